This design comes from an exercise in tuning for small area on the open sky130 flow, not from production work.
Function was checked by simulation only, so behaviour that the tests miss may differ from the original.
Order is by start time. A run may have started before the one above it ended, and the first run may already hold edits.
Not every run is shown, and edits may drop behaviour that the tests do not exercise.
The clock cells of runs 11 to 15 come from the design's own scripts or RTL, not from TritonCTS.
The flow treats the clock pin as an ideal source. Dropping or thinning the clock tree relies on that and would not hold on a real chip.
Power and IR drop assume default switching activity.

==> flow/run.sh <==
#!/bin/bash
# synth_recipe.tcl (not shown) runs the flow's synth.tcl, then flattens the netlist and writes it again
# the make line also repeats each setting of config.mk as NAME=value (left out here)
make -C /OpenROAD-flow-scripts/flow DESIGN_CONFIG=/design/flow/config.mk WORK_HOME=/design/flow/orfs CLKGATE_MAP_FILE= SYNTH_SCRIPT=/design/flow/synth_recipe.tcl finish
==> flow/config.mk <==
export PLATFORM = sky130hd
export DESIGN_NAME = top_level
export DESIGN_NICKNAME = top_level
export VERILOG_FILES = /design/flow/design.v
export SDC_FILE = /design/flow/constraint.sdc
export NUM_CORES = 4
export LEC_CHECK = 0
export CAP_MARGIN = 20
export CORE_MARGIN = 2
export CORE_UTILIZATION = 40
export SLEW_MARGIN = 20
==> flow/constraint.sdc <==
create_clock -name core_clock -period 10.0 [get_ports {clk}]
set_input_delay 2.0000 -clock core_clock [delete_from_list [all_inputs] [get_ports {clk}]]
set_output_delay 2.0000 -clock core_clock [all_outputs]
set_load 0.01 [all_outputs]
==> flow/design.v <==
module top_level(input wire clk, input wire rst, input wire[7:0] data, input wire[3:0] address, input wire wr, output wire[3:0] ch0_audio, ch1_audio, ch2_audio);
reg[9:0] active_sample0;
reg[9:0] active_sample1;
reg[9:0] active_sample2;
wire[9:0] triangle_sample;
wire[9:0] sawtooth_sample;
wire[9:0] noise_sample;
wire[9:0] ch0_pulse_sample;
wire[9:0] ch1_pulse_sample;
wire[9:0] sine_sample;
wire channel0_clk;
wire channel1_clk;
wire channel2_clk;
reg[7:0] ch0_freq;
reg[7:0] ch0_p_vol;
reg[7:0] ch0_duty;
reg[5:0] ch0_ctrl;
reg[7:0] ch1_freq;
reg[7:0] ch1_p_vol;
reg[7:0] ch1_duty;
reg[4:0] ch1_ctrl;
reg[7:0] ch2_freq;
reg[7:0] ch2_sample;
reg[4:0] ch2_ctrl;
always @(posedge clk)
begin
	if(rst)
	begin
		ch0_freq <= 8'h00;
		ch0_p_vol <= 8'h00;
		ch0_duty <= 8'h00;
		ch0_ctrl <= 6'h00;
		ch1_freq <= 8'h00;
		ch1_p_vol <= 8'h00;
		ch1_duty <= 8'h00;
		ch1_ctrl <= 5'h00;
		ch2_freq <= 8'h00;
		ch2_sample <= 8'h00;
		ch2_ctrl <= 5'h00;
	end
	else if(wr)
	begin
		if(~address[3])
			case(address[2:0])
			3'b000: ch0_freq <= data;
			3'b001: ch0_p_vol <= data;
			3'b010: ch0_duty <= data;
			3'b011: ch0_ctrl <= data[5:0];
			3'b100: ch1_freq <= data;
			3'b101: ch1_p_vol <= data;
			3'b110: ch1_duty <= data;
			3'b111: ch1_ctrl <= data[4:0];
			endcase
		else
			case(address[1:0])
			2'b00: ch2_freq <= data;
			2'b01: ch2_sample <= data;
			2'b10: ch2_ctrl <= data[4:0];
			2'b11: ch2_ctrl <= data[4:0];
			endcase
	end
end
always @(*)
begin
	case(ch0_ctrl[5:4])
	2'b00: active_sample0 = noise_sample;
	2'b01: active_sample0 = triangle_sample;
	2'b10: active_sample0 = noise_sample;
	2'b11: active_sample0 = ch0_pulse_sample;
	endcase
	if(ch1_ctrl[4])
		active_sample1 = sawtooth_sample;
	else
		active_sample1 = ch1_pulse_sample;
	if(ch2_ctrl[4])
		active_sample2 = sine_sample;
	else
		active_sample2 = {ch2_sample, 2'b00};
end
clock_synth csynth0(.rst(rst), .clk(clk), .freq(ch0_freq), .channel_clk(channel0_clk));
DAC DAC0_inst(.sample(active_sample0), .rst(rst), .clk(clk), .vol(ch0_ctrl[3:0]), .audio(ch0_audio));
triangle_synth tsynth0(.rst(rst), .clk(clk), .t_clk(channel0_clk), .triangle(triangle_sample));
pulse_synth psynth0(.duty(ch0_duty), .triangle(triangle_sample[9:2]), .p_vol(ch0_p_vol), .pulse(ch0_pulse_sample));
noise_synth nsynth0(.rst(rst), .clk(clk), .noise_clk(channel0_clk), .noise_sample(noise_sample));
clock_synth csynth1(.rst(rst), .clk(clk), .freq(ch1_freq), .channel_clk(channel1_clk));
DAC DAC1_inst(.sample(active_sample1), .rst(rst), .clk(clk), .vol(ch1_ctrl[3:0]), .audio(ch1_audio));
sawtooth_synth ssynth1(.rst(rst), .clk(clk), .s_clk(channel1_clk), .sawtooth(sawtooth_sample));
pulse_synth psynth1(.duty(ch1_duty), .triangle(sawtooth_sample[9:2]), .p_vol(ch1_p_vol), .pulse(ch1_pulse_sample));
clock_synth_low csynth2(.rst(rst), .clk(clk), .freq(ch2_freq), .channel_clk(channel2_clk));
DAC DAC2_inst(.sample(active_sample2), .rst(rst), .clk(clk), .vol(ch2_ctrl[3:0]), .audio(ch2_audio));
sine_synth isynth2(.rst(rst), .clk(clk), .channel_clk(channel2_clk), .sine_sample(sine_sample));
endmodule
module DAC(input wire[9:0]sample, input wire rst, input wire clk, input wire[3:0] vol, output wire[3:0] audio);
reg[9:0] DAC_counter;
reg comp_out;
assign audio = vol & {4{comp_out}};
always @(posedge clk)
begin
	if(rst)
		DAC_counter <= 10'd0;
	else
		DAC_counter <= DAC_counter + 10'd1;
end
always @(*)
begin
	comp_out = 1'b0;
	if(sample > DAC_counter)
		comp_out = 1'b1;
end
endmodule
module clock_synth(input wire rst, input wire clk, input wire[7:0] freq, output reg channel_clk);
reg[7:0] clk_count;
always @(posedge clk)
begin
	if(rst)
	begin
		channel_clk <= 1'b0;
		clk_count <= 8'h0;
	end
	else if(clk_count == freq)
	begin
		channel_clk <= 1'b1;
		clk_count <= 8'h0;
	end
	else
	begin
	channel_clk <= 1'b0;
	clk_count <= clk_count + 8'h1;
	end
end
endmodule
module clock_synth_low(input wire rst, input wire clk, input wire[7:0] freq, output reg channel_clk);
reg[9:0] clk_count;
always @(posedge clk)
begin
	if(rst)
	begin
		channel_clk <= 1'b0;
		clk_count <= 10'h0;
	end
	else if(clk_count[9:2] == freq)
	begin
		channel_clk <= 1'b1;
		clk_count <= 8'h0;
	end
	else
	begin
	channel_clk <= 1'b0;
	clk_count <= clk_count + 8'h1;
	end
end
endmodule
module triangle_synth(input wire rst, input wire clk, input wire t_clk, output reg[9:0] triangle);
reg counter_dir;
always @(posedge clk)
begin
	if(rst)
	begin
		triangle <= 10'd0;
		counter_dir <= 1'b0;
	end
	else
	begin
		if(t_clk)
			triangle <= triangle + {{9{counter_dir}}, 1'b1};
		if(triangle == 10'd1023)
			counter_dir <= 1'b1;
		if(triangle == 10'd1)
			counter_dir <= 1'b0;
	end
end
endmodule
module sawtooth_synth(input wire rst, input wire clk, input wire s_clk, output wire[9:0] sawtooth);
reg[10:0] sawtooth_counter;
always @(posedge clk)
begin
	if(rst)
		sawtooth_counter <= 11'd0;
	else if(s_clk)
		sawtooth_counter <= sawtooth_counter + 11'd1;
end
assign sawtooth = sawtooth_counter[10:1];
endmodule
module pulse_synth(input wire[7:0] duty, input wire[7:0] triangle, input wire[7:0] p_vol, output wire[9:0] pulse);
assign pulse = (duty > triangle) ? {p_vol, 2'b00} : 10'd0;
endmodule
module noise_synth(input wire rst, input wire clk, input wire noise_clk, output reg[9:0] noise_sample);
wire next_bit;
reg[9:0] s_reg;
reg[3:0] cycle_count;
assign next_bit = s_reg[3] ^ s_reg[0];
always @(posedge clk)
begin
	if(rst)
	begin
		s_reg <= 10'h001;
		cycle_count <= 4'h0;
		noise_sample <= 10'h000;
	end
	else if(noise_clk)
	begin
		s_reg <= {next_bit, s_reg[9:1]};
		if(cycle_count == 4'd9)
		begin
			cycle_count <= 4'h0;
			noise_sample <= s_reg;
		end
		else
			cycle_count <= cycle_count + 4'h1;
	end
end
endmodule
module sine_synth(input wire rst, input wire clk, input wire channel_clk, output wire[9:0] sine_sample);
reg[7:0] triangle;
reg direction;
reg[13:0] integral;
always @(posedge clk)
begin
	if(rst)
	begin
		triangle <= 8'd0;
		direction <= 1'b0;
		integral <= 14'd0;
	end
	else if(channel_clk)
	begin
		triangle <= triangle + {{7{direction}}, 1'b1};
		if(triangle == 8'd126)
			direction <= 1'b1;
		if(triangle == 8'h82)
			direction <= 1'b0;
		integral <= integral + {{6{triangle[7]}}, triangle};
	end
end
assign sine_sample = integral[13:4];
endmodule
==> impl_metrics.xml, run 1 <==
<?xml version="1.0" encoding="UTF-8"?>
<metrics>
  <group name="min_path">
    <metric name="hp-start" unit="">ch2_sample[7]</metric>
    <metric name="worst_hold_path.num_cells" unit="">2</metric>
    <metric name="worstHoldPathType" unit="">flip-flop to flip-flop</metric>
    <metric name="endpoint_of_the_worst_hold_path" unit="">ch2_sample[7]</metric>
  </group>
  <group name="sta">
    <metric name="max_freq" unit="GHz">0.155</metric>
    <metric name="clock-skew-final" unit="ps">41.7</metric>
    <metric name="hold_viol_final" unit="">0</metric>
    <metric name="setup-tns-final" unit="ps">0</metric>
    <metric name="worst_setup_slack_after_layout" unit="ps">3550</metric>
    <metric name="finalCriticalPeriod" unit="ps">6450</metric>
    <metric name="grt_setup_unrepaired" unit="">false</metric>
    <metric name="worst-slew-pin-transition" unit="ps">1050</metric>
    <metric name="setup_viol" unit="">0</metric>
    <metric name="timing.max_slew.rel_slack" unit="">0.298</metric>
    <metric name="final.period_utilization" unit="">0.645</metric>
    <metric name="final-max-slew-violation-count" unit="">0</metric>
  </group>
  <group name="route">
    <metric name="detail_route.wirelength" unit="mm">23.5</metric>
    <metric name="drc" unit="">0</metric>
    <metric name="drt-wirelength-per-cell" unit="um">14.8</metric>
    <metric name="drt-initial-drc-count" unit="">350</metric>
    <metric name="dr.pass1.iters" unit="">4</metric>
    <metric name="total_via_count_in_the_routed_design" unit="">8141</metric>
    <metric name="average_via_count_per_standard_cell" unit="">5.12</metric>
    <metric name="antenna_violating_nets_post_route" unit="">0</metric>
  </group>
  <group name="grt">
    <metric name="groute.layer.met1.usage" unit="">0.225</metric>
    <metric name="grtUsageMet3" unit="">0.0242</metric>
    <metric name="grt_start_max_net_pins" unit="">101</metric>
    <metric name="via_count_of_the_first_global_routing_pass" unit="">8037</metric>
    <metric name="globalRoute.totalOverflow" unit="">0</metric>
    <metric name="wire_length_of_the_first_global_routing_pass" unit="mm">39.8</metric>
    <metric name="grt_most_used_layer" unit="">met2</metric>
    <metric name="antenna_found_initial" unit="">0</metric>
    <metric name="groute.usage.overall" unit="">0.168</metric>
    <metric name="met2_usage" unit="">0.287</metric>
  </group>
  <group name="logic_synthesis">
    <metric name="asyncSetResetFlopFracSynth" unit="">0</metric>
    <metric name="post_synth_net_total" unit="">1328</metric>
    <metric name="synth_unique_cells" unit="">57</metric>
    <metric name="number_of_enable_flip_flop_cells_after_synthesis" unit="">0</metric>
    <metric name="ys.flop_type" unit="">dfxtp_1</metric>
    <metric name="synth_register_bits" unit="">208</metric>
    <metric name="number_of_instances_in_the_synthesized_netlist" unit="">1230</metric>
    <metric name="synth-seq-area-share" unit="">0.385</metric>
    <metric name="syn-cell-area" unit="mm2">0.0108</metric>
    <metric name="postSynthAreaPerCell" unit="um2">8.79</metric>
    <metric name="ys_warn_count" unit="">8</metric>
  </group>
  <group name="placement">
    <metric name="detailed_place_hpwl" unit="mm">15.9</metric>
    <metric name="detailedPlace.worstSlack" unit="ps">4120</metric>
    <metric name="portBuffers" unit="">26</metric>
    <metric name="gp_routability_congestion" unit="">0.803</metric>
  </group>
  <group name="cts">
    <metric name="cts_resized" unit="">0</metric>
    <metric name="cts_inserted_buffers" unit="">24</metric>
    <metric name="clock_sinks" unit="">208</metric>
    <metric name="cts.path.max_buffers" unit="">3</metric>
    <metric name="clock_slew_at_the_register_clock_pins_of_the_worst_setup_and_hold_paths" unit="ps">60</metric>
    <metric name="postCtsSetupBuffers" unit="">0</metric>
    <metric name="cts_max_level" unit="">1</metric>
    <metric name="cts_hold_repair.buffers" unit="">0</metric>
    <metric name="clock_tree.root_cell" unit="">clkbuf_16</metric>
    <metric name="clock_tree_from_tritoncts" unit="">built</metric>
    <metric name="clock_insertion_delay_worst_skew" unit="ps">540</metric>
  </group>
  <group name="critical_path">
    <metric name="worstRegToRegCells" unit="">6</metric>
    <metric name="critical_path_end_type" unit="">output port</metric>
    <metric name="crit_path_frequent_cell" unit="">o21a_1</metric>
    <metric name="worst-setup-path-type" unit="">flip-flop to output port</metric>
    <metric name="cp.required" unit="ps">8000</metric>
    <metric name="slowest_stage_cell_crit_path" unit="">a221oi_1</metric>
    <metric name="crit_path_max_fanout" unit="">8</metric>
    <metric name="worst-endpoint-arrival" unit="ps">4450</metric>
    <metric name="reg2reg_from" unit="">isynth2.triangle[7]</metric>
    <metric name="crit_path_cell_chain" unit="">inv_1 &gt; ha_1 &gt; nor2b_1 &gt; o21a_1 &gt; o21a_1 &gt; o21ai_0 &gt; a221oi_1 &gt; a22o_1 &gt; ha_1 &gt; a21o_1 &gt; a21o_1 &gt; a21oi_1 &gt; nor2_1 &gt; o21a_1 &gt; and2_1 &gt; clkdlybuf4s50_1</metric>
    <metric name="regToRegEndpoint" unit="">isynth2.integral[13]</metric>
    <metric name="startpoint_type" unit="">flip-flop</metric>
    <metric name="critical_path_s_largest_stage_delay" unit="ps">850</metric>
    <metric name="reg2reg_setup_slack" unit="ps">7560</metric>
    <metric name="critical_path_buf_inv_count" unit="">2</metric>
    <metric name="critPathTopFamily" unit="">compound AO/OA/AOI/OAI gates</metric>
  </group>
  <group name="status">
    <metric name="run_status" unit="">no timing/DRC/antenna violations</metric>
  </group>
  <group name="cells_and_area">
    <metric name="largest_registers" unit="">isynth2.integral x14, ssynth1.sawtooth_counter x11</metric>
    <metric name="multi_input_area" unit="mm2">0.00623</metric>
    <metric name="post-route-util" unit="">0.459</metric>
    <metric name="antennaDiodeCount" unit="">0</metric>
    <metric name="top_register" unit="">isynth2.integral</metric>
    <metric name="post_route_cells_drive_above_1_share" unit="">0.0520</metric>
    <metric name="finalNetCount" unit="">1332</metric>
    <metric name="area.growth.synth_to_final" unit="%">13.3</metric>
    <metric name="number_of_flip_flops_in_the_largest_register" unit="">14</metric>
    <metric name="register_area" unit="mm2">0.00416</metric>
    <metric name="fillers" unit="">2597</metric>
  </group>
  <group name="floorplan">
    <metric name="core" unit="mm2">0.0267</metric>
    <metric name="die-area" unit="mm2">0.0284</metric>
    <metric name="num_io_pins" unit="">27</metric>
    <metric name="start_util" unit="">0.405</metric>
    <metric name="die-height" unit="um">168</metric>
    <metric name="placementRows" unit="">60</metric>
    <metric name="die-width" unit="um">168</metric>
  </group>
  <group name="power_and_ir_drop">
    <metric name="worst_ir_drop_vdd" unit="V">0.000121</metric>
    <metric name="power.density" unit="mW/mm2">164</metric>
    <metric name="leakage" unit="nW">5.15</metric>
  </group>
  <group name="job">
    <metric name="maxCapViolations" unit="">0</metric>
  </group>
</metrics>
[final cells by class]
type / instances / share of cell area
Clock buffer: 28 / 0.0535
Timing Repair Buffer: 30 / 0.0238
Tap cell: 341 / 0.0348
Multi-Input combinational cell: 910 / 0.509
Sequential cell: 208 / 0.340
Clock inverter: 14 / 0.0211
Inverter: 60 / 0.0184
[placed cells by master (no fill, tap or decap), types with 41 or more instances in the layout]
cell type,instances
dfxtp_1,208
ha_1,80
inv_1,59
mux2i_1,104
nand2_1,59
nand3_1,65
nor2_1,200
o21ai_0,41
xnor2_1,48
xor2_1,44
[power breakdown]
group	switching, W	internal, W	total (W)	leakage (nW)
sequential	0.0000217	0.000849	0.000871	1.68
clock	0.000358	0.000648	0.00101	0.450
combinational	0.0000838	0.0000546	0.000138	3.02
total	0.000464	0.00155	0.00202	5.15
[worst register-to-register path, cell delays in order (launching register included)]
cell and delay (ps):
dfxtp_1 650, ha_1 410, a21o_1 240, a2111o_1 360
and3_1 200, o211ai_2 140, mux2_1 330
[cells in the mapped netlist, types with 9 or more instances]
cell / instances / area share
xnor2_1: 48 / 0.039
clkbuf_1: 39 / 0.014
nand2_1: 59 / 0.020
nor2b_1: 20 / 0.012
nand3b_1: 10 / 0.0069
and2_1: 14 / 0.0081
a21o_1: 20 / 0.014
buf_1: 9 / 0.0031
nand3_1: 65 / 0.030
nor3_1: 17 / 0.0079
a21oi_1: 40 / 0.019
o21ai_0: 41 / 0.019
ha_1: 80 / 0.093
dfxtp_1: 208 / 0.38
a211oi_1: 10 / 0.0069
xor2_1: 44 / 0.036
inv_1: 59 / 0.020
and3_1: 20 / 0.012
nand4_1: 15 / 0.0087
nor4_1: 10 / 0.0058
a22o_1: 9 / 0.0073
mux2i_1: 104 / 0.096
nor2_1: 200 / 0.069
[worst max path at each step]
stage	cells past startpoint	to	from	slack (ps)
global placement	16	ch1_audio[3]	ssynth1.sawtooth_counter[4]	4190
floorplan	15	ch1_audio[0]	ssynth1.sawtooth_counter[4]	5060
detailed placement	16	ch1_audio[2]	ssynth1.sawtooth_counter[4]	4120
global route	16	ch1_audio[2]	ssynth1.sawtooth_counter[4]	3260
finish	16	ch1_audio[2]	ssynth1.sawtooth_counter[4]	3550
CTS	16	ch1_audio[2]	ssynth1.sawtooth_counter[4]	3540
[metal layers]
layer | wire [um] | vias up
li1 | - | 4253
met2 | 10900 | 81
met3 | 762 | 28
met4 | 313 | 0
met5 | 0 | -
met1 | 11600 | 3779
[kinds of logic (layout without fill, tap and decap cells)]
group           Yosys count  count (layout)  share of synthesized area
fa+ha+maj                83              83                     0.0981
buf+inv                 112             132                     0.0393
xor+xnor                 92              92                     0.0745
compound gates          167             167                      0.100
mux                     113             113                      0.106
simple gates            455             455                      0.197
flops                   208             208                      0.385
[stage by stage]
stage / instance area [um2] / total power (W) / std cells / hold slack (ps)
finish: 12300 / 0.00202 / 1591 / 451
global placement: 11300 / 0.00102 / 1549 / 441
floorplan: 10800 / 0.000987 / 1230 / 426
global route: 12300 / 0.00209 / 1591 / 482
CTS: 12300 / 0.00204 / 1591 / 453
detailed placement: 11300 / 0.00103 / 1549 / 445
==> inputs of run 2 (changes only) <==
==> flow/design.v (replaced) <==
module top_level(input wire clk, input wire rst, input wire[7:0] data, input wire[3:0] address, input wire wr, output wire[3:0] ch0_audio, ch1_audio, ch2_audio);
reg[7:0] ch0_freq;
reg[7:0] ch0_p_vol;
reg[7:0] ch0_duty;
reg[5:0] ch0_ctrl;
reg[7:0] ch1_freq;
reg[7:0] ch1_p_vol;
reg[7:0] ch1_duty;
reg[4:0] ch1_ctrl;
reg[7:0] ch2_freq;
reg[7:0] ch2_sample;
reg[4:0] ch2_ctrl;
wire[7:0] wdata = rst ? 8'h00 : data;
wire wsel = wr | rst;
wire lo = ~address[3] | rst;
wire hi = address[3] | rst;
always @(posedge clk)
begin
	if(wsel & lo & ((address[2:0] == 3'd0) | rst)) ch0_freq <= wdata;
	if(wsel & lo & ((address[2:0] == 3'd1) | rst)) ch0_p_vol <= wdata;
	if(wsel & lo & ((address[2:0] == 3'd2) | rst)) ch0_duty <= wdata;
	if(wsel & lo & ((address[2:0] == 3'd3) | rst)) ch0_ctrl <= wdata[5:0];
	if(wsel & lo & ((address[2:0] == 3'd4) | rst)) ch1_freq <= wdata;
	if(wsel & lo & ((address[2:0] == 3'd5) | rst)) ch1_p_vol <= wdata;
	if(wsel & lo & ((address[2:0] == 3'd6) | rst)) ch1_duty <= wdata;
	if(wsel & lo & ((address[2:0] == 3'd7) | rst)) ch1_ctrl <= wdata[4:0];
	if(wsel & hi & ((address[1:0] == 2'd0) | rst)) ch2_freq <= wdata;
	if(wsel & hi & ((address[1:0] == 2'd1) | rst)) ch2_sample <= wdata;
	if(wsel & hi & (address[1] | rst)) ch2_ctrl <= wdata[4:0];
end
reg[9:0] dac_count;
always @(posedge clk)
	if(rst) dac_count <= 10'd0;
	else dac_count <= dac_count + 10'd1;
reg[7:0] div0;
reg tick0;
always @(posedge clk)
	if(rst) begin div0 <= 8'd0; tick0 <= 1'b0; end
	else if(div0 == ch0_freq) begin div0 <= 8'd0; tick0 <= 1'b1; end
	else begin div0 <= div0 + 8'd1; tick0 <= 1'b0; end
reg[7:0] div1;
reg tick1;
always @(posedge clk)
	if(rst) begin div1 <= 8'd0; tick1 <= 1'b0; end
	else if(div1 == ch1_freq) begin div1 <= 8'd0; tick1 <= 1'b1; end
	else begin div1 <= div1 + 8'd1; tick1 <= 1'b0; end
reg[9:0] div2;
reg tick2;
always @(posedge clk)
	if(rst) begin div2 <= 10'd0; tick2 <= 1'b0; end
	else if(div2[9:2] == ch2_freq) begin div2 <= 10'd0; tick2 <= 1'b1; end
	else begin div2 <= div2 + 10'd1; tick2 <= 1'b0; end
reg[9:0] ch0_tri;
reg ch0_dir;
always @(posedge clk)
	if(rst) begin ch0_tri <= 10'd0; ch0_dir <= 1'b0; end
	else begin
		if(tick0) ch0_tri <= ch0_tri + {{9{ch0_dir}}, 1'b1};
		if(ch0_tri == 10'd1023) ch0_dir <= 1'b1;
		if(ch0_tri == 10'd1) ch0_dir <= 1'b0;
	end
reg[9:0] noise;
reg[3:0] noise_cnt;
wire noise_zero = (noise == 10'd0);
wire[9:0] noise_next = {noise[9] ^ noise[2] ^ noise[5],
                        noise[8] ^ noise[1] ^ noise[4],
                        noise[7] ^ noise[0] ^ noise[3],
                        noise[6:0] ^ noise[9:3]} | {1'b0, noise_zero, 6'd0, noise_zero, 1'b0};
always @(posedge clk)
	if(rst) begin noise <= 10'd0; noise_cnt <= 4'd0; end
	else if(tick0) begin
		if(noise_cnt == 4'd9) begin noise_cnt <= 4'd0; noise <= noise_next; end
		else noise_cnt <= noise_cnt + 4'd1;
	end
reg[10:0] saw1;
always @(posedge clk)
	if(rst) saw1 <= 11'd0;
	else if(tick1) saw1 <= saw1 + 11'd1;
reg[7:0] sin_tri;
reg sin_dir;
reg[13:0] sin_acc;
always @(posedge clk)
	if(rst) begin sin_tri <= 8'd0; sin_dir <= 1'b0; sin_acc <= 14'd0; end
	else if(tick2) begin
		sin_tri <= sin_tri + {{7{sin_dir}}, 1'b1};
		if(sin_tri == 8'd126) sin_dir <= 1'b1;
		if(sin_tri == 8'h82) sin_dir <= 1'b0;
		sin_acc <= sin_acc + {{6{sin_tri[7]}}, sin_tri};
	end
reg[9:0] s0;
always @(*)
	case(ch0_ctrl[5:4])
	2'b01: s0 = ch0_tri;
	2'b11: s0 = (ch0_duty > ch0_tri[9:2]) ? {ch0_p_vol, 2'b00} : 10'd0;
	default: s0 = noise;
	endcase
wire[9:0] s1 = ch1_ctrl[4] ? saw1[10:1] : ((ch1_duty > saw1[10:3]) ? {ch1_p_vol, 2'b00} : 10'd0);
wire[9:0] s2 = ch2_ctrl[4] ? sin_acc[13:4] : {ch2_sample, 2'b00};
assign ch0_audio = ch0_ctrl[3:0] & {4{s0 > dac_count}};
assign ch1_audio = ch1_ctrl[3:0] & {4{s1 > dac_count}};
assign ch2_audio = ch2_ctrl[3:0] & {4{s2 > dac_count}};
endmodule
==> run 2 against run 1 <==
  * Wire length down 16%
  * Clock skew down 33 ps
  * Synthesized area down 12%
  * Synthesized cell count down 22%
  * Register-to-register slack improved by 40 ps
  * Global-route usage fell by 0.18 points
  * Critical path depth unchanged
  * Maximum frequency increased by 4.2%
  * Critical endpoint is now ch1_audio[0]
  * Largest power group is now sequential cells
==> impl_metrics.xml, run 2 <==
<?xml version="1.0" encoding="UTF-8"?>
<metrics>
  <group name="status">
    <metric name="run_status" unit="">no timing/DRC/antenna violations</metric>
  </group>
  <group name="logic_synthesis">
    <metric name="number_of_instances_in_the_synthesized_netlist" unit="">956</metric>
    <metric name="postSynthAreaPerCell" unit="um2">9.94</metric>
    <metric name="synth_register_bits" unit="">178</metric>
    <metric name="synth-xor-area-share" unit="">0.0839</metric>
    <metric name="synth.top_cells.by_area" unit="">edfxtp_1 25%, dfxtp_1 21%, ha_1 10%</metric>
    <metric name="synth_unique_cells" unit="">61</metric>
    <metric name="synth-seq-area-share" unit="">0.459</metric>
    <metric name="asyncSetResetFlopFracSynth" unit="">0</metric>
    <metric name="largest_family_of_logic_cells_by_synthesized_area" unit="">simple AND/OR/NAND/NOR gates</metric>
    <metric name="synth_top_cell_area_share" unit="">0.253</metric>
    <metric name="synth-compound-area-share" unit="">0.110</metric>
    <metric name="ys.flop_type" unit="">dfxtp_1</metric>
    <metric name="synth_top_area_cell" unit="">edfxtp_1</metric>
    <metric name="number_of_enable_flip_flop_cells_after_synthesis" unit="">80</metric>
    <metric name="ys_warn_count" unit="">1</metric>
    <metric name="post_synth_most_frequent_cells" unit="">115 x nor2_1, 98 x dfxtp_1, 80 x edfxtp_1, 78 x ha_1, 57 x nand2_1</metric>
    <metric name="syn-cell-area" unit="mm2">0.00950</metric>
    <metric name="post-synth-top-count-cell" unit="">nor2_1</metric>
    <metric name="muxShareOfSynthArea" unit="">0.0232</metric>
    <metric name="post_synth_net_total" unit="">1052</metric>
    <metric name="post_synth_fa_ha_maj_area_fraction" unit="">0.109</metric>
    <metric name="synth-simple-area-share" unit="">0.185</metric>
  </group>
  <group name="cts">
    <metric name="clock_slew_at_the_register_clock_pins_of_the_worst_setup_and_hold_paths" unit="ps">70</metric>
    <metric name="clock_insertion_delay_worst_skew" unit="ps">430</metric>
    <metric name="clock_tree.root_cell" unit="">clkbuf_16</metric>
    <metric name="clock_tree_from_tritoncts" unit="">built</metric>
    <metric name="cts_max_level" unit="">4</metric>
    <metric name="clock_sinks" unit="">178</metric>
    <metric name="cts_resized" unit="">0</metric>
    <metric name="cts.path.max_buffers" unit="">2</metric>
    <metric name="cts_hold_repair.buffers" unit="">0</metric>
    <metric name="cts_inserted_buffers" unit="">17</metric>
    <metric name="postCtsSetupBuffers" unit="">0</metric>
  </group>
  <group name="critical_path">
    <metric name="critical_path_end_type" unit="">output port</metric>
    <metric name="worst-setup-path-type" unit="">flip-flop to output port</metric>
    <metric name="crit_path_max_fanout" unit="">8</metric>
    <metric name="startpoint_type" unit="">flip-flop</metric>
    <metric name="cp.required" unit="ps">8000</metric>
    <metric name="worst-endpoint-arrival" unit="ps">4190</metric>
  </group>
  <group name="route">
    <metric name="dr.pass1.iters" unit="">5</metric>
    <metric name="average_via_count_per_standard_cell" unit="">5.13</metric>
    <metric name="drt-initial-drc-count" unit="">268</metric>
    <metric name="detail_route.wirelength" unit="mm">19.8</metric>
    <metric name="drt-wirelength-per-cell" unit="um">15.1</metric>
    <metric name="total_via_count_in_the_routed_design" unit="">6707</metric>
    <metric name="antenna_violating_nets_post_route" unit="">0</metric>
    <metric name="drc" unit="">0</metric>
  </group>
  <group name="placement">
    <metric name="gp_routability_congestion" unit="">0.854</metric>
    <metric name="detailed_place_hpwl" unit="mm">13.7</metric>
    <metric name="place.detailed.instances" unit="">1276</metric>
    <metric name="portBuffers" unit="">26</metric>
    <metric name="placement.cell_area" unit="mm2">0.0101</metric>
  </group>
  <group name="sta">
    <metric name="max_freq" unit="GHz">0.162</metric>
    <metric name="hold_worst_slack" unit="ps">467</metric>
    <metric name="final.period_utilization" unit="">0.619</metric>
    <metric name="timing.max_slew.rel_slack" unit="">0.268</metric>
    <metric name="hold_viol_final" unit="">0</metric>
    <metric name="setup_viol" unit="">0</metric>
    <metric name="setup-tns-final" unit="ps">0</metric>
    <metric name="clock-skew-final" unit="ps">8.79</metric>
    <metric name="worst-slew-pin-transition" unit="ps">1100</metric>
    <metric name="final-max-slew-violation-count" unit="">0</metric>
    <metric name="grt_setup_unrepaired" unit="">false</metric>
    <metric name="finalCriticalPeriod" unit="ps">6190</metric>
  </group>
  <group name="cells_and_area">
    <metric name="area.growth.synth_to_final" unit="%">12.3</metric>
    <metric name="layout_commonest_cell" unit="">nor2_1</metric>
    <metric name="top_register" unit="">sin_acc</metric>
    <metric name="final_cell_count_no_fill" unit="">1308</metric>
    <metric name="number_of_flip_flops_in_the_largest_register" unit="">14</metric>
    <metric name="largest_registers" unit="">sin_acc x14, saw1 x11</metric>
    <metric name="post_route_cells_drive_above_1_share" unit="">0.0546</metric>
    <metric name="antennaDiodeCount" unit="">0</metric>
    <metric name="mostFrequentLayoutCells" unit="">115 x nor2_1, 98 x dfxtp_1, 80 x edfxtp_1, 78 x ha_1, 57 x nand2_1</metric>
    <metric name="fillers" unit="">2251</metric>
    <metric name="finalNetCount" unit="">1072</metric>
    <metric name="finalInstanceArea" unit="mm2">0.0107</metric>
  </group>
  <group name="power_and_ir_drop">
    <metric name="leakage" unit="nW">4.01</metric>
    <metric name="worst_ir_drop_vdd" unit="V">0.000132</metric>
    <metric name="power" unit="W">0.00165</metric>
    <metric name="power.density" unit="mW/mm2">154</metric>
  </group>
  <group name="floorplan">
    <metric name="start_util" unit="">0.406</metric>
    <metric name="placementRows" unit="">56</metric>
    <metric name="num_io_pins" unit="">27</metric>
    <metric name="die-area" unit="mm2">0.0250</metric>
    <metric name="core" unit="mm2">0.0234</metric>
    <metric name="die-width" unit="um">158</metric>
    <metric name="die-height" unit="um">158</metric>
  </group>
  <group name="job">
    <metric name="maxCapViolations" unit="">0</metric>
  </group>
  <group name="grt">
    <metric name="globalRoute.totalOverflow" unit="">0</metric>
    <metric name="groute.usage.overall" unit="">0.166</metric>
    <metric name="wire_length_of_the_first_global_routing_pass" unit="mm">32.1</metric>
    <metric name="via_count_of_the_first_global_routing_pass" unit="">6478</metric>
    <metric name="grt_start_max_net_pins" unit="">69</metric>
    <metric name="antenna_found_initial" unit="">0</metric>
  </group>
  <group name="min_path">
    <metric name="worstHoldPathType" unit="">flip-flop to flip-flop</metric>
  </group>
</metrics>
[run 2: changes by cell type in the layout (fill, tap and decap cells not counted), sizes merged, moves of 7 or more]
cell	delta
edfxtp	+80
nand3	-33
xnor2	-13
clkbuf	-11
bufinv	-7
nand3b	-8
inv	-8
xor2	+12
mux2i	-91
nand2b	+15
nor2	-86
and3	-16
a22oi	-8
dfxtp	-110
[run 2: layer usage]
| metal | share of wire | GRT usage |
|---|---|---|
| met3 | 0.029 | 0.0287 |
| met4 | 0.011 | 0.0506 |
| met1 | 0.50 | 0.228 |
| met2 | 0.46 | 0.267 |
| met5 | 0 | 0 |
[run 2: cell type report]
| class | instances | area (um2) | area share |
|---|---|---|---|
| multi-input cells | 705 | 4870 | 0.456 |
| flip-flops and latches | 178 | 4360 | 0.409 |
| clock buffers | 17 | 425 | 0.0399 |
| well taps | 319 | 399 | 0.0374 |
| repair buffers | 31 | 295 | 0.0277 |
| inverters | 43 | 161 | 0.0151 |
| clock inverters | 15 | 159 | 0.0149 |
[run 2: cell families (layout without fill, tap and decap cells)]
family / after synthesis / count (layout)
DFF: 178 / 178
xor gates and xnor gates: 91 / 91
adders and majority gates: 81 / 81
muxes: 21 / 21
buffers and inverters: 73 / 106
and+or+nand+nor: 350 / 350
AOI/OAI and AO/OA: 162 / 162
[run 2: stage by stage]
step	utilization	setup slack, ps
after floorplan	-	5230
after global placement	0.431	4420
after detailed placement	0.431	4340
after CTS	0.456	3840
after global routing	0.456	3600
final	0.456	3810
[run 2: final timing paths]
path	slack, ps	from	cells past startpoint	to
worst max-delay path	3810	saw1[4]	16	ch1_audio[0]
worst max register to register	7600	ch0_dir	7	ch0_tri[8]
worst min-delay path	470	div2[0]	1	div2[0]
worst min register to register	470	div2[0]	1	div2[0]
[run 2: power by group]
group / internal [W] / switching (W)
logic: 0.0000793 / 0.0000918
clock network: 0.000336 / 0.000322
registers: 0.000798 / 0.0000212
[run 2: critical path: stages, from the launching register on]
cell and delay, ps:
dfxtp_1 370, inv_1 80, ha_1 280, nor2b_1 130, o21a_1 120, o21a_1 100
o21ai_0 90, a221oi_2 600, a22o_1 260, ha_1 250, a21o_1 160, a21o_1 170
a21oi_1 140, nor2_1 60, o21a_1 240, and2_1 210, clkdlybuf4s50_1 480
==> inputs of run 3 (changes only) <==
--- a/flow/config.mk
+++ b/flow/config.mk
@@ -8,4 +8,5 @@
 export CAP_MARGIN = 20
 export CORE_MARGIN = 2
 export CORE_UTILIZATION = 40
+export CTS_BUF_LIST = sky130_fd_sc_hd__clkbuf_8
 export SLEW_MARGIN = 20
==> run 3 against run 2 <==
  * Still clean on timing, DRC and antenna
  * First-iteration DRC count up 23%
  * Non-clock buffer count unchanged
  * Highest routed layer unchanged
  * Combinational power about the same
  * Synthesized cell count unchanged
  * Register-to-register slack worse by 30 ps
==> impl_metrics.xml, run 3 <==
<?xml version="1.0" encoding="UTF-8"?>
<metrics>
  <group name="route">
    <metric name="dr.pass1.iters" unit="">7</metric>
    <metric name="drt-initial-drc-count" unit="">330</metric>
    <metric name="drt-wirelength-per-cell" unit="um">15.0</metric>
    <metric name="antenna_violating_nets_post_route" unit="">0</metric>
    <metric name="average_via_count_per_standard_cell" unit="">5.11</metric>
    <metric name="detail_route.wirelength" unit="mm">19.7</metric>
    <metric name="total_via_count_in_the_routed_design" unit="">6681</metric>
    <metric name="drc" unit="">0</metric>
  </group>
  <group name="placement">
    <metric name="detailed_place_hpwl" unit="mm">13.7</metric>
    <metric name="gp_routability_congestion" unit="">0.854</metric>
    <metric name="portBuffers" unit="">26</metric>
  </group>
  <group name="sta">
    <metric name="final.period_utilization" unit="">0.622</metric>
    <metric name="timing.max_slew.rel_slack" unit="">0.272</metric>
    <metric name="finalCriticalPeriod" unit="ps">6220</metric>
    <metric name="hold_viol_final" unit="">0</metric>
    <metric name="max_freq" unit="GHz">0.161</metric>
    <metric name="worst-slew-pin-transition" unit="ps">1090</metric>
    <metric name="setup-tns-final" unit="ps">0</metric>
    <metric name="clock-skew-final" unit="ps">15.1</metric>
    <metric name="final-max-slew-violation-count" unit="">0</metric>
    <metric name="setup_viol" unit="">0</metric>
    <metric name="grt_setup_unrepaired" unit="">false</metric>
  </group>
  <group name="critical_path">
    <metric name="worst-setup-path-type" unit="">flip-flop to output port</metric>
    <metric name="cp.required" unit="ps">8000</metric>
    <metric name="startpoint_type" unit="">flip-flop</metric>
    <metric name="crit_path_max_fanout" unit="">8</metric>
    <metric name="critical_path_end_type" unit="">output port</metric>
    <metric name="worst-endpoint-arrival" unit="ps">4220</metric>
    <metric name="worstRegToRegCells" unit="">7</metric>
  </group>
  <group name="logic_synthesis">
    <metric name="muxShareOfSynthArea" unit="">0.0232</metric>
    <metric name="post_synth_most_frequent_cells" unit="">115 x nor2_1, 98 x dfxtp_1, 80 x edfxtp_1, 78 x ha_1, 57 x nand2_1</metric>
    <metric name="largest_family_of_logic_cells_by_synthesized_area" unit="">simple AND/OR/NAND/NOR gates</metric>
    <metric name="post_synth_fa_ha_maj_area_fraction" unit="">0.109</metric>
    <metric name="synth-compound-area-share" unit="">0.110</metric>
    <metric name="asyncSetResetFlopFracSynth" unit="">0</metric>
    <metric name="post-synth-top-count-cell" unit="">nor2_1</metric>
    <metric name="ys.flop_type" unit="">dfxtp_1</metric>
    <metric name="number_of_enable_flip_flop_cells_after_synthesis" unit="">80</metric>
    <metric name="synth.top_cells.by_area" unit="">edfxtp_1 25%, dfxtp_1 21%, ha_1 10%</metric>
    <metric name="synth_unique_cells" unit="">61</metric>
    <metric name="post_synth_net_total" unit="">1052</metric>
    <metric name="postSynthAreaPerCell" unit="um2">9.94</metric>
    <metric name="syn-cell-area" unit="mm2">0.00950</metric>
    <metric name="synth-simple-area-share" unit="">0.185</metric>
    <metric name="synth-xor-area-share" unit="">0.0839</metric>
    <metric name="synth-seq-area-share" unit="">0.459</metric>
    <metric name="ys_warn_count" unit="">1</metric>
    <metric name="synth_top_area_cell" unit="">edfxtp_1</metric>
    <metric name="synth_top_cell_area_share" unit="">0.253</metric>
    <metric name="synth_register_bits" unit="">178</metric>
    <metric name="number_of_instances_in_the_synthesized_netlist" unit="">956</metric>
  </group>
  <group name="cells_and_area">
    <metric name="largest_registers" unit="">sin_acc x14, saw1 x11</metric>
    <metric name="number_of_flip_flops_in_the_largest_register" unit="">14</metric>
    <metric name="antennaDiodeCount" unit="">0</metric>
    <metric name="mostFrequentLayoutCells" unit="">115 x nor2_1, 98 x dfxtp_1, 80 x edfxtp_1, 78 x ha_1, 57 x nand2_1</metric>
    <metric name="post_route_cells_drive_above_1_share" unit="">0.0546</metric>
    <metric name="layout_commonest_cell" unit="">nor2_1</metric>
    <metric name="finalNetCount" unit="">1072</metric>
    <metric name="top_register" unit="">sin_acc</metric>
    <metric name="area.growth.synth_to_final" unit="%">10.3</metric>
  </group>
  <group name="cts">
    <metric name="clock_slew_at_the_register_clock_pins_of_the_worst_setup_and_hold_paths" unit="ps">110</metric>
    <metric name="cts_hold_repair.buffers" unit="">0</metric>
    <metric name="cts_resized" unit="">0</metric>
    <metric name="clock_sinks" unit="">178</metric>
    <metric name="cts.path.max_buffers" unit="">2</metric>
    <metric name="cts_inserted_buffers" unit="">17</metric>
    <metric name="clock_tree.root_cell" unit="">clkbuf_8</metric>
    <metric name="clock_insertion_delay_worst_skew" unit="ps">470</metric>
    <metric name="clock_tree_from_tritoncts" unit="">built</metric>
    <metric name="postCtsSetupBuffers" unit="">0</metric>
    <metric name="cts_max_level" unit="">4</metric>
  </group>
  <group name="floorplan">
    <metric name="placementRows" unit="">56</metric>
    <metric name="die-height" unit="um">158</metric>
    <metric name="num_io_pins" unit="">27</metric>
    <metric name="core" unit="mm2">0.0234</metric>
    <metric name="die-area" unit="mm2">0.0250</metric>
    <metric name="die-width" unit="um">158</metric>
    <metric name="start_util" unit="">0.406</metric>
  </group>
  <group name="status">
    <metric name="run_status" unit="">no timing/DRC/antenna violations</metric>
  </group>
  <group name="grt">
    <metric name="antenna_found_initial" unit="">0</metric>
    <metric name="globalRoute.totalOverflow" unit="">0</metric>
    <metric name="grt_start_max_net_pins" unit="">69</metric>
    <metric name="wire_length_of_the_first_global_routing_pass" unit="mm">32.0</metric>
    <metric name="via_count_of_the_first_global_routing_pass" unit="">6457</metric>
    <metric name="groute.usage.overall" unit="">0.164</metric>
  </group>
  <group name="power_and_ir_drop">
    <metric name="leakage" unit="nW">3.92</metric>
    <metric name="power" unit="W">0.00148</metric>
    <metric name="power.density" unit="mW/mm2">141</metric>
    <metric name="worst_ir_drop_vdd" unit="V">0.0000876</metric>
  </group>
  <group name="job">
    <metric name="maxCapViolations" unit="">0</metric>
  </group>
  <group name="min_path">
    <metric name="worst_hold_path.num_cells" unit="">1</metric>
    <metric name="worstHoldPathType" unit="">flip-flop to flip-flop</metric>
  </group>
</metrics>
[run 3: cell count changes in the layout (fill, tap and decap cells not counted)]
cell / before / now
clkbuf_8: 0 / 17
clkbuf_16: 17 / 0
[run 3: path summary, 6_finish.rpt]
path	from	endpoint	slack [ps]
setup / recovery	saw1[4]	ch1_audio[0]	3780
hold / removal	div2[0]	div2[0]	470
hold reg to reg	div2[0]	div2[0]	470
setup reg to reg	ch0_dir	ch0_tri[8]	7570
[run 3: cell type report]
class | instances | area [um2]
fill | 2277 | 12900
multi-input combinational | 705 | 4870
sequential | 178 | 4360
tap | 319 | 399
timing repair buffer | 31 | 295
clock buffer | 17 | 234
inverter | 43 | 161
clock inverter | 15 | 159
[run 3: cell families (layout without fill, tap and decap cells)]
group                    after synthesis  count (layout)
XOR/XNOR                              91              91
AO/OA/AOI/OAI                        162             162
adder cells (fa/ha/maj)               81              81
AND/OR/NAND/NOR                      350             350
multiplexers                          21              21
flip-flops                           178             178
buffers and inverters                 73             106
[run 3: metrics by stage]
step                      std cells  area (um2)  hold slack [ps]   util  setup slack [ps]
after detailed placement       1276       10100              452  0.431              4340
after global routing           1308       10500              504  0.448              3550
after CTS                      1308       10500              479  0.448              3790
final                          1308       10500              474  0.448              3780
after floorplan                 956        9500              426      -              5230
after global placement         1276       10100              444  0.431              4420
[run 3: where the power goes]
part           switching [W]  internal [W]
Combinational      0.0000915     0.0000793
Clock               0.000301      0.000189
Sequential         0.0000211      0.000798
[run 3: critical path, cell delays in order (launching register included)]
cell and delay, ps:
dfxtp_1 390, inv_1 90, ha_1 290, nor2b_1 130, o21a_1 120, o21a_1 110, o21ai_0 90, a221oi_2 590
a22o_1 260, ha_1 250, a21o_1 160, a21o_1 170, a21oi_1 140, nor2_1 60, o21a_1 240, and2_1 210
clkdlybuf4s50_1 480
[run 3: routing by layer]
metal / up-vias / routed length [um] / GRT usage
li1: 3446 / - / -
met1: 3137 / 9880 / 0.228
met2: 86 / 9020 / 0.265
met3: 12 / 558 / 0.0287
met4: 0 / 217 / 0.0455
met5: - / 0 / 0
==> inputs of run 4 (changes only) <==
==> flow/design.v (replaced) <==
module top_level(input wire clk, input wire rst, input wire[7:0] data, input wire[3:0] address, input wire wr, output wire[3:0] ch0_audio, ch1_audio, ch2_audio);
genvar i;
reg[7:0] ch0_freq;
reg[7:0] ch0_p_vol;
reg[7:0] ch0_nduty;
reg[5:0] ch0_ctrl;
reg[7:0] ch1_freq;
reg[7:0] ch1_p_vol;
reg[7:0] ch1_nduty;
reg[4:0] ch1_ctrl;
reg[7:0] ch2_freq;
reg[7:0] ch2_sample;
reg[4:0] ch2_ctrl;
wire[7:0] wdata = {8{~rst}} & data;
wire lo = wr & ~address[3];
wire hi = wr & address[3];
always @(posedge clk)
begin
	if(rst | (lo & (address[2:0] == 3'd0))) ch0_freq <= wdata;
	if(rst | (lo & (address[2:0] == 3'd1))) ch0_p_vol <= wdata;
	if(rst | (lo & (address[2:0] == 3'd2))) ch0_nduty <= ~wdata;
	if(rst | (lo & (address[2:0] == 3'd3))) ch0_ctrl <= wdata[5:0];
	if(rst | (lo & (address[2:0] == 3'd4))) ch1_freq <= wdata;
	if(rst | (lo & (address[2:0] == 3'd5))) ch1_p_vol <= wdata;
	if(rst | (lo & (address[2:0] == 3'd6))) ch1_nduty <= ~wdata;
	if(rst | (lo & (address[2:0] == 3'd7))) ch1_ctrl <= wdata[4:0];
	if(rst | (hi & (address[1:0] == 2'd0))) ch2_freq <= wdata;
	if(rst | (hi & (address[1:0] == 2'd1))) ch2_sample <= wdata;
	if(rst | (hi & address[1])) ch2_ctrl <= wdata[4:0];
end
reg[9:0] dac_n;
wire[10:0] dac_b;
assign dac_b[0] = 1'b1;
generate for(i=0;i<10;i=i+1) begin: dac_borrow
	assign dac_b[i+1] = dac_b[i] & ~dac_n[i];
end endgenerate
always @(posedge clk)
	dac_n <= {10{rst}} | (dac_n ^ dac_b[9:0]);
reg[7:0] div0;
reg tick0;
wire div0_match = ~|(div0 ^ ch0_freq);
wire[8:0] div0_c;
assign div0_c[0] = 1'b1;
generate for(i=0;i<8;i=i+1) begin: div0_carry
	assign div0_c[i+1] = div0_c[i] & div0[i];
end endgenerate
always @(posedge clk) begin
	div0 <= {8{~(rst | div0_match)}} & (div0 ^ div0_c[7:0]);
	tick0 <= ~rst & div0_match;
end
reg[7:0] div1;
reg tick1;
wire div1_match = ~|(div1 ^ ch1_freq);
wire[8:0] div1_c;
assign div1_c[0] = 1'b1;
generate for(i=0;i<8;i=i+1) begin: div1_carry
	assign div1_c[i+1] = div1_c[i] & div1[i];
end endgenerate
always @(posedge clk) begin
	div1 <= {8{~(rst | div1_match)}} & (div1 ^ div1_c[7:0]);
	tick1 <= ~rst & div1_match;
end
reg[9:0] div2;
reg tick2;
wire div2_match = ~|(div2[9:2] ^ ch2_freq);
wire[10:0] div2_c;
assign div2_c[0] = 1'b1;
generate for(i=0;i<10;i=i+1) begin: div2_carry
	assign div2_c[i+1] = div2_c[i] & div2[i];
end endgenerate
always @(posedge clk) begin
	div2 <= {10{~(rst | div2_match)}} & (div2 ^ div2_c[9:0]);
	tick2 <= ~rst & div2_match;
end
reg[9:0] ch0_tri;
reg ch0_dir;
wire[10:0] ch0_tc;
assign ch0_tc[0] = tick0;
generate for(i=0;i<10;i=i+1) begin: ch0_toggle
	assign ch0_tc[i+1] = ch0_tc[i] & (ch0_tri[i] ^ ch0_dir);
end endgenerate
always @(posedge clk) begin
	ch0_tri <= {10{~rst}} & (ch0_tri ^ ch0_tc[9:0]);
	if(rst) ch0_dir <= 1'b0;
	else if(&ch0_tri) ch0_dir <= 1'b1;
	else if(ch0_tri == 10'd1) ch0_dir <= 1'b0;
end
reg[9:0] noise;
reg[3:0] noise_cnt;
wire noise_zero = ~|noise;
wire noise_load = tick0 & (noise_cnt == 4'd9);
wire[9:0] noise_d = {noise[2] ^ noise[5], noise[1] ^ noise[4], noise[0] ^ noise[3], noise[9:3]}
                    | {1'b0, noise_zero, 6'd0, noise_zero, 1'b0};
always @(posedge clk) begin
	noise <= {10{~rst}} & (noise ^ ({10{noise_load}} & noise_d));
	if(rst | noise_load) noise_cnt <= 4'd0;
	else if(tick0) noise_cnt <= noise_cnt + 4'd1;
end
reg[10:0] saw1;
wire[11:0] saw1_c;
assign saw1_c[0] = tick1;
generate for(i=0;i<11;i=i+1) begin: saw1_carry
	assign saw1_c[i+1] = saw1_c[i] & saw1[i];
end endgenerate
always @(posedge clk)
	saw1 <= {11{~rst}} & (saw1 ^ saw1_c[10:0]);
reg[7:0] sin_tri;
reg sin_dir;
reg[9:0] sin_acc;
wire[63:0] sin_carry_table = 64'hdfccc300fcf33020;
wire sin_carry = sin_carry_table[{sin_tri[4:0], sin_dir}];
wire[8:0] sin_tc;
assign sin_tc[0] = tick2;
generate for(i=0;i<8;i=i+1) begin: sin_toggle
	assign sin_tc[i+1] = sin_tc[i] & (sin_tri[i] ^ sin_dir);
end endgenerate
wire sin_flip = tick2 & (sin_dir ? (sin_tri[7:2] == 6'b100000 && !sin_tri[0]) : (sin_tri[7:1] == 7'b0111111));
wire[9:0] sin_add = {10{tick2}} & {{6{sin_tri[7]}}, sin_tri[7:4]};
wire[10:0] sin_cy;
assign sin_cy[0] = tick2 & sin_carry;
wire[9:0] sin_sum;
generate for(i=0;i<10;i=i+1) begin: sin_adder
	assign sin_sum[i] = sin_acc[i] ^ sin_add[i] ^ sin_cy[i];
	assign sin_cy[i+1] = (sin_acc[i] & sin_add[i]) | (sin_acc[i] & sin_cy[i]) | (sin_add[i] & sin_cy[i]);
end endgenerate
always @(posedge clk) begin
	sin_tri <= {8{~rst}} & (sin_tri ^ sin_tc[7:0]);
	sin_dir <= ~rst & (sin_dir ^ sin_flip);
	sin_acc <= {10{~rst}} & sin_sum;
end
function gt_count(input [9:0] a, input [9:0] n);
	integer k; reg g;
	begin
		g = 1'b0;
		for(k=0;k<10;k=k+1) g = (a[k] & n[k]) | (a[k] & g) | (n[k] & g);
		gt_count = g;
	end
endfunction
function gt_duty(input [7:0] t, input [7:0] nd);
	integer k; reg g;
	begin
		g = 1'b1;
		for(k=0;k<8;k=k+1) g = (t[k] & nd[k]) | (t[k] & g) | (nd[k] & g);
		gt_duty = ~g;
	end
endfunction
reg[9:0] s0;
always @(*)
	case(ch0_ctrl[5:4])
	2'b01: s0 = ch0_tri;
	2'b11: s0 = gt_duty(ch0_tri[9:2], ch0_nduty) ? {ch0_p_vol, 2'b00} : 10'd0;
	default: s0 = noise;
	endcase
wire[9:0] s1 = ch1_ctrl[4] ? saw1[10:1] : (gt_duty(saw1[10:3], ch1_nduty) ? {ch1_p_vol, 2'b00} : 10'd0);
wire[9:0] s2 = ch2_ctrl[4] ? sin_acc : {ch2_sample, 2'b00};
assign ch0_audio = ch0_ctrl[3:0] & {4{gt_count(s0, dac_n)}};
assign ch1_audio = ch1_ctrl[3:0] & {4{gt_count(s1, dac_n)}};
assign ch2_audio = ch2_ctrl[3:0] & {4{gt_count(s2, dac_n)}};
endmodule
==> run 4 against run 3 <==
  * Critical path type is now flip-flop to flip-flop
  * Die area fell by 13%
  * Combinational power fell by 36%
  * Critical path depth did not move
  * Synthesized area fell by 13%
  * Sequential cell count fell by 4
==> impl_metrics.xml, run 4 <==
<?xml version="1.0" encoding="UTF-8"?>
<metrics>
  <group name="grt">
    <metric name="wire_length_of_the_first_global_routing_pass" unit="mm">27.5</metric>
    <metric name="antenna_found_initial" unit="">0</metric>
    <metric name="groute.usage.overall" unit="">0.160</metric>
    <metric name="grt_start_max_net_pins" unit="">88</metric>
    <metric name="via_count_of_the_first_global_routing_pass" unit="">5268</metric>
    <metric name="globalRoute.totalOverflow" unit="">0</metric>
  </group>
  <group name="critical_path">
    <metric name="worst-setup-path-type" unit="">flip-flop to flip-flop</metric>
    <metric name="critical_path_end_type" unit="">flip-flop</metric>
    <metric name="worst-endpoint-arrival" unit="ps">6030</metric>
    <metric name="crit_start" unit="">sin_tri[1]</metric>
    <metric name="startpoint_type" unit="">flip-flop</metric>
    <metric name="reg2reg_from" unit="">sin_tri[1]</metric>
    <metric name="crit_path_max_fanout" unit="">8</metric>
    <metric name="cp.required" unit="ps">10320</metric>
  </group>
  <group name="logic_synthesis">
    <metric name="number_of_enable_flip_flop_cells_after_synthesis" unit="">80</metric>
    <metric name="ys.flop_type" unit="">dfxtp_1</metric>
    <metric name="post_synth_most_frequent_cells" unit="">94 x dfxtp_1, 80 x edfxtp_1, 75 x nor2_1, 49 x inv_1, 48 x nand2_1</metric>
    <metric name="ys_warn_count" unit="">1</metric>
    <metric name="number_of_instances_in_the_synthesized_netlist" unit="">781</metric>
    <metric name="post_synth_net_total" unit="">849</metric>
    <metric name="synth_unique_cells" unit="">66</metric>
    <metric name="synth.top_cells.by_area" unit="">edfxtp_1 29%, dfxtp_1 23%, ha_1 6.7%</metric>
    <metric name="synth_register_bits" unit="">174</metric>
    <metric name="post-synth-top-count-cell" unit="">dfxtp_1</metric>
    <metric name="asyncSetResetFlopFracSynth" unit="">0</metric>
    <metric name="syn-cell-area" unit="mm2">0.00828</metric>
    <metric name="synth-seq-area-share" unit="">0.518</metric>
    <metric name="postSynthAreaPerCell" unit="um2">10.6</metric>
    <metric name="synth_top_cell_area_share" unit="">0.290</metric>
    <metric name="synth_top_area_cell" unit="">edfxtp_1</metric>
  </group>
  <group name="placement">
    <metric name="detailedPlace.worstSlack" unit="ps">4260</metric>
    <metric name="portBuffers" unit="">26</metric>
    <metric name="gp_routability_congestion" unit="">0.856</metric>
    <metric name="detailed_place_hpwl" unit="mm">11.6</metric>
  </group>
  <group name="sta">
    <metric name="hold_viol_final" unit="">0</metric>
    <metric name="setup_viol" unit="">0</metric>
    <metric name="worst_setup_slack_after_layout" unit="ps">4290</metric>
    <metric name="final.period_utilization" unit="">0.571</metric>
    <metric name="worst-slew-pin-transition" unit="ps">895</metric>
    <metric name="setup-tns-final" unit="ps">0</metric>
    <metric name="clock-skew-final" unit="ps">17.2</metric>
    <metric name="timing.max_slew.rel_slack" unit="">0.403</metric>
    <metric name="final-max-slew-violation-count" unit="">0</metric>
    <metric name="finalCriticalPeriod" unit="ps">5710</metric>
    <metric name="grt_setup_unrepaired" unit="">false</metric>
    <metric name="max_freq" unit="GHz">0.175</metric>
  </group>
  <group name="cts">
    <metric name="clock_slew_at_the_register_clock_pins_of_the_worst_setup_and_hold_paths" unit="ps">100</metric>
    <metric name="clock_tree_from_tritoncts" unit="">built</metric>
    <metric name="clock_sinks" unit="">174</metric>
    <metric name="cts_resized" unit="">0</metric>
    <metric name="clock_insertion_delay_worst_skew" unit="ps">460</metric>
    <metric name="cts_inserted_buffers" unit="">17</metric>
    <metric name="cts_hold_repair.buffers" unit="">0</metric>
    <metric name="cts_max_level" unit="">4</metric>
    <metric name="clock_tree.root_cell" unit="">clkbuf_8</metric>
    <metric name="postCtsSetupBuffers" unit="">0</metric>
    <metric name="cts.path.max_buffers" unit="">2</metric>
  </group>
  <group name="power_and_ir_drop">
    <metric name="worst_ir_drop_vdd" unit="V">0.0000971</metric>
    <metric name="power.net_switching" unit="W">0.000375</metric>
    <metric name="seq_power_share" unit="">0.566</metric>
    <metric name="p_int" unit="W">0.00104</metric>
    <metric name="power.density" unit="mW/mm2">155</metric>
    <metric name="pwr-share-clk" unit="">0.356</metric>
    <metric name="switching_share" unit="">0.264</metric>
    <metric name="leakage" unit="nW">3.66</metric>
    <metric name="power" unit="W">0.00142</metric>
    <metric name="pwr-share-comb" unit="">0.077</metric>
  </group>
  <group name="cells_and_area">
    <metric name="layout_commonest_cell" unit="">dfxtp_1</metric>
    <metric name="finalNetCount" unit="">863</metric>
    <metric name="post-route-util" unit="">0.452</metric>
    <metric name="post_route_cells_drive_above_1_share" unit="">0.0594</metric>
    <metric name="number_of_flip_flops_in_the_largest_register" unit="">11</metric>
    <metric name="fillers" unit="">1935</metric>
    <metric name="top_register" unit="">saw1</metric>
    <metric name="antennaDiodeCount" unit="">0</metric>
    <metric name="area.growth.synth_to_final" unit="%">10.9</metric>
    <metric name="mostFrequentLayoutCells" unit="">94 x dfxtp_1, 80 x edfxtp_1, 75 x nor2_1, 49 x inv_1, 48 x nand2_1</metric>
  </group>
  <group name="route">
    <metric name="drt-wirelength-per-cell" unit="um">15.5</metric>
    <metric name="average_via_count_per_standard_cell" unit="">5.07</metric>
    <metric name="antenna_violating_nets_post_route" unit="">0</metric>
    <metric name="drt-initial-drc-count" unit="">397</metric>
    <metric name="detail_route.wirelength" unit="mm">16.7</metric>
    <metric name="total_via_count_in_the_routed_design" unit="">5470</metric>
    <metric name="dr.pass1.iters" unit="">5</metric>
    <metric name="drc" unit="">0</metric>
  </group>
  <group name="floorplan">
    <metric name="die-height" unit="um">148</metric>
    <metric name="num_io_pins" unit="">27</metric>
    <metric name="start_util" unit="">0.408</metric>
    <metric name="die-area" unit="mm2">0.0219</metric>
    <metric name="die-width" unit="um">148</metric>
    <metric name="placementRows" unit="">52</metric>
    <metric name="core" unit="mm2">0.0203</metric>
  </group>
  <group name="min_path">
    <metric name="hp-start" unit="">div2[0]</metric>
    <metric name="worstHoldPathType" unit="">flip-flop to flip-flop</metric>
  </group>
  <group name="job">
    <metric name="maxCapViolations" unit="">0</metric>
  </group>
  <group name="status">
    <metric name="run_status" unit="">no timing/DRC/antenna violations</metric>
  </group>
</metrics>
==> run 4: cell types whose count changed in the layout (fill, tap and decap cells not counted), moves of 10 or more <==
cell     previous run  this run
xnor2_1            35        18
and2_1             15        28
nand3_1            32        10
nor3_1             21         7
nor2_1            115        75
xor2_1             56        46
ha_1               78        44
==> run 4: kinds of logic (layout without fill, tap and decap cells) <==
logic type	count (synthesis)	after routing	synth area share
flops	174	174	0.518
mux	10	10	0.0128
compound gates	152	152	0.122
xor+xnor	64	64	0.0677
simple gates	240	240	0.147
buf+inv	82	109	0.0373
fa+ha+maj	59	59	0.0957
==> run 4: worst paths after layout <==
| kind | end | slack (ps) | cells after the start |
|---|---|---|---|
| worst max-delay path | sin_acc[9] | 4290 | 16 |
| worst min register to register | div2[0] | 430 | 1 |
| worst max register to register | sin_acc[9] | 4290 | 16 |
| worst min-delay path | div2[0] | 430 | 1 |
==> run 4: per-layer routing <==
layer,up-vias,part of all wire,GRT usage
met2,82,0.47,0.259
met3,13,0.028,0.0272
met4,0,0.013,0.0533
li1,2774,-,-
met5,-,0,0
met1,2601,0.49,0.219
==> run 4: final cells by class <==
type	count	area (um2)	share of cell area
sequential	174	4280	0.467
timing repair buffer	27	263	0.0286
multi-input combinational	525	3680	0.401
inverter	50	188	0.0204
clock inverter	15	189	0.0206
tap	270	338	0.0368
clock buffer	17	234	0.0255
==> run 4: stage by stage <==
stage | cells | hold WS [ps] | cell area, um2
final | 1078 | 426 | 9180
after global routing | 1078 | 458 | 9180
after floorplan | 781 | 398 | 8280
after detailed placement | 1046 | 417 | 8760
after CTS | 1078 | 434 | 9180
after global placement | 1046 | 416 | 8760
==> run 4: power groups by stage <==
stage,sequential (W),clock [W],combinational [W]
after floorplan,0.000809,0,0.0000766
after global placement,0.000820,0,0.000110
after detailed placement,0.000821,0,0.000110
after CTS,0.000804,0.000523,0.000111
after global routing,0.000809,0.000546,0.000123
final,0.000804,0.000506,0.000110
==> run 4: worst max-delay path, stage by stage (launching register included) <==
cell and delay [ps]:
dfxtp_1 500, inv_1 130, ha_1 280, o311ai_0 300, o211ai_1 180, fa_1 440, fa_1 420, fa_1 420
fa_1 420, fa_1 420, fa_1 430, fa_1 430, fa_1 430, fa_1 410, xor2_1 170, xnor2_1 140
nor2_1 50
==> inputs of run 5 (changes only) <==
==> flow/flow/run.sh (new file) <==
#!/bin/bash
# Layout flow: the standard ORFS flow (standard.sh) with these changes:
#  - synthesis maps logic with an area-oriented ABC script (flow/abc_area.script)
#    in place of ORFS's delay-oriented one; everything else in synthesis is
#    the standard flow's own script, so the registers are the standard synthesis's;
#  - port buffers are sky130_fd_sc_hd__buf_1;
#  - CTS builds the tree from clkbuf_8 without dummy loads.
# Each tool's full output goes to the ORFS logs under orfs/logs; make's own
# output goes to flow.log here.
set -euo pipefail
here=$(pwd)
mkdir -p "$here/myflow"
# The standard flow's synthesis script, with synth.tcl patched to use our ABC script
sed "s#source \$::env(SCRIPTS_DIR)/synth.tcl#source $here/myflow/synth.tcl#" synth_recipe.tcl > "$here/myflow/synth_recipe.tcl"
sed 's#^source \$::env(SCRIPTS_DIR)/synth_preamble.tcl#&\nset abc_args [lreplace $abc_args 1 1 $::env(AREA_ABC_SCRIPT)]#' \
  "$FLOW_HOME/scripts/synth.tcl" > "$here/myflow/synth.tcl"
grep -q AREA_ABC_SCRIPT "$here/myflow/synth.tcl"
export AREA_ABC_SCRIPT="$here/flow/abc_area.script"
bash standard.sh \
  SYNTH_SCRIPT="$here/myflow/synth_recipe.tcl" \
  AREA_ABC_SCRIPT="$AREA_ABC_SCRIPT" \
  BUFFER_PORTS_ARGS="-buffer_cell sky130_fd_sc_hd__buf_1" \
  CTS_ARGS="-sink_clustering_enable -repair_clock_nets -dont_use_dummy_load -buf_list sky130_fd_sc_hd__clkbuf_8" \
  finish > "$here/flow.log" 2>&1
==> flow/flow/abc_area.script (new file) <==
strash
dch -f
amap
strash
dch -f
amap
==> flow/standard.sh (new file) <==
#!/bin/bash
# synth_recipe.tcl (not shown) runs the flow's synth.tcl, then flattens the netlist and writes it again
# the make line also repeats each setting of config.mk as NAME=value (left out here)
make -C /OpenROAD-flow-scripts/flow DESIGN_CONFIG=/design/flow/config.mk WORK_HOME=/design/flow/orfs CLKGATE_MAP_FILE= SYNTH_SCRIPT=/design/flow/synth_recipe.tcl "${@:-finish}"
--- a/flow/config.mk
+++ b/flow/config.mk
@@ -8,5 +8,4 @@
 export CAP_MARGIN = 20
 export CORE_MARGIN = 2
 export CORE_UTILIZATION = 40
-export CTS_BUF_LIST = sky130_fd_sc_hd__clkbuf_8
 export SLEW_MARGIN = 20
removed: flow/run.sh
==> run 5 against run 4 <==
  * Still clean on timing, DRC and antenna
  * Sequential cell count unchanged
  * Final area decreased by 9.6%
  * Via count decreased by 1.7%
  * Wire length decreased by 2.7%
  * Clock skew increased by 8.2 ps
  * Worst hold slack improved by 2.6 ps
  * Core utilization decreased by 0.88 points
  * Combinational power decreased by 15%
  * Clock power decreased by 28%
  * Synthesized area decreased by 7.9%
  * Critical path type is now flip-flop to output port
  * Critical endpoint is now ch1_audio[1]
==> impl_metrics.xml, run 5 <==
<?xml version="1.0" encoding="UTF-8"?>
<metrics>
  <group name="status">
    <metric name="run_status" unit="">no timing/DRC/antenna violations</metric>
  </group>
  <group name="logic_synthesis">
    <metric name="synth_unique_cells" unit="">41</metric>
    <metric name="post-synth-top-count-cell" unit="">dfxtp_1</metric>
    <metric name="ys_warn_count" unit="">1</metric>
    <metric name="number_of_enable_flip_flop_cells_after_synthesis" unit="">80</metric>
    <metric name="postSynthAreaPerCell" unit="um2">10.7</metric>
    <metric name="synth-seq-area-share" unit="">0.562</metric>
    <metric name="synth_register_bits" unit="">174</metric>
    <metric name="post_synth_most_frequent_cells" unit="">94 x dfxtp_1, 80 x edfxtp_1, 79 x clkinv_1, 78 x nor2_1, 70 x nand2_1</metric>
    <metric name="synth_top_cell_area_share" unit="">0.315</metric>
    <metric name="post_synth_net_total" unit="">782</metric>
    <metric name="ys.flop_type" unit="">dfxtp_1</metric>
    <metric name="syn-cell-area" unit="mm2">0.00762</metric>
    <metric name="synth_top_area_cell" unit="">edfxtp_1</metric>
    <metric name="asyncSetResetFlopFracSynth" unit="">0</metric>
    <metric name="number_of_instances_in_the_synthesized_netlist" unit="">714</metric>
    <metric name="synth.top_cells.by_area" unit="">edfxtp_1 32%, dfxtp_1 25%, ha_1 7.2%</metric>
  </group>
  <group name="sta">
    <metric name="final.period_utilization" unit="">0.627</metric>
    <metric name="clock-skew-final" unit="ps">25.4</metric>
    <metric name="grt_setup_unrepaired" unit="">false</metric>
    <metric name="timing.max_slew.rel_slack" unit="">0.401</metric>
    <metric name="max_freq" unit="GHz">0.159</metric>
    <metric name="worst-slew-pin-transition" unit="ps">898</metric>
    <metric name="finalCriticalPeriod" unit="ps">6270</metric>
    <metric name="setup-tns-final" unit="ps">0</metric>
    <metric name="setup_viol" unit="">0</metric>
    <metric name="final-max-slew-violation-count" unit="">0</metric>
    <metric name="hold_viol_final" unit="">0</metric>
  </group>
  <group name="grt">
    <metric name="grt_start_max_net_pins" unit="">55</metric>
    <metric name="groute.usage.overall" unit="">0.170</metric>
    <metric name="via_count_of_the_first_global_routing_pass" unit="">5327</metric>
    <metric name="antenna_found_initial" unit="">0</metric>
    <metric name="globalRoute.totalOverflow" unit="">0</metric>
    <metric name="wire_length_of_the_first_global_routing_pass" unit="mm">26.8</metric>
  </group>
  <group name="cts">
    <metric name="cts_max_level" unit="">4</metric>
    <metric name="clock_slew_at_the_register_clock_pins_of_the_worst_setup_and_hold_paths" unit="ps">80</metric>
    <metric name="postCtsSetupBuffers" unit="">0</metric>
    <metric name="clock_sinks" unit="">174</metric>
    <metric name="cts_inserted_buffers" unit="">17</metric>
    <metric name="cts.path.max_buffers" unit="">2</metric>
    <metric name="clock_tree_from_tritoncts" unit="">built</metric>
    <metric name="clock_insertion_delay_worst_skew" unit="ps">450</metric>
    <metric name="cts_resized" unit="">0</metric>
    <metric name="cts_hold_repair.buffers" unit="">0</metric>
    <metric name="clock_tree.root_cell" unit="">clkbuf_8</metric>
  </group>
  <group name="cells_and_area">
    <metric name="final_cell_count_no_fill" unit="">997</metric>
    <metric name="antennaDiodeCount" unit="">0</metric>
    <metric name="fillers" unit="">1750</metric>
    <metric name="top_register" unit="">saw1</metric>
    <metric name="finalNetCount" unit="">833</metric>
    <metric name="mostFrequentLayoutCells" unit="">94 x dfxtp_1, 80 x edfxtp_1, 79 x clkinv_1, 78 x nor2_1, 70 x nand2_1</metric>
    <metric name="layout_commonest_cell" unit="">dfxtp_1</metric>
    <metric name="post_route_cells_drive_above_1_share" unit="">0.0315</metric>
    <metric name="area.growth.synth_to_final" unit="%">8.80</metric>
    <metric name="number_of_flip_flops_in_the_largest_register" unit="">11</metric>
  </group>
  <group name="floorplan">
    <metric name="die-width" unit="um">142</metric>
    <metric name="num_io_pins" unit="">27</metric>
    <metric name="die-area" unit="mm2">0.0202</metric>
    <metric name="placementRows" unit="">50</metric>
    <metric name="die-height" unit="um">142</metric>
    <metric name="start_util" unit="">0.408</metric>
    <metric name="core" unit="mm2">0.0187</metric>
  </group>
  <group name="critical_path">
    <metric name="startpoint_type" unit="">flip-flop</metric>
    <metric name="cp.required" unit="ps">8000</metric>
    <metric name="crit_path_max_fanout" unit="">8</metric>
    <metric name="worst-setup-path-type" unit="">flip-flop to output port</metric>
    <metric name="worstRegToRegCells" unit="">17</metric>
    <metric name="critical_path_end_type" unit="">output port</metric>
    <metric name="reg2reg_setup_slack" unit="ps">4190</metric>
    <metric name="worst-endpoint-arrival" unit="ps">4270</metric>
  </group>
  <group name="placement">
    <metric name="portBuffers" unit="">26</metric>
    <metric name="place.detailed.instances" unit="">980</metric>
    <metric name="detailed_place_hpwl" unit="mm">11.4</metric>
    <metric name="gp_routability_congestion" unit="">0.829</metric>
  </group>
  <group name="job">
    <metric name="maxCapViolations" unit="">0</metric>
  </group>
  <group name="power_and_ir_drop">
    <metric name="worst_ir_drop_vdd" unit="V">0.0000882</metric>
    <metric name="power.density" unit="mW/mm2">151</metric>
    <metric name="leakage" unit="nW">3.11</metric>
  </group>
  <group name="route">
    <metric name="detail_route.wirelength" unit="mm">16.2</metric>
    <metric name="dr.pass1.iters" unit="">5</metric>
    <metric name="drc" unit="">0</metric>
    <metric name="average_via_count_per_standard_cell" unit="">5.39</metric>
    <metric name="total_via_count_in_the_routed_design" unit="">5375</metric>
    <metric name="drt-wirelength-per-cell" unit="um">16.3</metric>
    <metric name="antenna_violating_nets_post_route" unit="">0</metric>
    <metric name="drt-initial-drc-count" unit="">305</metric>
  </group>
  <group name="min_path">
    <metric name="worst_hold_path.num_cells" unit="">1</metric>
    <metric name="worstHoldPathType" unit="">flip-flop to flip-flop</metric>
  </group>
</metrics>
run 5: cell types whose count changed after synthesis, moves of 17 or more:
cell and change:
a221oi_1 +20, xnor2_1 -18, clkbuf_1 -29, nand2b_1 -20
o221ai_1 +20, nand2_1 +22, clkinv_1 +79, and3_1 +17
and2_1 -28, inv_1 -49, xor2_1 -40
run 5: kinds of logic (layout without fill, tap and decap cells):
group | count (synthesis) | in the layout | share of synthesized area
buf+inv | 79 | 128 | 0.0389
simple gates | 222 | 222 | 0.132
fa+ha+maj | 53 | 53 | 0.0958
flops | 174 | 174 | 0.562
compound gates | 180 | 180 | 0.164
xor+xnor | 6 | 6 | 0.00689
run 5: layout make-up:
cell class	count	area, um2	share of cell area
clock buffers	17	234	0.0282
inverters	79	297	0.0358
multi-input cells	461	3040	0.367
flip-flops and latches	174	4280	0.517
well taps	234	293	0.0353
repair buffers	32	144	0.0173
run 5: power breakdown:
group	switching (W)	internal [W]
combinational	0.0000611	0.0000327
clock	0.000212	0.000150
sequential	0.0000175	0.000781
total	0.000291	0.000964
run 5: final timing paths:
| check | startpoint | end |
|---|---|---|
| max | ch1_nduty[2] | ch1_audio[1] |
| min | dac_n[0] | dac_n[0] |
| max reg2reg | sin_tri[0] | sin_acc[9] |
| min reg2reg | dac_n[0] | dac_n[0] |
run 5: per-stage QoR:
step                total power [W]   util  hold WS [ps]  worst slack, ps  area [um2]
finish                      0.00125  0.443           429             3730        8290
global route                0.00131  0.443           441             3110        8290
CTS                         0.00127  0.443           424             3700        8290
detailed placement         0.000909  0.431           411             4170        8060
global placement           0.000906  0.431           410             4280        8060
floorplan                  0.000871      -           384             4490        7620
run 5: per-layer routing:
layer,part of all wire,track usage
met1,0.45,0.208
met2,0.50,0.306
met4,0.011,0.0432
met3,0.034,0.0357
met5,0,0
run 5: critical path, cell delays in order, from the launching register on:
cell	delay (ps)
edfxtp_1	390
a22oi_1	180
nand2_1	80
o221ai_1	70
nand2_1	70
o221ai_1	70
nand2_1	80
a221oi_1	780
nand2_1	120
a31oi_1	190
o21ai_0	130
o22ai_1	160
nor2_1	70
o221ai_1	210
nand2_1	70
and2_0	170
a21oi_1	130
o21bai_1	130
nor2_1	70
o22ai_1	110
nor2b_1	70
nor2_1	90
nor2b_1	100
nor2b_1	140
buf_1	170
==> inputs of run 6 (changes only) <==
--- a/flow/config.mk
+++ b/flow/config.mk
@@ -5,7 +5,8 @@
 export SDC_FILE = /design/flow/constraint.sdc
 export NUM_CORES = 4
 export LEC_CHECK = 0
-export CAP_MARGIN = 20
+export CAP_MARGIN = 0
 export CORE_MARGIN = 2
 export CORE_UTILIZATION = 40
-export SLEW_MARGIN = 20
+export GPL_TIMING_DRIVEN = 0
+export SLEW_MARGIN = 0
==> run 6 against run 5 <==
  * Clock skew shrank 4.4 ps
  * First-iteration DRC count grew 15%
  * Synthesized area is the same
  * Clock-buffer cell count is the same
  * Sequential cell count is the same
  * Core utilization shrank 0.13 points
  * Clock power is essentially flat
  * Global-route usage grew 0.074 points
  * Total power shrank 0.34%
  * Final area shrank 0.30%
  * Synthesized cell count is the same
  * Via count grew 0.89%
  * Largest power group unchanged
==> impl_metrics.xml, run 6 <==
<?xml version="1.0" encoding="UTF-8"?>
<metrics>
  <group name="min_path">
    <metric name="hp-start" unit="">dac_n[0]</metric>
    <metric name="worst_hold_path.num_cells" unit="">1</metric>
    <metric name="endpoint_of_the_worst_hold_path" unit="">dac_n[0]</metric>
    <metric name="worstHoldPathType" unit="">flip-flop to flip-flop</metric>
  </group>
  <group name="cells_and_area">
    <metric name="number_of_flip_flops_in_the_largest_register" unit="">11</metric>
    <metric name="mostFrequentLayoutCells" unit="">94 x dfxtp_1, 80 x edfxtp_1, 78 x nor2_1, 78 x clkinv_1, 70 x nand2_1</metric>
    <metric name="post_route_cells_drive_above_1_share" unit="">0.0264</metric>
    <metric name="finalInstanceArea" unit="mm2">0.00827</metric>
    <metric name="antennaDiodeCount" unit="">0</metric>
    <metric name="area.growth.synth_to_final" unit="%">8.47</metric>
    <metric name="finalNetCount" unit="">828</metric>
    <metric name="layout_commonest_cell" unit="">dfxtp_1</metric>
    <metric name="top_register" unit="">saw1</metric>
  </group>
  <group name="status">
    <metric name="run_status" unit="">no timing/DRC/antenna violations</metric>
  </group>
  <group name="logic_synthesis">
    <metric name="ys.flop_type" unit="">dfxtp_1</metric>
    <metric name="synth_top_cell_area_share" unit="">0.315</metric>
    <metric name="synth-seq-area-share" unit="">0.562</metric>
    <metric name="post_synth_most_frequent_cells" unit="">94 x dfxtp_1, 80 x edfxtp_1, 79 x clkinv_1, 78 x nor2_1, 70 x nand2_1</metric>
    <metric name="synth_unique_cells" unit="">41</metric>
    <metric name="number_of_enable_flip_flop_cells_after_synthesis" unit="">80</metric>
    <metric name="number_of_instances_in_the_synthesized_netlist" unit="">714</metric>
    <metric name="synth.top_cells.by_area" unit="">edfxtp_1 32%, dfxtp_1 25%, ha_1 7.2%</metric>
    <metric name="ys_warn_count" unit="">1</metric>
    <metric name="synth_register_bits" unit="">174</metric>
    <metric name="asyncSetResetFlopFracSynth" unit="">0</metric>
    <metric name="post-synth-top-count-cell" unit="">dfxtp_1</metric>
    <metric name="syn-cell-area" unit="mm2">0.00762</metric>
    <metric name="postSynthAreaPerCell" unit="um2">10.7</metric>
    <metric name="synth_top_area_cell" unit="">edfxtp_1</metric>
    <metric name="post_synth_net_total" unit="">782</metric>
  </group>
  <group name="cts">
    <metric name="clock_slew_at_the_register_clock_pins_of_the_worst_setup_and_hold_paths" unit="ps">70</metric>
    <metric name="clock_tree.root_cell" unit="">clkbuf_8</metric>
    <metric name="cts.path.max_buffers" unit="">2</metric>
    <metric name="cts_max_level" unit="">4</metric>
    <metric name="cts_resized" unit="">0</metric>
    <metric name="clock_sinks" unit="">174</metric>
    <metric name="clock_insertion_delay_worst_skew" unit="ps">450</metric>
    <metric name="cts_hold_repair.buffers" unit="">0</metric>
    <metric name="cts_inserted_buffers" unit="">17</metric>
    <metric name="postCtsSetupBuffers" unit="">0</metric>
    <metric name="clock_tree_from_tritoncts" unit="">built</metric>
  </group>
  <group name="critical_path">
    <metric name="reg2reg_from" unit="">sin_tri[1]</metric>
    <metric name="regToRegEndpoint" unit="">sin_acc[9]</metric>
    <metric name="startpoint_type" unit="">flip-flop</metric>
    <metric name="critical_path_end_type" unit="">output port</metric>
    <metric name="crit_path_max_fanout" unit="">8</metric>
    <metric name="reg2reg_setup_slack" unit="ps">4190</metric>
    <metric name="worst-setup-path-type" unit="">flip-flop to output port</metric>
    <metric name="cp.required" unit="ps">8000</metric>
    <metric name="worst-endpoint-arrival" unit="ps">4480</metric>
    <metric name="worstRegToRegCells" unit="">17</metric>
  </group>
  <group name="route">
    <metric name="dr.pass1.iters" unit="">5</metric>
    <metric name="total_via_count_in_the_routed_design" unit="">5423</metric>
    <metric name="drt-initial-drc-count" unit="">352</metric>
    <metric name="drt-wirelength-per-cell" unit="um">15.9</metric>
    <metric name="detail_route.wirelength" unit="mm">15.8</metric>
    <metric name="average_via_count_per_standard_cell" unit="">5.47</metric>
    <metric name="drc" unit="">0</metric>
    <metric name="antenna_violating_nets_post_route" unit="">0</metric>
  </group>
  <group name="sta">
    <metric name="grt_setup_unrepaired" unit="">false</metric>
    <metric name="finalCriticalPeriod" unit="ps">6480</metric>
    <metric name="setup_viol" unit="">0</metric>
    <metric name="clock-skew-final" unit="ps">21.0</metric>
    <metric name="hold_viol_final" unit="">0</metric>
    <metric name="timing.max_slew.rel_slack" unit="">0.107</metric>
    <metric name="setup-tns-final" unit="ps">0</metric>
    <metric name="max_freq" unit="GHz">0.154</metric>
    <metric name="hold_worst_slack" unit="ps">430</metric>
    <metric name="final-max-slew-violation-count" unit="">0</metric>
    <metric name="final.period_utilization" unit="">0.648</metric>
    <metric name="worst-slew-pin-transition" unit="ps">1330</metric>
  </group>
  <group name="floorplan">
    <metric name="placementRows" unit="">50</metric>
    <metric name="die-height" unit="um">142</metric>
    <metric name="die-area" unit="mm2">0.0202</metric>
    <metric name="core" unit="mm2">0.0187</metric>
    <metric name="start_util" unit="">0.408</metric>
    <metric name="die-width" unit="um">142</metric>
    <metric name="num_io_pins" unit="">27</metric>
  </group>
  <group name="grt">
    <metric name="via_count_of_the_first_global_routing_pass" unit="">5441</metric>
    <metric name="groute.usage.overall" unit="">0.171</metric>
    <metric name="grt_start_max_net_pins" unit="">55</metric>
    <metric name="wire_length_of_the_first_global_routing_pass" unit="mm">27.1</metric>
    <metric name="globalRoute.totalOverflow" unit="">0</metric>
    <metric name="antenna_found_initial" unit="">0</metric>
  </group>
  <group name="power_and_ir_drop">
    <metric name="leakage" unit="nW">3.10</metric>
    <metric name="power.density" unit="mW/mm2">151</metric>
    <metric name="worst_ir_drop_vdd" unit="V">0.0000788</metric>
    <metric name="power" unit="W">0.00125</metric>
  </group>
  <group name="placement">
    <metric name="placement.cell_area" unit="mm2">0.00804</metric>
    <metric name="detailed_place_hpwl" unit="mm">11.3</metric>
    <metric name="gp_routability_congestion" unit="">0.815</metric>
    <metric name="portBuffers" unit="">26</metric>
  </group>
  <group name="job">
    <metric name="maxCapViolations" unit="">0</metric>
  </group>
</metrics>
==> run 6: cell counts after synthesis <==
No cell type changed its count.
==> run 6: kinds of logic after synthesis <==
group / share of synthesized area
adder cells (fa/ha/maj): 0.0958
flip-flops: 0.562
AND/OR/NAND/NOR: 0.132
XOR/XNOR: 0.00689
AO/OA/AOI/OAI: 0.164
buffers and inverters: 0.0389
==> run 6: final cells by class <==
type | instances | area, um2
fillers | 1690 | 10400
inverters | 79 | 297
multi-input cells | 461 | 3040
repair buffers | 27 | 119
clock buffers | 17 | 234
flip-flops and latches | 174 | 4280
well taps | 234 | 293
==> run 6: worst max-delay path by stage <==
stage               depth (start not counted)      endpoint          from  slack (ps)
floorplan                                  17    sin_acc[9]    sin_tri[0]        4490
global placement                            3  ch0_p_vol[1]           rst        2610
detailed placement                         23  ch1_audio[2]  ch1_nduty[2]        4010
CTS                                        23  ch1_audio[2]  ch1_nduty[2]        3510
global route                               23  ch1_audio[1]  ch1_nduty[2]        2810
finish                                     23  ch1_audio[2]  ch1_nduty[2]        3520
==> run 6: layer usage <==
layer,vias to the layer above,track usage,share of wire
li1,2717,-,-
met1,2590,0.218,0.46
met2,84,0.288,0.49
met3,32,0.0353,0.028
met4,0,0.0637,0.023
met5,-,0,0
==> run 6: metrics by stage <==
step	utilization	setup WS, ps	std cells
final	0.442	3520	992
after global placement	0.428	2610	974
after floorplan	-	4490	714
after detailed placement	0.430	4010	975
after CTS	0.442	3510	992
after global routing	0.442	2810	992
==> run 6: worst max-delay path: stages, from the launching register on <==
cell,delay (ps)
edfxtp_1,410
a22oi_1,180
nand2_1,80
o221ai_1,60
nand2_1,80
o221ai_1,80
nand2_1,70
a221oi_1,840
a22oi_1,220
nor2_1,150
o21ai_0,120
o22ai_1,170
nor2_1,80
o221ai_1,220
nand2_1,90
and2_0,180
a21oi_1,130
o21bai_1,130
o21ai_0,120
nor2b_1,140
nor2_1,100
nor2b_1,110
nor2b_1,120
buf_1,160
==> run 6: where the power goes <==
part / switching, W / internal (W) / leakage (nW)
clock: 0.000209 / 0.000150 / 0.122
sequential: 0.0000178 / 0.000781 / 1.54
combinational: 0.0000601 / 0.0000318 / 1.43
==> inputs of run 7 (changes only) <==
--- a/flow/flow/run.sh
+++ b/flow/flow/run.sh
@@ -20,5 +20,5 @@
   SYNTH_SCRIPT="$here/myflow/synth_recipe.tcl" \
   AREA_ABC_SCRIPT="$AREA_ABC_SCRIPT" \
   BUFFER_PORTS_ARGS="-buffer_cell sky130_fd_sc_hd__buf_1" \
-  CTS_ARGS="-sink_clustering_enable -repair_clock_nets -dont_use_dummy_load -buf_list sky130_fd_sc_hd__clkbuf_8" \
+  CTS_ARGS="-sink_clustering_enable -repair_clock_nets -dont_use_dummy_load -buf_list sky130_fd_sc_hd__clkbuf_8 -sink_clustering_size 30 -sink_clustering_max_diameter 120" \
   finish > "$here/flow.log" 2>&1
==> flow/config.mk (replaced) <==
export PLATFORM = sky130hd
export DESIGN_NAME = top_level
export DESIGN_NICKNAME = top_level
export VERILOG_FILES = /design/flow/design.v
export SDC_FILE = /design/flow/constraint.sdc
export NUM_CORES = 4
export LEC_CHECK = 0
export CAP_MARGIN = 20
export CORE_MARGIN = 2
export CORE_UTILIZATION = 40
export SLEW_MARGIN = 20
==> run 7 against run 6 <==
  * Still clean
  * Clock skew increased by 4.4 ps
  * Setup slack improved by 210 ps
  * Register-to-register slack about the same
  * Clock power about the same
  * Worst hold slack got worse by 1.2 ps
  * Die area unchanged
  * Synthesized cell count unchanged
  * Core utilization increased by 0.13 points
  * Via count decreased by 0.89%
  * Final area increased by 0.30%
  * Sequential power about the same
  * Global-route usage decreased by 0.074 points
==> impl_metrics.xml, run 7 <==
<?xml version="1.0" encoding="UTF-8"?>
<metrics>
  <group name="route">
    <metric name="drt-initial-drc-count" unit="">305</metric>
    <metric name="average_via_count_per_standard_cell" unit="">5.39</metric>
    <metric name="dr.pass1.iters" unit="">5</metric>
    <metric name="drc" unit="">0</metric>
    <metric name="antenna_violating_nets_post_route" unit="">0</metric>
    <metric name="total_via_count_in_the_routed_design" unit="">5375</metric>
    <metric name="drt-wirelength-per-cell" unit="um">16.3</metric>
    <metric name="detail_route.wirelength" unit="mm">16.2</metric>
  </group>
  <group name="logic_synthesis">
    <metric name="post_synth_most_frequent_cells" unit="">94 x dfxtp_1, 80 x edfxtp_1, 79 x clkinv_1, 78 x nor2_1, 70 x nand2_1</metric>
    <metric name="synth-seq-area-share" unit="">0.562</metric>
    <metric name="ys_warn_count" unit="">1</metric>
    <metric name="number_of_enable_flip_flop_cells_after_synthesis" unit="">80</metric>
    <metric name="synth.top_cells.by_area" unit="">edfxtp_1 32%, dfxtp_1 25%, ha_1 7.2%</metric>
    <metric name="synth_top_cell_area_share" unit="">0.315</metric>
    <metric name="synth_register_bits" unit="">174</metric>
    <metric name="synth_top_area_cell" unit="">edfxtp_1</metric>
    <metric name="asyncSetResetFlopFracSynth" unit="">0</metric>
    <metric name="ys.flop_type" unit="">dfxtp_1</metric>
    <metric name="postSynthAreaPerCell" unit="um2">10.7</metric>
    <metric name="synth_unique_cells" unit="">41</metric>
    <metric name="post_synth_net_total" unit="">782</metric>
    <metric name="syn-cell-area" unit="mm2">0.00762</metric>
    <metric name="post-synth-top-count-cell" unit="">dfxtp_1</metric>
    <metric name="number_of_instances_in_the_synthesized_netlist" unit="">714</metric>
  </group>
  <group name="sta">
    <metric name="clock-skew-final" unit="ps">25.4</metric>
    <metric name="final-max-slew-violation-count" unit="">0</metric>
    <metric name="grt_setup_unrepaired" unit="">false</metric>
    <metric name="timing.max_slew.rel_slack" unit="">0.401</metric>
    <metric name="final.period_utilization" unit="">0.627</metric>
    <metric name="max_freq" unit="GHz">0.159</metric>
    <metric name="setup_viol" unit="">0</metric>
    <metric name="worst_setup_slack_after_layout" unit="ps">3730</metric>
    <metric name="hold_viol_final" unit="">0</metric>
    <metric name="worst-slew-pin-transition" unit="ps">898</metric>
    <metric name="setup-tns-final" unit="ps">0</metric>
    <metric name="finalCriticalPeriod" unit="ps">6270</metric>
  </group>
  <group name="cts">
    <metric name="clock_tree_from_tritoncts" unit="">built</metric>
    <metric name="cts_hold_repair.buffers" unit="">0</metric>
    <metric name="cts_max_level" unit="">4</metric>
    <metric name="postCtsSetupBuffers" unit="">0</metric>
    <metric name="clock_tree.root_cell" unit="">clkbuf_8</metric>
    <metric name="cts_resized" unit="">0</metric>
    <metric name="clock_slew_at_the_register_clock_pins_of_the_worst_setup_and_hold_paths" unit="ps">80</metric>
    <metric name="clock_insertion_delay_worst_skew" unit="ps">450</metric>
    <metric name="cts_inserted_buffers" unit="">17</metric>
    <metric name="cts.path.max_buffers" unit="">2</metric>
    <metric name="clock_sinks" unit="">174</metric>
  </group>
  <group name="grt">
    <metric name="grt_start_max_net_pins" unit="">55</metric>
    <metric name="wire_length_of_the_first_global_routing_pass" unit="mm">26.8</metric>
    <metric name="groute.usage.overall" unit="">0.170</metric>
    <metric name="globalRoute.totalOverflow" unit="">0</metric>
    <metric name="via_count_of_the_first_global_routing_pass" unit="">5327</metric>
    <metric name="antenna_found_initial" unit="">0</metric>
  </group>
  <group name="floorplan">
    <metric name="die-width" unit="um">142</metric>
    <metric name="num_io_pins" unit="">27</metric>
    <metric name="core" unit="mm2">0.0187</metric>
    <metric name="start_util" unit="">0.408</metric>
    <metric name="placementRows" unit="">50</metric>
    <metric name="die-area" unit="mm2">0.0202</metric>
    <metric name="die-height" unit="um">142</metric>
  </group>
  <group name="critical_path">
    <metric name="worst-setup-path-type" unit="">flip-flop to output port</metric>
    <metric name="cp.required" unit="ps">8000</metric>
    <metric name="critical_path_end_type" unit="">output port</metric>
    <metric name="crit_path_max_fanout" unit="">8</metric>
    <metric name="worst-endpoint-arrival" unit="ps">4270</metric>
    <metric name="startpoint_type" unit="">flip-flop</metric>
  </group>
  <group name="placement">
    <metric name="detailedPlace.worstSlack" unit="ps">4170</metric>
    <metric name="gp_routability_congestion" unit="">0.829</metric>
    <metric name="detailed_place_hpwl" unit="mm">11.4</metric>
    <metric name="portBuffers" unit="">26</metric>
  </group>
  <group name="cells_and_area">
    <metric name="antennaDiodeCount" unit="">0</metric>
    <metric name="finalNetCount" unit="">833</metric>
    <metric name="mostFrequentLayoutCells" unit="">94 x dfxtp_1, 80 x edfxtp_1, 79 x clkinv_1, 78 x nor2_1, 70 x nand2_1</metric>
    <metric name="number_of_flip_flops_in_the_largest_register" unit="">11</metric>
    <metric name="top_register" unit="">saw1</metric>
    <metric name="layout_commonest_cell" unit="">dfxtp_1</metric>
    <metric name="post_route_cells_drive_above_1_share" unit="">0.0315</metric>
    <metric name="area.growth.synth_to_final" unit="%">8.80</metric>
  </group>
  <group name="power_and_ir_drop">
    <metric name="pwr-share-clk" unit="">0.289</metric>
    <metric name="pwr-share-comb" unit="">0.075</metric>
    <metric name="switching_share" unit="">0.232</metric>
    <metric name="seq_power_share" unit="">0.636</metric>
    <metric name="worst_ir_drop_vdd" unit="V">0.0000882</metric>
    <metric name="power.density" unit="mW/mm2">151</metric>
    <metric name="leakage" unit="nW">3.11</metric>
    <metric name="power" unit="W">0.00125</metric>
    <metric name="power.net_switching" unit="W">0.000291</metric>
    <metric name="p_int" unit="W">0.000964</metric>
  </group>
  <group name="min_path">
    <metric name="worstHoldPathType" unit="">flip-flop to flip-flop</metric>
  </group>
  <group name="job">
    <metric name="maxCapViolations" unit="">0</metric>
  </group>
  <group name="status">
    <metric name="run_status" unit="">no timing/DRC/antenna violations</metric>
  </group>
</metrics>
==> run 7: cell types whose count changed in the layout (fill, tap and decap cells not counted) <==
| cell | change |
|---|---|
| buf_12 | -1 |
| buf_2 | -1 |
| clkinv_1 | +1 |
| o21ai_0 | -5 |
| buf_4 | +6 |
| o21ai_1 | +5 |
| clkbuf_2 | +1 |
| inv_2 | -1 |
==> run 7: kinds of logic after synthesis <==
group / share of synthesized area
and+or+nand+nor: 0.132
AOI/OAI and AO/OA: 0.164
DFF: 0.562
xor gates and xnor gates: 0.00689
buffers and inverters: 0.0389
adders and majority gates: 0.0958
==> run 7: area by class of cell <==
type	count	area (um2)
Clock buffer	17	234
Sequential cell	174	4280
Tap cell	234	293
Fill cell	1750	10400
Inverter	79	297
Timing Repair Buffer	32	144
Multi-Input combinational cell	461	3040
==> run 7: power groups by stage <==
stage / clock network [W] / registers [W] / logic, W
after floorplan: 0 / 0.000809 / 0.0000621
after global placement: 0 / 0.000814 / 0.0000921
after detailed placement: 0 / 0.000815 / 0.0000946
after CTS: 0.000376 / 0.000799 / 0.0000948
after global routing: 0.000398 / 0.000803 / 0.000107
final: 0.000362 / 0.000798 / 0.0000939
==> run 7: worst paths after layout <==
path / start / end / slack (ps) / depth (start not counted)
setup / recovery: ch1_nduty[2] / ch1_audio[1] / 3730 / 24
hold / removal: dac_n[0] / dac_n[0] / 430 / 1
setup reg to reg: sin_tri[0] / sin_acc[9] / 4190 / 17
hold reg to reg: dac_n[0] / dac_n[0] / 430 / 1
==> run 7: metrics by stage <==
step / cell area [um2] / std cells / hold WS, ps / utilization
finish: 8290 / 997 / 429 / 0.443
floorplan: 7620 / 714 / 384 / -
global placement: 8060 / 980 / 410 / 0.431
CTS: 8290 / 997 / 424 / 0.443
detailed placement: 8060 / 980 / 411 / 0.431
global route: 8290 / 997 / 441 / 0.443
==> run 7: metal layers <==
layer,track usage,up-vias,part of all wire
met5,0,-,0
met4,0.0432,0,0.011
met3,0.0357,17,0.034
met2,0.306,98,0.50
met1,0.208,2544,0.45
li1,-,2716,-
==> run 7: worst max-delay path, stage by stage (launching register included) <==
cell and delay [ps]:
edfxtp_1 390, a22oi_1 180, nand2_1 80, o221ai_1 70
nand2_1 70, o221ai_1 70, nand2_1 80, a221oi_1 780
nand2_1 120, a31oi_1 190, o21ai_0 130, o22ai_1 160
nor2_1 70, o221ai_1 210, nand2_1 70, and2_0 170
a21oi_1 130, o21bai_1 130, nor2_1 70, o22ai_1 110
nor2b_1 70, nor2_1 90, nor2b_1 100, nor2b_1 140
buf_1 170
==> inputs of run 8 (changes only) <==
--- a/flow/flow/run.sh
+++ b/flow/flow/run.sh
@@ -3,6 +3,7 @@
 #  - synthesis maps logic with an area-oriented ABC script (flow/abc_area.script)
 #    in place of ORFS's delay-oriented one; everything else in synthesis is
 #    the standard flow's own script, so the registers are the standard synthesis's;
+#  - adders are left to ABC too (no ADDER_MAP_FILE), not mapped to ha/fa cells first;
 #  - port buffers are sky130_fd_sc_hd__buf_1;
 #  - CTS builds the tree from clkbuf_8 without dummy loads.
 # Each tool's full output goes to the ORFS logs under orfs/logs; make's own
@@ -19,6 +20,7 @@
 bash standard.sh \
   SYNTH_SCRIPT="$here/myflow/synth_recipe.tcl" \
   AREA_ABC_SCRIPT="$AREA_ABC_SCRIPT" \
+  ADDER_MAP_FILE= \
   BUFFER_PORTS_ARGS="-buffer_cell sky130_fd_sc_hd__buf_1" \
-  CTS_ARGS="-sink_clustering_enable -repair_clock_nets -dont_use_dummy_load -buf_list sky130_fd_sc_hd__clkbuf_8 -sink_clustering_size 30 -sink_clustering_max_diameter 120" \
+  CTS_ARGS="-sink_clustering_enable -repair_clock_nets -dont_use_dummy_load -buf_list sky130_fd_sc_hd__clkbuf_8" \
   finish > "$here/flow.log" 2>&1
==> flow/flow/abc_area.script (replaced) <==
strash
balance
rewrite
refactor
balance
rewrite
rewrite -z
balance
refactor -z
rewrite -z
balance
dch -f
amap
strash
dch -f
amap
--- a/flow/config.mk
+++ b/flow/config.mk
@@ -5,7 +5,8 @@
 export SDC_FILE = /design/flow/constraint.sdc
 export NUM_CORES = 4
 export LEC_CHECK = 0
-export CAP_MARGIN = 20
+export CAP_MARGIN = 0
 export CORE_MARGIN = 2
 export CORE_UTILIZATION = 40
-export SLEW_MARGIN = 20
+export GPL_TIMING_DRIVEN = 0
+export SLEW_MARGIN = 0
==> run 8 against run 7 <==
  * Final area down 3.3%
  * Sequential share of layout area increased by 1.8 points
  * Maximum frequency is 8.3% lower
  * Wire length is 1.8% lower
  * Global-route usage decreased by 0.44 points
  * Core utilization is 0.15 points higher
  * Synthesized area fell by 3.4%
  * Critical path type unchanged
==> impl_metrics.xml, run 8 <==
<?xml version="1.0" encoding="UTF-8"?>
<metrics>
  <group name="cts">
    <metric name="clock_sinks" unit="">174</metric>
    <metric name="clock_insertion_delay_worst_skew" unit="ps">470</metric>
    <metric name="cts_resized" unit="">0</metric>
    <metric name="postCtsSetupBuffers" unit="">0</metric>
    <metric name="clock_tree_from_tritoncts" unit="">built</metric>
    <metric name="cts.path.max_buffers" unit="">2</metric>
    <metric name="cts_max_level" unit="">4</metric>
    <metric name="clock_tree.root_cell" unit="">clkbuf_8</metric>
    <metric name="cts_hold_repair.buffers" unit="">0</metric>
    <metric name="cts_inserted_buffers" unit="">17</metric>
    <metric name="clock_slew_at_the_register_clock_pins_of_the_worst_setup_and_hold_paths" unit="ps">90</metric>
  </group>
  <group name="power_and_ir_drop">
    <metric name="leakage" unit="nW">2.57</metric>
    <metric name="power.density" unit="mW/mm2">157</metric>
    <metric name="worst_ir_drop_vdd" unit="V">0.000108</metric>
  </group>
  <group name="floorplan">
    <metric name="start_util" unit="">0.409</metric>
    <metric name="placementRows" unit="">49</metric>
    <metric name="die-width" unit="um">140</metric>
    <metric name="die-area" unit="mm2">0.0195</metric>
    <metric name="die-height" unit="um">140</metric>
    <metric name="num_io_pins" unit="">27</metric>
    <metric name="core" unit="mm2">0.0180</metric>
  </group>
  <group name="route">
    <metric name="drc" unit="">0</metric>
    <metric name="antenna_violating_nets_post_route" unit="">0</metric>
    <metric name="detail_route.wirelength" unit="mm">15.9</metric>
    <metric name="dr.pass1.iters" unit="">6</metric>
    <metric name="average_via_count_per_standard_cell" unit="">5.31</metric>
    <metric name="drt-initial-drc-count" unit="">505</metric>
    <metric name="total_via_count_in_the_routed_design" unit="">5582</metric>
    <metric name="drt-wirelength-per-cell" unit="um">15.1</metric>
  </group>
  <group name="critical_path">
    <metric name="slowest_stage_cell_crit_path" unit="">dfxtp_1</metric>
    <metric name="regToRegEndpoint" unit="">sin_acc[9]</metric>
    <metric name="worstRegToRegCells" unit="">25</metric>
    <metric name="critical_path_s_largest_stage_delay" unit="ps">470</metric>
    <metric name="crit_start" unit="">ch0_tri[3]</metric>
    <metric name="reg2reg_from" unit="">sin_tri[0]</metric>
    <metric name="startpoint_type" unit="">flip-flop</metric>
    <metric name="reg2reg_setup_slack" unit="ps">6270</metric>
    <metric name="cp.required" unit="ps">8000</metric>
    <metric name="worst-setup-path-type" unit="">flip-flop to output port</metric>
    <metric name="worst-endpoint-arrival" unit="ps">4840</metric>
    <metric name="crit_path_max_fanout" unit="">8</metric>
    <metric name="critical_path_end_type" unit="">output port</metric>
  </group>
  <group name="min_path">
    <metric name="worstHoldPathType" unit="">flip-flop to flip-flop</metric>
    <metric name="endpoint_of_the_worst_hold_path" unit="">div0[0]</metric>
    <metric name="worst_hold_path.num_cells" unit="">1</metric>
    <metric name="hp-start" unit="">div0[0]</metric>
  </group>
  <group name="logic_synthesis">
    <metric name="ys.flop_type" unit="">dfxtp_1</metric>
    <metric name="synth_register_bits" unit="">174</metric>
    <metric name="post_synth_net_total" unit="">793</metric>
    <metric name="asyncSetResetFlopFracSynth" unit="">0</metric>
    <metric name="number_of_instances_in_the_synthesized_netlist" unit="">778</metric>
    <metric name="synth_top_area_cell" unit="">edfxtp_1</metric>
    <metric name="synth-seq-area-share" unit="">0.582</metric>
    <metric name="syn-cell-area" unit="mm2">0.00737</metric>
    <metric name="synth.top_cells.by_area" unit="">edfxtp_1 33%, dfxtp_1 26%, nor2_1 8.2%</metric>
    <metric name="post_synth_most_frequent_cells" unit="">160 x nor2_1, 94 x dfxtp_1, 83 x clkinv_1, 80 x edfxtp_1, 64 x nand2_1</metric>
    <metric name="postSynthAreaPerCell" unit="um2">9.47</metric>
    <metric name="number_of_enable_flip_flop_cells_after_synthesis" unit="">80</metric>
    <metric name="ys_warn_count" unit="">1</metric>
    <metric name="synth_top_cell_area_share" unit="">0.326</metric>
    <metric name="post-synth-top-count-cell" unit="">nor2_1</metric>
    <metric name="synth_unique_cells" unit="">35</metric>
  </group>
  <group name="cells_and_area">
    <metric name="post_route_cells_drive_above_1_share" unit="">0.0243</metric>
    <metric name="multi_input_area" unit="mm2">0.00278</metric>
    <metric name="fillers" unit="">1799</metric>
    <metric name="layout_commonest_cell" unit="">nor2_1</metric>
    <metric name="mostFrequentLayoutCells" unit="">160 x nor2_1, 94 x dfxtp_1, 83 x clkinv_1, 80 x edfxtp_1, 64 x nand2_1</metric>
    <metric name="register_area" unit="mm2">0.00428</metric>
    <metric name="antennaDiodeCount" unit="">0</metric>
    <metric name="area.growth.synth_to_final" unit="%">8.87</metric>
    <metric name="top_register" unit="">saw1</metric>
    <metric name="number_of_flip_flops_in_the_largest_register" unit="">11</metric>
    <metric name="finalNetCount" unit="">839</metric>
  </group>
  <group name="sta">
    <metric name="finalCriticalPeriod" unit="ps">6840</metric>
    <metric name="clock-skew-final" unit="ps">27.6</metric>
    <metric name="setup_viol" unit="">0</metric>
    <metric name="hold_worst_slack" unit="ps">422</metric>
    <metric name="grt_setup_unrepaired" unit="">false</metric>
    <metric name="worst-slew-pin-transition" unit="ps">1310</metric>
    <metric name="setup-tns-final" unit="ps">0</metric>
    <metric name="max_freq" unit="GHz">0.146</metric>
    <metric name="final-max-slew-violation-count" unit="">0</metric>
    <metric name="timing.max_slew.rel_slack" unit="">0.120</metric>
    <metric name="final.period_utilization" unit="">0.684</metric>
    <metric name="hold_viol_final" unit="">0</metric>
  </group>
  <group name="placement">
    <metric name="gp_routability_congestion" unit="">0.782</metric>
    <metric name="portBuffers" unit="">26</metric>
    <metric name="detailed_place_hpwl" unit="mm">11.1</metric>
  </group>
  <group name="status">
    <metric name="run_status" unit="">no timing/DRC/antenna violations</metric>
  </group>
  <group name="grt">
    <metric name="wire_length_of_the_first_global_routing_pass" unit="mm">25.4</metric>
    <metric name="via_count_of_the_first_global_routing_pass" unit="">4938</metric>
    <metric name="antenna_found_initial" unit="">0</metric>
    <metric name="groute.usage.overall" unit="">0.166</metric>
    <metric name="grt_start_max_net_pins" unit="">40</metric>
    <metric name="globalRoute.totalOverflow" unit="">0</metric>
  </group>
  <group name="job">
    <metric name="maxCapViolations" unit="">0</metric>
  </group>
</metrics>
## run 8: per-stage QoR
| stage | cell area [um2] | instances | power [W] | setup WS [ps] | util |
|---|---|---|---|---|---|
| 2_1_floorplan | 7370 | 778 | 0.000868 | 4410 | - |
| 3_3_place_gp | 7750 | 1033 | 0.000902 | 2620 | 0.430 |
| 3_5_place_dp | 7790 | 1034 | 0.000905 | 3680 | 0.432 |
| 4_1_cts | 8020 | 1051 | 0.00127 | 3170 | 0.445 |
| 5_1_grt | 8020 | 1051 | 0.00131 | 2640 | 0.445 |
| 6_report | 8020 | 1051 | 0.00126 | 3160 | 0.445 |
## run 8: worst max-delay path: cells and delay by family, from the launching register on
kind / cells / cell delay (ps)
compound gates: 15 / 2130
flops: 1 / 470
buf+inv: 1 / 150
simple gates: 13 / 1650
## run 8: cell families after synthesis
kind of cell	Yosys count	synth area share
AND/OR/NAND/NOR	294	0.170
AO/OA/AOI/OAI	227	0.206
flip-flops	174	0.582
buffers and inverters	83	0.0423
## run 8: layout make-up
class                   instances  share of cell area
multi-input cells             521               0.346
repair buffers                 27              0.0158
inverters                      83              0.0388
flip-flops and latches        174               0.534
well taps                     229              0.0357
clock buffers                  17              0.0292
## run 8: worst max-delay path by stage
stage                    to  cells past startpoint
6_report       ch0_audio[2]                     29
5_1_grt        ch0_audio[2]                     29
4_1_cts        ch0_audio[1]                     29
3_5_place_dp   ch0_audio[1]                     29
3_3_place_gp    ch2_ctrl[1]                      4
2_1_floorplan  ch0_audio[0]                     27
## run 8: report_power, final
| group | switching [W] | internal [W] |
|---|---|---|
| Combinational | 0.0000618 | 0.0000306 |
| Clock | 0.000218 | 0.000150 |
| Sequential | 0.0000152 | 0.000780 |
## run 8: routing by layer
layer  up-vias  GRT usage  part of all wire
li1       2937          -                 -
met1      2548      0.237              0.50
met2        83      0.254              0.45
met3        14     0.0389             0.040
met4         0     0.0432             0.010
met5         -          0                 0
==> inputs of run 9 (changes only) <==
--- a/flow/config.mk
+++ b/flow/config.mk
@@ -7,6 +7,7 @@
 export LEC_CHECK = 0
 export CAP_MARGIN = 0
 export CORE_MARGIN = 2
-export CORE_UTILIZATION = 40
+export CORE_UTILIZATION = 70
 export GPL_TIMING_DRIVEN = 0
+export PLACE_DENSITY = 0.85
 export SLEW_MARGIN = 0
==> run 9 against run 8 <==
  * Still clean on timing, DRC and antenna
  * Clock-buffer cell count unchanged
  * Synthesized area is the same
  * Maximum frequency up 0.40%
  * Total power decreased by 1.0%
  * Setup slack improved by 28 ps
  * Sequential cell count did not move
  * Global-route usage up 13 points
  * First-iteration DRC count increased by 13%
  * Synthesized cell count unchanged
  * Critical path depth down 1
  * Non-clock buffer count is 1 lower
  * Sequential power about the same
==> impl_metrics.xml, run 9 <==
<?xml version="1.0" encoding="UTF-8"?>
<metrics>
  <group name="critical_path">
    <metric name="worst-endpoint-arrival" unit="ps">4810</metric>
    <metric name="crit_start" unit="">ch0_tri[3]</metric>
    <metric name="critical_path_buf_inv_count" unit="">1</metric>
    <metric name="worstRegToRegCells" unit="">26</metric>
    <metric name="crit_path_frequent_cell" unit="">a21oi_1</metric>
    <metric name="startpoint_type" unit="">flip-flop</metric>
    <metric name="regToRegEndpoint" unit="">sin_acc[9]</metric>
    <metric name="cp.required" unit="ps">8000</metric>
    <metric name="reg2reg_from" unit="">sin_tri[2]</metric>
    <metric name="crit_path_end" unit="">ch0_audio[0]</metric>
    <metric name="slowest_stage_cell_crit_path" unit="">a211oi_1</metric>
    <metric name="crit_path_max_fanout" unit="">8</metric>
    <metric name="crit_cells" unit="">28</metric>
    <metric name="critPathTopFamily" unit="">compound AO/OA/AOI/OAI gates</metric>
    <metric name="critical_path_end_type" unit="">output port</metric>
    <metric name="critical_path_s_largest_stage_delay" unit="ps">760</metric>
    <metric name="reg2reg_setup_slack" unit="ps">6190</metric>
    <metric name="worst-setup-path-type" unit="">flip-flop to output port</metric>
  </group>
  <group name="power_and_ir_drop">
    <metric name="leakage" unit="nW">2.56</metric>
    <metric name="worst_ir_drop_vdd" unit="V">0.000155</metric>
    <metric name="power.density" unit="mW/mm2">158</metric>
  </group>
  <group name="sta">
    <metric name="grt_setup_unrepaired" unit="">false</metric>
    <metric name="worst-slew-pin-transition" unit="ps">1320</metric>
    <metric name="clock-skew-final" unit="ps">22.6</metric>
    <metric name="setup-tns-final" unit="ps">0</metric>
    <metric name="final-max-slew-violation-count" unit="">0</metric>
    <metric name="final.period_utilization" unit="">0.681</metric>
    <metric name="max_freq" unit="GHz">0.147</metric>
    <metric name="setup_viol" unit="">0</metric>
    <metric name="timing.max_slew.rel_slack" unit="">0.114</metric>
    <metric name="hold_viol_final" unit="">0</metric>
    <metric name="finalCriticalPeriod" unit="ps">6810</metric>
  </group>
  <group name="route">
    <metric name="drc" unit="">0</metric>
    <metric name="detail_route.wirelength" unit="mm">16.0</metric>
    <metric name="antenna_violating_nets_post_route" unit="">0</metric>
    <metric name="total_via_count_in_the_routed_design" unit="">5992</metric>
    <metric name="drt-wirelength-per-cell" unit="um">16.7</metric>
    <metric name="dr.pass1.iters" unit="">6</metric>
    <metric name="drt-initial-drc-count" unit="">570</metric>
    <metric name="average_via_count_per_standard_cell" unit="">6.26</metric>
  </group>
  <group name="logic_synthesis">
    <metric name="synth_top_cell_area_share" unit="">0.326</metric>
    <metric name="synth_top_area_cell" unit="">edfxtp_1</metric>
    <metric name="synth_register_bits" unit="">174</metric>
    <metric name="synth-seq-area-share" unit="">0.582</metric>
    <metric name="syn-cell-area" unit="mm2">0.00737</metric>
    <metric name="post-synth-top-count-cell" unit="">nor2_1</metric>
    <metric name="number_of_enable_flip_flop_cells_after_synthesis" unit="">80</metric>
    <metric name="synth.top_cells.by_area" unit="">edfxtp_1 33%, dfxtp_1 26%, nor2_1 8.2%</metric>
    <metric name="synth_unique_cells" unit="">35</metric>
    <metric name="number_of_instances_in_the_synthesized_netlist" unit="">778</metric>
    <metric name="ys.flop_type" unit="">dfxtp_1</metric>
    <metric name="asyncSetResetFlopFracSynth" unit="">0</metric>
    <metric name="post_synth_most_frequent_cells" unit="">160 x nor2_1, 94 x dfxtp_1, 83 x clkinv_1, 80 x edfxtp_1, 64 x nand2_1</metric>
    <metric name="ys_warn_count" unit="">1</metric>
    <metric name="postSynthAreaPerCell" unit="um2">9.47</metric>
    <metric name="post_synth_net_total" unit="">793</metric>
  </group>
  <group name="placement">
    <metric name="detailed_place_hpwl" unit="mm">11.1</metric>
    <metric name="gp_routability_congestion" unit="">0.866</metric>
    <metric name="portBuffers" unit="">26</metric>
  </group>
  <group name="cts">
    <metric name="postCtsSetupBuffers" unit="">0</metric>
    <metric name="clock_tree.root_cell" unit="">clkbuf_8</metric>
    <metric name="clock_sinks" unit="">174</metric>
    <metric name="cts_inserted_buffers" unit="">17</metric>
    <metric name="cts_max_level" unit="">4</metric>
    <metric name="clock_tree_from_tritoncts" unit="">built</metric>
    <metric name="cts.path.max_buffers" unit="">2</metric>
    <metric name="clock_slew_at_the_register_clock_pins_of_the_worst_setup_and_hold_paths" unit="ps">80</metric>
    <metric name="cts_resized" unit="">0</metric>
    <metric name="clock_insertion_delay_worst_skew" unit="ps">440</metric>
    <metric name="cts_hold_repair.buffers" unit="">0</metric>
  </group>
  <group name="grt">
    <metric name="groute.usage.overall" unit="">0.300</metric>
    <metric name="antenna_found_initial" unit="">0</metric>
    <metric name="globalRoute.totalOverflow" unit="">0</metric>
    <metric name="via_count_of_the_first_global_routing_pass" unit="">5677</metric>
    <metric name="grt_start_max_net_pins" unit="">51</metric>
    <metric name="wire_length_of_the_first_global_routing_pass" unit="mm">26.5</metric>
  </group>
  <group name="floorplan">
    <metric name="die-area" unit="mm2">0.0114</metric>
    <metric name="start_util" unit="">0.717</metric>
    <metric name="placementRows" unit="">37</metric>
    <metric name="die-width" unit="um">107</metric>
    <metric name="die-height" unit="um">107</metric>
    <metric name="num_io_pins" unit="">27</metric>
    <metric name="core" unit="mm2">0.0103</metric>
  </group>
  <group name="cells_and_area">
    <metric name="area.growth.synth_to_final" unit="%">6.91</metric>
    <metric name="post-route-util" unit="">0.766</metric>
    <metric name="post_route_cells_drive_above_1_share" unit="">0.0231</metric>
    <metric name="finalNetCount" unit="">838</metric>
    <metric name="layout_commonest_cell" unit="">nor2_1</metric>
    <metric name="antennaDiodeCount" unit="">0</metric>
    <metric name="mostFrequentLayoutCells" unit="">160 x nor2_1, 94 x dfxtp_1, 83 x clkinv_1, 80 x edfxtp_1, 64 x nand2_1</metric>
    <metric name="fillers" unit="">728</metric>
    <metric name="number_of_flip_flops_in_the_largest_register" unit="">11</metric>
    <metric name="top_register" unit="">saw1</metric>
  </group>
  <group name="job">
    <metric name="maxCapViolations" unit="">0</metric>
  </group>
  <group name="status">
    <metric name="run_status" unit="">no timing/DRC/antenna violations</metric>
  </group>
  <group name="min_path">
    <metric name="worstHoldPathType" unit="">flip-flop to flip-flop</metric>
  </group>
</metrics>
-- run 9: cell counts after synthesis --
Identical to the previous run, type by type.
-- run 9: power breakdown --
group | internal [W] | total, W | switching, W
sequential | 0.000781 | 0.000797 | 0.0000161
combinational | 0.0000295 | 0.0000913 | 0.0000618
clock | 0.000150 | 0.000356 | 0.000205
-- run 9: cells by family (layout without fill, tap and decap cells) --
logic type,after synthesis,in the layout,synth area share
DFF,174,174,0.582
AOI/OAI and AO/OA,227,227,0.206
buffers and inverters,83,126,0.0423
and+or+nand+nor,294,294,0.170
-- run 9: worst min-delay path by stage --
stage / endpoint / from / cells after the start
2_1_floorplan: dac_n[0] / dac_n[0] / 1
3_3_place_gp: div0[0] / div0[0] / 1
3_5_place_dp: div1[0] / div1[0] / 1
4_1_cts: div1[0] / div1[0] / 1
5_1_grt: div1[0] / div1[0] / 1
6_report: div1[0] / div1[0] / 1
-- run 9: area by class of cell --
cell class              instances  area, um2  area share
flip-flops and latches        174       4280       0.544
multi-input cells             521       2780       0.353
inverters                      83        312      0.0396
clock buffers                  17        234      0.0297
well taps                     136        170      0.0216
repair buffers                 26       98.8      0.0125
-- run 9: per-stage QoR --
stage	hold slack, ps	setup slack, ps	std cells	power, W	area [um2]
floorplan	396	4410	778	0.000868	7370
global placement	408	3310	940	0.000895	7630
detailed placement	417	3760	940	0.000901	7640
CTS	433	3230	957	0.00125	7880
global route	450	2690	957	0.00129	7880
finish	427	3190	957	0.00124	7880
-- run 9: layer usage --
layer / part of all wire / GRT usage / up-vias
li1: - / - / 2933
met1: 0.43 / 0.386 / 2797
met2: 0.48 / 0.495 / 216
met3: 0.066 / 0.0644 / 46
met4: 0.027 / 0.126 / 0
met5: 0 / 0 / -
-- run 9: worst register-to-register path: stages (launching register included) --
cell and delay [ps]:
dfxtp_1 460, clkinv_1 160, nor2_1 200, nor2_1 60
nor2_1 90, nor3_1 50, nor3_1 280, nor2_1 70
nor2_1 190, nor2_1 60, nor2_1 160, nor2_1 70
nor2_1 160, nor2_1 60, nor2_1 150, nor2_1 60
nor2_1 170, o22ai_1 140, o21ai_0 150, o21a_1 180
nand2_1 70, o21ai_0 100, and2_0 190, a21oi_1 50
a21oi_1 180, o21ai_0 90, a21oi_1 160
==> inputs of run 10 (changes only) <==
--- a/flow/design.v
+++ b/flow/design.v
@@ -115,13 +115,20 @@
 	assign sin_tc[i+1] = sin_tc[i] & (sin_tri[i] ^ sin_dir);
 end endgenerate
 wire sin_flip = tick2 & (sin_dir ? (sin_tri[7:2] == 6'b100000 && !sin_tri[0]) : (sin_tri[7:1] == 7'b0111111));
-wire[9:0] sin_add = {10{tick2}} & {{6{sin_tri[7]}}, sin_tri[7:4]};
-wire[10:0] sin_cy;
+wire[3:0] sin_add = {4{tick2}} & sin_tri[7:4];
+wire[4:0] sin_cy;
 assign sin_cy[0] = tick2 & sin_carry;
 wire[9:0] sin_sum;
-generate for(i=0;i<10;i=i+1) begin: sin_adder
+generate for(i=0;i<4;i=i+1) begin: sin_adder
 	assign sin_sum[i] = sin_acc[i] ^ sin_add[i] ^ sin_cy[i];
 	assign sin_cy[i+1] = (sin_acc[i] & sin_add[i]) | (sin_acc[i] & sin_cy[i]) | (sin_add[i] & sin_cy[i]);
+end endgenerate
+wire sin_neg = tick2 & sin_tri[7];
+wire[6:0] sin_tg;
+assign sin_tg[0] = sin_cy[4] ^ sin_neg;
+generate for(i=0;i<6;i=i+1) begin: sin_updown
+	assign sin_sum[4+i] = sin_acc[4+i] ^ sin_tg[i];
+	assign sin_tg[i+1] = sin_tg[i] & (sin_acc[4+i] ^ sin_neg);
 end endgenerate
 always @(posedge clk) begin
 	sin_tri <= {8{~rst}} & (sin_tri ^ sin_tc[7:0]);
==> run 10 against run 9 <==
  * Global-route usage up 0.11 points
  * Die area down 0.48%
  * Synthesized cell count down 2.1%
  * Critical path depth down 3
  * Largest power group unchanged
  * Clock power about the same
  * Wire length about the same
  * Critical path type unchanged
  * Non-clock buffer count up 1
  * Maximum frequency up 0.83%
  * Total power up 0.29%
==> impl_metrics.xml, run 10 <==
<?xml version="1.0" encoding="UTF-8"?>
<metrics>
  <group name="status">
    <metric name="run_status" unit="">no timing/DRC/antenna violations</metric>
  </group>
  <group name="floorplan">
    <metric name="placementRows" unit="">37</metric>
    <metric name="die-width" unit="um">106</metric>
    <metric name="core" unit="mm2">0.0102</metric>
    <metric name="die-area" unit="mm2">0.0113</metric>
    <metric name="die-height" unit="um">106</metric>
    <metric name="start_util" unit="">0.717</metric>
    <metric name="num_io_pins" unit="">27</metric>
  </group>
  <group name="grt">
    <metric name="antenna_found_initial" unit="">0</metric>
    <metric name="grt_start_max_net_pins" unit="">39</metric>
    <metric name="wire_length_of_the_first_global_routing_pass" unit="mm">26.1</metric>
    <metric name="groute.usage.overall" unit="">0.301</metric>
    <metric name="via_count_of_the_first_global_routing_pass" unit="">5558</metric>
    <metric name="globalRoute.totalOverflow" unit="">0</metric>
  </group>
  <group name="logic_synthesis">
    <metric name="synth.top_cells.by_area" unit="">edfxtp_1 33%, dfxtp_1 26%, nor2_1 7.2%</metric>
    <metric name="synth_unique_cells" unit="">37</metric>
    <metric name="number_of_instances_in_the_synthesized_netlist" unit="">762</metric>
    <metric name="syn-cell-area" unit="mm2">0.00733</metric>
    <metric name="synth_register_bits" unit="">174</metric>
    <metric name="synth-seq-area-share" unit="">0.584</metric>
    <metric name="ys.flop_type" unit="">dfxtp_1</metric>
    <metric name="post_synth_net_total" unit="">777</metric>
    <metric name="post-synth-top-count-cell" unit="">nor2_1</metric>
    <metric name="synth_top_area_cell" unit="">edfxtp_1</metric>
    <metric name="number_of_enable_flip_flop_cells_after_synthesis" unit="">80</metric>
    <metric name="postSynthAreaPerCell" unit="um2">9.62</metric>
    <metric name="asyncSetResetFlopFracSynth" unit="">0</metric>
    <metric name="post_synth_most_frequent_cells" unit="">140 x nor2_1, 94 x dfxtp_1, 89 x clkinv_1, 80 x edfxtp_1, 57 x nand2_1</metric>
    <metric name="ys_warn_count" unit="">1</metric>
    <metric name="synth_top_cell_area_share" unit="">0.328</metric>
  </group>
  <group name="sta">
    <metric name="grt_setup_unrepaired" unit="">false</metric>
    <metric name="clock-skew-final" unit="ps">45.2</metric>
    <metric name="hold_worst_slack" unit="ps">428</metric>
    <metric name="worst-slew-pin-transition" unit="ps">1250</metric>
    <metric name="setup_viol" unit="">0</metric>
    <metric name="max_freq" unit="GHz">0.148</metric>
    <metric name="setup-tns-final" unit="ps">0</metric>
    <metric name="finalCriticalPeriod" unit="ps">6750</metric>
    <metric name="final-max-slew-violation-count" unit="">0</metric>
    <metric name="hold_viol_final" unit="">0</metric>
    <metric name="final.period_utilization" unit="">0.675</metric>
    <metric name="timing.max_slew.rel_slack" unit="">0.159</metric>
  </group>
  <group name="power_and_ir_drop">
    <metric name="seq_power_share" unit="">0.640</metric>
    <metric name="pwr-share-clk" unit="">0.287</metric>
    <metric name="leakage" unit="nW">2.57</metric>
    <metric name="switching_share" unit="">0.230</metric>
    <metric name="worst_ir_drop_vdd" unit="V">0.000153</metric>
    <metric name="power.net_switching" unit="W">0.000286</metric>
    <metric name="pwr-share-comb" unit="">0.074</metric>
    <metric name="power.density" unit="mW/mm2">159</metric>
    <metric name="p_int" unit="W">0.000961</metric>
  </group>
  <group name="min_path">
    <metric name="worstHoldPathType" unit="">flip-flop to flip-flop</metric>
  </group>
  <group name="cells_and_area">
    <metric name="finalInstanceArea" unit="mm2">0.00786</metric>
    <metric name="post-route-util" unit="">0.768</metric>
    <metric name="mostFrequentLayoutCells" unit="">140 x nor2_1, 94 x dfxtp_1, 89 x clkinv_1, 80 x edfxtp_1, 57 x nand2_1</metric>
    <metric name="antennaDiodeCount" unit="">0</metric>
    <metric name="layout_commonest_cell" unit="">nor2_1</metric>
    <metric name="post_route_cells_drive_above_1_share" unit="">0.0248</metric>
    <metric name="top_register" unit="">saw1</metric>
    <metric name="finalNetCount" unit="">823</metric>
    <metric name="area.growth.synth_to_final" unit="%">7.22</metric>
    <metric name="number_of_flip_flops_in_the_largest_register" unit="">11</metric>
  </group>
  <group name="placement">
    <metric name="placement.cell_area" unit="mm2">0.00763</metric>
    <metric name="gp_routability_congestion" unit="">0.868</metric>
    <metric name="portBuffers" unit="">26</metric>
    <metric name="detailed_place_hpwl" unit="mm">11.3</metric>
  </group>
  <group name="route">
    <metric name="antenna_violating_nets_post_route" unit="">0</metric>
    <metric name="detail_route.wirelength" unit="mm">16.0</metric>
    <metric name="average_via_count_per_standard_cell" unit="">6.30</metric>
    <metric name="drt-initial-drc-count" unit="">480</metric>
    <metric name="drc" unit="">0</metric>
    <metric name="dr.pass1.iters" unit="">8</metric>
    <metric name="total_via_count_in_the_routed_design" unit="">5939</metric>
    <metric name="drt-wirelength-per-cell" unit="um">17.0</metric>
  </group>
  <group name="cts">
    <metric name="cts_inserted_buffers" unit="">17</metric>
    <metric name="clock_sinks" unit="">174</metric>
    <metric name="cts_hold_repair.buffers" unit="">0</metric>
    <metric name="clock_insertion_delay_worst_skew" unit="ps">470</metric>
    <metric name="cts_max_level" unit="">4</metric>
    <metric name="cts.path.max_buffers" unit="">2</metric>
    <metric name="postCtsSetupBuffers" unit="">0</metric>
    <metric name="clock_tree.root_cell" unit="">clkbuf_8</metric>
    <metric name="clock_slew_at_the_register_clock_pins_of_the_worst_setup_and_hold_paths" unit="ps">80</metric>
    <metric name="clock_tree_from_tritoncts" unit="">built</metric>
    <metric name="cts_resized" unit="">0</metric>
  </group>
  <group name="critical_path">
    <metric name="critPathTopFamily" unit="">compound AO/OA/AOI/OAI gates</metric>
    <metric name="cp.required" unit="ps">8000</metric>
    <metric name="worst-endpoint-arrival" unit="ps">4750</metric>
    <metric name="crit_path_max_fanout" unit="">10</metric>
    <metric name="critical_path_buf_inv_count" unit="">2</metric>
    <metric name="startpoint_type" unit="">flip-flop</metric>
    <metric name="critical_path_s_largest_stage_delay" unit="ps">560</metric>
    <metric name="crit_path_frequent_cell" unit="">nor2_1</metric>
    <metric name="worst-setup-path-type" unit="">flip-flop to output port</metric>
    <metric name="critical_path_end_type" unit="">output port</metric>
    <metric name="slowest_stage_cell_crit_path" unit="">nor2_1</metric>
  </group>
  <group name="job">
    <metric name="maxCapViolations" unit="">0</metric>
  </group>
</metrics>
==> run 10: worst reg2reg max path, cell delays in order (launching register included) <==
cell and delay (ps):
dfxtp_1 510, clkinv_1 230, a21oi_1 190, o22a_1 140
nor2_1 40, nor3_1 320, nor2_1 80, nor2_1 160
nor2_1 60, nor2_1 150, o22ai_1 110, nor3_1 240
o22ai_1 140, clkinv_1 70, o221ai_1 130, clkinv_1 100
o221ai_1 130, clkinv_1 90, o221ai_1 150, a221oi_1 320
nor2_1 70, a211oi_1 210
==> run 10: cell families (layout without fill, tap and decap cells) <==
group           count (synthesis)  in the layout  share of synthesized area
simple gates                  262            262                      0.153
flops                         174            174                      0.584
compound gates                237            237                      0.217
buf+inv                        89            133                     0.0456
==> run 10: area by class of cell <==
class / instances / area, um2
Clock buffer: 17 / 234
Tap cell: 136 / 170
Fill cell: 671 / 2370
Multi-Input combinational cell: 499 / 2720
Inverter: 89 / 334
Sequential cell: 174 / 4280
Timing Repair Buffer: 27 / 119
==> run 10: power by group through the flow <==
stage	Sequential [W]	Clock [W]	Combinational [W]
floorplan	0.000807	0	0.0000610
global placement	0.000811	0	0.0000854
detailed placement	0.000813	0	0.0000901
CTS	0.000797	0.000358	0.0000907
global route	0.000801	0.000384	0.000102
finish	0.000798	0.000358	0.0000918
==> run 10: layer usage <==
layer	GRT usage	up-vias	share of wire
met2	0.509	241	0.49
met5	0	-	0
met4	0.104	0	0.016
met1	0.378	2782	0.42
met3	0.0760	25	0.076
li1	-	2891	-
==> run 10: through the flow <==
stage               cells  total power, W  setup slack, ps
finish                942         0.00125             3250
global placement      924        0.000896             3250
detailed placement    925        0.000903             3850
CTS                   942         0.00125             3330
global route          942         0.00129             2760
floorplan             762        0.000868             4570
==> run 10: path summary, 6_finish.rpt <==
kind,from,endpoint,slack (ps),cells past startpoint
max,ch0_ctrl[4],ch0_audio[0],3250,25
min,div1[0],div1[0],430,1
max reg2reg,sin_dir,sin_acc[9],6270,21
min reg2reg,div1[0],div1[0],430,1
==> inputs of run 11 (changes only) <==
--- a/flow/flow/run.sh
+++ b/flow/flow/run.sh
@@ -5,7 +5,8 @@
 #    the standard flow's own script, so the registers are the standard synthesis's;
 #  - adders are left to ABC too (no ADDER_MAP_FILE), not mapped to ha/fa cells first;
 #  - port buffers are sky130_fd_sc_hd__buf_1;
-#  - CTS builds the tree from clkbuf_8 without dummy loads.
+#  - the clock tree is built by flow/clock_tree.tcl (a root clkbuf_4 driving one
+#    clkbuf_8 per group of about 17 flip-flops) in place of TritonCTS.
 # Each tool's full output goes to the ORFS logs under orfs/logs; make's own
 # output goes to flow.log here.
 set -euo pipefail
@@ -22,5 +23,5 @@
   AREA_ABC_SCRIPT="$AREA_ABC_SCRIPT" \
   ADDER_MAP_FILE= \
   BUFFER_PORTS_ARGS="-buffer_cell sky130_fd_sc_hd__buf_1" \
-  CTS_ARGS="-sink_clustering_enable -repair_clock_nets -dont_use_dummy_load -buf_list sky130_fd_sc_hd__clkbuf_8" \
+  PRE_CTS_TCL="$here/flow/clock_tree.tcl" \
   finish > "$here/flow.log" 2>&1
==> flow/flow/clock_tree.tcl (new file) <==
# Hand-built two-level clock tree: the clock port drives one root buffer, which
# drives one leaf buffer per group of flip-flops. The groups come from recursive
# bisection of the flip-flops' positions, so every leaf drives about as many.
proc ct_split {items k} {
  # items: list of {x y iterm}; returns list of k groups
  if {$k <= 1} { return [list $items] }
  set xs [lmap it $items {lindex $it 0}]
  set ys [lmap it $items {lindex $it 1}]
  set w [expr {[tcl::mathfunc::max {*}$xs] - [tcl::mathfunc::min {*}$xs]}]
  set h [expr {[tcl::mathfunc::max {*}$ys] - [tcl::mathfunc::min {*}$ys]}]
  set idx [expr {$w >= $h ? 0 : 1}]
  set sorted [lsort -real -index $idx $items]
  set k1 [expr {$k / 2}]
  set n1 [expr {int(round(double([llength $items]) * $k1 / $k))}]
  set a [lrange $sorted 0 [expr {$n1 - 1}]]
  set b [lrange $sorted $n1 end]
  return [concat [ct_split $a $k1] [ct_split $b [expr {$k - $k1}]]]
}
proc build_clock_tree {clkname nleaf rootcell leafcell} {
  set db [ord::get_db]
  set block [ord::get_db_block]
  set clknet [$block findNet $clkname]
  set items {}
  foreach it [$clknet getITerms] {
    set bb [[$it getInst] getBBox]
    lappend items [list [expr {([$bb xMin] + [$bb xMax]) / 2.0}] [expr {([$bb yMin] + [$bb yMax]) / 2.0}] $it]
  }
  set groups [ct_split $items $nleaf]
  set rootnet [odb::dbNet_create $block clknet_root]
  $rootnet setSigType CLOCK
  set sx 0; set sy 0
  set k 0
  foreach g $groups {
    set gx 0; set gy 0
    foreach it $g { set gx [expr {$gx + [lindex $it 0]}]; set gy [expr {$gy + [lindex $it 1]}] }
    set gx [expr {int($gx / [llength $g])}]; set gy [expr {int($gy / [llength $g])}]
    set sx [expr {$sx + $gx}]; set sy [expr {$sy + $gy}]
    set buf [odb::dbInst_create $block [$db findMaster $leafcell] clkleaf_$k]
    $buf setLocation $gx $gy
    $buf setPlacementStatus PLACED
    set net [odb::dbNet_create $block clknet_leaf_$k]
    $net setSigType CLOCK
    [$buf findITerm A] connect $rootnet
    [$buf findITerm X] connect $net
    foreach it $g {
      set iterm [lindex $it 2]
      $iterm disconnect
      $iterm connect $net
    }
    incr k
  }
  set root [odb::dbInst_create $block [$db findMaster $rootcell] clkroot]
  $root setLocation [expr {int($sx / $nleaf)}] [expr {int($sy / $nleaf)}]
  $root setPlacementStatus PLACED
  [$root findITerm A] connect $clknet
  [$root findITerm X] connect $rootnet
}

# Used as PRE_CTS_TCL: build the tree here, and make the CTS step's own
# clock_tree_synthesis call a no-op that only marks the clock as propagated.
# About 17 flip-flops per clkbuf_8 keeps their clock slew near 110 ps.
set ct_sinks [llength [[[ord::get_db_block] findNet clk] getITerms]]
set ct_leaves [expr {max(1, int(ceil($ct_sinks / 17.5)))}]
puts "manual clock tree: $ct_sinks sinks, $ct_leaves leaf buffers"
build_clock_tree clk $ct_leaves sky130_fd_sc_hd__clkbuf_4 sky130_fd_sc_hd__clkbuf_8
global_connect
rename clock_tree_synthesis cts_not_used
proc clock_tree_synthesis {args} {
  set_propagated_clock [all_clocks]
  puts "clock_tree_synthesis skipped: the tree was built by flow/clock_tree.tcl"
}
==> run 11 against run 10 <==
  * Still clean on timing, DRC and antenna
  * Clock skew down 37 ps
  * Total power is 5.1% lower
  * Register-to-register slack got worse by 110 ps
  * Die area unchanged
  * Core utilization shrank 0.87 points
  * Sequential power about the same
  * Combinational power about the same
  * Setup slack worse by 79 ps
  * Final area decreased by 1.1%
==> impl_metrics.xml, run 11 <==
<?xml version="1.0" encoding="UTF-8"?>
<metrics>
  <group name="grt">
    <metric name="groute.usage.overall" unit="">0.290</metric>
    <metric name="globalRoute.totalOverflow" unit="">0</metric>
    <metric name="antenna_found_initial" unit="">0</metric>
    <metric name="wire_length_of_the_first_global_routing_pass" unit="mm">26.6</metric>
    <metric name="grt_start_max_net_pins" unit="">39</metric>
    <metric name="via_count_of_the_first_global_routing_pass" unit="">5618</metric>
  </group>
  <group name="logic_synthesis">
    <metric name="number_of_instances_in_the_synthesized_netlist" unit="">762</metric>
    <metric name="post-synth-top-count-cell" unit="">nor2_1</metric>
    <metric name="synth_register_bits" unit="">174</metric>
    <metric name="post_synth_most_frequent_cells" unit="">140 x nor2_1, 94 x dfxtp_1, 89 x clkinv_1, 80 x edfxtp_1, 57 x nand2_1</metric>
    <metric name="synth-seq-area-share" unit="">0.584</metric>
    <metric name="synth_top_area_cell" unit="">edfxtp_1</metric>
    <metric name="synth.top_cells.by_area" unit="">edfxtp_1 33%, dfxtp_1 26%, nor2_1 7.2%</metric>
    <metric name="synth_top_cell_area_share" unit="">0.328</metric>
    <metric name="postSynthAreaPerCell" unit="um2">9.62</metric>
    <metric name="ys_warn_count" unit="">1</metric>
    <metric name="synth_unique_cells" unit="">37</metric>
    <metric name="ys.flop_type" unit="">dfxtp_1</metric>
    <metric name="asyncSetResetFlopFracSynth" unit="">0</metric>
    <metric name="post_synth_net_total" unit="">777</metric>
    <metric name="number_of_enable_flip_flop_cells_after_synthesis" unit="">80</metric>
    <metric name="syn-cell-area" unit="mm2">0.00733</metric>
  </group>
  <group name="placement">
    <metric name="gp_routability_congestion" unit="">0.868</metric>
    <metric name="detailed_place_hpwl" unit="mm">11.3</metric>
    <metric name="detailedPlace.worstSlack" unit="ps">3850</metric>
    <metric name="placement.cell_area" unit="mm2">0.00763</metric>
    <metric name="portBuffers" unit="">26</metric>
    <metric name="place.detailed.instances" unit="">925</metric>
  </group>
  <group name="sta">
    <metric name="timing.max_slew.rel_slack" unit="">0.167</metric>
    <metric name="worst-slew-pin-transition" unit="ps">1240</metric>
    <metric name="setup-tns-final" unit="ps">0</metric>
    <metric name="setup_viol" unit="">0</metric>
    <metric name="finalCriticalPeriod" unit="ps">6830</metric>
    <metric name="grt_setup_unrepaired" unit="">false</metric>
    <metric name="max_freq" unit="GHz">0.146</metric>
    <metric name="final.period_utilization" unit="">0.683</metric>
    <metric name="worst_setup_slack_after_layout" unit="ps">3170</metric>
    <metric name="final-max-slew-violation-count" unit="">0</metric>
    <metric name="clock-skew-final" unit="ps">8.58</metric>
    <metric name="hold_viol_final" unit="">0</metric>
  </group>
  <group name="critical_path">
    <metric name="worst-endpoint-arrival" unit="ps">4830</metric>
    <metric name="cp.required" unit="ps">8000</metric>
    <metric name="crit_path_max_fanout" unit="">10</metric>
    <metric name="worst-setup-path-type" unit="">flip-flop to output port</metric>
    <metric name="startpoint_type" unit="">flip-flop</metric>
    <metric name="critical_path_end_type" unit="">output port</metric>
  </group>
  <group name="cells_and_area">
    <metric name="number_of_flip_flops_in_the_largest_register" unit="">11</metric>
    <metric name="antennaDiodeCount" unit="">0</metric>
    <metric name="post-route-util" unit="">0.760</metric>
    <metric name="finalInstanceArea" unit="mm2">0.00777</metric>
    <metric name="finalNetCount" unit="">817</metric>
    <metric name="post_route_cells_drive_above_1_share" unit="">0.0175</metric>
    <metric name="mostFrequentLayoutCells" unit="">140 x nor2_1, 94 x dfxtp_1, 89 x clkinv_1, 80 x edfxtp_1, 57 x nand2_1</metric>
    <metric name="layout_commonest_cell" unit="">nor2_1</metric>
    <metric name="final_cell_count_no_fill" unit="">936</metric>
    <metric name="top_register" unit="">saw1</metric>
    <metric name="area.growth.synth_to_final" unit="%">6.01</metric>
  </group>
  <group name="status">
    <metric name="run_status" unit="">no timing/DRC/antenna violations</metric>
  </group>
  <group name="power_and_ir_drop">
    <metric name="pwr-share-clk" unit="">0.248</metric>
    <metric name="leakage" unit="nW">2.52</metric>
    <metric name="seq_power_share" unit="">0.674</metric>
    <metric name="pwr-share-comb" unit="">0.078</metric>
    <metric name="switching_share" unit="">0.236</metric>
    <metric name="power.density" unit="mW/mm2">152</metric>
    <metric name="p_int" unit="W">0.000904</metric>
    <metric name="power.net_switching" unit="W">0.000279</metric>
    <metric name="worst_ir_drop_vdd" unit="V">0.000126</metric>
  </group>
  <group name="floorplan">
    <metric name="placementRows" unit="">37</metric>
    <metric name="die-height" unit="um">106</metric>
    <metric name="die-area" unit="mm2">0.0113</metric>
    <metric name="die-width" unit="um">106</metric>
    <metric name="start_util" unit="">0.717</metric>
    <metric name="core" unit="mm2">0.0102</metric>
    <metric name="num_io_pins" unit="">27</metric>
  </group>
  <group name="job">
    <metric name="maxCapViolations" unit="">0</metric>
  </group>
  <group name="route">
    <metric name="total_via_count_in_the_routed_design" unit="">5888</metric>
    <metric name="dr.pass1.iters" unit="">5</metric>
    <metric name="drt-initial-drc-count" unit="">506</metric>
    <metric name="drc" unit="">0</metric>
    <metric name="detail_route.wirelength" unit="mm">16.2</metric>
    <metric name="average_via_count_per_standard_cell" unit="">6.29</metric>
    <metric name="drt-wirelength-per-cell" unit="um">17.3</metric>
    <metric name="antenna_violating_nets_post_route" unit="">0</metric>
  </group>
  <group name="min_path">
    <metric name="worstHoldPathType" unit="">flip-flop to flip-flop</metric>
  </group>
  <group name="cts">
    <metric name="clock_insertion_delay_worst_skew" unit="ps">550</metric>
    <metric name="postCtsSetupBuffers" unit="">0</metric>
    <metric name="cts_resized" unit="">0</metric>
    <metric name="cts_hold_repair.buffers" unit="">0</metric>
    <metric name="clock_slew_at_the_register_clock_pins_of_the_worst_setup_and_hold_paths" unit="ps">100</metric>
  </group>
</metrics>
-- run 11: cell counts after synthesis --
No cell type changed its count.
-- run 11: cell type report --
cell class | count | area, um2
flip-flops and latches | 174 | 4280
multi-input cells | 499 | 2720
fillers | 688 | 2460
inverters | 89 | 334
well taps | 136 | 170
plain buffers | 11 | 145
repair buffers | 27 | 119
-- run 11: per-layer routing --
layer  vias up  share of wire  GRT usage
met5         -              0          0
li1       2866              -          -
met4         0          0.028     0.0818
met3        45          0.076     0.0288
met2       247           0.48      0.505
met1      2730           0.41      0.387
-- run 11: critical path: stages (launching register included) --
cell      delay (ps)
edfxtp_1         430
clkinv_1         280
nor2_1           540
a22oi_1          180
nor2_1           140
nand2_1           60
o221ai_1          80
o21ai_0          140
nor2_1           130
a211oi_1          70
a221o_1          260
o21ai_0          100
nor2_1            60
nor2_1            90
a21oi_1           70
a21oi_1          210
nor2_1            80
a21oi_1          140
nand2b_1         140
o21ai_0           70
and2_0           180
a21oi_1          210
nor2_1            80
o22a_1           250
nor2b_1          140
buf_1            160
-- run 11: per-stage QoR --
step                      power (W)  hold slack, ps
after global routing        0.00122             456
final                       0.00118             431
after CTS                   0.00118             435
after floorplan            0.000868             400
after detailed placement   0.000903             421
after global placement     0.000896             409
-- run 11: logic make-up (layout without fill, tap and decap cells) --
kind of cell | after synthesis | in the layout | synth area share
and+or+nand+nor | 262 | 262 | 0.153
DFF | 174 | 174 | 0.584
AOI/OAI and AO/OA | 237 | 237 | 0.217
buffers and inverters | 89 | 127 | 0.0456
-- run 11: final timing paths --
path | startpoint | end | slack (ps) | cells after the start
max | ch0_ctrl[4] | ch0_audio[0] | 3170 | 25
min | div1[0] | div1[0] | 430 | 1
max reg2reg | sin_dir | sin_acc[9] | 6160 | 21
min reg2reg | div1[0] | div1[0] | 430 | 1
-- run 11: power groups by stage --
stage                     registers [W]  logic [W]  clock network (W)
after detailed placement       0.000813  0.0000901                  0
after floorplan                0.000807  0.0000610                  0
after global routing           0.000801   0.000102           0.000321
final                          0.000798  0.0000920           0.000294
after CTS                      0.000797  0.0000908           0.000296
after global placement         0.000811  0.0000854                  0
==> inputs of run 12 (changes only) <==
--- a/flow/flow/run.sh
+++ b/flow/flow/run.sh
@@ -1,6 +1,7 @@
 #!/bin/bash
 # Layout flow: the standard ORFS flow (standard.sh) with these changes:
-#  - synthesis maps logic with an area-oriented ABC script (flow/abc_area.script)
+#  - synthesis maps logic with an area-oriented ABC script (flow/abc_area.script:
+#    two minutes of &deepsyn AIG optimisation, then amap)
 #    in place of ORFS's delay-oriented one; everything else in synthesis is
 #    the standard flow's own script, so the registers are the standard synthesis's;
 #  - adders are left to ABC too (no ADDER_MAP_FILE), not mapped to ha/fa cells first;
==> flow/flow/abc_area.script (replaced) <==
strash
&get -n
&deepsyn -T 120
&put
dch -f
amap
strash
dch -f
amap
==> run 12 against run 11 <==
  * Still clean on timing, DRC and antenna
  * Worst hold slack got worse by 7.8 ps
  * Critical path depth shrank 4
  * Setup slack gained 650 ps
  * Largest cell class unchanged
==> impl_metrics.xml, run 12 <==
<?xml version="1.0" encoding="UTF-8"?>
<metrics>
  <group name="sta">
    <metric name="hold_worst_slack" unit="ps">423</metric>
    <metric name="timing.max_slew.rel_slack" unit="">0.145</metric>
    <metric name="finalCriticalPeriod" unit="ps">6190</metric>
    <metric name="worst_setup_slack_after_layout" unit="ps">3810</metric>
    <metric name="final-max-slew-violation-count" unit="">0</metric>
    <metric name="setup_viol" unit="">0</metric>
    <metric name="final.period_utilization" unit="">0.619</metric>
    <metric name="setup-tns-final" unit="ps">0</metric>
    <metric name="grt_setup_unrepaired" unit="">false</metric>
    <metric name="max_freq" unit="GHz">0.162</metric>
    <metric name="worst-slew-pin-transition" unit="ps">1270</metric>
    <metric name="clock-skew-final" unit="ps">9.43</metric>
    <metric name="hold_viol_final" unit="">0</metric>
  </group>
  <group name="route">
    <metric name="average_via_count_per_standard_cell" unit="">6.21</metric>
    <metric name="drt-initial-drc-count" unit="">489</metric>
    <metric name="top_layer_used" unit="">met4</metric>
    <metric name="drt-wirelength-per-cell" unit="um">16.6</metric>
    <metric name="total_via_count_in_the_routed_design" unit="">5777</metric>
    <metric name="route.met3.wl" unit="mm">1.12</metric>
    <metric name="drc" unit="">0</metric>
    <metric name="met1_length" unit="mm">6.51</metric>
    <metric name="dr.pass1.iters" unit="">6</metric>
    <metric name="antenna_violating_nets_post_route" unit="">0</metric>
    <metric name="detail_route.wirelength" unit="mm">15.4</metric>
    <metric name="routed_met2_length" unit="mm">7.53</metric>
  </group>
  <group name="logic_synthesis">
    <metric name="synth_register_bits" unit="">174</metric>
    <metric name="ys_warn_count" unit="">1</metric>
    <metric name="synth-seq-area-share" unit="">0.592</metric>
    <metric name="muxShareOfSynthArea" unit="">0</metric>
    <metric name="synth-compound-area-share" unit="">0.217</metric>
    <metric name="synth-simple-area-share" unit="">0.145</metric>
    <metric name="number_of_enable_flip_flop_cells_after_synthesis" unit="">80</metric>
    <metric name="ys.flop_type" unit="">dfxtp_1</metric>
    <metric name="post-synth-top-count-cell" unit="">nor2_1</metric>
    <metric name="postSynthAreaPerCell" unit="um2">9.57</metric>
    <metric name="asyncSetResetFlopFracSynth" unit="">0</metric>
    <metric name="synth_top_area_cell" unit="">edfxtp_1</metric>
    <metric name="synth_unique_cells" unit="">37</metric>
    <metric name="syn-cell-area" unit="mm2">0.00723</metric>
    <metric name="post_synth_net_total" unit="">771</metric>
    <metric name="synth.top_cells.by_area" unit="">edfxtp_1 33%, dfxtp_1 26%, nor2_1 7.0%</metric>
    <metric name="post_synth_fa_ha_maj_area_fraction" unit="">0</metric>
    <metric name="number_of_instances_in_the_synthesized_netlist" unit="">756</metric>
    <metric name="synth_top_cell_area_share" unit="">0.332</metric>
    <metric name="synth-xor-area-share" unit="">0</metric>
    <metric name="post_synth_most_frequent_cells" unit="">134 x nor2_1, 94 x dfxtp_1, 89 x clkinv_1, 80 x edfxtp_1, 70 x nand2_1</metric>
    <metric name="largest_family_of_logic_cells_by_synthesized_area" unit="">compound AO/OA/AOI/OAI gates</metric>
  </group>
  <group name="critical_path">
    <metric name="crit_path_frequent_cell" unit="">nor2_1</metric>
    <metric name="critical_path_end_type" unit="">output port</metric>
    <metric name="startpoint_type" unit="">flip-flop</metric>
    <metric name="crit_path_end" unit="">ch0_audio[0]</metric>
    <metric name="crit_path_max_fanout" unit="">9</metric>
    <metric name="critical_path_s_largest_stage_delay" unit="ps">460</metric>
    <metric name="regToRegEndpoint" unit="">sin_acc[9]</metric>
    <metric name="cp.required" unit="ps">8000</metric>
    <metric name="worst-setup-path-type" unit="">flip-flop to output port</metric>
    <metric name="worst-endpoint-arrival" unit="ps">4190</metric>
    <metric name="reg2reg_from" unit="">sin_tri[0]</metric>
    <metric name="slowest_stage_cell_crit_path" unit="">edfxtp_1</metric>
    <metric name="crit_path_cell_chain" unit="">clkinv_1 &gt; nor2_1 &gt; a22oi_1 &gt; nor2_1 &gt; a222oi_1 &gt; nor2_1 &gt; a221o_1 &gt; o21ai_0 &gt; o21ai_0 &gt; a222oi_1 &gt; o21bai_1 &gt; o21ai_0 &gt; nand2_1 &gt; a21oi_1 &gt; nor2_1 &gt; nor2_1 &gt; a21oi_1 &gt; nor2_1 &gt; nor2b_1 &gt; nor2b_1 &gt; buf_1</metric>
    <metric name="worstRegToRegCells" unit="">15</metric>
    <metric name="crit_start" unit="">ch0_ctrl[4]</metric>
    <metric name="reg2reg_setup_slack" unit="ps">6510</metric>
  </group>
  <group name="cells_and_area">
    <metric name="finalNetCount" unit="">811</metric>
    <metric name="post-route-util" unit="">0.753</metric>
    <metric name="post_route_cells_drive_above_1_share" unit="">0.0164</metric>
    <metric name="number_of_flip_flops_in_the_largest_register" unit="">11</metric>
    <metric name="antennaDiodeCount" unit="">0</metric>
    <metric name="area.growth.synth_to_final" unit="%">6.00</metric>
    <metric name="layout_commonest_cell" unit="">nor2_1</metric>
    <metric name="top_register" unit="">saw1</metric>
    <metric name="mostFrequentLayoutCells" unit="">134 x nor2_1, 94 x dfxtp_1, 89 x clkinv_1, 80 x edfxtp_1, 70 x nand2_1</metric>
  </group>
  <group name="min_path">
    <metric name="worst_hold_path.num_cells" unit="">1</metric>
    <metric name="worstHoldPathType" unit="">flip-flop to flip-flop</metric>
  </group>
  <group name="cts">
    <metric name="clock_slew_at_the_register_clock_pins_of_the_worst_setup_and_hold_paths" unit="ps">100</metric>
    <metric name="cts_resized" unit="">0</metric>
    <metric name="postCtsSetupBuffers" unit="">0</metric>
    <metric name="cts_hold_repair.buffers" unit="">0</metric>
    <metric name="clock_insertion_delay_worst_skew" unit="ps">530</metric>
  </group>
  <group name="placement">
    <metric name="detailed_place_hpwl" unit="mm">11.0</metric>
    <metric name="detailedPlace.worstSlack" unit="ps">4440</metric>
    <metric name="portBuffers" unit="">26</metric>
    <metric name="gp_routability_congestion" unit="">0.861</metric>
  </group>
  <group name="power_and_ir_drop">
    <metric name="pwr-share-comb" unit="">0.074</metric>
    <metric name="seq_power_share" unit="">0.681</metric>
    <metric name="p_int" unit="W">0.000901</metric>
    <metric name="leakage" unit="nW">2.48</metric>
    <metric name="power.net_switching" unit="W">0.000269</metric>
    <metric name="pwr-share-clk" unit="">0.245</metric>
    <metric name="switching_share" unit="">0.230</metric>
    <metric name="power.density" unit="mW/mm2">153</metric>
    <metric name="worst_ir_drop_vdd" unit="V">0.000122</metric>
  </group>
  <group name="floorplan">
    <metric name="core" unit="mm2">0.0102</metric>
    <metric name="placementRows" unit="">37</metric>
    <metric name="die-width" unit="um">106</metric>
    <metric name="num_io_pins" unit="">27</metric>
    <metric name="start_util" unit="">0.710</metric>
    <metric name="die-height" unit="um">106</metric>
    <metric name="die-area" unit="mm2">0.0112</metric>
  </group>
  <group name="status">
    <metric name="run_status" unit="">no timing/DRC/antenna violations</metric>
  </group>
  <group name="grt">
    <metric name="groute.usage.overall" unit="">0.279</metric>
    <metric name="wire_length_of_the_first_global_routing_pass" unit="mm">25.6</metric>
    <metric name="via_count_of_the_first_global_routing_pass" unit="">5407</metric>
    <metric name="antenna_found_initial" unit="">0</metric>
    <metric name="globalRoute.totalOverflow" unit="">0</metric>
    <metric name="grt_start_max_net_pins" unit="">46</metric>
  </group>
  <group name="job">
    <metric name="maxCapViolations" unit="">0</metric>
  </group>
</metrics>
[run 12: changes by cell type after synthesis, sizes merged, moves of 4 or more]
cell | previous run | this run
o21ai | 46 | 54
nand3 | 6 | 1
a31oi | 0 | 8
a211oi | 44 | 35
a221oi | 18 | 10
a22oi | 20 | 9
nand2 | 57 | 70
o22ai | 12 | 26
nor2 | 140 | 134
o221ai | 12 | 8
[run 12: kinds of logic (layout without fill, tap and decap cells)]
| family | Yosys count | after routing |
|---|---|---|
| compound gates | 241 | 241 |
| buf+inv | 89 | 127 |
| flops | 174 | 174 |
| simple gates | 252 | 252 |
[run 12: metal layers]
metal  vias up  GRT usage
li1       2834          -
met2       205      0.489
met4         0     0.0508
met3        29     0.0254
met1      2709      0.386
met5         -          0
[run 12: worst min-delay path by stage]
stage | from | to | slack (ps)
final | div1[0] | div1[0] | 420
after global routing | div0[0] | div0[0] | 440
after CTS | div1[0] | div1[0] | 420
after detailed placement | div1[0] | div1[0] | 410
after global placement | div0[0] | div0[0] | 410
after floorplan | dac_n[0] | dac_n[0] | 400
[run 12: cell type report]
cell class,instances,area (um2)
tap,136,170
fill,709,2520
buffer,11,145
multi-input combinational,493,2620
sequential,174,4280
inverter,89,334
timing repair buffer,27,119
[run 12: power groups by stage]
stage | Sequential, W | Combinational (W) | Clock (W)
6_report | 0.000797 | 0.0000866 | 0.000287
5_1_grt | 0.000801 | 0.0000959 | 0.000312
4_1_cts | 0.000796 | 0.0000855 | 0.000292
3_5_place_dp | 0.000812 | 0.0000847 | 0
3_3_place_gp | 0.000811 | 0.0000797 | 0
2_1_floorplan | 0.000807 | 0.0000560 | 0
[run 12: critical path, delay by kind of cell, from the launching register on]
kind,cells,cell delay [ps]
flip-flops,1,460
AND/OR/NAND/NOR,9,1070
AO/OA/AOI/OAI,10,1800
buffers and inverters,2,330
[run 12: through the flow]
stage          std cells  area, um2  power, W
2_1_floorplan        756       7230  0.000863
3_3_place_gp         918       7500  0.000890
3_5_place_dp         919       7520  0.000897
4_1_cts              930       7670   0.00117
5_1_grt              930       7670   0.00121
6_report             930       7670   0.00117
==> inputs of run 13 (changes only) <==
--- a/flow/flow/run.sh
+++ b/flow/flow/run.sh
@@ -6,8 +6,8 @@
 #    the standard flow's own script, so the registers are the standard synthesis's;
 #  - adders are left to ABC too (no ADDER_MAP_FILE), not mapped to ha/fa cells first;
 #  - port buffers are sky130_fd_sc_hd__buf_1;
-#  - the clock tree is built by flow/clock_tree.tcl (a root clkbuf_4 driving one
-#    clkbuf_8 per group of about 17 flip-flops) in place of TritonCTS.
+#  - the clock tree is built by flow/clock_tree.tcl (a root clkbuf_8 driving one
+#    clkbuf_4 per group of about 11 flip-flops) in place of TritonCTS.
 # Each tool's full output goes to the ORFS logs under orfs/logs; make's own
 # output goes to flow.log here.
 set -euo pipefail
--- a/flow/flow/clock_tree.tcl
+++ b/flow/flow/clock_tree.tcl
@@ -58,11 +58,11 @@
 
 # Used as PRE_CTS_TCL: build the tree here, and make the CTS step's own
 # clock_tree_synthesis call a no-op that only marks the clock as propagated.
-# About 17 flip-flops per clkbuf_8 keeps their clock slew near 110 ps.
+# About 11 flip-flops per clkbuf_4 keeps their clock slew near 120 ps.
 set ct_sinks [llength [[[ord::get_db_block] findNet clk] getITerms]]
-set ct_leaves [expr {max(1, int(ceil($ct_sinks / 17.5)))}]
+set ct_leaves [expr {max(1, int(ceil($ct_sinks / 11.0)))}]
 puts "manual clock tree: $ct_sinks sinks, $ct_leaves leaf buffers"
-build_clock_tree clk $ct_leaves sky130_fd_sc_hd__clkbuf_4 sky130_fd_sc_hd__clkbuf_8
+build_clock_tree clk $ct_leaves sky130_fd_sc_hd__clkbuf_8 sky130_fd_sc_hd__clkbuf_4
 global_connect
 rename clock_tree_synthesis cts_not_used
 proc clock_tree_synthesis {args} {
==> run 13 against run 12 <==
  * Global-route usage is 0.22 points higher
  * Via count is 1.4% higher
  * Critical path depth stayed put
  * Combinational power hardly changed
  * Setup slack better by 59 ps
==> impl_metrics.xml, run 13 <==
<?xml version="1.0" encoding="UTF-8"?>
<metrics>
  <group name="floorplan">
    <metric name="start_util" unit="">0.710</metric>
    <metric name="die-area" unit="mm2">0.0112</metric>
    <metric name="core" unit="mm2">0.0102</metric>
    <metric name="placementRows" unit="">37</metric>
    <metric name="die-width" unit="um">106</metric>
    <metric name="num_io_pins" unit="">27</metric>
    <metric name="die-height" unit="um">106</metric>
  </group>
  <group name="grt">
    <metric name="grt_start_max_net_pins" unit="">46</metric>
    <metric name="antenna_found_initial" unit="">0</metric>
    <metric name="groute.usage.overall" unit="">0.281</metric>
    <metric name="via_count_of_the_first_global_routing_pass" unit="">5456</metric>
    <metric name="wire_length_of_the_first_global_routing_pass" unit="mm">25.7</metric>
    <metric name="globalRoute.totalOverflow" unit="">0</metric>
  </group>
  <group name="route">
    <metric name="dr.pass1.iters" unit="">6</metric>
    <metric name="detail_route.wirelength" unit="mm">15.8</metric>
    <metric name="drc" unit="">0</metric>
    <metric name="antenna_violating_nets_post_route" unit="">0</metric>
    <metric name="total_via_count_in_the_routed_design" unit="">5857</metric>
    <metric name="drt-wirelength-per-cell" unit="um">16.8</metric>
    <metric name="drt-initial-drc-count" unit="">436</metric>
    <metric name="average_via_count_per_standard_cell" unit="">6.26</metric>
  </group>
  <group name="critical_path">
    <metric name="startpoint_type" unit="">flip-flop</metric>
    <metric name="crit_path_max_fanout" unit="">9</metric>
    <metric name="worst-setup-path-type" unit="">flip-flop to output port</metric>
    <metric name="crit_path_end" unit="">ch0_audio[0]</metric>
    <metric name="crit_start" unit="">ch0_ctrl[4]</metric>
    <metric name="crit_path_frequent_cell" unit="">nor2_1</metric>
    <metric name="slowest_stage_cell_crit_path" unit="">edfxtp_1</metric>
    <metric name="worst-endpoint-arrival" unit="ps">4130</metric>
    <metric name="critical_path_s_largest_stage_delay" unit="ps">460</metric>
    <metric name="worstRegToRegCells" unit="">15</metric>
    <metric name="reg2reg_from" unit="">sin_tri[0]</metric>
    <metric name="reg2reg_setup_slack" unit="ps">6430</metric>
    <metric name="critical_path_buf_inv_count" unit="">2</metric>
    <metric name="cp.required" unit="ps">8000</metric>
    <metric name="crit_cells" unit="">21</metric>
    <metric name="regToRegEndpoint" unit="">sin_acc[9]</metric>
    <metric name="crit_path_cell_chain" unit="">clkinv_1 &gt; nor2_1 &gt; a22oi_1 &gt; nor2_1 &gt; a222oi_1 &gt; nor2_1 &gt; a221o_1 &gt; o21ai_0 &gt; o21ai_0 &gt; a222oi_1 &gt; o21bai_1 &gt; o21ai_0 &gt; nand2_1 &gt; a21oi_1 &gt; nor2_1 &gt; nor2_1 &gt; a21oi_1 &gt; nor2_1 &gt; nor2b_1 &gt; nor2b_1 &gt; buf_1</metric>
    <metric name="critical_path_end_type" unit="">output port</metric>
    <metric name="critPathTopFamily" unit="">compound AO/OA/AOI/OAI gates</metric>
  </group>
  <group name="status">
    <metric name="run_status" unit="">no timing/DRC/antenna violations</metric>
  </group>
  <group name="sta">
    <metric name="setup_viol" unit="">0</metric>
    <metric name="clock-skew-final" unit="ps">13.1</metric>
    <metric name="final-max-slew-violation-count" unit="">0</metric>
    <metric name="finalCriticalPeriod" unit="ps">6130</metric>
    <metric name="worst-slew-pin-transition" unit="ps">1320</metric>
    <metric name="max_freq" unit="GHz">0.163</metric>
    <metric name="setup-tns-final" unit="ps">0</metric>
    <metric name="grt_setup_unrepaired" unit="">false</metric>
    <metric name="timing.max_slew.rel_slack" unit="">0.112</metric>
    <metric name="final.period_utilization" unit="">0.613</metric>
    <metric name="hold_viol_final" unit="">0</metric>
  </group>
  <group name="cells_and_area">
    <metric name="post_route_cells_drive_above_1_share" unit="">0.0238</metric>
    <metric name="area.growth.synth_to_final" unit="%">5.85</metric>
    <metric name="final_cell_count_no_fill" unit="">936</metric>
    <metric name="register_area" unit="mm2">0.00428</metric>
    <metric name="fillers" unit="">728</metric>
    <metric name="number_of_flip_flops_in_the_largest_register" unit="">11</metric>
    <metric name="top_register" unit="">saw1</metric>
    <metric name="layout_commonest_cell" unit="">nor2_1</metric>
    <metric name="mostFrequentLayoutCells" unit="">134 x nor2_1, 94 x dfxtp_1, 89 x clkinv_1, 80 x edfxtp_1, 70 x nand2_1</metric>
    <metric name="multi_input_area" unit="mm2">0.00262</metric>
    <metric name="antennaDiodeCount" unit="">0</metric>
    <metric name="finalNetCount" unit="">817</metric>
  </group>
  <group name="placement">
    <metric name="gp_routability_congestion" unit="">0.861</metric>
    <metric name="portBuffers" unit="">26</metric>
    <metric name="detailed_place_hpwl" unit="mm">11.0</metric>
    <metric name="place.detailed.instances" unit="">919</metric>
  </group>
  <group name="logic_synthesis">
    <metric name="ys_warn_count" unit="">1</metric>
    <metric name="ys.flop_type" unit="">dfxtp_1</metric>
    <metric name="post_synth_net_total" unit="">771</metric>
    <metric name="synth_unique_cells" unit="">37</metric>
    <metric name="syn-cell-area" unit="mm2">0.00723</metric>
    <metric name="synth-seq-area-share" unit="">0.592</metric>
    <metric name="post_synth_most_frequent_cells" unit="">134 x nor2_1, 94 x dfxtp_1, 89 x clkinv_1, 80 x edfxtp_1, 70 x nand2_1</metric>
    <metric name="synth.top_cells.by_area" unit="">edfxtp_1 33%, dfxtp_1 26%, nor2_1 7.0%</metric>
    <metric name="synth_top_cell_area_share" unit="">0.332</metric>
    <metric name="asyncSetResetFlopFracSynth" unit="">0</metric>
    <metric name="synth_register_bits" unit="">174</metric>
    <metric name="number_of_instances_in_the_synthesized_netlist" unit="">756</metric>
    <metric name="post-synth-top-count-cell" unit="">nor2_1</metric>
    <metric name="number_of_enable_flip_flop_cells_after_synthesis" unit="">80</metric>
    <metric name="synth_top_area_cell" unit="">edfxtp_1</metric>
    <metric name="postSynthAreaPerCell" unit="um2">9.57</metric>
  </group>
  <group name="cts">
    <metric name="clock_slew_at_the_register_clock_pins_of_the_worst_setup_and_hold_paths" unit="ps">110</metric>
    <metric name="postCtsSetupBuffers" unit="">0</metric>
    <metric name="cts_hold_repair.buffers" unit="">0</metric>
    <metric name="clock_insertion_delay_worst_skew" unit="ps">450</metric>
    <metric name="cts_resized" unit="">0</metric>
  </group>
  <group name="job">
    <metric name="maxCapViolations" unit="">0</metric>
  </group>
  <group name="min_path">
    <metric name="worstHoldPathType" unit="">flip-flop to flip-flop</metric>
  </group>
  <group name="power_and_ir_drop">
    <metric name="leakage" unit="nW">2.48</metric>
    <metric name="worst_ir_drop_vdd" unit="V">0.000122</metric>
    <metric name="power.density" unit="mW/mm2">152</metric>
  </group>
</metrics>
## run 13: cell counts after synthesis
Identical to the previous run, type by type.
## run 13: stage by stage
step	utilization	instance area [um2]	hold slack (ps)	power, W	worst slack (ps)
2_1_floorplan	-	7230	399	0.000863	5130
3_3_place_gp	0.737	7500	410	0.000890	3260
3_5_place_dp	0.739	7520	411	0.000897	4440
4_1_cts	0.752	7660	426	0.00117	3900
5_1_grt	0.752	7660	447	0.00121	3590
6_report	0.752	7660	426	0.00117	3870
## run 13: cell families after synthesis
logic type,share of synthesized area
simple gates,0.145
compound gates,0.217
buf+inv,0.0462
flops,0.592
## run 13: worst min-delay path by stage
stage / start / endpoint / cells past startpoint
final: div1[0] / div1[0] / 1
after global routing: div0[0] / div0[0] / 1
after CTS: div1[0] / div1[0] / 1
after detailed placement: div1[0] / div1[0] / 1
after global placement: div0[0] / div0[0] / 1
after floorplan: dac_n[0] / dac_n[0] / 1
## run 13: worst reg2reg max path: stages, from the launching register on
cell	delay [ps]
dfxtp_1	440
clkinv_1	200
o22ai_1	220
o22ai_1	120
a31oi_1	310
a21oi_1	180
nand2_1	90
o21ai_0	140
a22oi_1	330
clkinv_1	140
nor4_1	340
nand2_1	180
nor3_1	330
o22ai_1	170
o21ai_0	200
a21oi_1	60
## run 13: final cells by class
cell class,count,share of cell area
plain buffers,17,0.0175
inverters,89,0.0436
multi-input cells,493,0.342
flip-flops and latches,174,0.559
well taps,136,0.0222
repair buffers,27,0.0155
## run 13: where the power goes
part	total [W]	leakage [nW]	internal (W)	switching, W
combinational	0.0000868	0.858	0.0000274	0.0000594
clock	0.000283	0.0808	0.0000834	0.000200
sequential	0.000797	1.54	0.000780	0.0000165
## run 13: routing by layer
| layer | up-vias | GRT usage | routed length [um] |
|---|---|---|---|
| li1 | 2849 | - | - |
| met1 | 2773 | 0.380 | 6700 |
| met2 | 202 | 0.495 | 7680 |
| met3 | 33 | 0.0328 | 1080 |
| met4 | 0 | 0.0564 | 304 |
| met5 | - | 0 | 0 |
==> inputs of run 14 (changes only) <==
--- a/flow/flow/run.sh
+++ b/flow/flow/run.sh
@@ -5,9 +5,10 @@
 #    in place of ORFS's delay-oriented one; everything else in synthesis is
 #    the standard flow's own script, so the registers are the standard synthesis's;
 #  - adders are left to ABC too (no ADDER_MAP_FILE), not mapped to ha/fa cells first;
-#  - port buffers are sky130_fd_sc_hd__buf_1;
-#  - the clock tree is built by flow/clock_tree.tcl (a root clkbuf_8 driving one
-#    clkbuf_4 per group of about 11 flip-flops) in place of TritonCTS.
+#  - port buffers are sky130_fd_sc_hd__buf_1, except the reset port's, which
+#    flow/reset_buffer.tcl makes a buf_4 before the placement resizer;
+#  - the clock tree is built by flow/clock_tree.tcl (a root clkbuf_4 driving one
+#    clkbuf_8 per group of about 17 flip-flops) in place of TritonCTS.
 # Each tool's full output goes to the ORFS logs under orfs/logs; make's own
 # output goes to flow.log here.
 set -euo pipefail
@@ -24,5 +25,6 @@
   AREA_ABC_SCRIPT="$AREA_ABC_SCRIPT" \
   ADDER_MAP_FILE= \
   BUFFER_PORTS_ARGS="-buffer_cell sky130_fd_sc_hd__buf_1" \
+  PRE_RESIZE_TCL="$here/flow/reset_buffer.tcl" \
   PRE_CTS_TCL="$here/flow/clock_tree.tcl" \
   finish > "$here/flow.log" 2>&1
--- a/flow/flow/clock_tree.tcl
+++ b/flow/flow/clock_tree.tcl
@@ -58,11 +58,11 @@
 
 # Used as PRE_CTS_TCL: build the tree here, and make the CTS step's own
 # clock_tree_synthesis call a no-op that only marks the clock as propagated.
-# About 11 flip-flops per clkbuf_4 keeps their clock slew near 120 ps.
+# About 17 flip-flops per clkbuf_8 keeps their clock slew near 110 ps.
 set ct_sinks [llength [[[ord::get_db_block] findNet clk] getITerms]]
-set ct_leaves [expr {max(1, int(ceil($ct_sinks / 11.0)))}]
+set ct_leaves [expr {max(1, int(ceil($ct_sinks / 17.5)))}]
 puts "manual clock tree: $ct_sinks sinks, $ct_leaves leaf buffers"
-build_clock_tree clk $ct_leaves sky130_fd_sc_hd__clkbuf_8 sky130_fd_sc_hd__clkbuf_4
+build_clock_tree clk $ct_leaves sky130_fd_sc_hd__clkbuf_4 sky130_fd_sc_hd__clkbuf_8
 global_connect
 rename clock_tree_synthesis cts_not_used
 proc clock_tree_synthesis {args} {
==> flow/flow/reset_buffer.tcl (new file) <==
# Used as PRE_RESIZE_TCL: the reset port fans out to about a hundred gates, more
# than the buf_1 port buffer can drive. Make its port buffer a buf_4 before
# repair_design, which would otherwise add a buf_12 after it.
set rst_net [[[ord::get_db_block] findBTerm rst] getNet]
foreach it [$rst_net getITerms] {
  set inst [$it getInst]
  if {[[$inst getMaster] getName] eq "sky130_fd_sc_hd__buf_1"} {
    puts "reset port buffer [$inst getName]: buf_1 -> buf_4"
    replace_cell [get_cells [$inst getName]] sky130_fd_sc_hd__buf_4
  }
}
estimate_parasitics -placement
==> run 14 against run 13 <==
  * Still clean
  * Total power grew 0.58%
  * Die area is the same
  * Final area is essentially flat
  * Combinational power shrank 0.9%
  * Clock skew is essentially flat
  * Via count shrank 0.38%
  * Core utilization is essentially flat
  * Synthesized area is the same
  * Critical path depth is the same
  * Register-to-register slack gained 20 ps
  * Worst hold slack lost 0.80 ps
  * Synthesized cell count is the same
  * Critical endpoint is now ch0_audio[2]
==> impl_metrics.xml, run 14 <==
<?xml version="1.0" encoding="UTF-8"?>
<metrics>
  <group name="status">
    <metric name="run_status" unit="">no timing/DRC/antenna violations</metric>
  </group>
  <group name="logic_synthesis">
    <metric name="synth_register_bits" unit="">174</metric>
    <metric name="synth_top_area_cell" unit="">edfxtp_1</metric>
    <metric name="synth_unique_cells" unit="">37</metric>
    <metric name="post-synth-top-count-cell" unit="">nor2_1</metric>
    <metric name="post_synth_most_frequent_cells" unit="">134 x nor2_1, 94 x dfxtp_1, 89 x clkinv_1, 80 x edfxtp_1, 70 x nand2_1</metric>
    <metric name="ys.flop_type" unit="">dfxtp_1</metric>
    <metric name="asyncSetResetFlopFracSynth" unit="">0</metric>
    <metric name="ys_warn_count" unit="">1</metric>
    <metric name="number_of_enable_flip_flop_cells_after_synthesis" unit="">80</metric>
    <metric name="postSynthAreaPerCell" unit="um2">9.57</metric>
    <metric name="post_synth_net_total" unit="">771</metric>
    <metric name="synth.top_cells.by_area" unit="">edfxtp_1 33%, dfxtp_1 26%, nor2_1 7.0%</metric>
    <metric name="number_of_instances_in_the_synthesized_netlist" unit="">756</metric>
    <metric name="synth-seq-area-share" unit="">0.592</metric>
    <metric name="syn-cell-area" unit="mm2">0.00723</metric>
    <metric name="synth_top_cell_area_share" unit="">0.332</metric>
  </group>
  <group name="cts">
    <metric name="cts_hold_repair.buffers" unit="">0</metric>
    <metric name="cts_resized" unit="">0</metric>
    <metric name="clock_insertion_delay_worst_skew" unit="ps">540</metric>
    <metric name="postCtsSetupBuffers" unit="">0</metric>
    <metric name="clock_slew_at_the_register_clock_pins_of_the_worst_setup_and_hold_paths" unit="ps">100</metric>
  </group>
  <group name="grt">
    <metric name="met2_usage" unit="">0.484</metric>
    <metric name="groute.usage.overall" unit="">0.278</metric>
    <metric name="via_count_of_the_first_global_routing_pass" unit="">5429</metric>
    <metric name="antenna_found_initial" unit="">1</metric>
    <metric name="globalRoute.totalOverflow" unit="">0</metric>
    <metric name="grt_most_used_layer" unit="">met2</metric>
    <metric name="wire_length_of_the_first_global_routing_pass" unit="mm">25.4</metric>
    <metric name="grtUsageMet3" unit="">0.0278</metric>
    <metric name="grt_start_max_net_pins" unit="">54</metric>
    <metric name="groute.layer.met1.usage" unit="">0.378</metric>
  </group>
  <group name="sta">
    <metric name="timing.max_slew.rel_slack" unit="">0.142</metric>
    <metric name="final.period_utilization" unit="">0.628</metric>
    <metric name="clock-skew-final" unit="ps">13.5</metric>
    <metric name="grt_setup_unrepaired" unit="">false</metric>
    <metric name="finalCriticalPeriod" unit="ps">6280</metric>
    <metric name="max_freq" unit="GHz">0.159</metric>
    <metric name="setup_viol" unit="">0</metric>
    <metric name="setup-tns-final" unit="ps">0</metric>
    <metric name="worst-slew-pin-transition" unit="ps">1270</metric>
    <metric name="hold_viol_final" unit="">0</metric>
    <metric name="final-max-slew-violation-count" unit="">0</metric>
    <metric name="hold_worst_slack" unit="ps">425</metric>
  </group>
  <group name="floorplan">
    <metric name="placementRows" unit="">37</metric>
    <metric name="core" unit="mm2">0.0102</metric>
    <metric name="die-height" unit="um">106</metric>
    <metric name="num_io_pins" unit="">27</metric>
    <metric name="die-area" unit="mm2">0.0112</metric>
    <metric name="die-width" unit="um">106</metric>
    <metric name="start_util" unit="">0.710</metric>
  </group>
  <group name="job">
    <metric name="maxCapViolations" unit="">0</metric>
  </group>
  <group name="min_path">
    <metric name="worstHoldPathType" unit="">flip-flop to flip-flop</metric>
    <metric name="worst_hold_path.num_cells" unit="">1</metric>
    <metric name="endpoint_of_the_worst_hold_path" unit="">div1[0]</metric>
    <metric name="hp-start" unit="">div1[0]</metric>
  </group>
  <group name="placement">
    <metric name="gp_routability_congestion" unit="">0.861</metric>
    <metric name="place.detailed.instances" unit="">918</metric>
    <metric name="portBuffers" unit="">26</metric>
    <metric name="detailed_place_hpwl" unit="mm">11.0</metric>
  </group>
  <group name="critical_path">
    <metric name="reg2reg_setup_slack" unit="ps">6450</metric>
    <metric name="reg2reg_from" unit="">sin_tri[0]</metric>
    <metric name="critical_path_end_type" unit="">output port</metric>
    <metric name="worst-endpoint-arrival" unit="ps">4280</metric>
    <metric name="worst-setup-path-type" unit="">flip-flop to output port</metric>
    <metric name="regToRegEndpoint" unit="">sin_acc[9]</metric>
    <metric name="crit_start" unit="">ch0_ctrl[4]</metric>
    <metric name="worstRegToRegCells" unit="">15</metric>
    <metric name="crit_path_max_fanout" unit="">9</metric>
    <metric name="cp.required" unit="ps">8000</metric>
    <metric name="startpoint_type" unit="">flip-flop</metric>
  </group>
  <group name="cells_and_area">
    <metric name="number_of_flip_flops_in_the_largest_register" unit="">11</metric>
    <metric name="finalNetCount" unit="">810</metric>
    <metric name="post_route_cells_drive_above_1_share" unit="">0.0151</metric>
    <metric name="fillers" unit="">712</metric>
    <metric name="layout_commonest_cell" unit="">nor2_1</metric>
    <metric name="mostFrequentLayoutCells" unit="">134 x nor2_1, 94 x dfxtp_1, 89 x clkinv_1, 80 x edfxtp_1, 70 x nand2_1</metric>
    <metric name="final_cell_count_no_fill" unit="">930</metric>
    <metric name="top_register" unit="">saw1</metric>
    <metric name="area.growth.synth_to_final" unit="%">5.79</metric>
  </group>
  <group name="power_and_ir_drop">
    <metric name="leakage" unit="nW">2.47</metric>
    <metric name="power.density" unit="mW/mm2">153</metric>
    <metric name="worst_ir_drop_vdd" unit="V">0.000143</metric>
  </group>
  <group name="route">
    <metric name="total_via_count_in_the_routed_design" unit="">5835</metric>
    <metric name="average_via_count_per_standard_cell" unit="">6.27</metric>
    <metric name="drc" unit="">0</metric>
    <metric name="detail_route.wirelength" unit="mm">15.7</metric>
    <metric name="antenna_violating_nets_post_route" unit="">0</metric>
    <metric name="drt-initial-drc-count" unit="">522</metric>
    <metric name="drt-wirelength-per-cell" unit="um">16.8</metric>
    <metric name="dr.pass1.iters" unit="">7</metric>
  </group>
</metrics>
[run 14: cell counts after synthesis]
Identical to the previous run, type by type.
[run 14: layer usage]
metal | wire, um | vias to the layer above
li1 | - | 2828
met1 | 6490 | 2729
met2 | 7600 | 234
met3 | 1140 | 44
met4 | 435 | 0
met5 | 0 | -
[run 14: worst max-delay path, stage by stage (launching register included)]
cell	delay (ps)
edfxtp_1	460
clkinv_1	200
nor2_1	150
a22oi_1	220
nor2_1	80
a222oi_1	330
nor2_1	100
a221o_1	340
o21ai_0	60
o21ai_0	120
a222oi_1	300
o21bai_1	210
o21ai_0	110
nand2_1	80
a21oi_1	40
nor2_1	110
nor2_1	50
a21oi_1	120
nor2_1	50
nor2b_1	360
nor2b_1	100
buf_1	140
[run 14: logic make-up after synthesis]
group                  after synthesis  synth area share
buffers and inverters               89            0.0462
and+or+nand+nor                    252             0.145
AOI/OAI and AO/OA                  241             0.217
DFF                                174             0.592
[run 14: how the worst max path moves through the flow]
| stage | cells past startpoint | endpoint |
|---|---|---|
| after global routing | 23 | ch0_audio[1] |
| after global placement | 3 | ch0_nduty[2] |
| after floorplan | 20 | ch0_audio[0] |
| after detailed placement | 23 | ch0_audio[2] |
| after CTS | 23 | ch0_audio[2] |
| final | 21 | ch0_audio[2] |
[run 14: layout make-up]
cell class / count / area (um2) / share of cell area
tap: 136 / 170 / 0.0222
buffer: 11 / 145 / 0.0190
antenna: 1 / 2.50 / 0.000327
multi-input combinational: 493 / 2620 / 0.342
timing repair buffer: 26 / 101 / 0.0132
inverter: 89 / 334 / 0.0436
sequential: 174 / 4280 / 0.560
[run 14: stage by stage]
| stage | utilization | setup slack (ps) | cell area (um2) | power, W |
|---|---|---|---|---|
| 2_1_floorplan | - | 5130 | 7230 | 0.000863 |
| 6_report | 0.751 | 3720 | 7650 | 0.00117 |
| 5_1_grt | 0.751 | 3400 | 7650 | 0.00121 |
| 3_3_place_gp | 0.737 | 3260 | 7500 | 0.000890 |
| 4_1_cts | 0.751 | 3790 | 7650 | 0.00117 |
| 3_5_place_dp | 0.737 | 4400 | 7510 | 0.000896 |
[run 14: power by group]
part / total, W / switching (W) / leakage, nW / internal, W
registers: 0.000797 / 0.0000165 / 1.54 / 0.000780
logic: 0.0000860 / 0.0000593 / 0.849 / 0.0000267
clock network: 0.000291 / 0.000197 / 0.0765 / 0.0000935
total: 0.00117 / 0.000273 / 2.47 / 0.000901
==> inputs of run 15 (changes only) <==
--- a/flow/flow/run.sh
+++ b/flow/flow/run.sh
@@ -1,7 +1,7 @@
 #!/bin/bash
 # Layout flow: the standard ORFS flow (standard.sh) with these changes:
 #  - synthesis maps logic with an area-oriented ABC script (flow/abc_area.script:
-#    two minutes of &deepsyn AIG optimisation, then amap)
+#    five minutes of &deepsyn AIG optimisation, then amap)
 #    in place of ORFS's delay-oriented one; everything else in synthesis is
 #    the standard flow's own script, so the registers are the standard synthesis's;
 #  - adders are left to ABC too (no ADDER_MAP_FILE), not mapped to ha/fa cells first;
==> flow/flow/abc_area.script (replaced) <==
strash
&get -n
&deepsyn -T 300
&put
dch -f
amap
strash
dch -f
amap
==> run 15 against run 14 <==
  * Register-to-register slack about the same
  * Core utilization did not move
  * Critical path depth stayed put
  * Die area stayed put
  * Sequential power about the same
  * Clock skew did not move
  * Total power unchanged
  * Worst hold slack stayed put
  * Combinational power about the same
  * Via count is the same
  * Synthesized area unchanged
  * Setup slack unchanged
  * Largest power group unchanged
==> impl_metrics.xml, run 15 <==
<?xml version="1.0" encoding="UTF-8"?>
<metrics>
  <group name="status">
    <metric name="run_status" unit="">no timing/DRC/antenna violations</metric>
  </group>
  <group name="sta">
    <metric name="worst-slew-pin-transition" unit="ps">1270</metric>
    <metric name="final.period_utilization" unit="">0.628</metric>
    <metric name="setup-tns-final" unit="ps">0</metric>
    <metric name="finalCriticalPeriod" unit="ps">6280</metric>
    <metric name="max_freq" unit="GHz">0.159</metric>
    <metric name="grt_setup_unrepaired" unit="">false</metric>
    <metric name="setup_viol" unit="">0</metric>
    <metric name="clock-skew-final" unit="ps">13.5</metric>
    <metric name="hold_viol_final" unit="">0</metric>
    <metric name="final-max-slew-violation-count" unit="">0</metric>
    <metric name="timing.max_slew.rel_slack" unit="">0.142</metric>
  </group>
  <group name="critical_path">
    <metric name="crit_start" unit="">ch0_ctrl[4]</metric>
    <metric name="startpoint_type" unit="">flip-flop</metric>
    <metric name="worstRegToRegCells" unit="">15</metric>
    <metric name="reg2reg_setup_slack" unit="ps">6450</metric>
    <metric name="crit_path_max_fanout" unit="">9</metric>
    <metric name="critical_path_s_largest_stage_delay" unit="ps">460</metric>
    <metric name="cp.required" unit="ps">8000</metric>
    <metric name="worst-endpoint-arrival" unit="ps">4280</metric>
    <metric name="slowest_stage_cell_crit_path" unit="">edfxtp_1</metric>
    <metric name="critical_path_end_type" unit="">output port</metric>
    <metric name="crit_path_cell_chain" unit="">clkinv_1 &gt; nor2_1 &gt; a22oi_1 &gt; nor2_1 &gt; a222oi_1 &gt; nor2_1 &gt; a221o_1 &gt; o21ai_0 &gt; o21ai_0 &gt; a222oi_1 &gt; o21bai_1 &gt; o21ai_0 &gt; nand2_1 &gt; a21oi_1 &gt; nor2_1 &gt; nor2_1 &gt; a21oi_1 &gt; nor2_1 &gt; nor2b_1 &gt; nor2b_1 &gt; buf_1</metric>
    <metric name="worst-setup-path-type" unit="">flip-flop to output port</metric>
    <metric name="crit_cells" unit="">21</metric>
    <metric name="critPathTopFamily" unit="">compound AO/OA/AOI/OAI gates</metric>
    <metric name="crit_path_frequent_cell" unit="">nor2_1</metric>
    <metric name="critical_path_buf_inv_count" unit="">2</metric>
    <metric name="regToRegEndpoint" unit="">sin_acc[9]</metric>
    <metric name="reg2reg_from" unit="">sin_tri[0]</metric>
    <metric name="crit_path_end" unit="">ch0_audio[2]</metric>
  </group>
  <group name="job">
    <metric name="maxCapViolations" unit="">0</metric>
  </group>
  <group name="placement">
    <metric name="detailed_place_hpwl" unit="mm">11.0</metric>
    <metric name="place.detailed.instances" unit="">918</metric>
    <metric name="gp_routability_congestion" unit="">0.861</metric>
    <metric name="portBuffers" unit="">26</metric>
    <metric name="placement.cell_area" unit="mm2">0.00751</metric>
  </group>
  <group name="logic_synthesis">
    <metric name="largest_family_of_logic_cells_by_synthesized_area" unit="">compound AO/OA/AOI/OAI gates</metric>
    <metric name="ys.flop_type" unit="">dfxtp_1</metric>
    <metric name="post-synth-top-count-cell" unit="">nor2_1</metric>
    <metric name="synth_top_area_cell" unit="">edfxtp_1</metric>
    <metric name="muxShareOfSynthArea" unit="">0</metric>
    <metric name="synth-simple-area-share" unit="">0.145</metric>
    <metric name="number_of_enable_flip_flop_cells_after_synthesis" unit="">80</metric>
    <metric name="postSynthAreaPerCell" unit="um2">9.57</metric>
    <metric name="number_of_instances_in_the_synthesized_netlist" unit="">756</metric>
    <metric name="synth_unique_cells" unit="">37</metric>
    <metric name="synth.top_cells.by_area" unit="">edfxtp_1 33%, dfxtp_1 26%, nor2_1 7.0%</metric>
    <metric name="asyncSetResetFlopFracSynth" unit="">0</metric>
    <metric name="synth-compound-area-share" unit="">0.217</metric>
    <metric name="synth_top_cell_area_share" unit="">0.332</metric>
    <metric name="synth_register_bits" unit="">174</metric>
    <metric name="ys_warn_count" unit="">1</metric>
    <metric name="post_synth_most_frequent_cells" unit="">134 x nor2_1, 94 x dfxtp_1, 89 x clkinv_1, 80 x edfxtp_1, 70 x nand2_1</metric>
    <metric name="synth-seq-area-share" unit="">0.592</metric>
    <metric name="post_synth_net_total" unit="">771</metric>
    <metric name="syn-cell-area" unit="mm2">0.00723</metric>
    <metric name="post_synth_fa_ha_maj_area_fraction" unit="">0</metric>
    <metric name="synth-xor-area-share" unit="">0</metric>
  </group>
  <group name="cts">
    <metric name="cts_hold_repair.buffers" unit="">0</metric>
    <metric name="postCtsSetupBuffers" unit="">0</metric>
    <metric name="clock_insertion_delay_worst_skew" unit="ps">540</metric>
    <metric name="cts_resized" unit="">0</metric>
    <metric name="clock_slew_at_the_register_clock_pins_of_the_worst_setup_and_hold_paths" unit="ps">100</metric>
  </group>
  <group name="cells_and_area">
    <metric name="final_cell_count_no_fill" unit="">930</metric>
    <metric name="post_route_cells_drive_above_1_share" unit="">0.0151</metric>
    <metric name="number_of_flip_flops_in_the_largest_register" unit="">11</metric>
    <metric name="finalNetCount" unit="">810</metric>
    <metric name="top_register" unit="">saw1</metric>
    <metric name="mostFrequentLayoutCells" unit="">134 x nor2_1, 94 x dfxtp_1, 89 x clkinv_1, 80 x edfxtp_1, 70 x nand2_1</metric>
    <metric name="finalInstanceArea" unit="mm2">0.00765</metric>
    <metric name="layout_commonest_cell" unit="">nor2_1</metric>
    <metric name="area.growth.synth_to_final" unit="%">5.79</metric>
  </group>
  <group name="route">
    <metric name="drc" unit="">0</metric>
    <metric name="detail_route.wirelength" unit="mm">15.7</metric>
    <metric name="total_via_count_in_the_routed_design" unit="">5835</metric>
    <metric name="drt-wirelength-per-cell" unit="um">16.8</metric>
    <metric name="average_via_count_per_standard_cell" unit="">6.27</metric>
    <metric name="drt-initial-drc-count" unit="">522</metric>
    <metric name="antenna_violating_nets_post_route" unit="">0</metric>
    <metric name="dr.pass1.iters" unit="">7</metric>
  </group>
  <group name="power_and_ir_drop">
    <metric name="leakage" unit="nW">2.47</metric>
    <metric name="worst_ir_drop_vdd" unit="V">0.000143</metric>
    <metric name="power.density" unit="mW/mm2">153</metric>
  </group>
  <group name="grt">
    <metric name="globalRoute.totalOverflow" unit="">0</metric>
    <metric name="grt_most_used_layer" unit="">met2</metric>
    <metric name="antenna_found_initial" unit="">1</metric>
    <metric name="via_count_of_the_first_global_routing_pass" unit="">5429</metric>
    <metric name="grt_start_max_net_pins" unit="">54</metric>
    <metric name="groute.layer.met1.usage" unit="">0.378</metric>
    <metric name="groute.usage.overall" unit="">0.278</metric>
    <metric name="wire_length_of_the_first_global_routing_pass" unit="mm">25.4</metric>
    <metric name="grtUsageMet3" unit="">0.0278</metric>
    <metric name="met2_usage" unit="">0.484</metric>
  </group>
  <group name="floorplan">
    <metric name="die-width" unit="um">106</metric>
    <metric name="core" unit="mm2">0.0102</metric>
    <metric name="die-height" unit="um">106</metric>
    <metric name="placementRows" unit="">37</metric>
    <metric name="start_util" unit="">0.710</metric>
    <metric name="die-area" unit="mm2">0.0112</metric>
    <metric name="num_io_pins" unit="">27</metric>
  </group>
  <group name="min_path">
    <metric name="worstHoldPathType" unit="">flip-flop to flip-flop</metric>
  </group>
</metrics>
==> run 15: per-stage QoR <==
step,setup slack [ps],total power (W),utilization,hold WS [ps]
after global routing,3400,0.00121,0.751,445
after global placement,3260,0.000890,0.737,410
after CTS,3790,0.00117,0.751,427
after detailed placement,4400,0.000896,0.737,411
after floorplan,5130,0.000863,-,399
final,3720,0.00117,0.751,425
==> run 15: layout make-up <==
class                           count  area [um2]
Timing Repair Buffer               26         101
Fill cell                         712        2530
Inverter                           89         334
Sequential cell                   174        4280
Multi-Input combinational cell    493        2620
Buffer                             11         145
Antenna cell                        1        2.50
Tap cell                          136         170
==> run 15: kinds of logic (layout without fill, tap and decap cells) <==
family	Yosys count	count (layout)
and+or+nand+nor	252	252
AOI/OAI and AO/OA	241	241
DFF	174	174
buffers and inverters	89	126
other	0	1
==> run 15: worst min-delay path by stage <==
stage	slack, ps	depth (start not counted)	from	to
2_1_floorplan	400	1	dac_n[0]	dac_n[0]
6_report	430	1	div1[0]	div1[0]
4_1_cts	430	1	div1[0]	div1[0]
3_5_place_dp	410	1	div1[0]	div1[0]
3_3_place_gp	410	1	div0[0]	div0[0]
5_1_grt	440	1	div0[0]	div0[0]
==> run 15: layer usage <==
layer | part of all wire | wire [um] | vias to the layer above
li1 | - | - | 2828
met1 | 0.41 | 6490 | 2729
met2 | 0.48 | 7600 | 234
met3 | 0.073 | 1140 | 44
met4 | 0.028 | 435 | 0
met5 | 0 | 0 | -
==> run 15: power breakdown <==
part           internal (W)  leakage, nW  switching, W
Combinational     0.0000267        0.849     0.0000593
Clock             0.0000935       0.0765      0.000197
Sequential         0.000780         1.54     0.0000165

## what the ideal ports hide
The flow's constraints put no driver on any port. The routed layouts listed below were extracted and timed again, unchanged, in two steps. Step 1 sets driving cells, clkbuf_16 on the clock port and buf_2 on the other inputs (assumed; they add their load-dependent delay and slew). Step 2 also shifts input and output timing later by t, the mid clock arrival at the registers, as if the neighbouring blocks saw the same clock. Three values: no drivers, after step 1, after step 2; two values: the first two.
run | t (ns) | slack for setup (ns) | worst data-port slew with drivers (ns) | pins driven straight from the clock port
run 1 | 0.567 | 3.555 / 3.508 / 4.075 | 0.04 | 1
run 2 | 0.482 | 3.813 / 3.761 / 4.243 | 0.04 | 1
run 3 | 0.505 | 3.784 / 3.737 / 4.242 | 0.04 | 1
run 4 | 0.493 | 4.288 / 4.288 / 4.288 | 0.03 | 1
run 5 | 0.474 | 3.728 / 3.690 / 4.164 | 0.03 | 1
run 6 | 0.477 | 3.517 / 3.480 / 3.956 | 0.04 | 1
run 7 | 0.474 | 3.728 / 3.690 / 4.164 | 0.03 | 1
run 8 | 0.487 | 3.162 / 3.123 / 3.610 | 0.04 | 1
run 9 | 0.476 | 3.190 / 3.152 / 3.627 | 0.04 | 1
run 10 | 0.486 | 3.246 / 3.212 / 3.698 | 0.03 | 1
run 11 | 0.575 | 3.167 / 3.134 / 3.709 | 0.03 | 1
run 12 | 0.559 | 3.812 / 3.779 / 4.338 | 0.03 | 1
run 13 | 0.477 | 3.871 / 3.837 / 4.314 | 0.04 | 1
run 14 | 0.570 | 3.724 / 3.687 / 4.257 | 0.04 | 1
run 15 | 0.570 | 3.724 / 3.687 / 4.257 | 0.04 | 1
After both steps every run listed still meets setup and hold.
